Source: an optimization exercise on an open RTL-to-GDS flow (aim: small area). Production flows keep margins and buffers that such runs may drop. RTL that was checked went through simulation tests only; none was proved equivalent to the original. Runs are listed by start time; runs that overlapped did not see each other's results, and the first one shown may already differ from the original design. Not every run is shown, and edits may drop behaviour that the tests do not exercise. Function not checked in run 3: the RTL went through the layout flow alone. The clock cells of runs 13 to 17 come from the design's own scripts or RTL, not from TritonCTS. The clock input has no modelled driver; a real chip could not lean on it and would need a root buffer or a full tree. Power and IR drop assume default switching activity.

--- flow/run.sh ---
#!/bin/bash
# synth_recipe.tcl (not shown) runs the flow's synth.tcl, then flattens the netlist and writes it again
# the make line also repeats each setting of config.mk as NAME=value (left out here)
make -C /OpenROAD-flow-scripts/flow DESIGN_CONFIG=/design/flow/config.mk WORK_HOME=/design/flow/orfs CLKGATE_MAP_FILE= SYNTH_SCRIPT=/design/flow/synth_recipe.tcl finish
--- flow/config.mk ---
export PLATFORM = sky130hd
export DESIGN_NAME = dcsg
export DESIGN_NICKNAME = dcsg
export VERILOG_FILES = /design/flow/design.v
export SDC_FILE = /design/flow/constraint.sdc
export NUM_CORES = 4
export LEC_CHECK = 0
export CAP_MARGIN = 20
export CORE_MARGIN = 2
export CORE_UTILIZATION = 40
export SLEW_MARGIN = 20
--- flow/constraint.sdc ---
create_clock -name core_clock -period 5.0 [get_ports {clk}]
set_input_delay 1.0000 -clock core_clock [delete_from_list [all_inputs] [get_ports {clk}]]
set_output_delay 1.0000 -clock core_clock [all_outputs]
set_load 0.01 [all_outputs]
--- flow/design.v ---
module dcsg #(parameter CLK = 3579545)
	(clk, reset, wr, data, sound_out);
input clk, reset, wr;
input [7:0] data;
output [15:0] sound_out;
localparam DCSG_CLK = 3579545;
localparam DCSG_DIV = (CLK + DCSG_CLK / 8) / (DCSG_CLK / 4);  
reg [6:0] freq_u[0:3];
reg [3:0] freq_l[0:3], att_n[0:3];
reg [2:0] last;
reg [1:0] nf;
reg fb;
integer k;
always @(posedge clk)
	if (reset) begin
		last <= 0;
		nf <= 0;
		fb <= 0;
		for (k = 0; k < 4; k = k + 1) begin
			freq_u[k] <= 0;
			freq_l[k] <= 0;
			att_n[k] <= 0;
		end
	end
	else if (wr)
		if (data[7]) begin
			last <= data[6:4];
			if (data[4]) att_n[data[6:5]] <= ~data[3:0];
			else begin
				freq_l[data[6:5]] <= data[3:0];
				if (&data[6:5]) { fb, nf } <= data[2:0];
			end
		end
		else if (~last[0]) freq_u[last[2:1]] <= data[6:0];
reg [10:0] period[0:3];
reg update_period, update_period3;
wire [1:0] period_adr = update_period ? last[2:1] : 2'b11;
wire [2:0] regsel = data[7] ? data[6:4] : last;
always @(posedge clk) begin
	if (reset) begin
		update_period <= 1'b0;
		update_period3 <= 1'b0;
		for (k = 0; k < 4; k = k + 1) period[k] <= 0;
	end
	else begin
	if (update_period) begin
		update_period <= 1'b0;
		period[period_adr] <= { freq_u[last[2:1]], freq_l[last[2:1]] };
	end
	else if (wr & ~&regsel[2:1] & ~regsel[0])
		update_period <= 1'b1;
	if (~update_period & update_period3) begin
		update_period3 <= 1'b0;
		period[period_adr] <= &nf ? { freq_u[2'b10], freq_l[2'b10], 1'b0 } : 11'h20 << nf;
	end
	else if (wr & (regsel[2] & (regsel[1] | &nf) & ~regsel[0]))
		update_period3 <= 1'b1;
	end
end
function [12:0] tbl;
input [3:0] l;
	case (l)
		4'hf: tbl = 13'h1fff;
		4'he: tbl = 13'h196a;
		4'hd: tbl = 13'h1430;
		4'hc: tbl = 13'h1009;
		4'hb: tbl = 13'h0cbc;
		4'ha: tbl = 13'h0a1e;
		4'h9: tbl = 13'h0809;
		4'h8: tbl = 13'h0662;
		4'h7: tbl = 13'h0512;
		4'h6: tbl = 13'h0407;
		4'h5: tbl = 13'h0333;
		4'h4: tbl = 13'h028a;
		4'h3: tbl = 13'h0204;
		4'h2: tbl = 13'h019a;
		4'h1: tbl = 13'h0146;
		4'h0: tbl = 13'h0000;
	endcase
endfunction
reg [5:0] divcnt;
reg out[0:3];
reg [15:0] acc, sound_out;
reg [1:0] i;
reg [10:0] count[0:3];
wire [10:0] count_next = count[i] - 1'b1;
wire trig = ~|count_next;
wire [12:0] level = tbl(att_n[i]);
wire [15:0] acc_d = out[i] ? acc + level : acc - level;
reg [14:0] lfsr;
always @(posedge clk)
	if (reset) begin
		divcnt <= 0;
		acc <= 0;
		sound_out <= 0;
		i <= 0;
		lfsr <= 15'b1;
		for (k = 0; k < 4; k = k + 1) begin
			count[k] <= 0;
			out[k] <= 0;
		end
	end
	else if (|divcnt) divcnt <= divcnt - 1'b1;
	else begin
		divcnt <= DCSG_DIV - 1;
		count[i] <= trig ? period[i] : count_next;
		if (trig) out[i] <= &i ? lfsr[14] : ~out[i];
		if (wr & regsel == 3'b110) lfsr <= 15'b1;
		else if (trig & &i)
			lfsr <= { lfsr[13:0], lfsr[14] ^ lfsr[13] & fb };
		acc <= &i ? 0 : acc_d;
		if (&i) sound_out <= acc_d;
		i <= i + 1;
	end
endmodule
==> summary.md, run 1 <==
| Metric | Value |
|---|---|
| Status | `complete, no violations` |
| Clock latency (worst-skew pair) | `0.52 ns` |
| P_sw | `2.16 mW` |
| I/O pins | `27` |
| VDD IR max | `323 µV` |
| Post-DR wirelength/cell | `17.1 µm` |
| Area grow syn2layout | `13.2%` |
| Power share of the combinational group | `36.8%` |
| Share of cells above drive strength 1 | `11.7%` |
| Starting Density | `40.4%` |
| Vias in the first global route | `7124` |
| Count leader, synth | `edfxtp_1` |
| Cells on worst reg2reg path | `17` |
| Largest net degree at the start of global routing | `82` |
| Global-route usage over all layers | `16.4%` |
| GRT overflow | `0` |
| GP Congestion | `0.862` |
| Hold path depth | `2` |
| Sequential share of power | `35.1%` |
| Mean post-synth cell area | `11.3 µm²` |
| Fin crit period | `4.58 ns` |
| Seq/Total Area, Yosys | `54.7%` |
| Placed Instances | `1285` |
| CTS clk-pin slew, worst paths | `0.06 ns` |
| Sw Ratio | `34.3%` |
| CTS Buf Count | `24` |
| Synth Cell Area | `10800 µm²` |
| Port Buffer Count | `26` |
| Antenna Violating Nets Remaining | `0` |
| Worst EP required | `5.43 ns` |
| Yosys top cell area share | `42.3%` |
| Core Util, Final | `45.7%` |
| FMAX | `218 MHz` |
| CTS tree | `done` |
| Flops & latches, synth | `219` |
| Cell Pwr Density | `516 nW/µm²` |
| EDFF count, synth | `152` |
| Routed vias/inst | `5.24` |
| Dpl hpwl | `15.3 mm` |
| Worst Tran Pin Value | `0.817 ns` |
| CTS root buffer | `clkbuf_16` |
| Multi-input logic area | `4580 µm²` |
| CTS Sinks | `219` |
| DR iter-0 viols | `343` |
| Layout Cells excl Fill | `1330` |
| # rows | `60` |
| Area contributors post-synth | `edfxtp_1 42%, dfxtp_1 12%, mux4_2 7.7%` |
| Die height | `168 µm` |
| Deepest clock path buffer count | `3` |
| CP Class | `reg -> reg` |
| Reg2reg setup slack | `0.42 ns` |
| Hold wc startpoint | `sound_out[11]$_SDFFE_PP0P_` |
| Hold WC Path Type | `reg -> reg` |
| Max incr delay on CP | `0.61 ns` |
| Peak fanout along the critical path | `7` |
| Final hold slack | `0.452 ns` |
| Reg area | `5910 µm²` |
| Netlist cell types | `59` |
| Pins Over Slew Limit | `0` |
| Final Hold Viols | `0` |
| Skew final | `0.0280 ns` |
| Commonest cells in the synthesized netlist | `152 x edfxtp_1, 143 x nor2_1, 67 x dfxtp_1, 67 x nand2_1, 45 x a21oi_1` |
| Core footprint | `26700 µm²` |
| Vias | `6965` |
| Filler cells | `2442` |
| Sum Neg Setup Slack | `0 ns` |
| Prevailing post-synth register cell | `edfxtp_1` |
| Syn Inst Count | `954` |
| Startpoint types | `register` |
| Slew margin rel. | `45.5%` |
| CP endpoint kind | `register` |
| ANT cells | `0` |
| Level count of the clock H-tree | `1` |
| CP max-delay cell | `mux4_2` |
| Clk pwr share | `28.1%` |
| Nets | `1013` |
| Hold endpoint | `sound_out[11]$_SDFFE_PP0P_` |
| Worst R2R End | `sound_out[14]$_SDFFE_PP0P_` |
| Initial antenna violation count | `0` |
| Worst-path cell chain | `mux4_2, ha_1, mux2_2, mux2i_1, and3_1, nor4bb_1, a21oi_1, xor2_1, ha_1, nand2_1, nor2_1, a22oi_1, a31o_2, o21ai_0, xor2_1, nand2_1, a21oi_1` |
| Dominant cell type by area after synthesis | `edfxtp_1` |
| Final setup viols | `0` |
| Die area | `28300 µm²` |
| Drt pass-1 iters | `5` |
| Final period utilization | `91.7%` |
| First-pass GRT wire length | `37.3 mm` |
| Asr flop ratio synth | `0%` |
| RSZ-0062 raised after global routing | `no` |
| CTS Hold Buffers Added | `0` |
| Max-Cap Viols | `0` |
| Chip width | `168 µm` |
| Final WL | `22.7 mm` |
| DR DRC count | `0` |
| Yosys warning total | `1` |
| Leakage | `4.50 nW` |
| CP arrival | `5.02 ns` |
| Int Pwr | `4.14 mW` |
## worst max path at each step
stage / cells after the start / end / slack, ns / start
2_1_floorplan: 20 / sound_out[15]$_SDFFE_PP0P_ / 0.57 / register
3_3_place_gp: 20 / sound_out[15]$_SDFFE_PP0P_ / 0.46 / register
3_5_place_dp: 20 / sound_out[15]$_SDFFE_PP0P_ / 0.38 / register
4_1_cts: 20 / sound_out[15]$_SDFFE_PP0P_ / 0.38 / register
5_1_grt: 19 / sound_out[15]$_SDFFE_PP0P_ / 0.004 / register
6_report: 17 / sound_out[14]$_SDFFE_PP0P_ / 0.42 / register
## critical path, delay by kind of cell, from the launching register on
| family | cells | cell delay (ns) |
|---|---|---|
| AO/OA/AOI/OAI | 5 | 0.87 |
| AND/OR/NAND/NOR | 5 | 1.05 |
| XOR/XNOR | 2 | 0.36 |
| adder cells (fa/ha/maj) | 2 | 0.63 |
| flip-flops | 1 | 0.41 |
| multiplexers | 3 | 1.19 |
## power by group through the flow
| stage | Sequential, mW | Clock, mW | Combinational [mW] |
|---|---|---|---|
| after detailed placement | 2.25 | 0 | 2.30 |
| after global placement | 2.25 | 0 | 2.30 |
| after CTS | 2.21 | 1.81 | 2.32 |
| final | 2.21 | 1.77 | 2.32 |
| after global routing | 2.23 | 1.88 | 2.61 |
| after floorplan | 2.21 | 0 | 1.83 |
## repair_timing
item,in CTS,in global routing
resized for setup,0,3
endpoints found under the hold margin,0,0
endpoints found under the setup margin,0,3
buffers inserted,0,1
## per-stage QoR
step	setup WS, ns	instance area [µm²]	power, mW
floorplan	0.570	10800	4.04
global placement	0.455	11400	4.55
detailed placement	0.381	11400	4.55
CTS	0.384	12200	6.34
global route	0.00423	12200	6.72
finish	0.416	12200	6.30
## cell type report
class / instances / area share [%]
Sequential cell: 219 / 48.4
Multi-Input combinational cell: 652 / 37.5
Clock buffer: 38 / 6.27
Tap cell: 341 / 3.49
Timing Repair Buffer: 42 / 3.07
Inverter: 32 / 0.983
Clock inverter: 6 / 0.379
## per-layer routing
layer	vias up	GRT usage (%)	wire [µm]
met1	3343	21.8	10500
li1	3482	-	-
met3	32	2.28	795
met4	0	3.86	380
met2	108	28.4	11000
met5	-	0	0
## registers in the layout (all words and copies together) (netlist names), 2 cells and up, named ones only
register   flops
count         44
period        44
freq_u        28
acc           16
att_n         16
freq_l        16
sound_out     16
lfsr          15
divcnt         6
out            4
last           3
i              2
nf             2
## cell usage in the layout (no fill, tap or decap), types with 26 or more instances in the layout
cell       instances
inv_1             31
nand2_1           67
clkbuf_16         26
nor2_1           142
nand2b_1          35
dfxtp_1           66
ha_1              30
and2_1            43
edfxtp_1         152
a21oi_1           45
mux4_2            37
## logic make-up (layout without fill, tap and decap cells)
family / after synthesis / count (layout) / share of synthesized area, %
buffers and inverters: 83 / 118 / 3.02
DFF: 219 / 219 / 54.7
and+or+nand+nor: 373 / 373 / 16.9
muxes: 54 / 54 / 9.34
xor gates and xnor gates: 39 / 39 / 3.16
adders and majority gates: 31 / 31 / 3.66
AOI/OAI and AO/OA: 155 / 155 / 9.26
==> run 2: changes to the inputs <==
==> flow/design.v (replaced) <==
module dcsg #(parameter CLK = 3579545)
	(clk, reset, wr, data, sound_out);
input clk, reset, wr;
input [7:0] data;
output [15:0] sound_out;
reg [2:0] last;
reg fb;
reg [3:0] att_n[0:3];
wire [2:0] regsel = data[7] ? data[6:4] : last;
integer k;
always @(posedge clk)
	if (reset) begin
		last <= 0;
		fb <= 0;
		for (k = 0; k < 4; k = k + 1) att_n[k] <= 0;
	end
	else if (wr & data[7]) begin
		last <= data[6:4];
		if (data[4]) att_n[data[6:5]] <= ~data[3:0];
		else if (&data[6:5]) fb <= data[2];
	end
reg [1:0] divcnt, i;
wire step = ~|divcnt;
always @(posedge clk)
	if (reset) begin
		divcnt <= 0;
		i <= 0;
	end
	else begin
		divcnt <= divcnt - 1'b1;
		if (step) i <= i + 1'b1;
	end
reg pv, plo;
reg [6:0] pd;
reg [10:0] period[0:2];
reg [1:0] nf;
reg z;
wire pnoise = &last[2:1];
wire pdefer = last[2] & ~last[1] & (divcnt == 2'd1) & (&i);
always @(posedge clk)
	if (reset) pv <= 0;
	else if (wr) pv <= ~regsel[0] & (data[7] | ~&regsel[2:1]);
	else if (~pdefer) pv <= 0;
always @(posedge clk)
	if (wr) begin
		plo <= data[7];
		pd <= data[6:0];
	end
always @(posedge clk)
	if (reset) begin
		nf <= 0;
		z <= 1;
		for (k = 0; k < 3; k = k + 1) period[k] <= 0;
	end
	else if (pv & ~pdefer)
		if (pnoise) begin
			nf <= pd[1:0];
			z <= 0;
		end
		else if (plo) period[last[2:1]][3:0] <= pd[3:0];
		else period[last[2:1]][10:4] <= pd;
wire [10:0] period3 = z ? 11'h000 : &nf ? { period[2][9:0], 1'b0 } : 11'h20 << nf;
wire [10:0] period_i = &i ? period3 : period[i];
function [12:0] tbl;
input [3:0] l;
	case (l)
		4'hf: tbl = 13'h1fff;
		4'he: tbl = 13'h196a;
		4'hd: tbl = 13'h1430;
		4'hc: tbl = 13'h1009;
		4'hb: tbl = 13'h0cbc;
		4'ha: tbl = 13'h0a1e;
		4'h9: tbl = 13'h0809;
		4'h8: tbl = 13'h0662;
		4'h7: tbl = 13'h0512;
		4'h6: tbl = 13'h0407;
		4'h5: tbl = 13'h0333;
		4'h4: tbl = 13'h028a;
		4'h3: tbl = 13'h0204;
		4'h2: tbl = 13'h019a;
		4'h1: tbl = 13'h0146;
		4'h0: tbl = 13'h0000;
	endcase
endfunction
reg [14:0] lfsr;
reg [11:0] ch[0:3];
reg fr;
wire [11:0] cur = fr ? 12'h000 : ch[0];
wire [10:0] count_next = cur[10:0] - 1'b1;
wire trig = ~|count_next;
wire out = cur[11];
wire [11:0] nxt = { trig ? (&i ? lfsr[14] : ~out) : out, trig ? period_i : count_next };
reg [15:0] acc, sound_out;
wire [12:0] level = tbl(att_n[i]);
wire [15:0] acc_b = |i ? acc : 16'h0000;
wire [15:0] acc_d = out ? acc_b + level : acc_b - level;
always @(posedge clk)
	if (step) begin
		ch[0] <= ch[1];
		ch[1] <= ch[2];
		ch[2] <= ch[3];
		ch[3] <= nxt;
		acc <= acc_d;
	end
always @(posedge clk)
	if (reset) begin
		fr <= 1;
		sound_out <= 0;
		lfsr <= 15'b1;
	end
	else if (step) begin
		if (&i) begin
			fr <= 0;
			sound_out <= acc_d;
		end
		if (wr & regsel == 3'b110) lfsr <= 15'b1;
		else if (trig & &i)
			lfsr <= { lfsr[13:0], lfsr[14] ^ lfsr[13] & fb };
	end
endmodule
==> run 2 against run 1 <==
Effect of this change: still clean; core utilization is 1.3 points higher; sequential power decreased by 16%; synthesized cell count down 23%; first-iteration DRC count rose by 11%; register-to-register slack got worse by 0.12 ns; sequential share of layout area increased by 0.96 points; critical path type unchanged.
==> summary.md, run 2 <==
| Metric | Value |
|---|---|
| Status | `complete, no violations` |
| Placed cell area | `9230 µm²` |
| Slew margin rel. | `38.7%` |
| Global-route usage over all layers | `16.7%` |
| Mean post-synth cell area | `11.7 µm²` |
| Area contributors post-synth | `edfxtp_1 46%, dfxtp_1 11%, mux4_2 4.4%` |
| Vias | `5700` |
| Fin crit period | `4.71 ns` |
| Initial antenna violation count | `0` |
| Routed vias/inst | `5.34` |
| Synth Area in Simple Gates | `15.5%` |
| Clock latency (worst-skew pair) | `0.44 ns` |
| Cells on worst reg2reg path | `19` |
| Final period utilization | `94.2%` |
| Port Buffer Count | `26` |
| FMAX | `212 MHz` |
| Clk pwr share | `30.7%` |
| Largest family of logic cells by synthesized area | `simple AND/OR/NAND/NOR gates` |
| Int Pwr | `3.12 mW` |
| Top reg by flops | `ch` |
| DR DRC count | `0` |
| Share of cells above drive strength 1 | `10.8%` |
| Final WL | `17.7 mm` |
| EDFF count, synth | `132` |
| Max reg flops | `48` |
| VDD IR max | `243 µV` |
| Dpl hpwl | `12.3 mm` |
| I/O pins | `27` |
| First-pass GRT wire length | `29.0 mm` |
| Netlist cell types | `70` |
| Commonest non-fill, non-tap cell in the layout | `edfxtp_1` |
| Final setup viols | `0` |
| Syn Inst Count | `738` |
| Chip width | `151 µm` |
| Antenna Violating Nets Remaining | `0` |
| GP Congestion | `0.870` |
| Worst R2R End | `sound_out[15]$_SDFFE_PP0P_` |
| CP Class | `reg -> reg` |
| Largest net degree at the start of global routing | `68` |
| Post-synthesis adder-cell area fraction | `4.57%` |
| Synth Cell Area | `8650 µm²` |
| CTS Hold Buffers Added | `0` |
| Deepest clock path buffer count | `2` |
| CTS tree | `done` |
| Worst Tran Pin Value | `0.919 ns` |
| Startpoint types | `register` |
| Core footprint | `21100 µm²` |
| Sequential share of power | `40.9%` |
| Hold path depth | `0` |
| Max-Cap Viols | `0` |
| Hold wc startpoint | `ch[3][6]$_DFFE_PP_` |
| Area grow syn2layout | `14.6%` |
| Asr flop ratio synth | `0%` |
| Die area | `22800 µm²` |
| CP arrival | `5.04 ns` |
| Starting Density | `41.0%` |
| Final Hold Viols | `0` |
| Hold endpoint | `ch[2][6]$_DFFE_PP_` |
| Largest registers | `ch: 48 flops, period: 44 flops` |
| ANT cells | `0` |
| Count leader, synth | `edfxtp_1` |
| Seq/Total Area, Yosys | `56.5%` |
| Cell Pwr Density | `455 nW/µm²` |
| Post-route cell area | `9910 µm²` |
| P_sw | `1.40 mW` |
| Fraction of synthesized area in multiplexers | `6.99%` |
| Pins Over Slew Limit | `0` |
| Worst EP required | `5.33 ns` |
| CTS root buffer | `clkbuf_16` |
| Max incr delay on CP | `0.57 ns` |
| Skew final | `0.00953 ns` |
| CTS Buf Count | `17` |
| Compound-Gate Fraction of Synth Area | `10.6%` |
| # rows | `53` |
| Yosys top cell area share | `45.8%` |
| Sw Ratio | `30.9%` |
| Most used cell, CP | `ha_1` |
| CP max-delay cell | `mux4_2` |
| CTS Sinks | `178` |
| Power share of the combinational group | `28.4%` |
| Nets | `822` |
| Leakage | `3.53 nW` |
| Drt pass-1 iters | `5` |
| CTS clk-pin slew, worst paths | `0.07 ns` |
| Peak fanout along the critical path | `6` |
| Die height | `151 µm` |
| Hold WC Path Type | `reg -> reg` |
| Commonest cells after routing, fill and taps aside | `132 x edfxtp_1, 61 x nand2_1, 56 x nor2_1, 50 x a21oi_1, 46 x dfxtp_1` |
| Layout Cells excl Fill | `1068` |
| Level count of the clock H-tree | `4` |
| DR iter-0 viols | `380` |
| Post-DR wirelength/cell | `16.6 µm` |
| Dominant cell type by area after synthesis | `edfxtp_1` |
| Reg2reg setup slack | `0.29 ns` |
| GRT overflow | `0` |
| Placed Instances | `1029` |
| Worst-path cell chain | `mux4_2, inv_1, ha_1, or3_1, nand2_1, ha_1, nand4_1, or2_2, nand2_1, xor2_1, ha_1, a21oi_1, o21bai_1, a21oi_1, o21a_1, o31a_1, o21ai_0, xnor3_1, o21ba_1` |
| Synth Area in XOR/XNOR | `3.10%` |
| Commonest cells in the synthesized netlist | `132 x edfxtp_1, 61 x nand2_1, 56 x nor2_1, 50 x a21oi_1, 46 x dfxtp_1` |
| CP endpoint kind | `register` |
| Flops & latches, synth | `178` |
| Vias in the first global route | `5612` |
| Yosys warning total | `2` |
| Prevailing post-synth register cell | `edfxtp_1` |
[run 2: cell count changes in the layout (fill, tap and decap cells not counted), sizes merged, moves of 12 or more]
cell / delta
a22o: -15
and3: -16
clkbuf: -21
dfxtp: -21
edfxtp: -20
mux4: -20
nand2b: -16
nand3: +12
nor2: -87
nor2b: +19
o22ai: -14
[run 2: metal layers]
metal	GRT usage [%]	up-vias	share of wire [%]
li1	-	2761	-
met1	23.2	2799	47
met2	26.4	128	48
met3	3.55	12	3.8
met4	4.63	0	0.90
met5	0	-	0
[run 2: worst max-delay path by stage]
stage / end / from / slack (ns) / cells past startpoint
after floorplan: sound_out[15]$_SDFFE_PP0P_ / register / 0.34 / 19
after detailed placement: sound_out[15]$_SDFFE_PP0P_ / register / 0.22 / 19
after global placement: sound_out[15]$_SDFFE_PP0P_ / register / 0.36 / 19
after CTS: sound_out[15]$_SDFFE_PP0P_ / register / 0.22 / 19
final: sound_out[15]$_SDFFE_PP0P_ / register / 0.29 / 19
after global routing: sound_out[15]$_SDFFE_PP0P_ / register / -0.008 / 15
[run 2: cell type report]
class                           count  area, µm²
Clock buffer                       17        425
Clock inverter                     15        194
Fill cell                        1914      11200
Inverter                           24       90.1
Multi-Input combinational cell    515       3580
Sequential cell                   178       4880
Tap cell                          275        344
Timing Repair Buffer               44        390
[run 2: through the flow]
stage | setup slack (ns) | TNS, ns | power, mW | utilization, % | hold WS [ns]
2_1_floorplan | 0.344 | 0 | 2.84 | - | 0.400
5_1_grt | -0.00793 | -0.00793 | 4.77 | 47.0 | 0.423
4_1_cts | 0.216 | 0 | 4.52 | 46.7 | 0.420
3_5_place_dp | 0.219 | 0 | 3.13 | 43.8 | 0.405
3_3_place_gp | 0.364 | 0 | 3.09 | 43.8 | 0.401
6_report | 0.291 | 0 | 4.51 | 47.0 | 0.417
[run 2: cell families (layout without fill, tap and decap cells)]
family / Yosys count / in the layout
compound gates: 143 / 143
xor+xnor: 29 / 29
fa+ha+maj: 31 / 31
buf+inv: 55 / 100
flops: 178 / 178
mux: 37 / 37
other cells: 1 / 11
simple gates: 264 / 264
[run 2: power by group through the flow]
stage / Combinational, mW / Clock [mW] / Sequential, mW
2_1_floorplan: 0.979 / 0 / 1.86
3_3_place_gp: 1.22 / 0 / 1.87
3_5_place_dp: 1.25 / 0 / 1.88
4_1_cts: 1.26 / 1.41 / 1.85
5_1_grt: 1.43 / 1.47 / 1.86
6_report: 1.28 / 1.39 / 1.85
[run 2: worst max-delay path: cells and delay by family (launching register included)]
family          cells  cell delay (ns)
compound gates      7             1.07
simple gates        5             1.05
fa+ha+maj           3             0.82
mux                 1             0.57
xor+xnor            2             0.54
buf+inv             1             0.15
flops               1             0.40
[run 2: repair_timing]
item / in CTS / in global routing
hold endpoints to repair: 0 / 0
setup buffers: 0 / 7
gates resized for setup: 0 / 2
endpoints found under the setup margin: 0 / 7
==> run 3: changes to the inputs <==
--- a/flow/design.v
+++ b/flow/design.v
@@ -32,7 +32,7 @@
 	end
 reg pv, plo;
 reg [6:0] pd;
-reg [10:0] period[0:2];
+reg [10:0] p0, p1, p2;
 reg [1:0] nf;
 reg z;
 wire pnoise = &last[2:1];
@@ -50,17 +50,25 @@
 	if (reset) begin
 		nf <= 0;
 		z <= 1;
-		for (k = 0; k < 3; k = k + 1) period[k] <= 0;
+		p0 <= 0;
+		p1 <= 0;
+		p2 <= 0;
 	end
 	else if (pv & ~pdefer)
 		if (pnoise) begin
 			nf <= pd[1:0];
 			z <= 0;
 		end
-		else if (plo) period[last[2:1]][3:0] <= pd[3:0];
-		else period[last[2:1]][10:4] <= pd;
-wire [10:0] period3 = z ? 11'h000 : &nf ? { period[2][9:0], 1'b0 } : 11'h20 << nf;
-wire [10:0] period_i = &i ? period3 : period[i];
+		else case ({ last[2:1], plo })
+			3'b000: p0[10:4] <= pd;
+			3'b001: p0[3:0] <= pd[3:0];
+			3'b010: p1[10:4] <= pd;
+			3'b011: p1[3:0] <= pd[3:0];
+			3'b100: p2[10:4] <= pd;
+			3'b101: p2[3:0] <= pd[3:0];
+		endcase
+wire [10:0] period3 = z ? 11'h000 : &nf ? { p2[9:0], 1'b0 } : 11'h20 << nf;
+wire [10:0] period_i = i[1] ? (i[0] ? period3 : p2) : (i[0] ? p1 : p0);
 function [12:0] tbl;
 input [3:0] l;
 	case (l)
@@ -83,38 +91,44 @@
 	endcase
 endfunction
 reg [14:0] lfsr;
-reg [11:0] ch[0:3];
-reg fr;
-wire [11:0] cur = fr ? 12'h000 : ch[0];
-wire [10:0] count_next = cur[10:0] - 1'b1;
-wire trig = ~|count_next;
-wire out = cur[11];
-wire [11:0] nxt = { trig ? (&i ? lfsr[14] : ~out) : out, trig ? period_i : count_next };
+reg [2:0] r[0:15];
+reg bw, fr;
+wire fr0 = fr & ~|i;
+wire [2:0] din = fr ? 3'b000 : r[15];
+wire bin = step | bw;
+wire [2:0] dsub = din - { 2'b00, bin };
+wire [2:0] dout = ~|divcnt[1:0] | divcnt[1] ? dsub : { din[2], dsub[1:0] };
+wire out = ~fr0 & r[0][2];
+wire trig = ~fr0 & ~|{ r[0][1:0], r[1], r[2], r[3] };
+wire load = step & (trig | fr0);
+wire [11:0] nxt = { ~fr0 & (&i ? lfsr[14] : ~out), period_i | {11{fr0}} };
+always @(posedge clk) begin
+	bw <= bin & ~|din;
+	r[0] <= dout;
+	r[1] <= load ? nxt[11:9] : r[0];
+	r[2] <= load ? nxt[8:6] : r[1];
+	r[3] <= load ? nxt[5:3] : r[2];
+	r[4] <= load ? nxt[2:0] : r[3];
+	for (k = 5; k < 16; k = k + 1) r[k] <= r[k - 1];
+end
 reg [15:0] acc, sound_out;
 wire [12:0] level = tbl(att_n[i]);
 wire [15:0] acc_b = |i ? acc : 16'h0000;
-wire [15:0] acc_d = out ? acc_b + level : acc_b - level;
+wire sub = step & ~out;
+wire [15:0] acc_d = acc_b + ({ 3'b000, step ? level : 13'h0000 } ^ {16{sub}}) + { 15'd0, sub };
 always @(posedge clk)
-	if (step) begin
-		ch[0] <= ch[1];
-		ch[1] <= ch[2];
-		ch[2] <= ch[3];
-		ch[3] <= nxt;
-		acc <= acc_d;
-	end
+	acc <= acc_d;
 always @(posedge clk)
 	if (reset) begin
 		fr <= 1;
 		sound_out <= 0;
 		lfsr <= 15'b1;
 	end
-	else if (step) begin
-		if (&i) begin
-			fr <= 0;
-			sound_out <= acc_d;
-		end
-		if (wr & regsel == 3'b110) lfsr <= 15'b1;
-		else if (trig & &i)
+	else begin
+		if ((divcnt == 2'd1) & (&i)) fr <= 0;
+		if (step & (&i)) sound_out <= acc_d;
+		if (step & wr & regsel == 3'b110) lfsr <= 15'b1;
+		else if (step & trig & (&i))
 			lfsr <= { lfsr[13:0], lfsr[14] ^ lfsr[13] & fb };
 	end
 endmodule
--- a/flow/config.mk
+++ b/flow/config.mk
@@ -5,7 +5,9 @@
 export SDC_FILE = /design/flow/constraint.sdc
 export NUM_CORES = 4
 export LEC_CHECK = 0
+export ABC_AREA = 1
 export CAP_MARGIN = 20
 export CORE_MARGIN = 2
-export CORE_UTILIZATION = 40
+export CORE_UTILIZATION = 60
+export CTS_BUF_LIST = sky130_fd_sc_hd__clkbuf_8
 export SLEW_MARGIN = 20
==> run 3 against run 2 <==
Effect of this change: sequential share of layout area is 4.5 points lower; critical path depth is 1 higher; synthesized area is 16% lower; routed wire length is 17% lower; core utilization is 21 points higher; worst hold slack worse by 0.084 ns; critical path type unchanged; critical endpoint is now sound_out[14]$_SDFFE_PP0P_; largest power group unchanged; highest routed layer unchanged.
==> summary.md, run 3 <==
| Metric | Value |
|---|---|
| Status | `complete, no violations` |
| Pins Over Slew Limit | `0` |
| # rows | `40` |
| Total power | `3.70 mW` |
| Final Hold Viols | `0` |
| Max incr delay on CP | `0.51 ns` |
| Area grow syn2layout | `10.8%` |
| I/O pins | `27` |
| Post-route setup slack | `0.608 ns` |
| CTS Buf Count | `17` |
| Vias in the first global route | `5377` |
| Global-route usage over all layers | `23.9%` |
| Setup slack after placement | `0.630 ns` |
| Final period utilization | `87.8%` |
| Final setup viols | `0` |
| Synth Area in XOR/XNOR | `2.27%` |
| VDD IR max | `237 µV` |
| Yosys top cell area share | `39.7%` |
| Die height | `114 µm` |
| Syn Inst Count | `876` |
| CP Class | `reg -> reg` |
| Asr flop ratio synth | `0%` |
| Netlist cell types | `52` |
| Count leader, synth | `dfxtp_1` |
| Nets | `935` |
| Max reg flops | `48` |
| Clock latency (worst-skew pair) | `0.45 ns` |
| Starting Density | `61.0%` |
| Largest family of logic cells by synthesized area | `compound AO/OA/AOI/OAI gates` |
| CTS clk-pin slew, worst paths | `0.10 ns` |
| Antenna Violating Nets Remaining | `0` |
| Routed vias/inst | `5.42` |
| Core footprint | `11900 µm²` |
| Skew final | `0.0122 ns` |
| Area contributors post-synth | `dfxtp_1 40%, edfxtp_1 9.9%, o21ai_0 6.3%` |
| Mean post-synth cell area | `8.29 µm²` |
| GRT overflow | `0` |
| Largest net degree at the start of global routing | `41` |
| CTS resizes | `0` |
| Fin crit period | `4.39 ns` |
| Dominant cell type by area after synthesis | `dfxtp_1` |
| Port Buffer Count | `26` |
| First-pass GRT wire length | `24.8 mm` |
| Placed cell area | `7610 µm²` |
| EDFF count, synth | `24` |
| Seq/Total Area, Yosys | `49.6%` |
| Commonest non-fill, non-tap cell in the layout | `dfxtp_1` |
| Worst EP required | `5.36 ns` |
| Sum Neg Setup Slack | `0 ns` |
| Chip width | `114 µm` |
| CP arrival | `4.75 ns` |
| Fraction of synthesized area in multiplexers | `0.138%` |
| Prevailing post-synth register cell | `dfxtp_1` |
| Worst r2r src | `i[0]$_SDFFE_PP0P_` |
| Synth Cell Area | `7260 µm²` |
| ANT cells | `0` |
| Cell Pwr Density | `460 nW/µm²` |
| Startpoint types | `register` |
| Commonest cells after routing, fill and taps aside | `144 x dfxtp_1, 116 x nand2_1, 114 x inv_1, 104 x nor2_1, 92 x o21ai_0` |
| Top reg by flops | `r` |
| Hold WC Path Type | `reg -> reg` |
| Hold wc startpoint | `r[4][0]$_DFF_P_` |
| Post-DR wirelength/cell | `13.9 µm` |
| Post-route cell area | `8050 µm²` |
| Most used cell, CP | `nand2_1` |
| Hold path depth | `0` |
| Die area | `13000 µm²` |
| Level count of the clock H-tree | `4` |
| Yosys warning total | `2` |
| Worst Tran Pin Value | `0.660 ns` |
| Reg2reg setup slack | `0.61 ns` |
| FMAX | `228 MHz` |
| DR iter-0 viols | `463` |
| CTS Sinks | `168` |
| Cells on worst reg2reg path | `20` |
| Peak fanout along the critical path | `26` |
| Worst R2R End | `sound_out[14]$_SDFFE_PP0P_` |
| Leakage | `3.42 nW` |
| GP Congestion | `0.912` |
| Commonest cells in the synthesized netlist | `144 x dfxtp_1, 116 x nand2_1, 114 x inv_1, 104 x nor2_1, 92 x o21ai_0` |
| Synth Area in Simple Gates | `17.3%` |
| Dpl hpwl | `10.7 mm` |
| Compound-Gate Fraction of Synth Area | `17.6%` |
| CTS tree | `done` |
| Share of cells above drive strength 1 | `8.14%` |
| Buf/Inv on CP | `3` |
| CP endpoint kind | `register` |
| DR DRC count | `0` |
| Post-synthesis adder-cell area fraction | `4.93%` |
| Max-Cap Viols | `0` |
| Worst-path cell chain | `inv_2, ha_1, nand2_1, nand2_1, nand2_2, clkinv_1, nand2_1, o21ai_0, ha_1, a21oi_1, o21ai_0, o21bai_1, a21oi_1, o21ai_1, nand2_1, nand2_1, nand2_1, nand3_1, nand2_1, inv_1` |
| Post-CTS Repair Setup Buffers | `0` |
| Drt pass-1 iters | `5` |
| Slew margin rel. | `56.0%` |
| Hold endpoint | `r[5][0]$_DFF_P_` |
| Crit path max-delay family | `simple AND/OR/NAND/NOR gates` |
| CTS Hold Buffers Added | `0` |
| CTS root buffer | `clkbuf_8` |
| Core Util, Final | `67.6%` |
| Initial antenna violation count | `0` |
| Flops & latches, synth | `168` |
| Final WL | `14.7 mm` |
| Deepest clock path buffer count | `2` |
| CP max-delay cell | `dfxtp_1` |
| RSZ-0062 raised after global routing | `no` |
| Vias | `5728` |
[run 3: cell types whose count changed in the layout (fill, tap and decap cells not counted), sizes merged, moves of 17 or more]
cell	change
mux4	-17
inv	+98
o21ai	+71
a21oi	+33
and2	-37
nor2	+49
nand2b	-19
nand2	+73
dfxtp	+98
edfxtp	-108
nor2b	-25
[run 3: metrics by stage]
step	instances	hold slack [ns]
floorplan	876	0.310
global placement	1024	0.310
detailed placement	1024	0.312
CTS	1056	0.334
global route	1056	0.339
finish	1056	0.333
[run 3: worst register-to-register path: cells and delay by family, from the launching register on]
family          cells  cell delay (ns)
simple gates        9             1.43
compound gates      6             0.92
fa+ha+maj           2             0.87
buf+inv             3             0.58
flops               1             0.51
[run 3: worst max path at each step]
stage / from / to / slack (ns) / depth (start not counted)
CTS: i[0]$_SDFFE_PP0P_ / sound_out[14]$_SDFFE_PP0P_ / 0.62 / 19
finish: i[0]$_SDFFE_PP0P_ / sound_out[14]$_SDFFE_PP0P_ / 0.61 / 20
detailed placement: i[0]$_SDFFE_PP0P_ / sound_out[14]$_SDFFE_PP0P_ / 0.63 / 19
global placement: i[0]$_SDFFE_PP0P_ / sound_out[14]$_SDFFE_PP0P_ / 0.76 / 19
global route: i[0]$_SDFFE_PP0P_ / sound_out[14]$_SDFFE_PP0P_ / 0.12 / 19
floorplan: i[0]$_SDFFE_PP0P_ / sound_out[14]$_SDFFE_PP0P_ / 1.62 / 21
[run 3: power breakdown]
group          internal [mW]  switching [mW]  total, mW
Combinational          0.342           0.629      0.970
Sequential              1.60          0.0846       1.69
Clock                  0.517           0.529       1.05
Total                   2.46            1.24       3.70
[run 3: cell type report]
type	instances	area [µm²]
Tap cell	147	184
Fill cell	1005	3860
Inverter	121	464
Sequential cell	168	3600
Multi-Input combinational cell	559	3070
Clock inverter	15	209
Timing Repair Buffer	29	283
Clock buffer	17	234
[run 3: cells by family after synthesis]
kind of cell	after synthesis
flops	168
xor+xnor	18
compound gates	227
buf+inv	149
simple gates	285
mux	1
fa+ha+maj	28
[run 3: routing by layer]
layer	GRT usage [%]	wire length [µm]
met5	0	0
met4	7.72	197
met3	5.53	794
met2	38.5	6800
met1	31.9	6940
==> run 4: changes to the inputs <==
--- a/flow/design.v
+++ b/flow/design.v
@@ -27,8 +27,8 @@
 		i <= 0;
 	end
 	else begin
-		divcnt <= divcnt - 1'b1;
-		if (step) i <= i + 1'b1;
+		divcnt <= { divcnt[1] ^ ~divcnt[0], ~divcnt[0] };
+		if (step) i <= { i[1] ^ i[0], ~i[0] };
 	end
 reg pv, plo;
 reg [6:0] pd;
@@ -96,14 +96,16 @@
 wire fr0 = fr & ~|i;
 wire [2:0] din = fr ? 3'b000 : r[15];
 wire bin = step | bw;
-wire [2:0] dsub = din - { 2'b00, bin };
+wire bw1 = bin & ~din[0];
+wire bw2 = bw1 & ~din[1];
+wire [2:0] dsub = { din[2] ^ bw2, din[1] ^ bw1, din[0] ^ bin };
 wire [2:0] dout = ~|divcnt[1:0] | divcnt[1] ? dsub : { din[2], dsub[1:0] };
 wire out = ~fr0 & r[0][2];
 wire trig = ~fr0 & ~|{ r[0][1:0], r[1], r[2], r[3] };
 wire load = step & (trig | fr0);
 wire [11:0] nxt = { ~fr0 & (&i ? lfsr[14] : ~out), period_i | {11{fr0}} };
 always @(posedge clk) begin
-	bw <= bin & ~|din;
+	bw <= bw2 & ~din[2];
 	r[0] <= dout;
 	r[1] <= load ? nxt[11:9] : r[0];
 	r[2] <= load ? nxt[8:6] : r[1];
@@ -115,7 +117,15 @@
 wire [12:0] level = tbl(att_n[i]);
 wire [15:0] acc_b = |i ? acc : 16'h0000;
 wire sub = step & ~out;
-wire [15:0] acc_d = acc_b + ({ 3'b000, step ? level : 13'h0000 } ^ {16{sub}}) + { 15'd0, sub };
+wire [15:0] acc_y = { 3'b000, step ? level : 13'h0000 } ^ {16{sub}};
+wire [16:0] acc_c;
+wire [15:0] acc_d;
+assign acc_c[0] = sub;
+genvar b;
+generate for (b = 0; b < 16; b = b + 1) begin : add
+	assign acc_d[b] = acc_b[b] ^ acc_y[b] ^ acc_c[b];
+	assign acc_c[b + 1] = acc_b[b] & acc_y[b] | acc_c[b] & (acc_b[b] ^ acc_y[b]);
+end endgenerate
 always @(posedge clk)
 	acc <= acc_d;
 always @(posedge clk)
--- a/flow/config.mk
+++ b/flow/config.mk
@@ -5,7 +5,6 @@
 export SDC_FILE = /design/flow/constraint.sdc
 export NUM_CORES = 4
 export LEC_CHECK = 0
-export ABC_AREA = 1
 export CAP_MARGIN = 20
 export CORE_MARGIN = 2
 export CORE_UTILIZATION = 60
==> run 4 against run 3 <==
Effect of this change: now fails the layout checks on setup timing; final cell count decreased by 21%; routed wire length fell by 12%; worst setup slack lost 2.8 ns; die area down 6.9%; synthesized cell count decreased by 28%; final area down 2.0%; clock power hardly changed; fmax is 39% lower; synthesized area down 7.2%; total power is 4.8% lower; clock skew hardly changed.
==> summary.md, run 4 <==
| Metric | Value |
|---|---|
| Mean post-synth cell area | `10.7 µm²` |
| Max-Cap Viols | `0` |
| Worst Tran Pin Value | `0.966 ns` |
| VDD IR max | `364 µV` |
| Buf/Inv on CP | `3` |
| Routed vias/inst | `5.37` |
| I/O pins | `27` |
| Yosys top cell area share | `42.8%` |
| ANT cells | `0` |
| Leakage | `3.17 nW` |
| Clock latency (worst-skew pair) | `0.44 ns` |
| CTS clk-pin slew, worst paths | `0.09 ns` |
| CTS tree | `done` |
| Final Hold Viols | `0` |
| RSZ-0062 raised after global routing | `yes` |
| Skew final | `0.0126 ns` |
| Prevailing post-synth register cell | `dfxtp_1` |
| Pins Over Slew Limit | `0` |
| Most used cell, CP | `fa_2` |
| Reg2reg setup slack | `-2.24 ns` |
| Crit path max-delay family | `adder cells` |
| Post-DR wirelength/cell | `15.4 µm` |
| Starting Density | `61.9%` |
| CTS Sinks | `168` |
| Cells on worst reg2reg path | `26` |
| Chip width | `110 µm` |
| Antenna Violating Nets Remaining | `0` |
| Die height | `110 µm` |
| SO Viols | `setup timing` |
| Top reg by flops | `r` |
| Slew margin rel. | `35.6%` |
| DR iter-0 viols | `265` |
| Max reg flops | `48` |
| Hold WC Path Type | `reg -> reg` |
| DR DRC count | `0` |
| Dominant cell type by area after synthesis | `dfxtp_1` |
| Vias in the first global route | `4537` |
| Post-route setup slack | `-2.24 ns` |
| Commonest cells after routing, fill and taps aside | `143 x dfxtp_1, 104 x nor2_1, 71 x mux2i_1, 45 x buf_4, 32 x nand2_1` |
| Level count of the clock H-tree | `4` |
| Vias | `4502` |
| Flops & latches, synth | `168` |
| Final period utilization | `145%` |
| Drt pass-1 iters | `4` |
| Yosys warning total | `2` |
| Initial antenna violation count | `0` |
| Port Buffer Count | `26` |
| Fin crit period | `7.24 ns` |
| Commonest non-fill, non-tap cell in the layout | `dfxtp_1` |
| Global-route usage over all layers | `23.7%` |
| Seq/Total Area, Yosys | `53.5%` |
| CTS Buf Count | `17` |
| Worst EP required | `5.29 ns` |
| Final setup viols | `14` |
| Total power | `3.53 mW` |
| Final hold slack | `0.328 ns` |
| Hold wc startpoint | `r[7][2]$_DFF_P_` |
| Share of cells above drive strength 1 | `17.8%` |
| First-pass GRT wire length | `21.8 mm` |
| Area contributors post-synth | `dfxtp_1 43%, edfxtp_1 11%, mux2i_1 11%` |
| Die area | `12100 µm²` |
| Status | `finished with violations` |
| Syn Inst Count | `629` |
| Max incr delay on CP | `0.52 ns` |
| Hold endpoint | `r[8][2]$_DFF_P_` |
| GRT overflow | `0` |
| # rows | `38` |
| CP Class | `reg -> reg` |
| Deepest clock path buffer count | `2` |
| Netlist cell types | `60` |
| Area grow syn2layout | `17.1%` |
| CTS root buffer | `clkbuf_8` |
| Synth Cell Area | `6740 µm²` |
| Commonest cells in the synthesized netlist | `144 x dfxtp_1, 104 x nor2_1, 71 x mux2i_1, 33 x nand2_1, 29 x inv_1` |
| Core footprint | `10900 µm²` |
| Hold path depth | `0` |
| Nets | `723` |
| Dpl hpwl | `8.97 mm` |
| CP arrival | `7.53 ns` |
| GP Congestion | `0.815` |
| Asr flop ratio synth | `0%` |
| CP max-delay cell | `mux4_2` |
| Post-CTS Repair Setup Buffers | `0` |
| Peak fanout along the critical path | `3` |
| Startpoint types | `register` |
| Sum Neg Setup Slack | `-17.51 ns` |
| CP endpoint kind | `register` |
| Cell Pwr Density | `447 nW/µm²` |
| EDFF count, synth | `24` |
| Worst R2R End | `sound_out[15]$_SDFFE_PP0P_` |
| FMAX | `138 MHz` |
| Count leader, synth | `dfxtp_1` |
| CTS Hold Buffers Added | `0` |
| Largest net degree at the start of global routing | `70` |
| Final WL | `12.9 mm` |
## run 4: timing repair
item / 4_1_cts / 5_1_grt
endpoints found under the setup margin: 14 / 16
resized for setup: 1 / 2
pin swaps: 3 / 1
## run 4: worst reg2reg max path, stage by stage (launching register included)
cell	delay, ns
dfxtp_4	0.38
mux4_2	0.52
inv_2	0.10
ha_4	0.22
xnor2_2	0.14
o21ai_2	0.17
mux2_4	0.20
nand2_4	0.05
fa_2	0.33
fa_2	0.36
fa_2	0.35
fa_2	0.36
fa_2	0.35
fa_2	0.35
fa_2	0.34
fa_2	0.34
inv_2	0.06
fa_1	0.15
inv_1	0.05
fa_2	0.34
fa_2	0.37
fa_2	0.37
fa_2	0.40
fa_2	0.36
xnor2_2	0.15
xnor2_1	0.19
a211oi_1	0.10
## run 4: kinds of logic after synthesis
kind of cell | count (synthesis) | synth area share [%]
simple gates | 198 | 13.8
flops | 168 | 53.5
compound gates | 85 | 8.39
mux | 79 | 12.8
buf+inv | 64 | 3.92
fa+ha+maj | 27 | 6.57
xor+xnor | 8 | 1.04
## run 4: final cells by class
class                   instances  area [µm²]
well taps                     140         175
clock inverters                14         186
repair buffers                 71         593
flip-flops and latches        168        3610
clock buffers                  18         248
multi-input cells             397        2970
fillers                       816        3000
inverters                      30         115
## run 4: where the power goes
group,switching [mW],internal [mW],total (mW)
sequential,0.0816,1.61,1.70
combinational,0.413,0.384,0.797
clock,0.513,0.522,1.03
## run 4: how the worst max path moves through the flow
stage,slack (ns),depth (start not counted),start,endpoint
3_5_place_dp,-2.31,26,register,sound_out[15]$_SDFFE_PP0P_
2_1_floorplan,-2.20,26,register,sound_out[15]$_SDFFE_PP0P_
6_report,-2.24,26,register,sound_out[15]$_SDFFE_PP0P_
4_1_cts,-2.26,26,register,sound_out[15]$_SDFFE_PP0P_
3_3_place_gp,-2.19,26,register,sound_out[15]$_SDFFE_PP0P_
5_1_grt,-2.48,26,register,sound_out[15]$_SDFFE_PP0P_
## run 4: stage by stage
| stage | util, % | cells | setup slack, ns | cell area [µm²] |
|---|---|---|---|---|
| 2_1_floorplan | - | 629 | -2.20 | 6810 |
| 3_3_place_gp | 68.3 | 806 | -2.19 | 7440 |
| 3_5_place_dp | 68.3 | 806 | -2.31 | 7440 |
| 4_1_cts | 72.3 | 838 | -2.26 | 7880 |
| 5_1_grt | 72.5 | 838 | -2.48 | 7890 |
| 6_report | 72.5 | 838 | -2.24 | 7890 |
## run 4: per-layer routing
metal	track usage, %	up-vias	part of all wire (%)
met5	0	-	0
met4	9.13	0	1.7
met3	5.11	18	3.4
met1	31.3	2127	48
met2	38.4	86	47
li1	-	2271	-
==> run 5: changes to the inputs <==
==> flow/config.mk (replaced) <==
export PLATFORM = sky130hd
export DESIGN_NAME = dcsg
export DESIGN_NICKNAME = dcsg
export VERILOG_FILES = /design/flow/design.v
export SDC_FILE = /design/flow/constraint.sdc
export NUM_CORES = 4
export LEC_CHECK = 0
export CAP_MARGIN = 0
export CORE_MARGIN = 2
export CORE_UTILIZATION = 60
export CTS_BUF_LIST = sky130_fd_sc_hd__clkbuf_4 sky130_fd_sc_hd__clkbuf_8
export SLEW_MARGIN = 0
==> run 5 against run 4 <==
Effect of this change: still fails the layout checks on setup timing; sequential share of layout area is 0.051 points higher; fmax about the same; global-route usage is the same; non-clock buffer count stayed put; critical path type unchanged.
==> summary.md, run 5 <==
| Metric | Value |
|---|---|
| Status | `finished with violations` |
| SO Viols | `setup timing` |
| Level count of the clock H-tree | `4` |
| Slew margin rel. | `22.4%` |
| Core Util, Final | `72.4%` |
| Top reg by flops | `r` |
| Placed cell area | `7440 µm²` |
| Worst EP required | `5.29 ns` |
| Syn Inst Count | `629` |
| Startpoint types | `register` |
| Layout Cells excl Fill | `838` |
| Synth Area in Simple Gates | `13.8%` |
| Final setup viols | `14` |
| First-pass GRT wire length | `21.8 mm` |
| Final WL | `12.9 mm` |
| Final Hold Viols | `0` |
| GP Congestion | `0.815` |
| Dpl hpwl | `8.97 mm` |
| Netlist cell types | `60` |
| VDD IR max | `364 µV` |
| CTS Buf Count | `17` |
| Antenna Violating Nets Remaining | `0` |
| Clock latency (worst-skew pair) | `0.44 ns` |
| Compound-Gate Fraction of Synth Area | `8.39%` |
| CTS Sinks | `168` |
| Sum Neg Setup Slack | `-17.50 ns` |
| Final period utilization | `145%` |
| Largest family of logic cells by synthesized area | `simple AND/OR/NAND/NOR gates` |
| GRT overflow | `0` |
| Post-route setup slack | `-2.23 ns` |
| Hold WC Path Type | `reg -> reg` |
| Deepest clock path buffer count | `2` |
| Post-synthesis adder-cell area fraction | `6.57%` |
| Cell Pwr Density | `448 nW/µm²` |
| Starting Density | `61.9%` |
| Max-Cap Viols | `0` |
| FMAX | `138 MHz` |
| Area grow syn2layout | `16.9%` |
| Area contributors post-synth | `dfxtp_1 43%, edfxtp_1 11%, mux2i_1 11%` |
| Dominant cell type by area after synthesis | `dfxtp_1` |
| Die area | `12100 µm²` |
| CTS clk-pin slew, worst paths | `0.09 ns` |
| Count leader, synth | `dfxtp_1` |
| Vias | `4527` |
| Asr flop ratio synth | `0%` |
| Chip width | `110 µm` |
| Placed Instances | `806` |
| RSZ-0062 raised after global routing | `yes` |
| Yosys top cell area share | `42.8%` |
| Leakage | `3.17 nW` |
| Pins Over Slew Limit | `0` |
| CP arrival | `7.53 ns` |
| Multi-input logic area | `2960 µm²` |
| Setup slack after placement | `-2.31 ns` |
| CP endpoint kind | `register` |
| ANT cells | `0` |
| Post-DR wirelength/cell | `15.4 µm` |
| Synth Cell Area | `6740 µm²` |
| Reg area | `3610 µm²` |
| Commonest non-fill, non-tap cell in the layout | `dfxtp_1` |
| Die height | `110 µm` |
| CTS root buffer | `clkbuf_8` |
| Synth Area in XOR/XNOR | `1.04%` |
| Post-route cell area | `7880 µm²` |
| Routed vias/inst | `5.40` |
| Fin crit period | `7.23 ns` |
| DR DRC count | `0` |
| CTS tree | `done` |
| Drt pass-1 iters | `4` |
| CP Class | `reg -> reg` |
| Share of cells above drive strength 1 | `17.8%` |
| Core footprint | `10900 µm²` |
| Nets | `723` |
| Flops & latches, synth | `168` |
| Peak fanout along the critical path | `3` |
| Vias in the first global route | `4537` |
| Largest net degree at the start of global routing | `70` |
| I/O pins | `27` |
| Fraction of synthesized area in multiplexers | `12.8%` |
| Port Buffer Count | `26` |
| Skew final | `0.0125 ns` |
| Max reg flops | `48` |
| Commonest cells after routing, fill and taps aside | `143 x dfxtp_1, 104 x nor2_1, 71 x mux2i_1, 45 x buf_4, 32 x nand2_1` |
| Yosys warning total | `2` |
| Total power | `3.53 mW` |
| Mean post-synth cell area | `10.7 µm²` |
| DR iter-0 viols | `235` |
| Initial antenna violation count | `0` |
| # rows | `38` |
| Final hold slack | `0.328 ns` |
| Cells on worst reg2reg path | `26` |
| EDFF count, synth | `24` |
| Worst Tran Pin Value | `1.16 ns` |
| Hold path depth | `0` |
| Global-route usage over all layers | `23.7%` |
| Seq/Total Area, Yosys | `53.5%` |
| Filler cells | `816` |
| Commonest cells in the synthesized netlist | `144 x dfxtp_1, 104 x nor2_1, 71 x mux2i_1, 33 x nand2_1, 29 x inv_1` |
| Prevailing post-synth register cell | `dfxtp_1` |
[run 5: cell counts after synthesis]
Identical to the previous run, type by type.
[run 5: logic make-up after synthesis]
kind of cell | count (synthesis)
fa+ha+maj | 27
simple gates | 198
compound gates | 85
flops | 168
mux | 79
xor+xnor | 8
buf+inv | 64
[run 5: final cells by class]
class / count / area share (%)
clock buffers: 18 / 3.14
clock inverters: 14 / 2.37
inverters: 30 / 1.46
multi-input cells: 397 / 37.5
flip-flops and latches: 168 / 45.8
well taps: 140 / 2.22
repair buffers: 71 / 7.53
[run 5: path summary, 6_finish.rpt]
| path | startpoint | slack [ns] | to |
|---|---|---|---|
| setup / recovery | register | -2.23 | sound_out[15]$_SDFFE_PP0P_ |
| hold reg to reg | r[7][2]$_DFF_P_ | 0.33 | r[8][2]$_DFF_P_ |
| setup reg to reg | register | -2.23 | sound_out[15]$_SDFFE_PP0P_ |
| hold / removal | r[7][2]$_DFF_P_ | 0.33 | r[8][2]$_DFF_P_ |
[run 5: repair_timing]
item / CTS / global route
hold buffers: 0 / 0
resized for setup: 1 / 2
setup buffers: 0 / 0
pin swaps: 3 / 1
setup endpoints to repair: 14 / 16
[run 5: routing by layer]
layer,wire [µm],share of wire [%],global-route usage [%],vias to the layer above
met2,5930,46,38.4,85
li1,-,-,-,2263
met3,484,3.8,5.11,20
met5,0,0,0,-
met1,6270,49,31.3,2159
met4,217,1.7,9.13,0
[run 5: power breakdown]
part,internal (mW),total [mW],switching [mW]
combinational,0.384,0.797,0.413
sequential,1.61,1.70,0.0813
clock,0.522,1.04,0.513
[run 5: critical path: stages, from the launching register on]
cell	delay, ns
dfxtp_4	0.38
mux4_2	0.52
inv_2	0.10
ha_4	0.22
xnor2_2	0.14
o21ai_2	0.17
mux2_4	0.19
nand2_4	0.05
fa_2	0.33
fa_2	0.36
fa_2	0.35
fa_2	0.36
fa_2	0.35
fa_2	0.35
fa_2	0.34
fa_2	0.34
inv_2	0.06
fa_1	0.15
inv_1	0.05
fa_2	0.34
fa_2	0.37
fa_2	0.37
fa_2	0.40
fa_2	0.36
xnor2_2	0.14
xnor2_1	0.19
a211oi_1	0.10
==> run 6: changes to the inputs <==
--- a/flow/design.v
+++ b/flow/design.v
@@ -8,17 +8,20 @@
 reg [3:0] att_n[0:3];
 wire [2:0] regsel = data[7] ? data[6:4] : last;
 integer k;
+wire [3:0] att_d = ~data[3:0] & {4{~reset}};
+wire att_w = wr & data[7] & data[4];
 always @(posedge clk)
 	if (reset) begin
 		last <= 0;
 		fb <= 0;
-		for (k = 0; k < 4; k = k + 1) att_n[k] <= 0;
 	end
 	else if (wr & data[7]) begin
 		last <= data[6:4];
-		if (data[4]) att_n[data[6:5]] <= ~data[3:0];
-		else if (&data[6:5]) fb <= data[2];
+		if (~data[4] & &data[6:5]) fb <= data[2];
 	end
+always @(posedge clk)
+	for (k = 0; k < 4; k = k + 1)
+		if (reset | att_w & data[6:5] == k) att_n[k] <= att_d;
 reg [1:0] divcnt, i;
 wire step = ~|divcnt;
 always @(posedge clk)
@@ -46,27 +49,26 @@
 		plo <= data[7];
 		pd <= data[6:0];
 	end
+wire apply = pv & ~pdefer;
+wire [6:0] pdr = pd & {7{~reset}};
+wire [2:0] psel = { last[2:1], plo };
 always @(posedge clk)
 	if (reset) begin
 		nf <= 0;
 		z <= 1;
-		p0 <= 0;
-		p1 <= 0;
-		p2 <= 0;
 	end
-	else if (pv & ~pdefer)
-		if (pnoise) begin
-			nf <= pd[1:0];
-			z <= 0;
-		end
-		else case ({ last[2:1], plo })
-			3'b000: p0[10:4] <= pd;
-			3'b001: p0[3:0] <= pd[3:0];
-			3'b010: p1[10:4] <= pd;
-			3'b011: p1[3:0] <= pd[3:0];
-			3'b100: p2[10:4] <= pd;
-			3'b101: p2[3:0] <= pd[3:0];
-		endcase
+	else if (apply & pnoise) begin
+		nf <= pd[1:0];
+		z <= 0;
+	end
+always @(posedge clk) begin
+	if (reset | apply & psel == 3'b000) p0[10:4] <= pdr;
+	if (reset | apply & psel == 3'b001) p0[3:0] <= pdr[3:0];
+	if (reset | apply & psel == 3'b010) p1[10:4] <= pdr;
+	if (reset | apply & psel == 3'b011) p1[3:0] <= pdr[3:0];
+	if (reset | apply & psel == 3'b100) p2[10:4] <= pdr;
+	if (reset | apply & psel == 3'b101) p2[3:0] <= pdr[3:0];
+end
 wire [10:0] period3 = z ? 11'h000 : &nf ? { p2[9:0], 1'b0 } : 11'h20 << nf;
 wire [10:0] period_i = i[1] ? (i[0] ? period3 : p2) : (i[0] ? p1 : p0);
 function [12:0] tbl;
@@ -118,14 +120,7 @@
 wire [15:0] acc_b = |i ? acc : 16'h0000;
 wire sub = step & ~out;
 wire [15:0] acc_y = { 3'b000, step ? level : 13'h0000 } ^ {16{sub}};
-wire [16:0] acc_c;
-wire [15:0] acc_d;
-assign acc_c[0] = sub;
-genvar b;
-generate for (b = 0; b < 16; b = b + 1) begin : add
-	assign acc_d[b] = acc_b[b] ^ acc_y[b] ^ acc_c[b];
-	assign acc_c[b + 1] = acc_b[b] & acc_y[b] | acc_c[b] & (acc_b[b] ^ acc_y[b]);
-end endgenerate
+wire [15:0] acc_d = acc_b + acc_y + { 15'd0, sub };
 always @(posedge clk)
 	acc <= acc_d;
 always @(posedge clk)
==> flow/config.mk (replaced) <==
export PLATFORM = sky130hd
export DESIGN_NAME = dcsg
export DESIGN_NICKNAME = dcsg
export VERILOG_FILES = /design/flow/design.v
export SDC_FILE = /design/flow/constraint.sdc
export NUM_CORES = 4
export LEC_CHECK = 0
export CAP_MARGIN = 20
export CORE_MARGIN = 2
export CORE_UTILIZATION = 60
export CTS_BUF_LIST = sky130_fd_sc_hd__clkbuf_8
export SLEW_MARGIN = 20
==> run 6 against run 5 <==
Effect of this change: now clean on timing, DRC and antenna; clock power up 6%; total power up 8.6%; synthesized cell count up 8.7%; clock skew down 0.0025 ns; critical path depth down 8; fmax up 55%; final cell count up 2.7%; register-to-register slack better by 2.6 ns; critical path type unchanged; largest power group unchanged.
==> summary.md, run 6 <==
| Metric | Value |
|---|---|
| EDFF count, synth | `57` |
| CTS Buf Count | `17` |
| Final Hold Viols | `0` |
| Area grow syn2layout | `12.0%` |
| Yosys warning total | `3` |
| Global-route usage over all layers | `23.1%` |
| RSZ-0062 raised after global routing | `no` |
| Dominant cell type by area after synthesis | `dfxtp_1` |
| Seq/Total Area, Yosys | `55.4%` |
| GP Congestion | `0.892` |
| Int Pwr | `2.67 mW` |
| FMAX | `214 MHz` |
| CTS root buffer | `clkbuf_8` |
| Post-CTS Repair Setup Buffers | `0` |
| CTS clk-pin slew, worst paths | `0.09 ns` |
| Vias in the first global route | `4750` |
| Commonest non-fill, non-tap cell in the layout | `dfxtp_1` |
| Layout Cells excl Fill | `861` |
| GRT overflow | `0` |
| Asr flop ratio synth | `0%` |
| Final period utilization | `93.5%` |
| Routed vias/inst | `5.75` |
| CP endpoint kind | `register` |
| Deepest clock path buffer count | `2` |
| Worst Tran Pin Value | `1.06 ns` |
| CTS Hold Buffers Added | `0` |
| Reg2reg setup slack | `0.32 ns` |
| Pins Over Slew Limit | `0` |
| Count leader, synth | `dfxtp_1` |
| Flops & latches, synth | `166` |
| Leakage | `3.01 nW` |
| VDD IR max | `446 µV` |
| Peak fanout along the critical path | `9` |
| Max-Cap Viols | `0` |
| CTS Sinks | `166` |
| Placed Instances | `829` |
| Skew final | `0.0100 ns` |
| Synth Cell Area | `7030 µm²` |
| Antenna Violating Nets Remaining | `0` |
| Drt pass-1 iters | `4` |
| DR DRC count | `0` |
| CP arrival | `5.03 ns` |
| Slew margin rel. | `28.4%` |
| Sw Ratio | `30.3%` |
| DR iter-0 viols | `363` |
| Sequential share of power | `45.1%` |
| Cell Pwr Density | `487 nW/µm²` |
| CP Class | `reg -> reg` |
| Vias | `4949` |
| Netlist cell types | `63` |
| Largest net degree at the start of global routing | `41` |
| Filler cells | `887` |
| Area contributors post-synth | `dfxtp_1 31%, edfxtp_1 24%, ha_1 5.2%` |
| Mean post-synth cell area | `10.3 µm²` |
| Max reg flops | `48` |
| ANT cells | `0` |
| P_sw | `1.16 mW` |
| Initial antenna violation count | `0` |
| Final setup viols | `0` |
| Prevailing post-synth register cell | `dfxtp_1` |
| Power share of the combinational group | `26.1%` |
| Share of cells above drive strength 1 | `7.80%` |
| Dpl hpwl | `9.91 mm` |
| # rows | `39` |
| Chip width | `112 µm` |
| Commonest cells in the synthesized netlist | `109 x dfxtp_1, 85 x nand2_1, 57 x edfxtp_1, 54 x nor2_1, 49 x a21oi_1` |
| CTS resizes | `0` |
| First-pass GRT wire length | `22.9 mm` |
| Commonest cells after routing, fill and taps aside | `109 x dfxtp_1, 85 x nand2_1, 57 x edfxtp_1, 54 x nor2_1, 49 x a21oi_1` |
| Fin crit period | `4.68 ns` |
| Clk pwr share | `28.8%` |
| Hold WC Path Type | `reg -> reg` |
| Startpoint types | `register` |
| Port Buffer Count | `26` |
| Die area | `12600 µm²` |
| Top reg by flops | `r` |
| Post-DR wirelength/cell | `16.1 µm` |
| Die height | `112 µm` |
| Yosys top cell area share | `31.0%` |
| Status | `complete, no violations` |
| CTS tree | `done` |
| I/O pins | `27` |
| Core Util, Final | `68.9%` |
| Nets | `746` |
| Sum Neg Setup Slack | `0 ns` |
| Worst EP required | `5.35 ns` |
| Starting Density | `61.6%` |
| Syn Inst Count | `684` |
| Clock latency (worst-skew pair) | `0.46 ns` |
| Core footprint | `11400 µm²` |
| Level count of the clock H-tree | `4` |
| Final WL | `13.8 mm` |
run 6: changes by cell type in the layout (fill, tap and decap cells not counted), sizes merged, moves of 23 or more:
cell,previous run,this run
mux2i,71,9
nand2,33,85
nor2,104,55
buf,46,8
dfxtp,144,109
edfxtp,24,57
a21oi,27,50
run 6: routing by layer:
| layer | vias up | global-route usage (%) | share of wire, % |
|---|---|---|---|
| met4 | 0 | 10.4 | 1.7 |
| met1 | 2327 | 30.3 | 47 |
| li1 | 2471 | - | - |
| met2 | 132 | 37.2 | 47 |
| met3 | 19 | 4.91 | 4.6 |
| met5 | - | 0 | 0 |
run 6: per-stage QoR:
stage	hold slack [ns]	total power, mW	setup WS [ns]	cell area, µm²
6_report	0.328	3.83	0.323	7870
5_1_grt	0.338	4.04	0.0352	7870
4_1_cts	0.331	3.85	0.365	7870
3_5_place_dp	0.312	2.75	0.396	7400
3_3_place_gp	0.310	2.73	0.499	7400
2_1_floorplan	0.310	2.50	0.274	7030
run 6: final cells by class:
class                      instances  area, µm²  share of cell area (%)
sequential                       166       3890                    49.5
clock buffer                      18        248                    3.15
inverter                          23       86.3                    1.10
timing repair buffer              34        320                    4.07
tap                              143        179                    2.27
clock inverter                    14        221                    2.81
multi-input combinational        463       2920                    37.1
run 6: kinds of logic (layout without fill, tap and decap cells):
kind of cell	count (synthesis)	count (layout)	synth area share (%)
and+or+nand+nor	238	238	15.9
AOI/OAI and AO/OA	149	149	13.8
xor gates and xnor gates	26	26	3.24
DFF	166	166	55.4
buffers and inverters	55	89	3.04
muxes	20	20	3.20
adders and majority gates	30	30	5.44
run 6: final timing paths:
kind                      from                    endpoint  cells after the start
max reg2reg  i[0]$_SDFFE_PP0P_  sound_out[14]$_SDFFE_PP0P_                     18
max          i[0]$_SDFFE_PP0P_  sound_out[14]$_SDFFE_PP0P_                     18
min            r[5][0]$_DFF_P_             r[6][0]$_DFF_P_                      0
min reg2reg    r[5][0]$_DFF_P_             r[6][0]$_DFF_P_                      0
run 6: power by group through the flow:
stage | clock network (mW) | registers (mW) | logic (mW)
floorplan | 0 | 1.72 | 0.780
global placement | 0 | 1.75 | 0.973
detailed placement | 0 | 1.76 | 0.992
CTS | 1.12 | 1.73 | 0.998
global route | 1.17 | 1.75 | 1.12
finish | 1.10 | 1.73 | 1.00
run 6: critical path, stage by stage, from the launching register on:
cell      delay (ns)
dfxtp_1         0.52
inv_1           0.11
ha_1            0.26
a222oi_1        0.31
inv_1           0.06
mux2_2          0.30
ha_1            0.41
a211o_1         0.29
o21ai_0         0.09
xor2_1          0.18
nor2_1          0.08
ha_1            0.32
a21oi_1         0.32
o21bai_1        0.13
a21oi_1         0.37
o21ba_2         0.20
and2_1          0.16
o21ai_0         0.15
a211o_1         0.29
==> run 7: changes to the inputs <==
--- a/flow/design.v
+++ b/flow/design.v
@@ -120,7 +120,63 @@
 wire [15:0] acc_b = |i ? acc : 16'h0000;
 wire sub = step & ~out;
 wire [15:0] acc_y = { 3'b000, step ? level : 13'h0000 } ^ {16{sub}};
-wire [15:0] acc_d = acc_b + acc_y + { 15'd0, sub };
+wire [15:0] acc_d;
+wire [15:0] ag = acc_b & acc_y;
+wire [15:0] ap = acc_b ^ acc_y;
+wire g_0_0 = ag[0] | ap[0] & sub;
+wire g_1_0 = ag[1] | ap[1] & g_0_0;
+wire g_3_2 = ag[3] | ap[3] & ag[2];
+wire p_3_2 = ap[3] & ap[2];
+wire g_5_4 = ag[5] | ap[5] & ag[4];
+wire p_5_4 = ap[5] & ap[4];
+wire g_7_6 = ag[7] | ap[7] & ag[6];
+wire p_7_6 = ap[7] & ap[6];
+wire g_9_8 = ag[9] | ap[9] & ag[8];
+wire p_9_8 = ap[9] & ap[8];
+wire g_11_10 = ag[11] | ap[11] & ag[10];
+wire p_11_10 = ap[11] & ap[10];
+wire g_13_12 = ag[13] | ap[13] & ag[12];
+wire p_13_12 = ap[13] & ap[12];
+wire g_15_14 = ag[15] | ap[15] & ag[14];
+wire p_15_14 = ap[15] & ap[14];
+wire g_3_0 = g_3_2 | p_3_2 & g_1_0;
+wire g_7_4 = g_7_6 | p_7_6 & g_5_4;
+wire p_7_4 = p_7_6 & p_5_4;
+wire g_11_8 = g_11_10 | p_11_10 & g_9_8;
+wire p_11_8 = p_11_10 & p_9_8;
+wire g_15_12 = g_15_14 | p_15_14 & g_13_12;
+wire p_15_12 = p_15_14 & p_13_12;
+wire g_7_0 = g_7_4 | p_7_4 & g_3_0;
+wire g_15_8 = g_15_12 | p_15_12 & g_11_8;
+wire p_15_8 = p_15_12 & p_11_8;
+wire g_15_0 = g_15_8 | p_15_8 & g_7_0;
+wire g_11_0 = g_11_8 | p_11_8 & g_7_0;
+wire g_5_0 = g_5_4 | p_5_4 & g_3_0;
+wire g_9_0 = g_9_8 | p_9_8 & g_7_0;
+wire g_13_0 = g_13_12 | p_13_12 & g_11_0;
+wire g_2_0 = ag[2] | ap[2] & g_1_0;
+wire g_4_0 = ag[4] | ap[4] & g_3_0;
+wire g_6_0 = ag[6] | ap[6] & g_5_0;
+wire g_8_0 = ag[8] | ap[8] & g_7_0;
+wire g_10_0 = ag[10] | ap[10] & g_9_0;
+wire g_12_0 = ag[12] | ap[12] & g_11_0;
+wire g_14_0 = ag[14] | ap[14] & g_13_0;
+assign acc_d[0] = ap[0] ^ sub;
+assign acc_d[1] = ap[1] ^ g_0_0;
+assign acc_d[2] = ap[2] ^ g_1_0;
+assign acc_d[3] = ap[3] ^ g_2_0;
+assign acc_d[4] = ap[4] ^ g_3_0;
+assign acc_d[5] = ap[5] ^ g_4_0;
+assign acc_d[6] = ap[6] ^ g_5_0;
+assign acc_d[7] = ap[7] ^ g_6_0;
+assign acc_d[8] = ap[8] ^ g_7_0;
+assign acc_d[9] = ap[9] ^ g_8_0;
+assign acc_d[10] = ap[10] ^ g_9_0;
+assign acc_d[11] = ap[11] ^ g_10_0;
+assign acc_d[12] = ap[12] ^ g_11_0;
+assign acc_d[13] = ap[13] ^ g_12_0;
+assign acc_d[14] = ap[14] ^ g_13_0;
+assign acc_d[15] = ap[15] ^ g_14_0;
 always @(posedge clk)
 	acc <= acc_d;
 always @(posedge clk)
==> run 7 against run 6 <==
Effect of this change: synthesized area down 2.2%; synthesized cell count down 11%; first-iteration DRC count down 29%; fmax down 2.7%; sequential share of layout area up 0.39 points; total power down 6.5%; routed wire length down 2.4%.
==> summary.md, run 7 <==
| Metric | Value |
|---|---|
| Status | `complete, no violations` |
| Global-route usage over all layers | `22.8%` |
| GP Congestion | `0.851` |
| Startpoint types | `register` |
| Flops & latches, synth | `166` |
| Dominant cell type by area after synthesis | `dfxtp_1` |
| Commonest non-fill, non-tap cell in the layout | `dfxtp_1` |
| Leakage | `3.20 nW` |
| Core footprint | `11300 µm²` |
| Worst r2r src | `i[1]$_SDFFE_PP0P_` |
| Final period utilization | `96.1%` |
| Reg2reg setup slack | `0.20 ns` |
| Area contributors post-synth | `dfxtp_1 32%, edfxtp_1 25%, mux2i_1 6.7%` |
| CTS tree | `done` |
| Prevailing post-synth register cell | `dfxtp_1` |
| Syn Inst Count | `607` |
| Clock latency (worst-skew pair) | `0.46 ns` |
| Total power | `3.58 mW` |
| Mean post-synth cell area | `11.3 µm²` |
| ANT cells | `0` |
| Filler cells | `872` |
| I/O pins | `27` |
| Yosys top cell area share | `31.7%` |
| Worst Tran Pin Value | `0.988 ns` |
| Seq/Total Area, Yosys | `56.6%` |
| Post-DR wirelength/cell | `16.9 µm` |
| Netlist cell types | `62` |
| CP endpoint kind | `register` |
| Slew margin rel. | `33.9%` |
| Antenna Violating Nets Remaining | `0` |
| Commonest cells after routing, fill and taps aside | `107 x dfxtp_1, 57 x edfxtp_1, 54 x nor2_1, 50 x nand2_1, 43 x mux2i_1` |
| Final Hold Viols | `0` |
| Cells on worst reg2reg path | `21` |
| VDD IR max | `494 µV` |
| # rows | `39` |
| Asr flop ratio synth | `0%` |
| Peak fanout along the critical path | `4` |
| Port Buffer Count | `26` |
| Yosys warning total | `3` |
| Top reg by flops | `r` |
| Fin crit period | `4.80 ns` |
| GRT overflow | `0` |
| Hold endpoint | `r[5][0]$_DFF_P_` |
| Starting Density | `60.7%` |
| Final setup viols | `0` |
| DR DRC count | `0` |
| DR iter-0 viols | `257` |
| Hold WC Path Type | `reg -> reg` |
| Chip width | `111 µm` |
| Setup slack after placement | `-0.105 ns` |
| Final WL | `13.5 mm` |
| Routed vias/inst | `5.62` |
| First-pass GRT wire length | `22.0 mm` |
| Commonest cells in the synthesized netlist | `109 x dfxtp_1, 57 x edfxtp_1, 54 x nor2_1, 50 x nand2_1, 46 x mux2i_1` |
| Hold wc startpoint | `r[4][0]$_DFF_P_` |
| Sum Neg Setup Slack | `0 ns` |
| Die height | `111 µm` |
| Final hold slack | `0.330 ns` |
| Initial antenna violation count | `0` |
| EDFF count, synth | `57` |
| Die area | `12300 µm²` |
| CP Class | `reg -> reg` |
| Max reg flops | `48` |
| Drt pass-1 iters | `5` |
| Vias | `4499` |
| Post-route setup slack | `0.195 ns` |
| Area grow syn2layout | `13.7%` |
| Nets | `689` |
| Deepest clock path buffer count | `2` |
| Hold path depth | `0` |
| CTS root buffer | `clkbuf_8` |
| Worst R2R End | `sound_out[15]$_SDFFE_PP0P_` |
| Level count of the clock H-tree | `4` |
| CTS Sinks | `166` |
| CTS Buf Count | `17` |
| Max-Cap Viols | `0` |
| Skew final | `0.0143 ns` |
| Dpl hpwl | `9.57 mm` |
| Share of cells above drive strength 1 | `14.5%` |
| Largest net degree at the start of global routing | `54` |
| Vias in the first global route | `4336` |
| Worst EP required | `5.38 ns` |
| CTS clk-pin slew, worst paths | `0.09 ns` |
| Core Util, Final | `69.0%` |
| Cell Pwr Density | `458 nW/µm²` |
| Pins Over Slew Limit | `0` |
| FMAX | `208 MHz` |
| Count leader, synth | `dfxtp_1` |
| CP arrival | `5.19 ns` |
| Synth Cell Area | `6880 µm²` |
==> run 7: cell count changes in the layout (fill, tap and decap cells not counted), sizes merged, moves of 5 or more <==
cell	delta
a2111oi	+6
a21oi	-9
a222oi	-5
a31oi	-8
and3	-6
buf	+13
fa	+7
inv	+15
mux2	-5
mux2i	+39
nand2	-35
nand3	-11
o21ai	-16
xnor2	-11
==> run 7: layer usage <==
| metal | share of wire [%] | global-route usage, % |
|---|---|---|
| met1 | 50 | 33.6 |
| met2 | 44 | 33.3 |
| met3 | 4.2 | 5.85 |
| met4 | 1.4 | 7.65 |
| met5 | 0 | 0 |
==> run 7: timing repair <==
action | 4_1_cts | 5_1_grt
buffers inserted | 0 | 2
cloned | 0 | 0
gates resized for setup | 4 | 19
hold buffers | 0 | 0
endpoints found under the setup margin | 1 | 3
pin swaps | 3 | 6
==> run 7: critical path, stage by stage, from the launching register on <==
cell      delay (ns)
dfxtp_2         0.36
inv_1           0.10
ha_2            0.21
a222oi_1        0.54
mux2i_4         0.17
ha_4            0.26
inv_1           0.09
a211oi_2        0.05
mux2i_2         0.23
and2_1          0.19
a211oi_1        0.10
fa_2            0.43
a21o_1          0.17
a21o_1          0.20
a21oi_2         0.18
o32ai_2         0.15
o41a_1          0.36
fa_2            0.41
xnor2_2         0.14
xnor2_1         0.20
nand2_1         0.07
a21oi_1         0.14
==> run 7: logic make-up after synthesis <==
group,count (synthesis),share of synthesized area (%)
flops,166,56.6
fa+ha+maj,34,7.06
simple gates,169,11.4
xor+xnor,12,1.53
mux,55,8.75
buf+inv,63,3.73
compound gates,108,10.9
==> run 7: through the flow <==
stage / std cells / instance area [µm²]
floorplan: 607 / 6890
global placement: 766 / 7330
detailed placement: 766 / 7330
CTS: 798 / 7720
global route: 800 / 7820
finish: 800 / 7820
==> run 7: where the power goes <==
part,switching [mW],internal [mW],total [mW],leakage (nW)
registers,0.0726,1.64,1.71,1.47
logic,0.543,0.407,0.951,1.53
clock network,0.512,0.406,0.917,0.199
total,1.13,2.45,3.58,3.20
==> run 7: final cells by class <==
| type | instances | area (µm²) | area share, % |
|---|---|---|---|
| Sequential cell | 166 | 3900 | 49.8 |
| Timing Repair Buffer | 46 | 409 | 5.23 |
| Multi-Input combinational cell | 378 | 2820 | 36.1 |
| Tap cell | 143 | 179 | 2.29 |
| Inverter | 35 | 134 | 1.71 |
| Clock buffer | 17 | 234 | 2.99 |
| Clock inverter | 15 | 141 | 1.81 |
==> run 7: worst max-delay path by stage <==
stage,start,end,cells past startpoint
floorplan,i[0]$_SDFFE_PP0P_,sound_out[15]$_SDFFE_PP0P_,22
global placement,i[1]$_SDFFE_PP0P_,sound_out[15]$_SDFFE_PP0P_,21
detailed placement,i[1]$_SDFFE_PP0P_,sound_out[15]$_SDFFE_PP0P_,21
CTS,i[1]$_SDFFE_PP0P_,sound_out[15]$_SDFFE_PP0P_,21
global route,i[1]$_SDFFE_PP0P_,sound_out[15]$_SDFFE_PP0P_,21
finish,i[1]$_SDFFE_PP0P_,sound_out[15]$_SDFFE_PP0P_,21
==> run 8: changes to the inputs <==
==> flow/flow/run.sh (new file) <==
#!/bin/bash
# The standard layout (standard.sh, ORFS on sky130hd), with two changes:
# the port buffers are the smallest buffer, and clock tree synthesis adds no
# dummy loads. Each tool's output is in orfs/logs; make's output in standard.log.
set -euo pipefail
bash standard.sh \
	"BUFFER_PORTS_ARGS=-inputs -outputs -buffer_cell sky130_fd_sc_hd__buf_1" \
	"CTS_ARGS=-sink_clustering_enable -repair_clock_nets -buf_list sky130_fd_sc_hd__clkbuf_8 -dont_use_dummy_load" \
	finish > standard.log 2>&1
==> flow/standard.sh (new file) <==
#!/bin/bash
# synth_recipe.tcl (not shown) runs the flow's synth.tcl, then flattens the netlist and writes it again
# the make line also repeats each setting of config.mk as NAME=value (left out here)
make -C /OpenROAD-flow-scripts/flow DESIGN_CONFIG=/design/flow/config.mk WORK_HOME=/design/flow/orfs CLKGATE_MAP_FILE= SYNTH_SCRIPT=/design/flow/synth_recipe.tcl "${@:-finish}"
removed: flow/run.sh
==> run 8 against run 7 <==
Effect of this change: final cell count fell by 1.6%; clock skew is 0.0038 ns higher; critical endpoint unchanged; final area decreased by 4.0%; largest cell class unchanged; synthesized area is the same; sequential power about the same; total power is 6.8% lower; die area did not move; critical path type unchanged; still clean; sequential share of layout area grew 2.1 points; count of clock-buffer cells in the layout is the same.
==> summary.md, run 8 <==
| Metric | Value |
|---|---|
| Peak fanout along the critical path | `7` |
| I/O pins | `27` |
| Clock latency (worst-skew pair) | `0.45 ns` |
| Vias in the first global route | `4474` |
| Worst R2R End | `sound_out[15]$_SDFFE_PP0P_` |
| Synth Cell Area | `6880 µm²` |
| Prevailing post-synth register cell | `dfxtp_1` |
| Mean post-synth cell area | `11.3 µm²` |
| Routed vias/inst | `5.67` |
| Commonest cells in the synthesized netlist | `109 x dfxtp_1, 57 x edfxtp_1, 54 x nor2_1, 50 x nand2_1, 46 x mux2i_1` |
| Deepest clock path buffer count | `2` |
| Slew margin rel. | `26.5%` |
| Antenna Violating Nets Remaining | `0` |
| Nets | `691` |
| Starting Density | `60.7%` |
| Pins Over Slew Limit | `0` |
| ANT cells | `0` |
| Yosys warning total | `3` |
| CTS Sinks | `166` |
| Reg area | `3900 µm²` |
| Area grow syn2layout | `9.17%` |
| Hold endpoint | `r[7][1]$_DFF_P_` |
| Hold path depth | `0` |
| GRT overflow | `0` |
| Reg2reg setup slack | `0.20 ns` |
| Sum Neg Setup Slack | `0 ns` |
| Flops & latches, synth | `166` |
| Asr flop ratio synth | `0%` |
| Placed cell area | `7170 µm²` |
| Final period utilization | `96.0%` |
| Drt pass-1 iters | `5` |
| Startpoint types | `register` |
| Die height | `111 µm` |
| Commonest cells after routing, fill and taps aside | `107 x dfxtp_1, 57 x edfxtp_1, 54 x nor2_1, 50 x nand2_1, 45 x mux2i_1` |
| Leakage | `3.07 nW` |
| Port Buffer Count | `26` |
| Worst Tran Pin Value | `1.09 ns` |
| Hold wc startpoint | `r[6][1]$_DFF_P_` |
| Cell Pwr Density | `444 nW/µm²` |
| Die area | `12300 µm²` |
| Seq/Total Area, Yosys | `56.6%` |
| Area contributors post-synth | `dfxtp_1 32%, edfxtp_1 25%, mux2i_1 6.7%` |
| FMAX | `208 MHz` |
| Syn Inst Count | `607` |
| Top reg by flops | `r` |
| Yosys top cell area share | `31.7%` |
| DR DRC count | `0` |
| GP Congestion | `0.883` |
| Fin crit period | `4.80 ns` |
| DR iter-0 viols | `343` |
| Filler cells | `882` |
| Netlist cell types | `62` |
| Multi-input logic area | `2800 µm²` |
| Max reg flops | `48` |
| # rows | `39` |
| Final WL | `13.4 mm` |
| Layout Cells excl Fill | `787` |
| Level count of the clock H-tree | `4` |
| Final setup viols | `0` |
| Share of cells above drive strength 1 | `12.1%` |
| Dominant cell type by area after synthesis | `dfxtp_1` |
| Skew final | `0.0180 ns` |
| Final Hold Viols | `0` |
| Hold WC Path Type | `reg -> reg` |
| Dpl hpwl | `9.38 mm` |
| Commonest non-fill, non-tap cell in the layout | `dfxtp_1` |
| Post-route cell area | `7510 µm²` |
| CP Class | `reg -> reg` |
| First-pass GRT wire length | `22.5 mm` |
| CTS Hold Buffers Added | `0` |
| Count leader, synth | `dfxtp_1` |
| Vias | `4459` |
| Max-Cap Viols | `0` |
| Post-DR wirelength/cell | `17.1 µm` |
| EDFF count, synth | `57` |
| Chip width | `111 µm` |
| CTS Buf Count | `17` |
| Initial antenna violation count | `0` |
| CP endpoint kind | `register` |
| Worst r2r src | `i[0]$_SDFFE_PP0P_` |
| Placed Instances | `766` |
| Core footprint | `11300 µm²` |
| Global-route usage over all layers | `23.2%` |
| CP arrival | `5.18 ns` |
| Largest net degree at the start of global routing | `50` |
| Status | `complete, no violations` |
| Worst EP required | `5.38 ns` |
| CTS clk-pin slew, worst paths | `0.08 ns` |
| CTS root buffer | `clkbuf_8` |
| Cells on worst reg2reg path | `20` |
| VDD IR max | `342 µV` |
| CTS tree | `done` |
[run 8: how the worst max path moves through the flow]
stage,start,endpoint
after floorplan,i[0]$_SDFFE_PP0P_,sound_out[15]$_SDFFE_PP0P_
after global placement,i[1]$_SDFFE_PP0P_,sound_out[15]$_SDFFE_PP0P_
after detailed placement,i[1]$_SDFFE_PP0P_,sound_out[15]$_SDFFE_PP0P_
after CTS,i[1]$_SDFFE_PP0P_,sound_out[15]$_SDFFE_PP0P_
after global routing,i[0]$_SDFFE_PP0P_,sound_out[15]$_SDFFE_PP0P_
final,i[0]$_SDFFE_PP0P_,sound_out[15]$_SDFFE_PP0P_
[run 8: kinds of logic after synthesis]
| family | after synthesis | share of synthesized area [%] |
|---|---|---|
| compound gates | 108 | 10.9 |
| xor+xnor | 12 | 1.53 |
| fa+ha+maj | 34 | 7.06 |
| buf+inv | 63 | 3.73 |
| flops | 166 | 56.6 |
| mux | 55 | 8.75 |
| simple gates | 169 | 11.4 |
[run 8: routing by layer]
metal  wire length (µm)  global-route usage, %
met5                  0                      0
met4                224                   8.81
met3                581                   5.74
met2               6050                   34.6
met1               6580                   33.2
[run 8: where the power goes]
group	leakage [nW]	internal, mW	switching [mW]
Clock	0.122	0.300	0.398
Sequential	1.47	1.64	0.0714
Combinational	1.48	0.397	0.528
Total	3.07	2.34	0.997
[run 8: layout make-up]
cell class                      instances  share of cell area (%)
Timing Repair Buffer                   48                    3.57
Tap cell                              143                    2.38
Inverter                               35                    1.80
Clock buffer                           17                    3.12
Sequential cell                       166                    51.9
Multi-Input combinational cell        378                    37.2
[run 8: stage by stage]
stage | setup WS (ns) | hold slack (ns) | util [%] | total power [mW]
floorplan | 0.102 | 0.310 | - | 2.37
global placement | 0.135 | 0.312 | 63.4 | 2.58
detailed placement | -0.0591 | 0.312 | 63.4 | 2.59
CTS | 0.0153 | 0.309 | 65.7 | 3.31
global route | -0.0489 | 0.318 | 66.3 | 3.53
finish | 0.200 | 0.318 | 66.3 | 3.34
[run 8: timing repair]
item	4_1_cts	5_1_grt
resized for setup	3	14
endpoints found under the setup margin	1	8
pin swaps	2	8
setup buffers	2	2
[run 8: worst max-delay path, stage by stage, from the launching register on]
cell,delay [ns]
dfxtp_2,0.35
ha_1,0.29
a222oi_1,0.57
mux2i_4,0.18
ha_4,0.32
inv_1,0.05
a211oi_1,0.15
mux2i_1,0.14
a21boi_1,0.21
a211oi_2,0.08
fa_2,0.38
a21o_1,0.18
a21o_1,0.22
a21oi_2,0.19
o32ai_2,0.14
o41a_1,0.42
fa_2,0.37
xnor2_2,0.14
xnor2_1,0.17
nand2_1,0.07
a21oi_1,0.14
==> run 9: changes to the inputs <==
==> flow/design.v (replaced) <==
module dcsg #(parameter CLK = 3579545)
	(clk, reset, wr, data, sound_out);
input clk, reset, wr;
input [7:0] data;
output [15:0] sound_out;
integer k;
reg [2:0] last;
reg fb;
reg [1:0] nf;
reg z;			 
reg [3:0] att_n[0:3];
reg [10:0] p0, p1, p2;
wire [2:0] regsel = data[7] ? data[6:4] : last;
wire latch = wr & data[7];
wire att_w = latch & data[4];
wire noise_w = latch & data[6:4] == 3'b110;
wire lo_w = latch & ~data[4] & ~&data[6:5];
wire hi_w = wr & ~data[7] & ~last[0] & ~&last[2:1];
wire [3:0] att_d = ~data[3:0] & {4{~reset}};
wire [6:0] pd = data[6:0] & {7{~reset}};
always @(posedge clk)
	if (reset) begin
		last <= 0;
		fb <= 0;
	end
	else if (latch) begin
		last <= data[6:4];
		if (noise_w) fb <= data[2];
	end
always @(posedge clk)
	for (k = 0; k < 4; k = k + 1)
		if (reset | att_w & data[6:5] == k) att_n[k] <= att_d;
wire [10:0] p0_d = { reset | hi_w & last[2:1] == 2'd0 ? pd : p0[10:4],
		     reset | lo_w & data[6:5] == 2'd0 ? pd[3:0] : p0[3:0] };
wire [10:0] p1_d = { reset | hi_w & last[2:1] == 2'd1 ? pd : p1[10:4],
		     reset | lo_w & data[6:5] == 2'd1 ? pd[3:0] : p1[3:0] };
wire [10:0] p2_d = { reset | hi_w & last[2:1] == 2'd2 ? pd : p2[10:4],
		     reset | lo_w & data[6:5] == 2'd2 ? pd[3:0] : p2[3:0] };
wire [1:0] nf_d = reset | noise_w ? pd[1:0] : nf;
wire z_d = reset | z & ~noise_w;
always @(posedge clk) begin
	p0 <= p0_d;
	p1 <= p1_d;
	p2 <= p2_d;
	nf <= nf_d;
	z <= z_d;
end
reg [1:0] divcnt, i;
wire step = ~|divcnt;
wire rd = divcnt == 2'd2;
always @(posedge clk)
	if (reset) begin
		divcnt <= 0;
		i <= 0;
	end
	else begin
		divcnt <= { divcnt[1] ^ ~divcnt[0], ~divcnt[0] };
		if (step) i <= { i[1] ^ i[0], ~i[0] };
	end
wire [10:0] p3_d = z_d ? 11'h000 : &nf_d ? { p2[9:0], 1'b0 } : 11'h20 << nf_d;
wire [10:0] pq_i = i[1] ? (i[0] ? p3_d : p2) : (i[0] ? p1 : p0);
wire byp_lo = lo_w & data[6:5] == i;
wire byp_hi = hi_w & last[2:1] == i;
wire [10:0] period_i = { byp_hi ? data[6:0] : pq_i[10:4], byp_lo ? data[3:0] : pq_i[3:0] };
reg [14:0] lfsr;
reg [2:0] r[0:15];
reg bw, fr, tg, ot;
wire [2:0] din = fr ? (divcnt == 2'd3 ? 3'b011 : 3'b111) : r[15];
wire bin = rd | bw;
wire bw1 = bin & ~din[0];
wire bw2 = bw1 & ~din[1];
wire [2:0] dsub = { din[2] ^ bw2, din[1] ^ bw1, din[0] ^ bin };
wire [2:0] dout = divcnt == 2'd3 ? { din[2], dsub[1:0] } : dsub;
wire rout = r[0][2];
wire rtrig = ~|{ r[0][1:0], r[1], r[2], r[3] };
wire load = rd & (rtrig | fr);
wire [11:0] nxt = { ~fr & (&i ? lfsr[14] : ~rout), period_i | {11{fr}} };
always @(posedge clk) begin
	bw <= bw2 & ~din[2];
	r[0] <= dout;
	r[1] <= load ? nxt[11:9] : r[0];
	r[2] <= load ? nxt[8:6] : r[1];
	r[3] <= load ? nxt[5:3] : r[2];
	r[4] <= load ? nxt[2:0] : r[3];
	for (k = 5; k < 16; k = k + 1) r[k] <= r[k - 1];
end
always @(posedge clk)
	if (reset) begin
		fr <= 1;
		tg <= 0;
		ot <= 0;
	end
	else begin
		if (divcnt == 2'd3 & ~|i) fr <= 0;
		if (rd) begin
			tg <= ~fr & rtrig;
			ot <= ~fr & rout;
		end
	end
function [12:0] tbl;
input [3:0] l;
	case (l)
		4'hf: tbl = 13'h1fff;
		4'he: tbl = 13'h196a;
		4'hd: tbl = 13'h1430;
		4'hc: tbl = 13'h1009;
		4'hb: tbl = 13'h0cbc;
		4'ha: tbl = 13'h0a1e;
		4'h9: tbl = 13'h0809;
		4'h8: tbl = 13'h0662;
		4'h7: tbl = 13'h0512;
		4'h6: tbl = 13'h0407;
		4'h5: tbl = 13'h0333;
		4'h4: tbl = 13'h028a;
		4'h3: tbl = 13'h0204;
		4'h2: tbl = 13'h019a;
		4'h1: tbl = 13'h0146;
		4'h0: tbl = 13'h0000;
	endcase
endfunction
reg [15:0] acc, sound_out;
wire [12:0] level = tbl(att_n[i]);
wire [15:0] acc_b = |i ? acc : 16'h0000;
wire sub = step & ~ot;
wire [15:0] acc_y = { 2'b00, step & ot, (step ? level : 13'h0000) ^ {13{sub}} };
wire [15:0] acc_d;
wire [15:0] ag = acc_b & acc_y;
wire [15:0] ap = acc_b ^ acc_y;
wire g_0_0 = ag[0] | ap[0] & sub;
wire g_1_0 = ag[1] | ap[1] & g_0_0;
wire g_3_2 = ag[3] | ap[3] & ag[2];
wire p_3_2 = ap[3] & ap[2];
wire g_5_4 = ag[5] | ap[5] & ag[4];
wire p_5_4 = ap[5] & ap[4];
wire g_7_6 = ag[7] | ap[7] & ag[6];
wire p_7_6 = ap[7] & ap[6];
wire g_9_8 = ag[9] | ap[9] & ag[8];
wire p_9_8 = ap[9] & ap[8];
wire g_11_10 = ag[11] | ap[11] & ag[10];
wire p_11_10 = ap[11] & ap[10];
wire g_13_12 = ag[13] | ap[13] & ag[12];
wire p_13_12 = ap[13] & ap[12];
wire g_15_14 = ag[15] | ap[15] & ag[14];
wire p_15_14 = ap[15] & ap[14];
wire g_3_0 = g_3_2 | p_3_2 & g_1_0;
wire g_7_4 = g_7_6 | p_7_6 & g_5_4;
wire p_7_4 = p_7_6 & p_5_4;
wire g_11_8 = g_11_10 | p_11_10 & g_9_8;
wire p_11_8 = p_11_10 & p_9_8;
wire g_15_12 = g_15_14 | p_15_14 & g_13_12;
wire p_15_12 = p_15_14 & p_13_12;
wire g_7_0 = g_7_4 | p_7_4 & g_3_0;
wire g_15_8 = g_15_12 | p_15_12 & g_11_8;
wire p_15_8 = p_15_12 & p_11_8;
wire g_15_0 = g_15_8 | p_15_8 & g_7_0;
wire g_11_0 = g_11_8 | p_11_8 & g_7_0;
wire g_5_0 = g_5_4 | p_5_4 & g_3_0;
wire g_9_0 = g_9_8 | p_9_8 & g_7_0;
wire g_13_0 = g_13_12 | p_13_12 & g_11_0;
wire g_2_0 = ag[2] | ap[2] & g_1_0;
wire g_4_0 = ag[4] | ap[4] & g_3_0;
wire g_6_0 = ag[6] | ap[6] & g_5_0;
wire g_8_0 = ag[8] | ap[8] & g_7_0;
wire g_10_0 = ag[10] | ap[10] & g_9_0;
wire g_12_0 = ag[12] | ap[12] & g_11_0;
wire g_14_0 = ag[14] | ap[14] & g_13_0;
assign acc_d[0] = ap[0] ^ sub;
assign acc_d[1] = ap[1] ^ g_0_0;
assign acc_d[2] = ap[2] ^ g_1_0;
assign acc_d[3] = ap[3] ^ g_2_0;
assign acc_d[4] = ap[4] ^ g_3_0;
assign acc_d[5] = ap[5] ^ g_4_0;
assign acc_d[6] = ap[6] ^ g_5_0;
assign acc_d[7] = ap[7] ^ g_6_0;
assign acc_d[8] = ap[8] ^ g_7_0;
assign acc_d[9] = ap[9] ^ g_8_0;
assign acc_d[10] = ap[10] ^ g_9_0;
assign acc_d[11] = ap[11] ^ g_10_0;
assign acc_d[12] = ap[12] ^ g_11_0;
assign acc_d[13] = ap[13] ^ g_12_0;
assign acc_d[14] = ap[14] ^ g_13_0;
assign acc_d[15] = ap[15] ^ g_14_0;
always @(posedge clk)
	acc <= acc_d;
always @(posedge clk)
	if (reset) begin
		sound_out <= 0;
		lfsr <= 15'b1;
	end
	else if (step) begin
		if (&i) sound_out <= { ~acc_d[15], acc_d[14:0] };
		if (wr & regsel == 3'b110) lfsr <= 15'b1;
		else if (tg & (&i))
			lfsr <= { lfsr[13:0], lfsr[14] ^ lfsr[13] & fb };
	end
endmodule
==> run 9 against run 8 <==
Effect of this change: still clean on timing, DRC and antenna; sequential share of layout area shrank 1.6 points; core utilization increased by 0.48 points; register-to-register slack gained 0.13 ns; sequential cell count fell by 7; global-route usage rose by 0.59 points; die area decreased by 0.96%; sequential power is 11% lower.
==> summary.md, run 9 <==
| Metric | Value |
|---|---|
| Port Buffer Count | `26` |
| # rows | `38` |
| Final period utilization | `93.4%` |
| CTS Sinks | `159` |
| Area contributors post-synth | `dfxtp_1 32%, edfxtp_1 22%, ha_1 5.1%` |
| Max-Cap Viols | `0` |
| CTS tree | `done` |
| Asr flop ratio synth | `0%` |
| Yosys warning total | `3` |
| Vias | `4786` |
| First-pass GRT wire length | `22.8 mm` |
| GP Congestion | `0.943` |
| Die height | `111 µm` |
| Worst r2r src | `i[0]$_SDFFE_PP0P_` |
| Area grow syn2layout | `7.30%` |
| Total power | `3.02 mW` |
| CTS clk-pin slew, worst paths | `0.08 ns` |
| Drt pass-1 iters | `5` |
| Global-route usage over all layers | `23.8%` |
| Hold WC Path Type | `reg -> reg` |
| Largest net degree at the start of global routing | `58` |
| Hold path depth | `0` |
| Status | `complete, no violations` |
| Deepest clock path buffer count | `2` |
| Top reg by flops | `r` |
| WL met3 | `762 µm` |
| CP Class | `reg -> reg` |
| GRT overflow | `0` |
| Top Layer Used | `met4` |
| CTS Hold Buffers Added | `0` |
| Routed wl met2 | `6.88 mm` |
| Reg2reg setup slack | `0.33 ns` |
| CP arrival | `5.03 ns` |
| FMAX | `214 MHz` |
| Fin crit period | `4.67 ns` |
| Dominant cell type by area after synthesis | `dfxtp_1` |
| Final hold slack | `0.312 ns` |
| Flops & latches, synth | `159` |
| Final WL | `14.0 mm` |
| ANT cells | `0` |
| Leakage | `2.79 nW` |
| Yosys top cell area share | `32.3%` |
| Cell Pwr Density | `414 nW/µm²` |
| Worst Tran Pin Value | `1.10 ns` |
| Share of cells above drive strength 1 | `7.69%` |
| Multi-input logic area | `2920 µm²` |
| Clock latency (worst-skew pair) | `0.45 ns` |
| Core Util, Final | `66.8%` |
| DR DRC count | `0` |
| Peak fanout along the critical path | `6` |
| Max reg flops | `48` |
| Routed vias/inst | `5.87` |
| Commonest non-fill, non-tap cell in the layout | `dfxtp_1` |
| Starting Density | `62.3%` |
| Wl on met1 | `5.98 mm` |
| Post-DR wirelength/cell | `17.1 µm` |
| Mean post-synth cell area | `10.4 µm²` |
| Reg area | `3670 µm²` |
| Final Hold Viols | `0` |
| Cells on worst reg2reg path | `20` |
| Nets | `724` |
| EDFF count, synth | `49` |
| Initial antenna violation count | `0` |
| Chip width | `111 µm` |
| Startpoint types | `register` |
| Prevailing post-synth register cell | `dfxtp_1` |
| Core footprint | `10900 µm²` |
| Dpl hpwl | `9.95 mm` |
| VDD IR max | `306 µV` |
| Syn Inst Count | `653` |
| Die area | `12200 µm²` |
| Filler cells | `863` |
| Final setup viols | `0` |
| Count leader, synth | `dfxtp_1` |
| Antenna Violating Nets Remaining | `0` |
| Netlist cell types | `67` |
| Slew margin rel. | `25.9%` |
| DR iter-0 viols | `352` |
| Hold wc startpoint | `r[7][0]$_DFF_P_` |
| CP endpoint kind | `register` |
| Pins Over Slew Limit | `0` |
| Commonest cells in the synthesized netlist | `110 x dfxtp_1, 62 x nand2_1, 54 x a21oi_1, 49 x edfxtp_1, 43 x nor2_1` |
| Level count of the clock H-tree | `4` |
| Worst R2R End | `sound_out[9]$_SDFFE_PP0P_` |
| Commonest cells after routing, fill and taps aside | `110 x dfxtp_1, 62 x nand2_1, 54 x a21oi_1, 49 x edfxtp_1, 43 x nor2_1` |
| Worst EP required | `5.36 ns` |
| I/O pins | `27` |
| Hold endpoint | `r[8][0]$_DFF_P_` |
| Skew final | `0.0377 ns` |
| Sum Neg Setup Slack | `0 ns` |
| Synth Cell Area | `6810 µm²` |
| CTS root buffer | `clkbuf_8` |
| Vias in the first global route | `4612` |
| Seq/Total Area, Yosys | `54.0%` |
| CTS Buf Count | `17` |
==> run 9: cell types whose count changed after synthesis, moves of 5 or more <==
cell,delta
a31o_2,-5
nand2_1,+12
nor2_1,-11
o21ai_0,+10
mux2i_1,-18
edfxtp_1,-8
o21a_1,+7
nand3_1,+22
a31oi_1,+5
a2111oi_0,-7
a21oi_1,+16
inv_1,-7
o22ai_1,+6
a21o_1,-5
==> run 9: layer usage <==
| layer | vias to the layer above | GRT usage, % |
|---|---|---|
| li1 | 2347 | - |
| met1 | 2272 | 29.7 |
| met2 | 142 | 38.9 |
| met3 | 25 | 7.46 |
| met4 | 0 | 9.17 |
| met5 | - | 0 |
==> run 9: timing repair <==
action,in CTS,in global routing
setup buffers,0,3
hold endpoints to repair,0,0
endpoints found under the setup margin,0,7
gates resized for setup,0,7
==> run 9: worst max-delay path: stages, from the launching register on <==
cell and delay [ns]:
dfxtp_1 0.40, inv_1 0.08, ha_1 0.24, a222oi_1 0.36, buf_4 0.18, a21oi_1 0.08
buf_4 0.18, ha_1 0.37, a211oi_1 0.06, mux2i_1 0.33, and3b_1 0.22, o21ai_1 0.09
fa_1 0.46, nand2b_1 0.20, a211o_1 0.31, nand2_1 0.07, a21oi_1 0.09, fa_1 0.49
xnor2_2 0.20, nand2_1 0.07, a21oi_1 0.13
==> run 9: kinds of logic (layout without fill, tap and decap cells) <==
family | Yosys count | in the layout | synth area share, %
adders and majority gates | 35 | 35 | 7.20
muxes | 33 | 33 | 4.98
and+or+nand+nor | 202 | 202 | 14.4
buffers and inverters | 61 | 84 | 3.71
DFF | 159 | 159 | 54.0
xor gates and xnor gates | 15 | 15 | 1.93
AOI/OAI and AO/OA | 148 | 148 | 13.8
==> run 9: worst max-delay path by stage <==
stage,from,endpoint
global placement,i[0]$_SDFFE_PP0P_,sound_out[15]$_SDFFE_PP0P_
CTS,i[0]$_SDFFE_PP0P_,sound_out[15]$_SDFFE_PP0P_
global route,i[0]$_SDFFE_PP0P_,sound_out[9]$_SDFFE_PP0P_
detailed placement,i[0]$_SDFFE_PP0P_,sound_out[15]$_SDFFE_PP0P_
finish,i[0]$_SDFFE_PP0P_,sound_out[9]$_SDFFE_PP0P_
floorplan,i[1]$_SDFFE_PP0P_,sound_out[15]$_SDFFE_PP0P_
==> run 9: layout make-up <==
| cell class | count | area share [%] |
|---|---|---|
| inverter | 28 | 1.44 |
| tap | 140 | 2.40 |
| sequential | 159 | 50.3 |
| multi-input combinational | 433 | 40.0 |
| clock buffer | 17 | 3.20 |
| timing repair buffer | 39 | 2.69 |
==> run 9: stage by stage <==
step           std cells  setup slack (ns)  area, µm²
2_1_floorplan        653             0.153       6810
3_3_place_gp         796             0.416       7010
3_5_place_dp         796             0.231       7010
4_1_cts              813             0.179       7250
5_1_grt              816           -0.0237       7300
6_report             816             0.331       7300
==> run 9: report_power, final <==
group	switching (mW)	internal (mW)	total, mW
clock network	0.382	0.299	0.681
registers	0.0460	1.47	1.52
logic	0.483	0.338	0.821
total	0.911	2.11	3.02
==> run 10: changes to the inputs <==
--- a/flow/config.mk
+++ b/flow/config.mk
@@ -9,4 +9,5 @@
 export CORE_MARGIN = 2
 export CORE_UTILIZATION = 60
 export CTS_BUF_LIST = sky130_fd_sc_hd__clkbuf_8
+export GPL_TIMING_DRIVEN = 0
 export SLEW_MARGIN = 20
==> run 10 against run 9 <==
Effect of this change: non-clock buffer count up 27; fmax down 0.45%; core utilization up 1.6 points; total power up 1.5%; via count up 4.7%; critical path type unchanged; critical endpoint is now sound_out[15]$_SDFFE_PP0P_; highest routed layer unchanged.
==> summary.md, run 10 <==
| Metric | Value |
|---|---|
| Commonest non-fill, non-tap cell in the layout | `dfxtp_1` |
| Hold WC Path Type | `reg -> reg` |
| Placed cell area | `7080 µm²` |
| Level count of the clock H-tree | `4` |
| Die area | `12200 µm²` |
| Mean post-synth cell area | `10.4 µm²` |
| Asr flop ratio synth | `0%` |
| CP startpoint | `i[0]$_SDFFE_PP0P_` |
| I/O pins | `27` |
| CTS root buffer | `clkbuf_8` |
| Startpoint types | `register` |
| Reg2reg setup slack | `0.31 ns` |
| Sum Neg Setup Slack | `0 ns` |
| Dpl hpwl | `10.8 mm` |
| # rows | `38` |
| Skew final | `0.0207 ns` |
| Worst r2r src | `i[0]$_SDFFE_PP0P_` |
| Leakage | `2.86 nW` |
| Count leader, synth | `dfxtp_1` |
| Worst EP required | `5.30 ns` |
| Core footprint | `10900 µm²` |
| Cell Pwr Density | `411 nW/µm²` |
| Share of cells above drive strength 1 | `9.10%` |
| CP arrival | `4.99 ns` |
| ANT cells | `0` |
| Final WL | `15.2 mm` |
| CTS Hold Buffers Added | `0` |
| Final setup viols | `0` |
| Pins Over Slew Limit | `0` |
| Die height | `111 µm` |
| Synth Cell Area | `6810 µm²` |
| Worst Tran Pin Value | `0.787 ns` |
| Layout Cells excl Fill | `843` |
| Area contributors post-synth | `dfxtp_1 32%, edfxtp_1 22%, ha_1 5.1%` |
| Post-DR wirelength/cell | `18.0 µm` |
| Final period utilization | `93.8%` |
| Hold endpoint | `r[8][1]$_DFF_P_` |
| Port Buffer Count | `24` |
| VDD IR max | `375 µV` |
| GP Congestion | `0.967` |
| Worst R2R End | `sound_out[15]$_SDFFE_PP0P_` |
| Max-Cap Viols | `0` |
| Placed Instances | `817` |
| Flops & latches, synth | `159` |
| CTS Buf Count | `17` |
| Largest net degree at the start of global routing | `20` |
| FMAX | `213 MHz` |
| Post-route cell area | `7480 µm²` |
| Top reg by flops | `r` |
| RSZ-0062 raised after global routing | `no` |
| Max reg flops | `48` |
| Routed vias/inst | `5.95` |
| Yosys top cell area share | `32.3%` |
| Hold path depth | `0` |
| DR iter-0 viols | `508` |
| Antenna Violating Nets Remaining | `0` |
| CP Class | `reg -> reg` |
| Final Hold Viols | `0` |
| Cells on worst reg2reg path | `21` |
| Vias in the first global route | `4992` |
| Prevailing post-synth register cell | `dfxtp_1` |
| Deepest clock path buffer count | `2` |
| CTS tree | `done` |
| First-pass GRT wire length | `24.9 mm` |
| GRT overflow | `0` |
| Commonest cells after routing, fill and taps aside | `109 x dfxtp_1, 62 x nand2_1, 53 x a21oi_1, 49 x edfxtp_1, 43 x nor2_1` |
| Nets | `751` |
| Hold wc startpoint | `r[7][1]$_DFF_P_` |
| Slew margin rel. | `47.1%` |
| Clock latency (worst-skew pair) | `0.45 ns` |
| Fin crit period | `4.69 ns` |
| Area grow syn2layout | `9.81%` |
| Yosys warning total | `3` |
| Status | `complete, no violations` |
| Commonest cells in the synthesized netlist | `110 x dfxtp_1, 62 x nand2_1, 54 x a21oi_1, 49 x edfxtp_1, 43 x nor2_1` |
| Syn Inst Count | `653` |
| DR DRC count | `0` |
| Chip width | `111 µm` |
| Drt pass-1 iters | `7` |
| Starting Density | `62.3%` |
| Initial antenna violation count | `0` |
| Netlist cell types | `67` |
| Global-route usage over all layers | `25.7%` |
| Seq/Total Area, Yosys | `54.0%` |
| Dominant cell type by area after synthesis | `dfxtp_1` |
| CTS clk-pin slew, worst paths | `0.08 ns` |
| Peak fanout along the critical path | `11` |
| EDFF count, synth | `49` |
| Vias | `5013` |
| CTS Sinks | `159` |
| CP endpoint kind | `register` |
[run 10: routing by layer]
| layer | track usage (%) | wire length [µm] | vias to the layer above |
|---|---|---|---|
| met2 | 44.6 | 7590 | 164 |
| met5 | 0 | 0 | - |
| li1 | - | - | 2414 |
| met1 | 31.8 | 6490 | 2406 |
| met3 | 5.54 | 795 | 29 |
| met4 | 8.83 | 289 | 0 |
[run 10: worst max-delay path: stages (launching register included)]
cell	delay, ns
dfxtp_2	0.36
buf_6	0.19
inv_1	0.09
ha_2	0.22
a222oi_1	0.31
buf_4	0.19
mux2i_4	0.09
buf_4	0.15
ha_1	0.22
or4_1	0.53
o211ai_1	0.13
mux2i_1	0.32
ha_1	0.32
o21a_1	0.14
o211a_1	0.25
a221oi_4	0.32
o21ai_1	0.10
ha_1	0.23
xnor2_2	0.17
nor2_1	0.06
a21oi_1	0.12
nor2_1	0.05
[run 10: stage by stage]
step / setup WS, ns / power (mW) / utilization (%) / hold slack (ns)
after floorplan: 0.153 / 2.13 / - / 0.310
after detailed placement: -1.02 / 2.33 / 64.7 / 0.312
final: 0.310 / 3.07 / 68.4 / 0.326
after global placement: -0.919 / 2.30 / 64.7 / 0.310
after CTS: 0.0271 / 3.04 / 67.7 / 0.324
after global routing: 0.0114 / 3.23 / 68.4 / 0.334
[run 10: logic make-up after synthesis]
| group | Yosys count | synth area share [%] |
|---|---|---|
| buf+inv | 61 | 3.71 |
| mux | 33 | 4.98 |
| compound gates | 148 | 13.8 |
| xor+xnor | 15 | 1.93 |
| fa+ha+maj | 35 | 7.20 |
| simple gates | 202 | 14.4 |
| flops | 159 | 54.0 |
[run 10: layout make-up]
type	count	area, µm²
Fill cell	839	3460
Tap cell	140	175
Sequential cell	159	3670
Clock buffer	17	234
Timing Repair Buffer	35	173
Multi-Input combinational cell	433	2960
Inverter	28	105
Buffer	31	154
[run 10: worst max path at each step]
stage / endpoint / slack (ns) / cells after the start
2_1_floorplan: sound_out[15]$_SDFFE_PP0P_ / 0.15 / 21
3_3_place_gp: sound_out[15]$_SDFFE_PP0P_ / -0.92 / 21
3_5_place_dp: sound_out[15]$_SDFFE_PP0P_ / -1.02 / 21
4_1_cts: sound_out[15]$_SDFFE_PP0P_ / 0.03 / 22
5_1_grt: sound_out[15]$_SDFFE_PP0P_ / 0.01 / 21
6_report: sound_out[15]$_SDFFE_PP0P_ / 0.31 / 21
[run 10: power by group]
| group | total, mW | switching, mW | internal (mW) |
|---|---|---|---|
| Sequential | 1.52 | 0.0450 | 1.47 |
| Clock | 0.684 | 0.384 | 0.299 |
| Combinational | 0.866 | 0.501 | 0.365 |
[run 10: repair_timing]
action | in CTS | in global routing
pin swaps | 4 | 7
buffers inserted | 5 | 6
endpoints found under the hold margin | 0 | 0
endpoints found under the setup margin | 26 | 14
resized for setup | 14 | 14
==> run 11: changes to the inputs <==
--- a/flow/flow/run.sh
+++ b/flow/flow/run.sh
@@ -5,5 +5,5 @@
 set -euo pipefail
 bash standard.sh \
 	"BUFFER_PORTS_ARGS=-inputs -outputs -buffer_cell sky130_fd_sc_hd__buf_1" \
-	"CTS_ARGS=-sink_clustering_enable -repair_clock_nets -buf_list sky130_fd_sc_hd__clkbuf_8 -dont_use_dummy_load" \
+	"CTS_ARGS=-sink_clustering_enable -repair_clock_nets -buf_list sky130_fd_sc_hd__clkbuf_8 -sink_clustering_size 30 -sink_clustering_max_diameter 80 -dont_use_dummy_load" \
 	finish > standard.log 2>&1
--- a/flow/config.mk
+++ b/flow/config.mk
@@ -9,5 +9,4 @@
 export CORE_MARGIN = 2
 export CORE_UTILIZATION = 60
 export CTS_BUF_LIST = sky130_fd_sc_hd__clkbuf_8
-export GPL_TIMING_DRIVEN = 0
 export SLEW_MARGIN = 20
==> run 11 against run 10 <==
Effect of this change: global-route usage is 1.9 points lower; worst hold slack worse by 0.014 ns; count of clock-buffer cells in the layout stayed put; sequential share of layout area is 1.1 points higher; sequential cell count stayed put; total power is 1.5% lower; register-to-register slack better by 0.02 ns; critical endpoint is now sound_out[9]$_SDFFE_PP0P_; largest cell class unchanged; largest power group unchanged; highest routed layer unchanged.
==> summary.md, run 11 <==
| Metric | Value |
|---|---|
| I/O pins | `27` |
| Worst EP required | `5.36 ns` |
| Top reg by flops | `r` |
| Peak fanout along the critical path | `6` |
| Total power | `3.02 mW` |
| Hold path depth | `0` |
| Flops & latches, synth | `159` |
| CTS tree | `done` |
| Synth Cell Area | `6810 µm²` |
| CP startpoint | `i[0]$_SDFFE_PP0P_` |
| Final setup viols | `0` |
| Vias | `4786` |
| Dominant cell type by area after synthesis | `dfxtp_1` |
| Prevailing post-synth register cell | `dfxtp_1` |
| CTS Sinks | `159` |
| Filler cells | `863` |
| Worst r2r src | `i[0]$_SDFFE_PP0P_` |
| Area contributors post-synth | `dfxtp_1 32%, edfxtp_1 22%, ha_1 5.1%` |
| Mean post-synth cell area | `10.4 µm²` |
| Share of cells above drive strength 1 | `7.69%` |
| Slew margin rel. | `25.9%` |
| FMAX | `214 MHz` |
| Final period utilization | `93.4%` |
| EDFF count, synth | `49` |
| Status | `complete, no violations` |
| Die area | `12200 µm²` |
| Final WL | `14.0 mm` |
| CP Class | `reg -> reg` |
| Post-DR wirelength/cell | `17.1 µm` |
| CP arrival | `5.03 ns` |
| Pins Over Slew Limit | `0` |
| Cells on worst reg2reg path | `20` |
| Commonest cells after routing, fill and taps aside | `110 x dfxtp_1, 62 x nand2_1, 54 x a21oi_1, 49 x edfxtp_1, 43 x nor2_1` |
| CP endpoint kind | `register` |
| Core Util, Final | `66.8%` |
| CTS Buf Count | `17` |
| Vias in the first global route | `4612` |
| First-pass GRT wire length | `22.8 mm` |
| Max reg flops | `48` |
| Placed Instances | `796` |
| Hold WC Path Type | `reg -> reg` |
| Core footprint | `10900 µm²` |
| Cell Pwr Density | `414 nW/µm²` |
| Startpoint types | `register` |
| Deepest clock path buffer count | `2` |
| DR iter-0 viols | `352` |
| Yosys warning total | `3` |
| Reg2reg setup slack | `0.33 ns` |
| Seq/Total Area, Yosys | `54.0%` |
| Global-route usage over all layers | `23.8%` |
| Skew final | `0.0377 ns` |
| ANT cells | `0` |
| Commonest cells in the synthesized netlist | `110 x dfxtp_1, 62 x nand2_1, 54 x a21oi_1, 49 x edfxtp_1, 43 x nor2_1` |
| Die height | `111 µm` |
| Sum Neg Setup Slack | `0 ns` |
| Area grow syn2layout | `7.30%` |
| GRT overflow | `0` |
| Largest net degree at the start of global routing | `58` |
| DR DRC count | `0` |
| Layout Cells excl Fill | `816` |
| Antenna Violating Nets Remaining | `0` |
| GP Congestion | `0.943` |
| Commonest non-fill, non-tap cell in the layout | `dfxtp_1` |
| Routed vias/inst | `5.87` |
| VDD IR max | `306 µV` |
| Worst Tran Pin Value | `1.10 ns` |
| Max-Cap Viols | `0` |
| CTS clk-pin slew, worst paths | `0.08 ns` |
| Nets | `724` |
| Dpl hpwl | `9.95 mm` |
| Final Hold Viols | `0` |
| Fin crit period | `4.67 ns` |
| CP endpoint | `sound_out[9]$_SDFFE_PP0P_` |
| Initial antenna violation count | `0` |
| Level count of the clock H-tree | `4` |
| Clock latency (worst-skew pair) | `0.45 ns` |
| Syn Inst Count | `653` |
| Drt pass-1 iters | `5` |
| Count leader, synth | `dfxtp_1` |
| Asr flop ratio synth | `0%` |
| Netlist cell types | `67` |
| CTS root buffer | `clkbuf_8` |
| Worst R2R End | `sound_out[9]$_SDFFE_PP0P_` |
| Leakage | `2.79 nW` |
| Chip width | `111 µm` |
| # rows | `38` |
| Starting Density | `62.3%` |
| Hold wc startpoint | `r[7][0]$_DFF_P_` |
| Port Buffer Count | `26` |
| Yosys top cell area share | `32.3%` |
## run 11: cell types whose count changed in the layout (fill, tap and decap cells not counted), moves of 3 or more
| cell | before | now |
|---|---|---|
| ha_2 | 3 | 0 |
| buf_6 | 3 | 0 |
| buf_1 | 29 | 25 |
| clkbuf_1 | 18 | 0 |
| ha_1 | 25 | 28 |
| buf_2 | 4 | 0 |
## run 11: layout make-up
type / instances / area [µm²] / area share [%]
flip-flops and latches: 159 / 3670 / 50.3
multi-input cells: 433 / 2920 / 40.0
clock buffers: 17 / 234 / 3.20
inverters: 28 / 105 / 1.44
repair buffers: 39 / 196 / 2.69
well taps: 140 / 175 / 2.40
## run 11: timing repair
action	in CTS	in global routing
endpoints found under the setup margin	0	7
resized for setup	0	7
hold buffers	0	0
buffers inserted	0	3
## run 11: how the worst min path moves through the flow
stage / endpoint / slack [ns]
finish: r[8][0]$_DFF_P_ / 0.31
global route: r[8][0]$_DFF_P_ / 0.32
CTS: r[8][0]$_DFF_P_ / 0.31
detailed placement: r[11][0]$_DFF_P_ / 0.31
global placement: r[14][1]$_DFF_P_ / 0.31
floorplan: r[10][0]$_DFF_P_ / 0.31
## run 11: kinds of logic after synthesis
family	count (synthesis)	synth area share [%]
buffers and inverters	61	3.71
and+or+nand+nor	202	14.4
muxes	33	4.98
DFF	159	54.0
xor gates and xnor gates	15	1.93
adders and majority gates	35	7.20
AOI/OAI and AO/OA	148	13.8
## run 11: report_power, final
group          total (mW)  internal [mW]  switching (mW)
Sequential           1.52           1.47          0.0460
Clock               0.681          0.299           0.382
Combinational       0.821          0.338           0.483
## run 11: critical path, cell delays in order, from the launching register on
cell,delay [ns]
dfxtp_1,0.40
inv_1,0.08
ha_1,0.24
a222oi_1,0.36
buf_4,0.18
a21oi_1,0.08
buf_4,0.18
ha_1,0.37
a211oi_1,0.06
mux2i_1,0.33
and3b_1,0.22
o21ai_1,0.09
fa_1,0.46
nand2b_1,0.20
a211o_1,0.31
nand2_1,0.07
a21oi_1,0.09
fa_1,0.49
xnor2_2,0.20
nand2_1,0.07
a21oi_1,0.13
## run 11: routing by layer
metal  share of wire (%)  GRT usage, %
met5                   0             0
met4                 2.4          9.17
met2                  49          38.9
met1                  43          29.7
met3                 5.5          7.46
## run 11: per-stage QoR
step	hold WS, ns	area, µm²	setup slack [ns]
global route	0.323	7300	-0.0237
global placement	0.310	7010	0.416
CTS	0.313	7250	0.179
floorplan	0.310	6810	0.153
detailed placement	0.312	7010	0.231
finish	0.312	7300	0.331
==> run 12: changes to the inputs <==
--- a/flow/flow/run.sh
+++ b/flow/flow/run.sh
@@ -5,5 +5,5 @@
 set -euo pipefail
 bash standard.sh \
 	"BUFFER_PORTS_ARGS=-inputs -outputs -buffer_cell sky130_fd_sc_hd__buf_1" \
-	"CTS_ARGS=-sink_clustering_enable -repair_clock_nets -buf_list sky130_fd_sc_hd__clkbuf_8 -sink_clustering_size 30 -sink_clustering_max_diameter 80 -dont_use_dummy_load" \
+	"CTS_ARGS=-sink_clustering_enable -repair_clock_nets -buf_list sky130_fd_sc_hd__clkbuf_8 -dont_use_dummy_load" \
 	finish > standard.log 2>&1
--- a/flow/config.mk
+++ b/flow/config.mk
@@ -5,8 +5,8 @@
 export SDC_FILE = /design/flow/constraint.sdc
 export NUM_CORES = 4
 export LEC_CHECK = 0
-export CAP_MARGIN = 20
+export CAP_MARGIN = 0
 export CORE_MARGIN = 2
 export CORE_UTILIZATION = 60
 export CTS_BUF_LIST = sky130_fd_sc_hd__clkbuf_8
-export SLEW_MARGIN = 20
+export SLEW_MARGIN = 0
==> run 12 against run 11 <==
Effect of this change: non-clock buffer count unchanged; global-route usage decreased by 0.58 points; final cell count unchanged; sequential share of layout area barely moved; die area unchanged; count of clock-buffer cells in the layout stayed put; via count rose by 0.71%; sequential power barely moved; critical path depth is the same; sequential cell count did not move; first-iteration DRC count fell by 9.7%; core utilization is essentially flat.
==> summary.md, run 12 <==
| Metric | Value |
|---|---|
| GRT overflow | `0` |
| Nets | `724` |
| Dominant cell type by area after synthesis | `dfxtp_1` |
| Flops & latches, synth | `159` |
| Most used cell, CP | `a21oi_1` |
| CTS tree | `done` |
| Routed vias/inst | `5.91` |
| CTS clk-pin slew, worst paths | `0.08 ns` |
| I/O pins | `27` |
| Final WL | `13.9 mm` |
| Leakage | `2.79 nW` |
| Seq/Total Area, Yosys | `54.0%` |
| Filler cells | `878` |
| Buf/Inv on CP | `3` |
| Worst EP required | `5.35 ns` |
| Syn Inst Count | `653` |
| Global-route usage over all layers | `23.3%` |
| Final Hold Viols | `0` |
| Level count of the clock H-tree | `4` |
| Vias | `4820` |
| CP Class | `reg -> reg` |
| Synth Cell Area | `6810 µm²` |
| Commonest non-fill, non-tap cell in the layout | `dfxtp_1` |
| Dpl hpwl | `9.93 mm` |
| Mean post-synth cell area | `10.4 µm²` |
| Largest net degree at the start of global routing | `58` |
| Status | `complete, no violations` |
| CTS Buf Count | `17` |
| Drt pass-1 iters | `5` |
| Vias in the first global route | `4619` |
| CTS Sinks | `159` |
| Reg area | `3670 µm²` |
| Top reg by flops | `r` |
| Peak fanout along the critical path | `6` |
| Cell Pwr Density | `414 nW/µm²` |
| Asr flop ratio synth | `0%` |
| Port Buffer Count | `26` |
| CP max-delay cell | `fa_1` |
| DR DRC count | `0` |
| Area grow syn2layout | `7.26%` |
| FMAX | `211 MHz` |
| Final hold slack | `0.320 ns` |
| CTS root buffer | `clkbuf_8` |
| GP Congestion | `0.943` |
| Yosys warning total | `3` |
| Startpoint types | `register` |
| Hold WC Path Type | `reg -> reg` |
| Die area | `12200 µm²` |
| Pins Over Slew Limit | `0` |
| Count leader, synth | `dfxtp_1` |
| Yosys top cell area share | `32.3%` |
| Worst-path cell chain | `inv_1, ha_1, a222oi_1, buf_4, a21oi_1, buf_4, ha_2, a211oi_1, mux2i_1, and3b_1, o21ai_1, fa_1, nand2b_1, a211o_1, nand2_1, a21oi_1, fa_1, xnor2_2, nand2_1, a21oi_1` |
| # rows | `38` |
| Die height | `111 µm` |
| First-pass GRT wire length | `22.5 mm` |
| Netlist cell types | `67` |
| Final setup viols | `0` |
| Clock latency (worst-skew pair) | `0.44 ns` |
| CP arrival | `5.09 ns` |
| ANT cells | `0` |
| Commonest cells in the synthesized netlist | `110 x dfxtp_1, 62 x nand2_1, 54 x a21oi_1, 49 x edfxtp_1, 43 x nor2_1` |
| Max reg flops | `48` |
| Skew final | `0.0314 ns` |
| Crit path max-delay family | `adder cells` |
| Share of cells above drive strength 1 | `7.69%` |
| Fin crit period | `4.75 ns` |
| Antenna Violating Nets Remaining | `0` |
| Prevailing post-synth register cell | `dfxtp_1` |
| Chip width | `111 µm` |
| Final period utilization | `94.9%` |
| Worst Tran Pin Value | `1.18 ns` |
| EDFF count, synth | `49` |
| DR iter-0 viols | `318` |
| Post-DR wirelength/cell | `17.1 µm` |
| CP endpoint kind | `register` |
| Max incr delay on CP | `0.49 ns` |
| Total power | `3.02 mW` |
| Deepest clock path buffer count | `2` |
| Area contributors post-synth | `dfxtp_1 32%, edfxtp_1 22%, ha_1 5.1%` |
| Starting Density | `62.3%` |
| Commonest cells after routing, fill and taps aside | `110 x dfxtp_1, 62 x nand2_1, 54 x a21oi_1, 49 x edfxtp_1, 43 x nor2_1` |
| Core footprint | `10900 µm²` |
| Slew margin rel. | `20.4%` |
| VDD IR max | `306 µV` |
| Initial antenna violation count | `0` |
| Max-Cap Viols | `0` |
| Multi-input logic area | `2920 µm²` |
## run 12: path summary, 6_finish.rpt
| check | depth (start not counted) | slack (ns) | end | start |
|---|---|---|---|---|
| worst max-delay path | 20 | 0.25 | sound_out[9]$_SDFFE_PP0P_ | i[0]$_SDFFE_PP0P_ |
| worst min-delay path | 0 | 0.32 | r[8][2]$_DFF_P_ | r[7][2]$_DFF_P_ |
| worst max register to register | 20 | 0.25 | sound_out[9]$_SDFFE_PP0P_ | i[0]$_SDFFE_PP0P_ |
| worst min register to register | 0 | 0.32 | r[8][2]$_DFF_P_ | r[7][2]$_DFF_P_ |
## run 12: routing by layer
| layer | track usage (%) | part of all wire, % |
|---|---|---|
| met3 | 5.21 | 4.9 |
| met2 | 39.1 | 50 |
| met4 | 9.67 | 2.7 |
| met1 | 29.1 | 42 |
| met5 | 0 | 0 |
## run 12: report_power, final
group	leakage, nW	total, mW	switching [mW]	internal, mW
logic	1.28	0.825	0.484	0.341
clock network	0.122	0.677	0.377	0.300
registers	1.39	1.52	0.0468	1.47
total	2.79	3.02	0.908	2.12
## run 12: through the flow
step	area [µm²]	instances	setup WS, ns	TNS (ns)	util (%)
after floorplan	6810	653	0.153	0	-
after global placement	7010	796	0.416	0	64.1
after detailed placement	7010	796	0.201	0	64.1
after CTS	7240	813	0.166	0	66.2
after global routing	7300	816	-0.0628	-0.0905	66.8
final	7300	816	0.253	0	66.8
## run 12: timing repair
item                       4_1_cts  5_1_grt
setup endpoints to repair        0        9
hold buffers                     0        0
gates resized for setup          0        8
setup buffers                    0        3
## run 12: layout make-up
cell class / count / area share, %
tap: 140 / 2.40
timing repair buffer: 39 / 2.69
clock buffer: 17 / 3.20
inverter: 28 / 1.44
multi-input combinational: 433 / 40.0
sequential: 159 / 50.3
## run 12: kinds of logic (layout without fill, tap and decap cells)
kind of cell	after synthesis	count (layout)	share of synthesized area (%)
muxes	33	33	4.98
DFF	159	159	54.0
buffers and inverters	61	84	3.71
xor gates and xnor gates	15	15	1.93
and+or+nand+nor	202	202	14.4
AOI/OAI and AO/OA	148	148	13.8
adders and majority gates	35	35	7.20
## run 12: worst register-to-register path, cell delays in order (launching register included)
cell	delay, ns
dfxtp_1	0.40
inv_1	0.09
ha_1	0.24
a222oi_1	0.36
buf_4	0.18
a21oi_1	0.08
buf_4	0.18
ha_2	0.36
a211oi_1	0.06
mux2i_1	0.35
and3b_1	0.22
o21ai_1	0.09
fa_1	0.46
nand2b_1	0.20
a211o_1	0.31
nand2_1	0.07
a21oi_1	0.09
fa_1	0.49
xnor2_2	0.24
nand2_1	0.08
a21oi_1	0.13
==> run 13: changes to the inputs <==
==> flow/flow/run.sh (replaced) <==
#!/bin/bash
# The standard layout (standard.sh, ORFS on sky130hd), with two changes:
# the port buffers are the smallest buffer, and the clock tree is built by
# cts.tcl (one small root buffer and six leaf buffers) in place of ORFS's CTS.
# Logs: standard_place.log and standard.log (make), cts.log (clock tree),
# and ORFS's own logs in orfs/logs.
set -euo pipefail
ARGS=("BUFFER_PORTS_ARGS=-inputs -outputs -buffer_cell sky130_fd_sc_hd__buf_1")
bash standard.sh "${ARGS[@]}" place > standard_place.log 2>&1
RESULTS=$PWD/orfs/results/sky130hd/dcsg/base NBUF=6 \
	CBUF=sky130_fd_sc_hd__clkbuf_16 RBUF=sky130_fd_sc_hd__clkbuf_4 CLKNET=clk \
	openroad -no_init -exit flow/cts.tcl > cts.log 2>&1
bash standard.sh "${ARGS[@]}" finish > standard.log 2>&1
==> flow/flow/clock_tree.tcl (new file) <==
# Clock tree by hand: the clock port drives one RBUF buffer, which drives NBUF
# buffers of type CBUF, each driving the flip-flops nearest to it.
set nbuf $::env(NBUF)
set cbuf $::env(CBUF)
set block [ord::get_db_block]
set clknet [$block findNet $::env(CLKNET)]
set master [[ord::get_db] findMaster $cbuf]
# the clock sinks and their locations
set sinks {}
foreach it [$clknet getITerms] {
  set inst [$it getInst]
  set bb [$inst getBBox]
  lappend sinks [list $it [expr {([$bb xMin] + [$bb xMax]) / 2}] [expr {([$bb yMin] + [$bb yMax]) / 2}]]
}
puts "clock sinks: [llength $sinks]"
# k-means on the sink locations, seeded along the diagonal
set cx {}; set cy {}
set xs [lsort -integer [lmap s $sinks {lindex $s 1}]]
set ys [lsort -integer [lmap s $sinks {lindex $s 2}]]
set n [llength $sinks]
for {set k 0} {$k < $nbuf} {incr k} {
  set q [expr {int(($k + 0.5) * $n / $nbuf)}]
  lappend cx [lindex $xs $q]
  lappend cy [lindex $ys [expr {$n - 1 - $q}]]
}
# balanced assignment: each cluster takes at most ceil(n / nbuf) sinks
set cap [expr {($n + $nbuf - 1) / $nbuf}]
for {set iter 0} {$iter < 30} {incr iter} {
  set pairs {}
  set si 0
  foreach s $sinks {
    for {set k 0} {$k < $nbuf} {incr k} {
      set d [expr {abs([lindex $s 1] - [lindex $cx $k]) + abs([lindex $s 2] - [lindex $cy $k])}]
      lappend pairs [list $d $si $k]
    }
    incr si
  }
  set pairs [lsort -integer -index 0 $pairs]
  set asg [lrepeat $n -1]
  set cnt [lrepeat $nbuf 0]
  foreach p $pairs {
    lassign $p d si k
    if {[lindex $asg $si] >= 0 || [lindex $cnt $k] >= $cap} continue
    lset asg $si $k
    lset cnt $k [expr {[lindex $cnt $k] + 1}]
  }
  set sx [lrepeat $nbuf 0]; set sy [lrepeat $nbuf 0]
  for {set si 0} {$si < $n} {incr si} {
    set k [lindex $asg $si]
    lset sx $k [expr {[lindex $sx $k] + [lindex $sinks $si 1]}]
    lset sy $k [expr {[lindex $sy $k] + [lindex $sinks $si 2]}]
  }
  for {set k 0} {$k < $nbuf} {incr k} {
    if {[lindex $cnt $k] > 0} {
      lset cx $k [expr {[lindex $sx $k] / [lindex $cnt $k]}]
      lset cy $k [expr {[lindex $sy $k] / [lindex $cnt $k]}]
    }
  }
}
puts "cluster sizes: $cnt"
# the root buffer, at the middle of the leaf buffers, between the port and the leaves
set rmaster [[ord::get_db] findMaster $::env(RBUF)]
set root [odb::dbInst_create $block $rmaster clkbuf_hand_root]
set rnet [odb::dbNet_create $block clknet_hand_root]
$rnet setSigType CLOCK
[$root findITerm A] connect $clknet
[$root findITerm X] connect $rnet
set mx 0; set my 0
for {set k 0} {$k < $nbuf} {incr k} { set mx [expr {$mx + [lindex $cx $k]}]; set my [expr {$my + [lindex $cy $k]}] }
$root setLocation [expr {$mx / $nbuf}] [expr {$my / $nbuf}]
$root setPlacementStatus PLACED
# make the leaf buffers and move the sinks onto them
for {set k 0} {$k < $nbuf} {incr k} {
  set inst [odb::dbInst_create $block $master clkbuf_hand_$k]
  set net [odb::dbNet_create $block clknet_hand_$k]
  $net setSigType CLOCK
  [$inst findITerm A] connect $rnet
  [$inst findITerm X] connect $net
  $inst setLocation [lindex $cx $k] [lindex $cy $k]
  $inst setPlacementStatus PLACED
  lappend nets $net
}
for {set si 0} {$si < $n} {incr si} {
  set it [lindex $sinks $si 0]
  set k [lindex $asg $si]
  $it disconnect
  $it connect [lindex $nets $k]
}
==> flow/flow/cts.tcl (new file) <==
# Replaces ORFS's clock tree synthesis step: reads the placed design, builds
# the clock tree by hand (clock_tree.tcl), legalizes, and writes the files
# the rest of the standard flow reads.
set plat $::env(FLOW_HOME)/platforms/sky130hd
set res $::env(RESULTS)
read_lef $plat/lef/sky130_fd_sc_hd.tlef
read_lef $plat/lef/sky130_fd_sc_hd_merged.lef
read_liberty $plat/lib/sky130_fd_sc_hd__tt_025C_1v80.lib
read_db $res/3_place.odb
read_sdc $res/3_place.sdc
source $plat/setRC.tcl
source [file dirname [info script]]/clock_tree.tcl
detailed_placement
check_placement -verbose
set_propagated_clock [all_clocks]
estimate_parasitics -placement
report_clock_skew
report_worst_slack -max
report_worst_slack -min
unset_propagated_clock [all_clocks]
write_db $res/4_1_cts.odb
write_sdc -no_timestamp $res/4_cts.sdc
--- a/flow/config.mk
+++ b/flow/config.mk
@@ -5,8 +5,8 @@
 export SDC_FILE = /design/flow/constraint.sdc
 export NUM_CORES = 4
 export LEC_CHECK = 0
-export CAP_MARGIN = 0
+export CAP_MARGIN = 20
 export CORE_MARGIN = 2
 export CORE_UTILIZATION = 60
 export CTS_BUF_LIST = sky130_fd_sc_hd__clkbuf_8
-export SLEW_MARGIN = 0
+export SLEW_MARGIN = 20
==> run 13 against run 12 <==
Effect of this change: die area is the same; core utilization shrank 0.78 points; sequential share of layout area grew 0.61 points; combinational power shrank 2%; critical path depth is the same; clock power shrank 15%; total power shrank 3.9%; via count shrank 2.0%; fmax grew 2.3%; first-iteration DRC count grew 14%; sequential power is essentially flat; worst hold slack gained 0.0098 ns; critical path type unchanged; largest power group unchanged.
==> summary.md, run 13 <==
| Metric | Value |
|---|---|
| Peak fanout along the critical path | `6` |
| GRT overflow | `0` |
| Core footprint | `10900 µm²` |
| Final setup viols | `0` |
| ANT cells | `0` |
| Startpoint types | `register` |
| Worst EP required | `5.44 ns` |
| Post-synthesis adder-cell area fraction | `7.20%` |
| Area contributors post-synth | `dfxtp_1 32%, edfxtp_1 22%, ha_1 5.1%` |
| DR DRC count | `0` |
| Largest family of logic cells by synthesized area | `simple AND/OR/NAND/NOR gates` |
| Total power | `2.91 mW` |
| Count leader, synth | `dfxtp_1` |
| Antenna Violating Nets Remaining | `0` |
| Fraction of synthesized area in multiplexers | `4.98%` |
| Max-Cap Viols | `0` |
| Post-route setup slack | `0.358 ns` |
| # rows | `38` |
| Drt pass-1 iters | `5` |
| Post-DR wirelength/cell | `17.1 µm` |
| First-pass GRT wire length | `22.8 mm` |
| Top reg by flops | `r` |
| CP Class | `reg -> reg` |
| EDFF count, synth | `49` |
| Synth Area in XOR/XNOR | `1.93%` |
| Worst Tran Pin Value | `1.09 ns` |
| Dpl hpwl | `9.95 mm` |
| Final period utilization | `92.8%` |
| Dominant cell type by area after synthesis | `dfxtp_1` |
| Synth Cell Area | `6810 µm²` |
| Syn Inst Count | `653` |
| Commonest cells in the synthesized netlist | `110 x dfxtp_1, 62 x nand2_1, 54 x a21oi_1, 49 x edfxtp_1, 43 x nor2_1` |
| Commonest cells after routing, fill and taps aside | `109 x dfxtp_1, 62 x nand2_1, 54 x a21oi_1, 49 x edfxtp_1, 43 x nor2_1` |
| VDD IR max | `428 µV` |
| Final Hold Viols | `0` |
| Final WL | `13.8 mm` |
| Max reg flops | `48` |
| I/O pins | `27` |
| Seq/Total Area, Yosys | `54.0%` |
| Starting Density | `62.3%` |
| Mean post-synth cell area | `10.4 µm²` |
| Yosys top cell area share | `32.3%` |
| Commonest non-fill, non-tap cell in the layout | `dfxtp_1` |
| Chip width | `111 µm` |
| Die area | `12200 µm²` |
| Yosys warning total | `3` |
| Flops & latches, synth | `159` |
| FMAX | `215 MHz` |
| Largest net degree at the start of global routing | `58` |
| Slew margin rel. | `26.9%` |
| Cell Pwr Density | `403 nW/µm²` |
| Asr flop ratio synth | `0%` |
| Prevailing post-synth register cell | `dfxtp_1` |
| Fin crit period | `4.64 ns` |
| Vias | `4725` |
| Compound-Gate Fraction of Synth Area | `13.8%` |
| Share of cells above drive strength 1 | `6.16%` |
| Hold WC Path Type | `reg -> reg` |
| Vias in the first global route | `4572` |
| Netlist cell types | `67` |
| CP endpoint kind | `register` |
| Port Buffer Count | `26` |
| CP arrival | `5.08 ns` |
| Clock latency (worst-skew pair) | `0.51 ns` |
| Skew final | `0.0102 ns` |
| Final hold slack | `0.329 ns` |
| Die height | `111 µm` |
| Setup slack after placement | `0.231 ns` |
| DR iter-0 viols | `362` |
| Area grow syn2layout | `6.01%` |
| Routed vias/inst | `5.86` |
| Global-route usage over all layers | `22.2%` |
| Synth Area in Simple Gates | `14.4%` |
| CTS clk-pin slew, worst paths | `0.10 ns` |
| Initial antenna violation count | `0` |
| GP Congestion | `0.943` |
| Leakage | `2.74 nW` |
| Status | `complete, no violations` |
| Nets | `714` |
| Pins Over Slew Limit | `0` |
[run 13: power by group]
part	internal (mW)	switching, mW	total (mW)
Sequential	1.47	0.0465	1.52
Combinational	0.333	0.479	0.812
Clock	0.222	0.352	0.574
Total	2.03	0.877	2.91
[run 13: path summary, 6_finish.rpt]
check	to	cells after the start	slack, ns	from
max	sound_out[9]$_SDFFE_PP0P_	20	0.36	i[1]$_SDFFE_PP0P_
min	r[13][1]$_DFF_P_	0	0.33	r[12][1]$_DFF_P_
max reg2reg	sound_out[9]$_SDFFE_PP0P_	20	0.36	i[1]$_SDFFE_PP0P_
min reg2reg	r[13][1]$_DFF_P_	0	0.33	r[12][1]$_DFF_P_
[run 13: area by class of cell]
cell class / count / area [µm²]
plain buffers: 7 / 158
fillers: 871 / 3720
inverters: 28 / 105
multi-input cells: 433 / 2910
flip-flops and latches: 159 / 3670
well taps: 140 / 175
repair buffers: 39 / 196
[run 13: logic make-up after synthesis]
| logic type | after synthesis |
|---|---|
| AND/OR/NAND/NOR | 202 |
| flip-flops | 159 |
| AO/OA/AOI/OAI | 148 |
| buffers and inverters | 61 |
| adder cells (fa/ha/maj) | 35 |
| multiplexers | 33 |
| XOR/XNOR | 15 |
[run 13: worst max-delay path, cell delays in order (launching register included)]
cell      delay (ns)
dfxtp_1         0.39
inv_1           0.08
ha_1            0.24
a222oi_1        0.32
buf_4           0.18
a21oi_1         0.08
buf_4           0.18
ha_1            0.37
a211oi_1        0.06
mux2i_1         0.32
and3b_1         0.22
o21ai_1         0.09
fa_1            0.45
nand2b_1        0.20
a211o_1         0.30
nand2_1         0.07
a21oi_1         0.09
fa_1            0.46
xnor2_1         0.27
nand2_1         0.08
a21oi_1         0.13
[run 13: stage by stage]
step | std cells | util [%] | area (µm²) | setup TNS, ns
floorplan | 653 | - | 6810 | 0
global placement | 796 | 64.1 | 7010 | 0
detailed placement | 796 | 64.1 | 7010 | 0
global route | 806 | 66.0 | 7220 | -0.0290
finish | 806 | 66.0 | 7220 | 0
[run 13: metal layers]
layer,wire [µm],global-route usage [%]
met1,5960,29.5
met2,6890,39.8
met3,679,2.36
met4,226,4.33
met5,0,0
==> run 14: changes to the inputs <==
==> flow/design.v (replaced) <==
module dcsg #(parameter CLK = 3579545)
	(clk, reset, wr, data, sound_out);
input clk, reset, wr;
input [7:0] data;
output [15:0] sound_out;
reg [2:0] last;
reg fb;
reg [3:0] att_n[0:3];
wire [2:0] regsel = data[7] ? data[6:4] : last;
integer k;
wire [3:0] att_d = ~data[3:0] & {4{~reset}};
wire att_w = wr & data[7] & data[4];
always @(posedge clk)
	if (reset) begin
		last <= 0;
		fb <= 0;
	end
	else if (wr & data[7]) begin
		last <= data[6:4];
		if (~data[4] & &data[6:5]) fb <= data[2];
	end
always @(posedge clk)
	for (k = 0; k < 4; k = k + 1)
		if (reset | att_w & data[6:5] == k) att_n[k] <= att_d;
reg [1:0] divcnt, i;
wire step = ~|divcnt;
always @(posedge clk)
	if (reset) begin
		divcnt <= 0;
		i <= 0;
	end
	else begin
		divcnt <= { divcnt[1] ^ ~divcnt[0], ~divcnt[0] };
		if (step) i <= { i[1] ^ i[0], ~i[0] };
	end
reg pv, plo;
reg [6:0] pd;
reg [10:0] p0, p1, p2;
reg [1:0] nf;
reg z;
wire pnoise = &last[2:1];
wire pdefer = last[2] & ~last[1] & (divcnt == 2'd1) & (&i);
always @(posedge clk)
	if (reset) pv <= 0;
	else if (wr) pv <= ~regsel[0] & (data[7] | ~&regsel[2:1]);
	else if (~pdefer) pv <= 0;
always @(posedge clk)
	if (wr) begin
		plo <= data[7];
		pd <= data[6:0];
	end
wire apply = pv & ~pdefer;
wire [6:0] pdr = pd & {7{~reset}};
wire [2:0] psel = { last[2:1], plo };
always @(posedge clk)
	if (reset) begin
		nf <= 0;
		z <= 1;
	end
	else if (apply & pnoise) begin
		nf <= pd[1:0];
		z <= 0;
	end
always @(posedge clk) begin
	if (reset | apply & psel == 3'b000) p0[10:4] <= pdr;
	if (reset | apply & psel == 3'b001) p0[3:0] <= pdr[3:0];
	if (reset | apply & psel == 3'b010) p1[10:4] <= pdr;
	if (reset | apply & psel == 3'b011) p1[3:0] <= pdr[3:0];
	if (reset | apply & psel == 3'b100) p2[10:4] <= pdr;
	if (reset | apply & psel == 3'b101) p2[3:0] <= pdr[3:0];
end
wire [10:0] period3 = z ? 11'h000 : &nf ? { p2[9:0], 1'b0 } : 11'h20 << nf;
wire [10:0] period_i = i[1] ? (i[0] ? period3 : p2) : (i[0] ? p1 : p0);
function [12:0] tbl;
input [3:0] l;
	case (l)
		4'hf: tbl = 13'h1fff;
		4'he: tbl = 13'h196a;
		4'hd: tbl = 13'h1430;
		4'hc: tbl = 13'h1009;
		4'hb: tbl = 13'h0cbc;
		4'ha: tbl = 13'h0a1e;
		4'h9: tbl = 13'h0809;
		4'h8: tbl = 13'h0662;
		4'h7: tbl = 13'h0512;
		4'h6: tbl = 13'h0407;
		4'h5: tbl = 13'h0333;
		4'h4: tbl = 13'h028a;
		4'h3: tbl = 13'h0204;
		4'h2: tbl = 13'h019a;
		4'h1: tbl = 13'h0146;
		4'h0: tbl = 13'h0000;
	endcase
endfunction
reg [14:0] lfsr;
reg [2:0] r[0:15];
reg bw, fr;
wire fr0 = fr & ~|i;
wire [2:0] din = fr ? 3'b000 : r[15];
wire bin = step | bw;
wire bw1 = bin & ~din[0];
wire bw2 = bw1 & ~din[1];
wire [2:0] dsub = { din[2] ^ bw2, din[1] ^ bw1, din[0] ^ bin };
wire [2:0] dout = ~|divcnt[1:0] | divcnt[1] ? dsub : { din[2], dsub[1:0] };
wire out = ~fr0 & r[0][2];
wire trig = ~fr0 & ~|{ r[0][1:0], r[1], r[2], r[3] };
wire load = step & (trig | fr0);
wire [11:0] nxt = { ~fr0 & (&i ? lfsr[14] : ~out), period_i | {11{fr0}} };
always @(posedge clk) begin
	bw <= bw2 & ~din[2];
	r[0] <= dout;
	r[1] <= load ? nxt[11:9] : r[0];
	r[2] <= load ? nxt[8:6] : r[1];
	r[3] <= load ? nxt[5:3] : r[2];
	r[4] <= load ? nxt[2:0] : r[3];
	for (k = 5; k < 16; k = k + 1) r[k] <= r[k - 1];
end
reg [15:0] acc, sound_out;
wire [12:0] level = tbl(att_n[i]);
wire [15:0] acc_b = |i ? acc : 16'h0000;
wire sub = step & ~out;
wire [15:0] acc_y = { 2'b00, step & out, (step ? level : 13'h0000) ^ {13{sub}} };
wire [15:0] acc_d;
wire [15:0] ag = acc_b & acc_y;
wire [15:0] ap = acc_b ^ acc_y;
wire g_0_0 = ag[0] | ap[0] & sub;
wire g_1_0 = ag[1] | ap[1] & g_0_0;
wire g_3_2 = ag[3] | ap[3] & ag[2];
wire p_3_2 = ap[3] & ap[2];
wire g_5_4 = ag[5] | ap[5] & ag[4];
wire p_5_4 = ap[5] & ap[4];
wire g_7_6 = ag[7] | ap[7] & ag[6];
wire p_7_6 = ap[7] & ap[6];
wire g_9_8 = ag[9] | ap[9] & ag[8];
wire p_9_8 = ap[9] & ap[8];
wire g_11_10 = ag[11] | ap[11] & ag[10];
wire p_11_10 = ap[11] & ap[10];
wire g_13_12 = ag[13] | ap[13] & ag[12];
wire p_13_12 = ap[13] & ap[12];
wire g_15_14 = ag[15] | ap[15] & ag[14];
wire p_15_14 = ap[15] & ap[14];
wire g_3_0 = g_3_2 | p_3_2 & g_1_0;
wire g_7_4 = g_7_6 | p_7_6 & g_5_4;
wire p_7_4 = p_7_6 & p_5_4;
wire g_11_8 = g_11_10 | p_11_10 & g_9_8;
wire p_11_8 = p_11_10 & p_9_8;
wire g_15_12 = g_15_14 | p_15_14 & g_13_12;
wire p_15_12 = p_15_14 & p_13_12;
wire g_7_0 = g_7_4 | p_7_4 & g_3_0;
wire g_15_8 = g_15_12 | p_15_12 & g_11_8;
wire p_15_8 = p_15_12 & p_11_8;
wire g_15_0 = g_15_8 | p_15_8 & g_7_0;
wire g_11_0 = g_11_8 | p_11_8 & g_7_0;
wire g_5_0 = g_5_4 | p_5_4 & g_3_0;
wire g_9_0 = g_9_8 | p_9_8 & g_7_0;
wire g_13_0 = g_13_12 | p_13_12 & g_11_0;
wire g_2_0 = ag[2] | ap[2] & g_1_0;
wire g_4_0 = ag[4] | ap[4] & g_3_0;
wire g_6_0 = ag[6] | ap[6] & g_5_0;
wire g_8_0 = ag[8] | ap[8] & g_7_0;
wire g_10_0 = ag[10] | ap[10] & g_9_0;
wire g_12_0 = ag[12] | ap[12] & g_11_0;
wire g_14_0 = ag[14] | ap[14] & g_13_0;
assign acc_d[0] = ap[0] ^ sub;
assign acc_d[1] = ap[1] ^ g_0_0;
assign acc_d[2] = ap[2] ^ g_1_0;
assign acc_d[3] = ap[3] ^ g_2_0;
assign acc_d[4] = ap[4] ^ g_3_0;
assign acc_d[5] = ap[5] ^ g_4_0;
assign acc_d[6] = ap[6] ^ g_5_0;
assign acc_d[7] = ap[7] ^ g_6_0;
assign acc_d[8] = ap[8] ^ g_7_0;
assign acc_d[9] = ap[9] ^ g_8_0;
assign acc_d[10] = ap[10] ^ g_9_0;
assign acc_d[11] = ap[11] ^ g_10_0;
assign acc_d[12] = ap[12] ^ g_11_0;
assign acc_d[13] = ap[13] ^ g_12_0;
assign acc_d[14] = ap[14] ^ g_13_0;
assign acc_d[15] = ap[15] ^ g_14_0;
always @(posedge clk)
	acc <= acc_d;
always @(posedge clk)
	if (reset) begin
		fr <= 1;
		sound_out <= 0;
		lfsr <= 15'b1;
	end
	else begin
		if ((divcnt == 2'd1) & (&i)) fr <= 0;
		if (step & (&i)) sound_out <= { ~acc_d[15], acc_d[14:0] };
		if (step & wr & regsel == 3'b110) lfsr <= 15'b1;
		else if (step & trig & (&i))
			lfsr <= { lfsr[13:0], lfsr[14] ^ lfsr[13] & fb };
	end
endmodule
==> run 14 against run 13 <==
Effect of this change: still clean on timing, DRC and antenna; worst setup slack better by 0.031 ns; combinational power down 8.9%; synthesized cell count down 5.1%; final cell count down 4.0%; core utilization down 0.54 points; global-route usage down 1.0 points; die area down 1.2%; via count down 9.1%; worst hold slack better by 0.0049 ns; critical endpoint is now sound_out[13]$_SDFFE_PP0P_; highest routed layer unchanged.
==> summary.md, run 14 <==
| Metric | Value |
|---|---|
| DR iter-0 viols | `315` |
| Post-DR wirelength/cell | `16.0 µm` |
| Drt pass-1 iters | `7` |
| Prevailing post-synth register cell | `dfxtp_1` |
| Initial antenna violation count | `1` |
| GP Congestion | `0.859` |
| Area grow syn2layout | `6.03%` |
| Routed vias/inst | `5.55` |
| Commonest cells after routing, fill and taps aside | `109 x dfxtp_1, 75 x nand2_1, 62 x nor2_1, 57 x edfxtp_1, 50 x a21oi_1` |
| DR DRC count | `0` |
| FMAX | `217 MHz` |
| Flops & latches, synth | `166` |
| Leakage | `2.75 nW` |
| Max reg flops | `48` |
| Cell Pwr Density | `423 nW/µm²` |
| Vias | `4294` |
| Asr flop ratio synth | `0%` |
| VDD IR max | `405 µV` |
| Skew final | `0.0159 ns` |
| Commonest non-fill, non-tap cell in the layout | `dfxtp_1` |
| Slew margin rel. | `50.2%` |
| CP endpoint kind | `register` |
| Final Hold Viols | `0` |
| I/O pins | `27` |
| Pins Over Slew Limit | `0` |
| Worst EP required | `5.45 ns` |
| Fin crit period | `4.61 ns` |
| Dominant cell type by area after synthesis | `dfxtp_1` |
| Die height | `110 µm` |
| Clock latency (worst-skew pair) | `0.52 ns` |
| Syn Inst Count | `620` |
| Port Buffer Count | `26` |
| Startpoint types | `register` |
| Final period utilization | `92.2%` |
| Netlist cell types | `51` |
| Filler cells | `866` |
| Peak fanout along the critical path | `5` |
| Nets | `680` |
| Total power | `3.02 mW` |
| Final setup viols | `0` |
| CP arrival | `5.06 ns` |
| CTS clk-pin slew, worst paths | `0.10 ns` |
| Yosys warning total | `3` |
| Hold WC Path Type | `reg -> reg` |
| CP Class | `reg -> reg` |
| # rows | `38` |
| Area contributors post-synth | `dfxtp_1 32%, edfxtp_1 25%, ha_1 5.0%` |
| Antenna Violating Nets Remaining | `0` |
| Vias in the first global route | `4138` |
| Final hold slack | `0.334 ns` |
| Chip width | `110 µm` |
| Mean post-synth cell area | `10.8 µm²` |
| Synth Cell Area | `6720 µm²` |
| Seq/Total Area, Yosys | `57.9%` |
| Share of cells above drive strength 1 | `5.53%` |
| Die area | `12100 µm²` |
| Dpl hpwl | `8.99 mm` |
| Core footprint | `10900 µm²` |
| Yosys top cell area share | `32.5%` |
| Worst Tran Pin Value | `0.747 ns` |
| Global-route usage over all layers | `21.2%` |
| Largest net degree at the start of global routing | `31` |
| Max-Cap Viols | `0` |
| GRT overflow | `0` |
| Commonest cells in the synthesized netlist | `109 x dfxtp_1, 75 x nand2_1, 62 x nor2_1, 57 x edfxtp_1, 51 x a21oi_1` |
| Starting Density | `61.7%` |
| Final WL | `12.4 mm` |
| Top reg by flops | `r` |
| First-pass GRT wire length | `20.3 mm` |
| RSZ-0062 raised after global routing | `no` |
| Status | `complete, no violations` |
| Sum Neg Setup Slack | `0 ns` |
| Count leader, synth | `dfxtp_1` |
| EDFF count, synth | `57` |
run 14: logic make-up after synthesis:
| logic type | after synthesis | share of synthesized area (%) |
|---|---|---|
| flops | 166 | 57.9 |
| fa+ha+maj | 34 | 7.11 |
| compound gates | 109 | 10.4 |
| buf+inv | 56 | 3.20 |
| mux | 38 | 6.01 |
| xor+xnor | 11 | 1.43 |
| simple gates | 206 | 13.9 |
run 14: worst paths after layout:
| path | startpoint | to | slack [ns] | depth (start not counted) |
|---|---|---|---|---|
| max reg2reg | i[0]$_SDFFE_PP0P_ | sound_out[13]$_SDFFE_PP0P_ | 0.39 | 20 |
| min | r[10][2]$_DFF_P_ | r[11][2]$_DFF_P_ | 0.33 | 0 |
| max | i[0]$_SDFFE_PP0P_ | sound_out[13]$_SDFFE_PP0P_ | 0.39 | 20 |
| min reg2reg | r[10][2]$_DFF_P_ | r[11][2]$_DFF_P_ | 0.33 | 0 |
run 14: layout make-up:
cell class                      instances  area [µm²]  area share (%)
Inverter                               27         101            1.42
Multi-Input combinational cell        398        2630            36.9
Timing Repair Buffer                   35         166            2.33
Sequential cell                       166        3890            54.6
Buffer                                  7         158            2.21
Tap cell                              140         175            2.46
Antenna cell                            1        2.50          0.0351
run 14: routing by layer:
layer	global-route usage, %	wire length [µm]
met1	27.8	5660
met3	1.60	387
met5	0	0
met2	39.0	6100
met4	3.53	206
run 14: through the flow:
stage / setup WS, ns / area, µm² / cells / utilization [%]
finish: 0.389 / 7130 / 774 / 65.5
global route: 0.00885 / 7120 / 773 / 65.4
detailed placement: 0.358 / 6930 / 764 / 63.7
floorplan: 0.495 / 6720 / 620 / -
global placement: 0.511 / 6930 / 764 / 63.7
run 14: power by group:
part | switching, mW | total [mW] | internal (mW)
Clock | 0.368 | 0.591 | 0.223
Sequential | 0.0694 | 1.69 | 1.62
Combinational | 0.433 | 0.740 | 0.307
run 14: worst max-delay path, cell delays in order (launching register included):
cell and delay, ns:
dfxtp_1 0.43, inv_1 0.14, ha_1 0.27, a222oi_1 0.45
mux2i_2 0.19, ha_1 0.38, mux2i_1 0.14, a22o_1 0.23
mux2i_1 0.22, nand2_1 0.10, fa_1 0.46, nor2b_1 0.12
o21a_1 0.13, o21ai_0 0.10, nand2_1 0.11, a32oi_1 0.12
nor2b_1 0.17, fa_1 0.43, xnor2_1 0.17, nand2_1 0.07
a21oi_1 0.14
==> run 15: changes to the inputs <==
--- a/flow/config.mk
+++ b/flow/config.mk
@@ -7,6 +7,6 @@
 export LEC_CHECK = 0
 export CAP_MARGIN = 20
 export CORE_MARGIN = 2
-export CORE_UTILIZATION = 60
+export CORE_UTILIZATION = 65
 export CTS_BUF_LIST = sky130_fd_sc_hd__clkbuf_8
 export SLEW_MARGIN = 20
==> run 15 against run 14 <==
Effect of this change: still clean on timing, DRC and antenna; via count grew 1.9%; worst hold slack got worse by 0.0025 ns; clock power increased by 2%; combinational power is 0.9% lower; synthesized cell count is the same; sequential power about the same; core utilization grew 4.3 points; register-to-register slack hardly changed; critical path depth increased by 1; largest cell class unchanged; highest routed layer unchanged.
==> summary.md, run 15 <==
| Metric | Value |
|---|---|
| Area contributors post-synth | `dfxtp_1 32%, edfxtp_1 25%, ha_1 5.0%` |
| Leakage | `2.75 nW` |
| Vias | `4375` |
| Compound-Gate Fraction of Synth Area | `10.4%` |
| Fraction of synthesized area in multiplexers | `6.01%` |
| Worst EP required | `5.47 ns` |
| Most used cell, CP | `nand2_1` |
| FMAX | `217 MHz` |
| GRT overflow | `0` |
| Dominant cell type by area after synthesis | `dfxtp_1` |
| Nets | `679` |
| Hold wc startpoint | `r[14][1]$_DFF_P_` |
| Largest net degree at the start of global routing | `43` |
| Global-route usage over all layers | `23.3%` |
| Prevailing post-synth register cell | `dfxtp_1` |
| Seq/Total Area, Yosys | `57.9%` |
| Slew margin rel. | `44.1%` |
| Commonest cells in the synthesized netlist | `109 x dfxtp_1, 75 x nand2_1, 62 x nor2_1, 57 x edfxtp_1, 51 x a21oi_1` |
| Antenna Violating Nets Remaining | `0` |
| Max incr delay on CP | `0.45 ns` |
| Synth Area in Simple Gates | `13.9%` |
| Starting Density | `66.0%` |
| Final WL | `12.8 mm` |
| Synth Cell Area | `6720 µm²` |
| Syn Inst Count | `620` |
| CP arrival | `5.08 ns` |
| Mean post-synth cell area | `10.8 µm²` |
| Pins Over Slew Limit | `0` |
| Worst r2r src | `i[1]$_SDFFE_PP0P_` |
| Yosys warning total | `3` |
| Total power | `3.02 mW` |
| CP max-delay cell | `fa_1` |
| CP endpoint kind | `register` |
| Max reg flops | `48` |
| Core footprint | `10200 µm²` |
| Status | `complete, no violations` |
| Chip width | `106 µm` |
| Final setup viols | `0` |
| Max-Cap Viols | `0` |
| Vias in the first global route | `4211` |
| Port Buffer Count | `26` |
| Synth Area in XOR/XNOR | `1.43%` |
| # rows | `37` |
| Initial antenna violation count | `1` |
| Worst-path cell chain | `inv_1, ha_1, a222oi_1, mux2_4, inv_1, ha_1, mux2i_1, a22o_1, mux2i_1, nand2_1, fa_1, nor2b_1, o21a_1, o21ai_0, nand2_1, a32oi_1, nor2b_1, fa_1, xnor2_1, nand2_1, a21oi_1` |
| DR iter-0 viols | `238` |
| RSZ-0062 raised after global routing | `no` |
| Largest family of logic cells by synthesized area | `simple AND/OR/NAND/NOR gates` |
| Commonest non-fill, non-tap cell in the layout | `dfxtp_1` |
| Final period utilization | `92.1%` |
| Asr flop ratio synth | `0%` |
| Peak fanout along the critical path | `9` |
| Startpoint types | `register` |
| CTS clk-pin slew, worst paths | `0.11 ns` |
| Post-synthesis adder-cell area fraction | `7.11%` |
| Placed cell area | `6940 µm²` |
| Commonest cells after routing, fill and taps aside | `109 x dfxtp_1, 75 x nand2_1, 62 x nor2_1, 57 x edfxtp_1, 51 x a21oi_1` |
| Post-route cell area | `7100 µm²` |
| EDFF count, synth | `57` |
| Dpl hpwl | `9.16 mm` |
| CP Class | `reg -> reg` |
| GP Congestion | `0.882` |
| Hold WC Path Type | `reg -> reg` |
| Skew final | `0.0163 ns` |
| Drt pass-1 iters | `4` |
| Fin crit period | `4.61 ns` |
| Sum Neg Setup Slack | `0 ns` |
| Count leader, synth | `dfxtp_1` |
| Final Hold Viols | `0` |
| Placed Instances | `761` |
| Die area | `11200 µm²` |
| Die height | `106 µm` |
| Routed vias/inst | `5.69` |
| Clock latency (worst-skew pair) | `0.53 ns` |
| I/O pins | `27` |
| Post-DR wirelength/cell | `16.6 µm` |
| Area grow syn2layout | `5.64%` |
| Worst Tran Pin Value | `0.839 ns` |
| CP startpoint | `i[1]$_SDFFE_PP0P_` |
| Share of cells above drive strength 1 | `4.75%` |
| Netlist cell types | `51` |
| First-pass GRT wire length | `21.1 mm` |
| VDD IR max | `284 µV` |
| Yosys top cell area share | `32.5%` |
| Cell Pwr Density | `425 nW/µm²` |
| Top reg by flops | `r` |
| DR DRC count | `0` |
| Layout Cells excl Fill | `769` |
| Flops & latches, synth | `166` |
==> run 15: where the power goes <==
part / leakage, nW / internal, mW / switching (mW) / total (mW)
clock: 0.0785 / 0.223 / 0.378 / 0.601
combinational: 1.21 / 0.300 / 0.432 / 0.733
sequential: 1.47 / 1.62 / 0.0673 / 1.68
==> run 15: final timing paths <==
path                                                   end  slack, ns  depth (start not counted)
worst max-delay path            sound_out[13]$_SDFFE_PP0P_       0.39                         21
worst min-delay path                      r[15][1]$_DFF_P_       0.33                          0
worst max register to register  sound_out[13]$_SDFFE_PP0P_       0.39                         21
worst min register to register            r[15][1]$_DFF_P_       0.33                          0
==> run 15: layer usage <==
metal  vias to the layer above  GRT usage [%]  wire length [µm]
met5                         -              0                 0
met4                         0           4.79               266
met3                        18           2.60               530
met2                        98           40.8              6280
met1                      2099           31.7              5680
li1                       2160              -                 -
==> run 15: worst max-delay path, delay by kind of cell, from the launching register on <==
family          cells  cell delay (ns)
buf+inv             2             0.22
xor+xnor            1             0.18
compound gates      6             1.07
simple gates        5             0.58
flops               1             0.40
fa+ha+maj           4             1.46
mux                 3             0.63
==> run 15: per-stage QoR <==
step	setup slack [ns]	utilization, %	hold slack, ns
2_1_floorplan	0.495	-	0.310
3_3_place_gp	0.580	68.1	0.313
3_5_place_dp	0.337	68.1	0.312
5_1_grt	0.0302	69.7	0.339
6_report	0.394	69.7	0.332
==> run 15: cell type report <==
| type | instances | area (µm²) |
|---|---|---|
| buffer | 7 | 158 |
| multi-input combinational | 398 | 2620 |
| tap | 136 | 170 |
| timing repair buffer | 34 | 159 |
| antenna | 1 | 2.50 |
| inverter | 27 | 101 |
| fill | 794 | 3080 |
| sequential | 166 | 3890 |
==> run 15: logic make-up (layout without fill, tap and decap cells) <==
kind of cell / Yosys count / after routing
and+or+nand+nor: 206 / 206
muxes: 38 / 38
AOI/OAI and AO/OA: 109 / 109
adders and majority gates: 34 / 34
other: 0 / 1
buffers and inverters: 56 / 68
DFF: 166 / 166
xor gates and xnor gates: 11 / 11
==> run 16: changes to the inputs <==
--- a/flow/config.mk
+++ b/flow/config.mk
@@ -7,6 +7,7 @@
 export LEC_CHECK = 0
 export CAP_MARGIN = 20
 export CORE_MARGIN = 2
-export CORE_UTILIZATION = 65
+export CORE_UTILIZATION = 60
 export CTS_BUF_LIST = sky130_fd_sc_hd__clkbuf_8
+export PLACE_DENSITY = 0.75
 export SLEW_MARGIN = 20
==> run 16 against run 15 <==
Effect of this change: combinational power is 1% higher; critical endpoint unchanged; final area is 0.42% higher; die area up 8.0%; critical path depth did not move; synthesized cell count stayed put; largest cell class unchanged; via count rose by 0.11%; core utilization is 4.2 points lower; register-to-register slack gained 0.04 ns; sequential power hardly changed; still clean.
==> summary.md, run 16 <==
| Metric | Value |
|---|---|
| I/O pins | `27` |
| Yosys top cell area share | `32.5%` |
| Slew margin rel. | `47.3%` |
| CP Class | `reg -> reg` |
| Peak fanout along the critical path | `7` |
| Drt pass-1 iters | `6` |
| DR iter-0 viols | `337` |
| Worst Tran Pin Value | `0.788 ns` |
| Worst EP required | `5.46 ns` |
| Prevailing post-synth register cell | `dfxtp_1` |
| GRT overflow | `0` |
| Die area | `12100 µm²` |
| Commonest non-fill, non-tap cell in the layout | `dfxtp_1` |
| Final WL | `12.4 mm` |
| Initial antenna violation count | `1` |
| Mean post-synth cell area | `10.8 µm²` |
| Top reg by flops | `r` |
| Clock latency (worst-skew pair) | `0.52 ns` |
| Pins Over Slew Limit | `0` |
| CP startpoint | `i[0]$_SDFFE_PP0P_` |
| Commonest cells in the synthesized netlist | `109 x dfxtp_1, 75 x nand2_1, 62 x nor2_1, 57 x edfxtp_1, 51 x a21oi_1` |
| Yosys warning total | `3` |
| Crit path max-delay family | `adder cells` |
| Worst R2R End | `sound_out[13]$_SDFFE_PP0P_` |
| Commonest cells after routing, fill and taps aside | `107 x dfxtp_1, 75 x nand2_1, 62 x nor2_1, 57 x edfxtp_1, 51 x a21oi_1` |
| Setup slack after placement | `0.348 ns` |
| Status | `complete, no violations` |
| Max incr delay on CP | `0.48 ns` |
| Antenna Violating Nets Remaining | `0` |
| Die height | `110 µm` |
| DR DRC count | `0` |
| Worst r2r src | `i[0]$_SDFFE_PP0P_` |
| CTS clk-pin slew, worst paths | `0.10 ns` |
| Startpoint types | `register` |
| Reg2reg setup slack | `0.43 ns` |
| Port Buffer Count | `26` |
| Skew final | `0.00986 ns` |
| Synth Cell Area | `6720 µm²` |
| CP arrival | `5.02 ns` |
| Routed vias/inst | `5.65` |
| Dominant cell type by area after synthesis | `dfxtp_1` |
| Final period utilization | `91.4%` |
| Dpl hpwl | `8.88 mm` |
| Final Hold Viols | `0` |
| Count leader, synth | `dfxtp_1` |
| GP Congestion | `0.889` |
| Area grow syn2layout | `6.09%` |
| Vias | `4380` |
| CP max-delay cell | `fa_1` |
| Int Pwr | `2.15 mW` |
| Area contributors post-synth | `dfxtp_1 32%, edfxtp_1 25%, ha_1 5.0%` |
| CP endpoint | `sound_out[13]$_SDFFE_PP0P_` |
| Final setup viols | `0` |
| Global-route usage over all layers | `21.0%` |
| Flops & latches, synth | `166` |
| Max-Cap Viols | `0` |
| Power share of the combinational group | `24.6%` |
| Clk pwr share | `19.4%` |
| Leakage | `2.76 nW` |
| Most used cell, CP | `nand2_1` |
| Cells on worst reg2reg path | `21` |
| Cell Pwr Density | `422 nW/µm²` |
| Worst-path cell chain | `inv_1, ha_1, a222oi_1, mux2_4, inv_1, ha_1, mux2i_1, a22o_1, mux2i_1, nand2_1, fa_1, nor2b_1, o21a_1, o21ai_0, nand2_1, a32oi_1, nor2b_1, fa_1, xnor2_1, nand2_1, a21oi_1` |
| CP endpoint kind | `register` |
| Fin crit period | `4.57 ns` |
| Placed cell area | `6930 µm²` |
| VDD IR max | `397 µV` |
| CP Depth | `21` |
| Max reg flops | `48` |
| Largest net degree at the start of global routing | `31` |
| Hold WC Path Type | `reg -> reg` |
| Nets | `681` |
| Post-DR wirelength/cell | `16.0 µm` |
| Share of cells above drive strength 1 | `5.68%` |
| First-pass GRT wire length | `20.3 mm` |
| EDFF count, synth | `57` |
| Sequential share of power | `56.0%` |
| Post-route cell area | `7130 µm²` |
| # rows | `38` |
| Starting Density | `61.7%` |
| Vias in the first global route | `4221` |
| Core footprint | `10900 µm²` |
| Asr flop ratio synth | `0%` |
| Buf/Inv on CP | `2` |
| Chip width | `110 µm` |
| Post-route setup slack | `0.432 ns` |
| Netlist cell types | `51` |
| P_sw | `0.862 mW` |
| Syn Inst Count | `620` |
| Seq/Total Area, Yosys | `57.9%` |
| FMAX | `219 MHz` |
| Sw Ratio | `28.6%` |
[run 16: cell count changes in the layout (fill, tap and decap cells not counted)]
| cell | delta |
|---|---|
| buf_4 | +2 |
| dfxtp_1 | -2 |
| dfxtp_2 | +2 |
| mux2i_1 | -2 |
| mux2i_2 | +2 |
| o21ai_0 | +1 |
| o21ai_1 | -1 |
[run 16: per-stage QoR]
step / utilization [%] / std cells / power (mW) / hold WS (ns) / TNS [ns]
after detailed placement: 63.7 / 764 / 2.43 / 0.312 / 0
after global placement: 63.7 / 764 / 2.40 / 0.311 / 0
final: 65.5 / 775 / 3.01 / 0.333 / 0
after global routing: 65.5 / 774 / 3.19 / 0.342 / -0.0271
after floorplan: - / 620 / 2.25 / 0.310 / 0
[run 16: cell type report]
class | instances | area [µm²]
Fill cell | 844 | 3760
Antenna cell | 1 | 2.50
Multi-Input combinational cell | 398 | 2620
Timing Repair Buffer | 36 | 174
Sequential cell | 166 | 3900
Inverter | 27 | 101
Buffer | 7 | 158
Tap cell | 140 | 175
[run 16: worst register-to-register path: stages (launching register included)]
cell and delay [ns]:
dfxtp_2 0.39, inv_1 0.10, ha_1 0.26, a222oi_1 0.35
mux2_4 0.27, inv_1 0.08, ha_1 0.32, mux2i_1 0.14
a22o_1 0.22, mux2i_1 0.21, nand2_1 0.10, fa_1 0.48
nor2b_1 0.13, o21a_1 0.14, o21ai_0 0.10, nand2_1 0.11
a32oi_1 0.13, nor2b_1 0.17, fa_1 0.43, xnor2_1 0.17
nand2_1 0.07, a21oi_1 0.14
[run 16: worst min-delay path by stage]
stage | startpoint | endpoint | slack (ns) | cells after the start
finish | r[13][2]$_DFF_P_ | r[14][2]$_DFF_P_ | 0.33 | 0
global route | r[6][1]$_DFF_P_ | r[7][1]$_DFF_P_ | 0.34 | 0
detailed placement | r[13][0]$_DFF_P_ | r[14][0]$_DFF_P_ | 0.31 | 0
global placement | r[4][1]$_DFF_P_ | r[5][1]$_DFF_P_ | 0.31 | 0
floorplan | r[9][0]$_DFF_P_ | r[10][0]$_DFF_P_ | 0.31 | 0
[run 16: cells by family (layout without fill, tap and decap cells)]
kind of cell	count (synthesis)	after routing	share of synthesized area, %
AO/OA/AOI/OAI	109	109	10.4
XOR/XNOR	11	11	1.43
adder cells (fa/ha/maj)	34	34	7.11
buffers and inverters	56	70	3.20
flip-flops	166	166	57.9
multiplexers	38	38	6.01
other	0	1	0
AND/OR/NAND/NOR	206	206	13.9
[run 16: power by group through the flow]
stage | clock [mW] | combinational [mW] | sequential (mW)
after floorplan | 0 | 0.560 | 1.69
after global placement | 0 | 0.694 | 1.71
after detailed placement | 0 | 0.718 | 1.71
after global routing | 0.646 | 0.835 | 1.71
final | 0.586 | 0.741 | 1.68
[run 16: routing by layer]
metal	global-route usage (%)	wire length, µm	part of all wire (%)
met4	5.15	296	2.4
met2	36.3	6070	49
met3	1.19	441	3.6
met1	29.1	5580	45
met5	0	0	0
==> run 17: changes to the inputs <==
--- a/flow/config.mk
+++ b/flow/config.mk
@@ -7,7 +7,7 @@
 export LEC_CHECK = 0
 export CAP_MARGIN = 20
 export CORE_MARGIN = 2
-export CORE_UTILIZATION = 60
+export CORE_UTILIZATION = 65
 export CTS_BUF_LIST = sky130_fd_sc_hd__clkbuf_8
-export PLACE_DENSITY = 0.75
+export PLACE_DENSITY = 0.8
 export SLEW_MARGIN = 20
==> run 17 against run 16 <==
Effect of this change: still clean on timing, DRC and antenna; register-to-register slack about the same; worst hold slack worse by 0.0097 ns; clock skew up 0.0066 ns; first-iteration DRC count up 18%; final area up 0.47%; largest cell class unchanged; highest routed layer is now met5.
==> summary.md, run 17 <==
| Metric | Value |
|---|---|
| RSZ-0062 raised after global routing | `no` |
| Area grow syn2layout | `6.59%` |
| Pins Over Slew Limit | `0` |
| Peak fanout along the critical path | `5` |
| Netlist cell types | `51` |
| Max-Cap Viols | `0` |
| Largest net degree at the start of global routing | `54` |
| Skew final | `0.0165 ns` |
| Dpl hpwl | `9.37 mm` |
| Max incr delay on CP | `0.46 ns` |
| Post-route cell area | `7160 µm²` |
| Flops & latches, synth | `166` |
| Top reg by flops | `r` |
| Most used cell, CP | `ha_1` |
| EDFF count, synth | `57` |
| Placed cell area | `6930 µm²` |
| CP max-delay cell | `fa_1` |
| Slew margin rel. | `31.0%` |
| Sequential share of power | `55.0%` |
| Sw Ratio | `29.3%` |
| Prevailing post-synth register cell | `dfxtp_1` |
| Startpoint types | `register` |
| Status | `complete, no violations` |
| CP arrival | `4.93 ns` |
| GRT overflow | `0` |
| Count leader, synth | `dfxtp_1` |
| Final WL | `13.3 mm` |
| Cell Pwr Density | `428 nW/µm²` |
| First-pass GRT wire length | `21.5 mm` |
| Drt pass-1 iters | `5` |
| I/O pins | `27` |
| VDD IR max | `327 µV` |
| Hold WC Path Type | `reg -> reg` |
| Dominant cell type by area after synthesis | `dfxtp_1` |
| DR DRC count | `0` |
| Syn Inst Count | `620` |
| CP endpoint kind | `register` |
| Commonest cells after routing, fill and taps aside | `107 x dfxtp_1, 75 x nand2_1, 62 x nor2_1, 57 x edfxtp_1, 50 x a21oi_1` |
| # rows | `37` |
| Core footprint | `10200 µm²` |
| Final setup viols | `0` |
| Yosys warning total | `3` |
| Buf/Inv on CP | `2` |
| Final Hold Viols | `0` |
| CTS clk-pin slew, worst paths | `0.11 ns` |
| Commonest cells in the synthesized netlist | `109 x dfxtp_1, 75 x nand2_1, 62 x nor2_1, 57 x edfxtp_1, 51 x a21oi_1` |
| Total power | `3.06 mW` |
| GP Congestion | `0.855` |
| Nets | `685` |
| Synth Cell Area | `6720 µm²` |
| Max reg flops | `48` |
| Vias in the first global route | `4372` |
| Routed vias/inst | `5.83` |
| Int Pwr | `2.17 mW` |
| Starting Density | `66.0%` |
| Filler cells | `745` |
| Commonest non-fill, non-tap cell in the layout | `dfxtp_1` |
| Clock latency (worst-skew pair) | `0.53 ns` |
| Share of cells above drive strength 1 | `6.58%` |
| FMAX | `220 MHz` |
| Vias | `4512` |
| Crit path max-delay family | `compound AO/OA/AOI/OAI gates` |
| Fin crit period | `4.56 ns` |
| Mean post-synth cell area | `10.8 µm²` |
| Power share of the combinational group | `25.3%` |
| Leakage | `2.79 nW` |
| Port Buffer Count | `26` |
| Worst-path cell chain | `inv_1, ha_1, a222oi_1, mux2i_2, inv_1, ha_1, a21oi_1, a21oi_2, mux2i_2, ha_1, nor2b_1, o21a_1, o21ai_0, nand2_1, nand2_1, o21ai_0, fa_1, xor2_1, nor2_1, nor3_1` |
| CP Class | `reg -> reg` |
| Asr flop ratio synth | `0%` |
| P_sw | `0.898 mW` |
| Final period utilization | `91.1%` |
| Worst EP required | `5.37 ns` |
| Sum Neg Setup Slack | `0 ns` |
| Post-DR wirelength/cell | `17.2 µm` |
| Die height | `106 µm` |
| Chip width | `106 µm` |
| DR iter-0 viols | `399` |
| Clk pwr share | `19.7%` |
| Antenna Violating Nets Remaining | `0` |
| Initial antenna violation count | `1` |
| Seq/Total Area, Yosys | `57.9%` |
| ANT cells | `0` |
| Area contributors post-synth | `dfxtp_1 32%, edfxtp_1 25%, ha_1 5.0%` |
| Worst Tran Pin Value | `1.04 ns` |
| Global-route usage over all layers | `23.6%` |
| Die area | `11200 µm²` |
| Yosys top cell area share | `32.5%` |
==> run 17: cell counts after synthesis <==
No cell type changed its count.
==> run 17: metal layers <==
layer  global-route usage, %  part of all wire, %  vias to the layer above  wire, µm
met3                    2.10                  5.2                       22       688
met1                    32.9                   44                     2177      5820
met4                    6.20                  1.9                        2       246
met5                       0                0.083                        -        11
li1                        -                    -                     2175         -
met2                    40.0                   49                      136      6520
==> run 17: cells by family after synthesis <==
family                   Yosys count  share of synthesized area (%)
AO/OA/AOI/OAI                    109                           10.4
AND/OR/NAND/NOR                  206                           13.9
adder cells (fa/ha/maj)           34                           7.11
XOR/XNOR                          11                           1.43
buffers and inverters             56                           3.20
multiplexers                      38                           6.01
flip-flops                       166                           57.9
==> run 17: path summary, 6_finish.rpt <==
path	from	endpoint	slack, ns	cells after the start
worst max register to register	i[0]$_SDFFE_PP0P_	sound_out[11]$_SDFFE_PP0P_	0.44	20
worst max-delay path	i[0]$_SDFFE_PP0P_	sound_out[11]$_SDFFE_PP0P_	0.44	20
worst min register to register	r[14][1]$_DFF_P_	r[15][1]$_DFF_P_	0.32	0
worst min-delay path	r[14][1]$_DFF_P_	r[15][1]$_DFF_P_	0.32	0
==> run 17: cell type report <==
class | count | area (µm²) | area share (%)
Multi-Input combinational cell | 398 | 2640 | 36.8
Inverter | 27 | 101 | 1.41
Buffer | 7 | 158 | 2.20
Timing Repair Buffer | 40 | 204 | 2.85
Tap cell | 136 | 170 | 2.38
Sequential cell | 166 | 3900 | 54.4
==> run 17: metrics by stage <==
step                worst slack (ns)  util (%)  hold slack [ns]  instances
finish                         0.444      70.3            0.323        774
global route                 0.00616      70.3            0.339        774
detailed placement             0.395      68.0            0.313        760
global placement               0.544      68.0            0.313        760
floorplan                      0.495         -            0.310        620
==> run 17: power by group through the flow <==
stage / Clock (mW) / Combinational (mW) / Sequential [mW]
after floorplan: 0 / 0.560 / 1.69
after global placement: 0 / 0.706 / 1.71
after detailed placement: 0 / 0.722 / 1.71
after global routing: 0.657 / 0.867 / 1.71
final: 0.604 / 0.774 / 1.69

==> afterwards: timing with drivers on the ports <==
Ports are ideal in the flow. The routed layouts listed here were re-timed in OpenROAD.
Step 1: set_driving_cell puts a clkbuf_16 on clk and a buf_2 on each other input, an assumption about the parent block.
Step 2 times the ports against the registers' clock, not the clock port: input delays grow and output delays shrink by t, the midpoint of the rising clock arrivals with the driver on.
a / b / c = no drivers / after step 1 / after step 2; a / b = the first two.
run | t, ns | setup slack, ns | worst setup path at the end
run 1 | 0.558 | 0.416 / 0.416 / 0.416 | register to register
run 2 | 0.470 | 0.291 / 0.291 / 0.291 | register to register
run 3 | 0.479 | 0.608 / 0.608 / 0.608 | register to register
run 4 | 0.477 | -2.236 / -2.236 / -2.236 | register to register
run 5 | 0.477 | -2.235 / -2.235 / -2.235 | register to register
run 6 | 0.490 | 0.323 / 0.323 / 0.323 | register to register
run 7 | 0.488 | 0.195 / 0.195 / 0.195 | register to register
run 8 | 0.477 | 0.200 / 0.200 / 0.200 | register to register
run 9 | 0.462 | 0.331 / 0.331 / 0.331 | register to register
run 10 | 0.468 | 0.310 / 0.310 / 0.310 | register to register
run 11 | 0.462 | 0.331 / 0.331 / 0.331 | register to register
run 12 | 0.456 | 0.253 / 0.253 / 0.253 | register to register
run 13 | 0.534 | 0.358 / 0.358 / 0.358 | register to register
run 14 | 0.550 | 0.389 / 0.389 / 0.389 | register to register
run 15 | 0.551 | 0.394 / 0.394 / 0.394 | register to register
run 16 | 0.550 | 0.432 / 0.432 / 0.432 | register to register
run 17 | 0.554 | 0.444 / 0.444 / 0.444 | register to register
